What follows belongs to an exercise in optimizing a design on an open flow for small area; a production flow would make more cautious choices. RTL that was checked went through simulation tests only; none was proved equivalent to the original. Runs are listed by start time; runs that overlapped did not see each other's results, and the first one shown may already differ from the original design. Some runs may be left out. An edit can pass the tests and still lose a function that they never use. The RTL of runs 8 and 9 was laid out without a check of its function.

`flow/design.v`:
```
module LUT (
    input  clk,     
    input  rst_n,   
    input  ce,      
    input  pip,
    output reg [3:0] number
);
reg [207:0] poker_mem;
reg [5:0] pointer;
localparam [207:0] DECK = {
    4'd11, 4'd7 , 4'd9 , 4'd8 , 4'd4 , 4'd1 , 4'd13, 4'd1 , 4'd2 , 4'd12, 4'd10, 4'd2 , 4'd12,  
    4'd5 , 4'd9 , 4'd3 , 4'd12, 4'd1 , 4'd13, 4'd12, 4'd4 , 4'd11, 4'd9 , 4'd7 , 4'd7 , 4'd4 ,  
    4'd3 , 4'd12, 4'd13, 4'd1 , 4'd1 , 4'd1 , 4'd3 , 4'd12, 4'd5 , 4'd1 , 4'd13, 4'd11, 4'd10,  
    4'd13, 4'd4 , 4'd1 , 4'd5 , 4'd6 , 4'd11, 4'd7 , 4'd2 , 4'd2 , 4'd2 , 4'd8 , 4'd10, 4'd10   
};
always @(posedge clk or negedge rst_n) begin 
    if(~rst_n) begin
        number <= 'd0;
    end 
    else if (ce) begin
        if (pip) begin
            number <= (pointer < 6'd52) ? poker_mem[{pointer, 2'b00} +: 4] : 4'd0;
        end
        else begin
            number <= 'd0;
        end
    end
end
always @(posedge clk or negedge rst_n) begin 
    if(~rst_n) begin
        pointer <= 'd0;
    end 
    else if (ce) begin
        if(pip) begin
            pointer <= pointer + 'd1;
        end
    end
end
always @(posedge clk or negedge rst_n) begin
    if(!rst_n) begin
        poker_mem <= 208'd0;
    end 
    else begin
        poker_mem <= DECK;
    end
end
endmodule
module tenthirty(
    input clk,
    input rst_n,  
    input btn_m,  
    input btn_r,  
    output reg [7:0] seg7_sel,
    output reg [7:0] seg7,    
    output reg [7:0] seg7_l,  
    output reg [2:0] led  
);
parameter IDLE     		  = 3'd0;
parameter BEGINING        = 3'd1;
parameter HIT_CARD_PLAYER = 3'd2;
parameter HIT_CARD_DEALER = 3'd3;
parameter COMPARE  		  = 3'd4;
parameter DONE 	  		  = 3'd5;
parameter player = 1'b0;
parameter dealer = 1'b1;
reg [5:0] counter;  
always@(posedge clk or negedge rst_n) begin
    if(!rst_n) begin
        counter <= 0;
    end
    else begin
        counter <= counter + 1;
    end
end
wire dis_clk_rise = (counter[2:0] == 3'b011);      
wire d_clk_rise   = (counter[5:0] == 6'b011111);   
wire d_clk_fall   = (counter[5:0] == 6'b111111);   
reg [7:0] seg7_temp[0:7]; 
reg [7:0] seg7_hold[0:7]; 
reg [2:0] dis_cnt;
reg  pip;
wire [3:0] number;
reg [2:0] state, next_state;
reg [4:0] inhand_cards [0:4];
reg [2:0] round;
reg [5:0] player_total;
reg [5:0] dealer_total;
reg [3:0] int_part;
reg [2:0] pick_times;
reg [3:0] picked_number;
reg player_done;
reg dealer_done;
reg player_done_next;
reg dealer_done_next;
reg winner;
reg press_flag_1, press_flag_2;
wire btn_m_pluse;
wire btn_r_pluse;
always@(posedge clk or negedge rst_n) begin
	if(!rst_n) begin
		press_flag_1 <= 1'b0;
		press_flag_2 <= 1'b0;
	end
	else if(d_clk_rise) begin
		press_flag_1 <= btn_m;
		press_flag_2 <= btn_r;
	end
end	
assign btn_m_pluse = {btn_m, press_flag_1} == 2'b10 ? 1'b1 : 1'b0;
assign btn_r_pluse = {btn_r, press_flag_2} == 2'b10 ? 1'b1 : 1'b0;
always@(posedge clk or negedge rst_n) begin
	if(!rst_n) begin
		state <= IDLE;
	end
	else if(d_clk_rise) begin
		state <= next_state;
	end
end
always@(*) begin
	case(state)
		IDLE 			: next_state = (pip == 1'b1) ? BEGINING : IDLE;
		BEGINING        : next_state = HIT_CARD_PLAYER; 
		HIT_CARD_PLAYER : next_state = (player_done == 1'b1) ? HIT_CARD_DEALER : HIT_CARD_PLAYER;
		HIT_CARD_DEALER : next_state = (dealer_done == 1'b1) ? COMPARE : HIT_CARD_DEALER;
		COMPARE  		: next_state = (round == 3'd4) ? DONE : (btn_r_pluse == 1'b1) ? IDLE : COMPARE; 
		DONE 	  		: next_state = DONE; 
		default  		: next_state = IDLE; 
	endcase
end
always@(posedge clk or negedge rst_n) begin
	if(!rst_n) pip <= 1'b0;
	else if(d_clk_rise) pip <= btn_m_pluse;
end
always@(posedge clk or negedge rst_n) begin
	if(!rst_n) round <= 3'd0;
	else if(d_clk_rise && dealer_done_next && !dealer_done) round <= round + 3'd1;
end
always@(posedge clk or negedge rst_n) begin
	if(!rst_n) begin
		pick_times <= 3'd0;
	end
	else if(d_clk_rise) begin
		case(state)
			IDLE 		    : pick_times <= 3'd0;
			BEGINING        : pick_times <= 3'd1;
			HIT_CARD_PLAYER : pick_times <= (player_done == 1'b1) ? 3'd0 :
										   (pip == 1'b1) ? pick_times + 3'd1 : pick_times;
			HIT_CARD_DEALER : pick_times <= (dealer_done == 1'b1) ? 3'd0 :
										   (pip == 1'b1) ? pick_times + 3'd1 : pick_times;
			default         : pick_times <= pick_times;
		endcase
	end
end
always@(posedge clk or negedge rst_n) begin
	if(!rst_n) begin
		player_total <= 6'd0;
		dealer_total <= 6'd0;
	end
	else if(d_clk_fall) begin
		case(state)
			IDLE : begin
				player_total <= 6'd0;
				dealer_total <= 6'd0;
			end
			BEGINING        : player_total <= (picked_number == 11) ? player_total + 6'b00_0001 : (picked_number == 0) ?  player_total : player_total + (int_part<<1'b1);
			HIT_CARD_PLAYER : player_total <= (picked_number == 11) ? player_total + 6'b00_0001 : (picked_number == 0) ?  player_total : player_total + (int_part<<1'b1);
			HIT_CARD_DEALER : dealer_total <= (picked_number == 11) ? dealer_total + 6'b00_0001 : (picked_number == 0) ?  dealer_total : dealer_total + (int_part<<1'b1);
			default         : ;
		endcase
	end
end
always@(*) begin
	player_done_next = player_done;
	dealer_done_next = dealer_done;
	case(state)
		IDLE : begin
			player_done_next = 1'b0;
			dealer_done_next = 1'b0;
		end
		HIT_CARD_PLAYER : player_done_next = (player_done == 1'b1) ? 1'b0 : 
										 ((pick_times == 5) || (player_total > 6'b010101) || (btn_r_pluse == 1'b1)) ? 1'b1 : 1'b0;
		HIT_CARD_DEALER : dealer_done_next = (dealer_done == 1'b1) ? 1'b0 : 
										 ((pick_times == 5) || (dealer_total > 6'b010101) || (btn_r_pluse == 1'b1)) ? 1'b1 : 1'b0;
		default : ;
	endcase
end
always@(posedge clk or negedge rst_n) begin
	if(!rst_n) begin
		player_done <= 1'b0;
		dealer_done <= 1'b0;
	end
	else if(d_clk_rise) begin
		player_done <= player_done_next;
		dealer_done <= dealer_done_next;
	end
end
always@(*) begin
	int_part      = (number < 11) ? number : 4'd0;
	picked_number = (btn_r_pluse == 1'b1) ? 4'd0 : 
				    (number > 10)   ? 11   : number;
end			
reg player_pass_flag;
reg dealer_pass_flag;
reg player_pass_hold;
reg dealer_pass_hold;
always@(*) begin
	player_pass_flag = player_pass_hold;
	dealer_pass_flag = dealer_pass_hold;
	if(state == IDLE) begin
		player_pass_flag = 1'b0;
		dealer_pass_flag = 1'b0;
	end
	if(state == HIT_CARD_PLAYER) begin
		player_pass_flag = (pick_times == 5) && (player_total <= 6'b010101) ? 1'b1 : player_pass_hold;
	end
	else if(state == HIT_CARD_DEALER) begin
		dealer_pass_flag = (pick_times == 5) && (dealer_total <= 6'b010101) ? 1'b1 : dealer_pass_hold;
	end
end
always@(posedge clk or negedge rst_n) begin
	if(!rst_n) begin
		player_pass_hold <= 1'b0;
		dealer_pass_hold <= 1'b0;
	end
	else begin
		player_pass_hold <= player_pass_flag;
		dealer_pass_hold <= dealer_pass_flag;
	end
end
always@(*) begin
	if(state == COMPARE || state == DONE) begin
		if(dealer_pass_flag == 1'b1) winner = dealer;
		else if(player_pass_flag == 1'b1) winner = player;
		else if(player_total > 6'b010101) winner = dealer;
		else if(dealer_total > 6'b010101) winner = player;
		else if(player_total > dealer_total) winner = player;
		else if(player_total < dealer_total) winner = dealer;
		else winner = dealer;
	end
	else begin 
		winner = 1'b0; 
	end
end				
always@(posedge clk or negedge rst_n)begin
	if(!rst_n) begin
		inhand_cards[0] <= 5'd0;
		inhand_cards[1] <= 5'd0;
		inhand_cards[2] <= 5'd0;
		inhand_cards[3] <= 5'd0;
		inhand_cards[4] <= 5'd0;
	end
	else if(d_clk_fall) begin
		if(player_done == 1'b1 || dealer_done == 1'b1) begin
			inhand_cards[0] <= 5'd0;
			inhand_cards[1] <= 5'd0;
			inhand_cards[2] <= 5'd0;
			inhand_cards[3] <= 5'd0;
			inhand_cards[4] <= 5'd0;
		end
		else begin
			if(picked_number != 4'd0) begin
				case(state)
					IDLE : begin
						inhand_cards[0] <= 5'd0;
						inhand_cards[1] <= 5'd0;
						inhand_cards[2] <= 5'd0;
						inhand_cards[3] <= 5'd0;
						inhand_cards[4] <= 5'd0;
					end
					BEGINING : begin
						inhand_cards[0] <= picked_number;
					end
					HIT_CARD_PLAYER : begin
						case(pick_times)
							3'd2 : inhand_cards[1] <= picked_number;
							3'd3 : inhand_cards[2] <= picked_number;
							3'd4 : inhand_cards[3] <= picked_number;
							3'd5 : inhand_cards[4] <= picked_number;
							default : inhand_cards[0] <= 5'd0;
						endcase
					end
					HIT_CARD_DEALER : begin
						case(pick_times)
							3'd1 : inhand_cards[0] <= picked_number;
							3'd2 : inhand_cards[1] <= picked_number;
							3'd3 : inhand_cards[2] <= picked_number;
							3'd4 : inhand_cards[3] <= picked_number;
							3'd5 : inhand_cards[4] <= picked_number;
							default : inhand_cards[0] <= 5'd0;
						endcase
					end
					default : ;
				endcase
			end
		end
	end
end
parameter num_0_format = 8'b0011_1111;  
parameter num_1_format = 8'b0000_0110;  
parameter num_2_format = 8'b0101_1011;  
parameter num_3_format = 8'b0100_1111;  
parameter num_4_format = 8'b0110_0110;  
parameter num_5_format = 8'b0110_1101;  
parameter num_6_format = 8'b0111_1101;  
parameter num_7_format = 8'b0000_0111;  
parameter num_8_format = 8'b0111_1111;  
parameter num_9_format = 8'b0110_1111;  
parameter point_format = 8'b1000_0000;  
parameter line_format  = 8'b0000_0001;  
wire [7:0] digit_display_0,
		   digit_display_1,
		   digit_display_2,
		   digit_display_3,
		   digit_display_4,
		   player_total_digit_display,
		   dealer_total_digit_display;
wire [3:0] player_total_digit, dealer_total_digit;
assign digit_display_0 = inhand_cards[0] == 10 ? num_0_format : 
						 inhand_cards[0] == 1  ? num_1_format : 
						 inhand_cards[0] == 2  ? num_2_format : 
						 inhand_cards[0] == 3  ? num_3_format : 
						 inhand_cards[0] == 4  ? num_4_format : 
						 inhand_cards[0] == 5  ? num_5_format : 
						 inhand_cards[0] == 6  ? num_6_format : 
						 inhand_cards[0] == 7  ? num_7_format : 
						 inhand_cards[0] == 8  ? num_8_format : 
						 inhand_cards[0] == 9  ? num_9_format : point_format;
assign digit_display_1 = inhand_cards[1] == 10 ? num_0_format : 
						 inhand_cards[1] == 1  ? num_1_format : 
						 inhand_cards[1] == 2  ? num_2_format : 
						 inhand_cards[1] == 3  ? num_3_format : 
						 inhand_cards[1] == 4  ? num_4_format : 
						 inhand_cards[1] == 5  ? num_5_format : 
						 inhand_cards[1] == 6  ? num_6_format : 
						 inhand_cards[1] == 7  ? num_7_format : 
						 inhand_cards[1] == 8  ? num_8_format : 
						 inhand_cards[1] == 9  ? num_9_format : point_format;
assign digit_display_2 = inhand_cards[2] == 10 ? num_0_format : 
						 inhand_cards[2] == 1  ? num_1_format : 
						 inhand_cards[2] == 2  ? num_2_format : 
						 inhand_cards[2] == 3  ? num_3_format : 
						 inhand_cards[2] == 4  ? num_4_format : 
						 inhand_cards[2] == 5  ? num_5_format : 
						 inhand_cards[2] == 6  ? num_6_format : 
						 inhand_cards[2] == 7  ? num_7_format : 
						 inhand_cards[2] == 8  ? num_8_format : 
						 inhand_cards[2] == 9  ? num_9_format : point_format;					 
assign digit_display_3 = inhand_cards[3] == 10 ? num_0_format : 
						 inhand_cards[3] == 1  ? num_1_format : 
						 inhand_cards[3] == 2  ? num_2_format : 
						 inhand_cards[3] == 3  ? num_3_format : 
						 inhand_cards[3] == 4  ? num_4_format : 
						 inhand_cards[3] == 5  ? num_5_format : 
						 inhand_cards[3] == 6  ? num_6_format : 
						 inhand_cards[3] == 7  ? num_7_format : 
						 inhand_cards[3] == 8  ? num_8_format : 
						 inhand_cards[3] == 9  ? num_9_format : point_format;
assign digit_display_4 = inhand_cards[4] == 10 ? num_0_format : 
						 inhand_cards[4] == 1  ? num_1_format : 
						 inhand_cards[4] == 2  ? num_2_format : 
						 inhand_cards[4] == 3  ? num_3_format : 
						 inhand_cards[4] == 4  ? num_4_format : 
						 inhand_cards[4] == 5  ? num_5_format : 
						 inhand_cards[4] == 6  ? num_6_format : 
						 inhand_cards[4] == 7  ? num_7_format : 
						 inhand_cards[4] == 8  ? num_8_format : 
						 inhand_cards[4] == 9  ? num_9_format : point_format;						 
assign player_total_digit = ((player_total>>1'b1) >= 6'b010100) ? (player_total>>1'b1) - 5'b10100 : 
						    ((player_total>>1'b1) >= 6'b001010) ? (player_total>>1'b1) - 5'b01010 : player_total>>1'b1;
assign dealer_total_digit = ((dealer_total>>1'b1) >= 6'b001010) ? (dealer_total>>1'b1) - 5'b01010 : dealer_total>>1'b1;
assign player_total_digit_display = player_total_digit == 0  ? num_0_format : 
									player_total_digit == 1  ? num_1_format : 
									player_total_digit == 2  ? num_2_format : 
									player_total_digit == 3  ? num_3_format : 
									player_total_digit == 4  ? num_4_format : 
									player_total_digit == 5  ? num_5_format : 
									player_total_digit == 6  ? num_6_format : 
									player_total_digit == 7  ? num_7_format : 
									player_total_digit == 8  ? num_8_format : 
									player_total_digit == 9  ? num_9_format : 
									player_total_digit == 10 ? num_0_format : point_format;
assign dealer_total_digit_display = dealer_total_digit == 0  ? num_0_format : 
									dealer_total_digit == 1  ? num_1_format : 
									dealer_total_digit == 2  ? num_2_format : 
									dealer_total_digit == 3  ? num_3_format : 
									dealer_total_digit == 4  ? num_4_format : 
									dealer_total_digit == 5  ? num_5_format : 
									dealer_total_digit == 6  ? num_6_format : 
									dealer_total_digit == 7  ? num_7_format : 
									dealer_total_digit == 8  ? num_8_format : 
									dealer_total_digit == 9  ? num_9_format : 
									dealer_total_digit == 10 ? num_0_format : point_format;									
always@(*) begin
	seg7_temp[0] = seg7_hold[0];
	seg7_temp[1] = seg7_hold[1];
	seg7_temp[2] = seg7_hold[2];
	seg7_temp[3] = seg7_hold[3];
	seg7_temp[4] = seg7_hold[4];
	seg7_temp[5] = seg7_hold[5];
	seg7_temp[6] = seg7_hold[6];
	seg7_temp[7] = seg7_hold[7];
	begin
		case(state)
			IDLE : begin
				seg7_temp[0] = line_format;
				seg7_temp[1] = line_format;
				seg7_temp[2] = line_format;
				seg7_temp[3] = line_format;
				seg7_temp[4] = line_format;
				seg7_temp[5] = line_format;
				seg7_temp[6] = num_0_format;
				seg7_temp[7] = num_0_format;
			end	
			HIT_CARD_PLAYER : begin
			    case(pick_times)
					1 : begin
						seg7_temp[0] = digit_display_0;
						seg7_temp[1] = line_format;
						seg7_temp[2] = line_format;
						seg7_temp[3] = line_format;
						seg7_temp[4] = line_format;
					end
					2 : begin
						seg7_temp[1] = digit_display_1;
						seg7_temp[2] = line_format;
						seg7_temp[3] = line_format;
						seg7_temp[4] = line_format;
					end
					3 : begin
						seg7_temp[2] = digit_display_2;
						seg7_temp[3] = line_format;
						seg7_temp[4] = line_format;
					end
					4 : begin
						seg7_temp[3] = digit_display_3;
						seg7_temp[4] = line_format;
					end
					5 : begin
						seg7_temp[4] = digit_display_4;
					end
			    endcase
				seg7_temp[5] = ((player_total & 6'b00_0001) == 1) ? point_format : line_format;  
				seg7_temp[6] = player_total_digit_display;
				seg7_temp[7] =((player_total>>1'b1) > 19) ? num_2_format : 
							  ((player_total>>1'b1) > 9)  ? num_1_format : num_0_format;
			end
			HIT_CARD_DEALER : begin
				if(pick_times == 3'd0) begin
					seg7_temp[0] = line_format;
					seg7_temp[1] = line_format;
					seg7_temp[2] = line_format;
					seg7_temp[3] = line_format;
					seg7_temp[4] = line_format;
					seg7_temp[5] = line_format;
					seg7_temp[6] = num_0_format;
					seg7_temp[7] = num_0_format;
				end
				else begin
					case(pick_times)
						1 : begin
							seg7_temp[0] = digit_display_0;
							seg7_temp[1] = line_format;
							seg7_temp[2] = line_format;
							seg7_temp[3] = line_format;
							seg7_temp[4] = line_format;
						end
						2 : begin
							seg7_temp[1] = digit_display_1;
							seg7_temp[2] = line_format;
							seg7_temp[3] = line_format;
							seg7_temp[4] = line_format;
						end
						3 : begin
							seg7_temp[2] = digit_display_2;
							seg7_temp[3] = line_format;
							seg7_temp[4] = line_format;
						end
						4 : begin
							seg7_temp[3] = digit_display_3;
							seg7_temp[4] = line_format;
						end
						5 : begin
							seg7_temp[4] = digit_display_4;
						end
					endcase
					seg7_temp[5] = ((dealer_total & 6'b00_0001) == 1) ? point_format : line_format;  
					seg7_temp[6] = dealer_total_digit_display;
					seg7_temp[7] = ((dealer_total>>1'b1) > 19) ? num_2_format : 
								   ((dealer_total>>1'b1) > 19) ? num_1_format : num_0_format;
				end
			end
			COMPARE : begin
				seg7_temp[0] = ((player_total & 6'b00_0001) == 1) ? point_format : line_format;  
				seg7_temp[1] = player_total_digit_display;
				seg7_temp[2] =((player_total>>1'b1) > 19) ? num_2_format : 
							  ((player_total>>1'b1) > 9)  ? num_1_format : num_0_format;
				seg7_temp[3] = line_format;
				seg7_temp[4] = line_format;
				seg7_temp[5] = ((dealer_total & 6'b00_0001) == 1) ? point_format : line_format;  
				seg7_temp[6] = dealer_total_digit_display;
				seg7_temp[7] = ((dealer_total>>1'b1) > 19) ? num_2_format : 
							   ((dealer_total>>1'b1) > 19) ? num_1_format : num_0_format;
			end
		endcase
	end
end
always@(posedge clk or negedge rst_n) begin
	if(!rst_n) begin
		seg7_hold[0] <= line_format;
		seg7_hold[1] <= line_format;
		seg7_hold[2] <= line_format;
		seg7_hold[3] <= line_format;
		seg7_hold[4] <= line_format;
		seg7_hold[5] <= line_format;
		seg7_hold[6] <= num_0_format;
		seg7_hold[7] <= num_0_format;
	end
	else begin
		seg7_hold[0] <= seg7_temp[0];
		seg7_hold[1] <= seg7_temp[1];
		seg7_hold[2] <= seg7_temp[2];
		seg7_hold[3] <= seg7_temp[3];
		seg7_hold[4] <= seg7_temp[4];
		seg7_hold[5] <= seg7_temp[5];
		seg7_hold[6] <= seg7_temp[6];
		seg7_hold[7] <= seg7_temp[7];
	end
end
always@(posedge clk or negedge rst_n) begin
	if(!rst_n) begin
		led <= 3'b000;
	end
	else if(d_clk_rise) begin
		case(state)  
			COMPARE : led <= (winner == player) ? 3'b001 : (winner == dealer) ? 3'b010 : 3'b000;
			DONE 	: led <= 3'b100;
			default : led <= 3'b000;
		endcase
	end
end
always@(posedge clk or negedge rst_n) begin
    if(!rst_n) begin
        dis_cnt <= 0;
    end
    else if(dis_clk_rise) begin
        dis_cnt <= (dis_cnt >= 7) ? 0 : (dis_cnt + 1);
    end
end
always @(posedge clk or negedge rst_n) begin 
    if(!rst_n) begin
        seg7 <= 8'b0000_0001;
    end 
    else if(dis_clk_rise) begin
        if(!dis_cnt[2]) begin
            seg7 <= seg7_temp[dis_cnt];
        end
    end
end
always @(posedge clk or negedge rst_n) begin 
    if(!rst_n) begin
        seg7_l <= 8'b0000_0001;
    end 
    else if(dis_clk_rise) begin
        if(dis_cnt[2]) begin
            seg7_l <= seg7_temp[dis_cnt];
        end
    end
end
always@(posedge clk or negedge rst_n) begin
    if(!rst_n) begin
        seg7_sel <= 8'b11111111;
    end
    else if(dis_clk_rise) begin
        case(dis_cnt)
            0 : seg7_sel <= 8'b00000001;
            1 : seg7_sel <= 8'b00000010;
            2 : seg7_sel <= 8'b00000100;
            3 : seg7_sel <= 8'b00001000;
            4 : seg7_sel <= 8'b00010000;
            5 : seg7_sel <= 8'b00100000;
            6 : seg7_sel <= 8'b01000000;
            7 : seg7_sel <= 8'b10000000;
            default : seg7_sel <= 8'b11111111;
        endcase
    end
end
LUT inst_LUT (.clk(clk), .rst_n(rst_n), .ce(d_clk_rise), .pip(pip), .number(number));
endmodule
```
`flow/run.sh`:
```
#!/bin/bash
# synth_recipe.tcl (not shown) runs the flow's synth.tcl, then flattens the netlist and writes it again
# the make line also repeats each setting of config.mk as NAME=value (left out here)
make -C /OpenROAD-flow-scripts/flow DESIGN_CONFIG=/design/flow/config.mk WORK_HOME=/design/flow/orfs CLKGATE_MAP_FILE= SYNTH_SCRIPT=/design/flow/synth_recipe.tcl finish
```
`flow/config.mk`:
```
export PLATFORM = sky130hd
export DESIGN_NAME = tenthirty
export DESIGN_NICKNAME = tenthirty
export VERILOG_FILES = /design/flow/design.v
export SDC_FILE = /design/flow/constraint.sdc
export NUM_CORES = 4
export LEC_CHECK = 0
export CAP_MARGIN = 20
export CORE_MARGIN = 2
export CORE_UTILIZATION = 40
export SLEW_MARGIN = 20
```
`flow/constraint.sdc`:
```
create_clock -name core_clock -period 10.0 [get_ports {clk}]
set_input_delay 2.0000 -clock core_clock [delete_from_list [all_inputs] [get_ports {clk}]]
set_output_delay 2.0000 -clock core_clock [all_outputs]
set_load 0.01 [all_outputs]
```
==> results of run 1 <==
==> per-layer routing <==
layer | global-route usage | wire length (um)
met5 | 0 | 12
met4 | 0.0622 | 737
met3 | 0.0442 | 2000
met2 | 0.347 | 14100
met1 | 0.330 | 14700
==> logic make-up (layout without fill, tap and decap cells) <==
kind of cell / Yosys count / in the layout
multiplexers: 39 / 39
AO/OA/AOI/OAI: 403 / 403
buffers and inverters: 131 / 116
AND/OR/NAND/NOR: 412 / 412
adder cells (fa/ha/maj): 50 / 50
XOR/XNOR: 22 / 22
flip-flops: 159 / 159
other: 1 / 1
==> critical path, delay by kind of cell (launching register included) <==
family	cells	cell delay, ps
AO/OA/AOI/OAI	4	1720
flip-flops	1	770
AND/OR/NAND/NOR	3	820
buffers and inverters	1	310
adder cells (fa/ha/maj)	1	370
==> worst paths after layout <==
kind	start	endpoint	slack (ps)
setup reg to reg	player_total[3]$_DFFE_PN0P_	seg7[2]$_DFFE_PN0P_	5870
min in group asynchronous	rst_n	inst_LUT.pointer[3]$_DFFE_PN0P_	1640
setup / recovery	player_total[3]$_DFFE_PN0P_	seg7[2]$_DFFE_PN0P_	5870
hold / removal	seg7_hold[7][2]$_DFF_PN1_	seg7_hold[7][2]$_DFF_PN1_	470
max in group asynchronous	rst_n	seg7_hold[3][4]$_DFF_PN0_	7050
hold reg to reg	seg7_hold[7][2]$_DFF_PN1_	seg7_hold[7][2]$_DFF_PN1_	470
==> per-stage QoR <==
stage | setup WS (ps) | utilization | cell area [um^2]
2_1_floorplan | 6200 | - | 10600
3_3_place_gp | 5650 | 0.423 | 11000
3_5_place_dp | 5600 | 0.423 | 11000
4_1_cts | 5990 | 0.446 | 11600
5_1_grt | 5720 | 0.446 | 11600
6_report | 5870 | 0.446 | 11600
==> registers in the layout, indices dropped and copies added, names as in the netlist, 6 cells and up <==
signal / cells
inhand_cards: 20
dealer_total: 6
seg7_l: 8
counter: 6
seg7_hold: 64
seg7: 8
inst_LUT.pointer: 6
player_total: 6
seg7_sel: 8
==> cell type report <==
class | count | area, um^2
well taps | 335 | 419
flip-flops and latches | 159 | 4010
inverters | 46 | 173
multi-input cells | 927 | 6070
clock inverters | 14 | 158
repair buffers | 38 | 364
fillers | 2571 | 14400
clock buffers | 18 | 439
==> cell usage in the layout (no fill, tap or decap), types with 17 or more instances in the layout <==
master	synthesis	routed
dfrtp_1	131	131
nor2_1	92	92
a31oi_1	18	18
nand2_1	122	122
clkdlybuf4s50_1	0	29
nor2b_1	33	33
inv_1	44	44
ha_1	47	47
clkbuf_16	0	17
dfstp_2	28	28
nor3_1	26	26
a21oi_1	77	77
a211oi_1	18	18
and2_1	17	17
nand3_1	32	32
o21ai_0	97	97
mux2_2	30	30
==> load_flow_metrics.sql, run 1 <==
INSERT INTO impl_metrics (metric_group, metric, value, unit) VALUES
('worst_setup_path', 'critical_path.startpoint_type', 'flop', ''),
('logic_synthesis', 'async_reset_ff_frac', '1.00', ''),
('global_route', 'number_of_global_route_vias_before_repair', '8892', ''),
('clock_network', 'cts-buffers-inserted', '17', ''),
('global_route', 'grt_start_max_net_pins', '111', ''),
('global_route', 'grt_pass1_wl', '50600', 'um'),
('detailed_routing', 'via_count', '9321', ''),
('sta', 'slew_at_the_pin_closest_to_its_max_slew_limit', '959', 'ps'),
('min_path', 'timing.hold.worst_path_depth', '2', ''),
('clock_network', 'clock-sinks', '159', ''),
('floorplan', 'floorplan.initialDensity', '0.406', ''),
('sta', 'timing_max_transition_violations_final', '0', ''),
('clock_network', 'cts.root.buffer_cell', 'clkbuf_16', ''),
('worst_setup_path', 'critical_path_s_slowest_cell', 'dfrtp_1', ''),
('placed_design', 'place_congestion', '0.927', ''),
('sta', 'finalWorstPathRequiredPeriod', '4130', 'ps'),
('min_path', 'hold_class', 'reg -> reg', ''),
('sta', 'timing.slew.headroom', '0.361', ''),
('worst_setup_path', 'ff2ff_path_depth', '9', ''),
('logic_synthesis', 'synth_nets', '1270', ''),
('logic_synthesis', 'share_of_the_synthesized_netlist_area_taken_by_xor_and_xnor_gates', '0.0182', ''),
('detailed_routing', 'drt_iter0_drc', '945', ''),
('layout', 'fin_cells', '1537', ''),
('logic_synthesis', 'synth_mux_area_frac', '0.0404', ''),
('logic_synthesis', 'dominantRegCellSynth', 'dfrtp_1', ''),
('sta', 'fin_crit_sh', '0.413', ''),
('clock_network', 'postCtsResizedCells', '0', ''),
('worst_setup_path', 'cp_data_arrival_time', '4440', 'ps'),
('outcome', 'run_status', 'complete, no violations', ''),
('logic_synthesis', 'yosysTopAreaCell', 'dfrtp_1', ''),
('detailed_routing', 'final_antenna_net_count', '0', ''),
('worst_setup_path', 'cp.required', '10310', 'ps'),
('sta', 'fin_skew', '19.4', 'ps'),
('floorplan', 'num_io_pins', '31', ''),
('logic_synthesis', 'synth_compound_gate_area_share', '0.263', ''),
('sta', 'setup-violations-final', '0', ''),
('worst_setup_path', 'critPathMaxFanout', '17', ''),
('clock_network', 'clk_latency', '450', 'ps'),
('logic_synthesis', 'synth_common_cells', 'dfrtp_1 (131), nand2_1 (122), o21ai_0 (97), nor2_1 (92), a21oi_1 (77)', ''),
('logic_synthesis', 'yosysWarnings', '5', ''),
('logic_synthesis', 'synthAdderAreaFrac', '0.0603', ''),
('layout', 'final_net_count', '1242', ''),
('logic_synthesis', 'synth_seq_area_share', '0.379', ''),
('layout', 'final_layout_size_suffix_gt1_frac', '0.107', ''),
('worst_setup_path', 'timing_worst_setup_path_type', 'reg -> reg', ''),
('sta', 'hold_viol', '0', ''),
('clock_network', 'post-cts-setup-buffers', '0', ''),
('logic_synthesis', 'synthesis.instances', '1217', ''),
('worst_setup_path', 'cpMostUsedCell', 'o32ai_1', ''),
('layout', 'antenna-diode-count', '0', ''),
('placed_design', 'dp_cells', '1505', ''),
('logic_synthesis', 'post_synth_and_or_nand_nor_area_fraction', '0.191', ''),
('sta', 'clock.fmax', '0.242', 'GHz'),
('sta', 'final_hold_slack', '465', 'ps'),
('worst_setup_path', 'critical_path.cell_chain', 'inv_1 > ha_1 > nor4b_1 > a221oi_4 > and2_1 > o32ai_1 > nor2_1 > o32ai_1 > o21ai_0', ''),
('logic_synthesis', 'yosysMostFrequentCell', 'dfrtp_1', ''),
('clock_network', 'clkSlewWorstSetupHoldPaths', '80', 'ps'),
('placed_design', 'placement.io_buffers', '30', ''),
('clock_network', 'cts-htree-levels', '4', ''),
('detailed_routing', 'detail_route.drc_violations', '0', ''),
('detailed_routing', 'drt_first_pass_iters', '8', ''),
('logic_synthesis', 'mapped_cell_area', '0.0106', 'mm^2'),
('global_route', 'grt_usage', '0.227', ''),
('floorplan', 'placement_rows', '59', ''),
('floorplan', 'core_outline_area', '0.0261', 'mm^2'),
('clock_network', 'cts_tree', 'yes', ''),
('layout', 'synthToLayoutAreaGrowth', '9.87', '%'),
('run', 'cap_viol_max_count', '0', ''),
('floorplan', 'dieWidth', '167', 'um'),
('logic_synthesis', 'synth.top_cells.by_area', 'dfrtp_1 (31%), dfstp_2 (6.9%), ha_1 (5.6%)', ''),
('worst_setup_path', 'critPathMaxStageDelay', '770', 'ps');
Power of run 1 is not shown: the default activity estimate is doubtful for this run.
==> inputs of run 2 (changes only) <==
==> flow/design.v (replaced) <==
module LUT (
    input      [5:0] addr,
    output reg [3:0] card
);
always @(*) begin
    case (addr)
        6'd1: card = 4'd10;
        6'd2: card = 4'd10;
        6'd3: card = 4'd8;
        6'd4: card = 4'd2;
        6'd5: card = 4'd2;
        6'd6: card = 4'd2;
        6'd7: card = 4'd7;
        6'd8: card = 4'd11;
        6'd9: card = 4'd6;
        6'd10: card = 4'd5;
        6'd11: card = 4'd1;
        6'd12: card = 4'd4;
        6'd13: card = 4'd11;
        6'd14: card = 4'd10;
        6'd15: card = 4'd11;
        6'd16: card = 4'd11;
        6'd17: card = 4'd1;
        6'd18: card = 4'd5;
        6'd19: card = 4'd11;
        6'd20: card = 4'd3;
        6'd21: card = 4'd1;
        6'd22: card = 4'd1;
        6'd23: card = 4'd1;
        6'd24: card = 4'd11;
        6'd25: card = 4'd11;
        6'd26: card = 4'd3;
        6'd27: card = 4'd4;
        6'd28: card = 4'd7;
        6'd29: card = 4'd7;
        6'd30: card = 4'd9;
        6'd31: card = 4'd11;
        6'd32: card = 4'd4;
        6'd33: card = 4'd11;
        6'd34: card = 4'd11;
        6'd35: card = 4'd1;
        6'd36: card = 4'd11;
        6'd37: card = 4'd3;
        6'd38: card = 4'd9;
        6'd39: card = 4'd5;
        6'd40: card = 4'd11;
        6'd41: card = 4'd2;
        6'd42: card = 4'd10;
        6'd43: card = 4'd11;
        6'd44: card = 4'd2;
        6'd45: card = 4'd1;
        6'd46: card = 4'd11;
        6'd47: card = 4'd1;
        6'd48: card = 4'd4;
        6'd49: card = 4'd8;
        6'd50: card = 4'd9;
        6'd51: card = 4'd7;
        6'd52: card = 4'd11;
        default: card = 4'd0;
    endcase
end
endmodule
module tenthirty(
    input clk,
    input rst_n,  
    input btn_m,  
    input btn_r,  
    output reg [7:0] seg7_sel,
    output reg [7:0] seg7,    
    output reg [7:0] seg7_l,  
    output reg [2:0] led  
);
localparam IDLE            = 3'd0;
localparam BEGINING        = 3'd1;
localparam HIT_CARD_PLAYER = 3'd2;
localparam HIT_CARD_DEALER = 3'd3;
localparam COMPARE         = 3'd4;
localparam DONE            = 3'd5;
localparam [3:0] C_POINT = 4'd0;
localparam [3:0] C_NUM0  = 4'd10;
localparam [3:0] C_LINE  = 4'd12;
localparam [3:0] C_RST   = 4'd13;
reg [5:0] cnt;
always @(posedge clk or negedge rst_n) begin
    if (!rst_n) cnt <= 6'd4;
    else        cnt <= cnt + 6'd1;
end
wire       dis_en = (cnt[2:0] == 3'b111);    
wire       rise   = (cnt == 6'd35);          
wire       fall   = (cnt == 6'd3);           
wire [2:0] j      = cnt[5:3];                
reg press_flag_1, press_flag_2;
reg pip;       
reg nflag;     
always @(posedge clk or negedge rst_n) begin
    if (!rst_n) begin
        press_flag_1 <= 1'b0;
        press_flag_2 <= 1'b0;
        pip          <= 1'b0;
        nflag        <= 1'b0;
    end
    else if (rise) begin
        press_flag_1 <= btn_m;
        press_flag_2 <= btn_r;
        pip          <= btn_m & ~press_flag_1;
        nflag        <= pip;
    end
end
wire btn_r_pluse = btn_r & ~press_flag_2;
reg [2:0] state;
reg [2:0] pick_times;
reg       done;           
reg [2:0] round;
reg [5:0] pointer;
reg [5:0] player_total, dealer_total;
reg       player_pass, dealer_pass;
reg [4:0] valid;          
reg [1:0] led_code;
wire st_idle = (state == IDLE);
wire st_beg  = (state == BEGINING);
wire st_hp   = (state == HIT_CARD_PLAYER);
wire st_hd   = (state == HIT_CARD_DEALER);
wire st_cmp  = (state == COMPARE);
wire st_done = (state == DONE);
wire st_hit  = st_hp | st_hd;
wire [5:0] hand_total = st_hp ? player_total : dealer_total;
wire       hand_end   = (pick_times == 3'd5) || (hand_total > 6'd21) || btn_r_pluse;
reg [2:0] next_state;
always @(*) begin
    case (state)
        IDLE            : next_state = pip ? BEGINING : IDLE;
        BEGINING        : next_state = HIT_CARD_PLAYER;
        HIT_CARD_PLAYER : next_state = done ? HIT_CARD_DEALER : HIT_CARD_PLAYER;
        HIT_CARD_DEALER : next_state = done ? COMPARE : HIT_CARD_DEALER;
        COMPARE         : next_state = (round == 3'd4) ? DONE : btn_r_pluse ? IDLE : COMPARE;
        DONE            : next_state = DONE;
        default         : next_state = IDLE;
    endcase
end
wire winner = dealer_pass ? 1'b1 :
              player_pass ? 1'b0 :
              (player_total > 6'd21) ? 1'b1 :
              (dealer_total > 6'd21) ? 1'b0 :
              (player_total > dealer_total) ? 1'b0 : 1'b1;
always @(posedge clk or negedge rst_n) begin
    if (!rst_n) begin
        state      <= IDLE;
        pick_times <= 3'd0;
        done       <= 1'b0;
        round      <= 3'd0;
        pointer    <= 6'd0;
        led_code   <= 2'd0;
    end
    else if (rise) begin
        state <= next_state;
        if (st_hit) begin
            pick_times <= done ? 3'd0 : pick_times + {2'b00, pip};
            done       <= ~done & hand_end;
        end
        else begin
            pick_times <= {2'b00, st_beg};
            done       <= 1'b0;
        end
        if (st_hd & ~done & hand_end) round <= round + 3'd1;
        pointer  <= pointer + {5'd0, pip};
        led_code <= st_cmp ? (winner ? 2'd2 : 2'd1) : st_done ? 2'd3 : 2'd0;
    end
end
always @(*) begin
    led[0] = (led_code == 2'd1);
    led[1] = (led_code == 2'd2);
    led[2] = (led_code == 2'd3);
end
wire [2:0] back = cnt[2] ? (pick_times + ~j) : 3'd0;
wire [5:0] addr = pointer - {3'd0, back};
wire [3:0] card;
LUT inst_LUT (.addr(addr), .card(card));
wire [5:0] add = (~nflag | btn_r_pluse) ? 6'd0 :
                 (card == 4'd11) ? 6'd1 : {1'b0, card, 1'b0};
always @(posedge clk or negedge rst_n) begin
    if (!rst_n) begin
        player_total <= 6'd0;
        dealer_total <= 6'd0;
        valid        <= 5'd0;
    end
    else if (fall) begin
        if (st_idle) begin
            player_total <= 6'd0;
            dealer_total <= 6'd0;
        end
        if (st_beg | st_hp) player_total <= player_total + add;
        if (st_hd)          dealer_total <= dealer_total + add;
        if (nflag & ~done) begin
            if (st_beg) valid[0] <= ~btn_r_pluse;
            if (st_hit) begin
                case (pick_times)
                    3'd1: valid[0] <= ~btn_r_pluse;
                    3'd2: valid[1] <= ~btn_r_pluse;
                    3'd3: valid[2] <= ~btn_r_pluse;
                    3'd4: valid[3] <= ~btn_r_pluse;
                    3'd5: valid[4] <= ~btn_r_pluse;
                    default: ;
                endcase
            end
        end
    end
end
always @(posedge clk or negedge rst_n) begin
    if (!rst_n) begin
        player_pass <= 1'b0;
        dealer_pass <= 1'b0;
    end
    else begin
        if (st_idle) begin
            player_pass <= 1'b0;
            dealer_pass <= 1'b0;
        end
        if (st_hp && pick_times == 3'd5 && player_total <= 6'd21) player_pass <= 1'b1;
        if (st_hd && pick_times == 3'd5 && dealer_total <= 6'd21) dealer_pass <= 1'b1;
    end
end
function [3:0] half_code(input [5:0] t);
    half_code = t[0] ? C_POINT : C_LINE;
endfunction
function [3:0] units_code(input [5:0] t, input is_player);
    reg [4:0] h;
    reg [3:0] u;
    begin
        h = t[5:1];
        if (is_player)
            u = (h >= 5'd20) ? h - 5'd20 : (h >= 5'd10) ? h - 5'd10 : h;
        else
            u = (h >= 5'd10) ? h - 5'd10 : h;
        units_code = (u == 4'd0) ? C_NUM0 : (u > 4'd10) ? C_POINT : u;
    end
endfunction
function [3:0] tens_code(input [5:0] t, input is_player);
    reg [4:0] h;
    begin
        h = t[5:1];
        tens_code = (h > 5'd19) ? 4'd2 : (is_player && h > 5'd9) ? 4'd1 : C_NUM0;
    end
endfunction
wire live      = (j == pick_times - 3'd1);
wire live_void = live & (j[2] ? nflag : done);   
wire [3:0] card_code = (valid[j] & ~live_void) ? card : C_POINT;
reg [3:0] code;
always @(*) begin
    code = C_LINE;
    if (st_hit && !(st_hd && pick_times == 3'd0)) begin
        case (j)
            3'd5: code = half_code(hand_total);
            3'd6: code = units_code(hand_total, st_hp);
            3'd7: code = tens_code(hand_total, st_hp);
            default: code = (j >= pick_times) ? C_LINE : card_code;
        endcase
    end
    else if (st_cmp || st_done) begin
        case (j)
            3'd0: code = half_code(player_total);
            3'd1: code = units_code(player_total, 1'b1);
            3'd2: code = tens_code(player_total, 1'b1);
            3'd3: code = C_LINE;
            3'd4: code = C_LINE;
            3'd5: code = half_code(dealer_total);
            3'd6: code = units_code(dealer_total, 1'b0);
            3'd7: code = tens_code(dealer_total, 1'b0);
        endcase
    end
    else begin
        code = (j >= 3'd6) ? C_NUM0 : C_LINE;
    end
end
reg [3:0] seg_code_r, seg_code_l;
always @(posedge clk or negedge rst_n) begin
    if (!rst_n) begin
        seg_code_r <= C_RST;
        seg_code_l <= C_LINE;
    end
    else if (dis_en) begin
        if (!j[2]) seg_code_r <= code;
        else       seg_code_l <= code;
    end
end
function [7:0] seg_pattern(input [3:0] c);
    case (c)
        4'd1 : seg_pattern = 8'b0000_0110;
        4'd2 : seg_pattern = 8'b0101_1011;
        4'd3 : seg_pattern = 8'b0100_1111;
        4'd4 : seg_pattern = 8'b0110_0110;
        4'd5 : seg_pattern = 8'b0110_1101;
        4'd6 : seg_pattern = 8'b0111_1101;
        4'd7 : seg_pattern = 8'b0000_0111;
        4'd8 : seg_pattern = 8'b0111_1111;
        4'd9 : seg_pattern = 8'b0110_1111;
        4'd10: seg_pattern = 8'b0011_1111;
        4'd12: seg_pattern = 8'b0000_0001;
        4'd13: seg_pattern = 8'b0000_0001;
        default: seg_pattern = 8'b1000_0000;
    endcase
endfunction
always @(*) begin
    seg7   = seg_pattern(seg_code_r);
    seg7_l = seg_pattern(seg_code_l);
    seg7_sel = (seg_code_r == C_RST) ? 8'hff : (8'd1 << (j - 3'd1));
end
endmodule
==> run 2 against run 1 <==
Against the previous run: global-route usage fell by 1.9 points; first-iteration DRC count fell by 51%; critical endpoint is now player_total[3]$_DFFE_PN0P_; cell count fell by 39%; still clean; die area fell by 42%; clock skew fell by 8.2 ps; sequential share of layout area fell by 13 points; largest cell class unchanged; critical path depth rose by 9; worst setup slack got worse by 2100 ps; non-clock buffer count fell by 4; highest routed layer is now met4; core utilization rose by 0.19 points; critical path type unchanged.
==> load_flow_metrics.sql, run 2 <==
INSERT INTO impl_metrics (metric_group, metric, value, unit) VALUES
('detailed_routing', 'drt-wirelength-per-cell', '17.6', 'um'),
('logic_synthesis', 'netlist-cell-type-count', '76', ''),
('detailed_routing', 'post_drt_via_cell_ratio', '6.01', ''),
('worst_setup_path', 'critPathMaxFanout', '17', ''),
('detailed_routing', 'drt_wl_total', '16600', 'um'),
('logic_synthesis', 'synth_nets', '827', ''),
('clock_network', 'cts_tree', 'yes', ''),
('floorplan', 'floorplan.initialDensity', '0.411', ''),
('worst_setup_path', 'cp_data_arrival_time', '6410', 'ps'),
('sta', 'fin_skew', '11.2', 'ps'),
('sta', 'timing.slew.headroom', '0.403', ''),
('layout', 'final_net_count', '827', ''),
('clock_network', 'clk_latency', '310', 'ps'),
('layout', 'layout.filler_cells', '1458', ''),
('logic_synthesis', 'synth_top_area_frac', '0.204', ''),
('logic_synthesis', 'yosysMostFrequentCell', 'nand2_1', ''),
('sta', 'setup-violations-final', '0', ''),
('placed_design', 'hpwl_reported_at_the_end_of_detailed_placement', '12600', 'um'),
('sta', 'slew_at_the_pin_closest_to_its_max_slew_limit', '887', 'ps'),
('logic_synthesis', 'synth_common_cells', 'nand2_1 (89), ha_1 (62), o21ai_0 (61), nor2_1 (54), dfrtp_1 (49)', ''),
('logic_synthesis', 'mapped_cell_area', '0.00600', 'mm^2'),
('logic_synthesis', 'yosysWarnings', '2', ''),
('sta', 'hold_viol', '0', ''),
('clock_network', 'clock-sinks', '55', ''),
('floorplan', 'dieWidth', '126', 'um'),
('logic_synthesis', 'synth_seq_area_share', '0.231', ''),
('floorplan', 'fp.dieArea', '0.0160', 'mm^2'),
('global_route', 'number_of_global_route_vias_before_repair', '5423', ''),
('clock_network', 'clkSlewWorstSetupHoldPaths', '80', 'ps'),
('detailed_routing', 'final_antenna_net_count', '0', ''),
('global_route', 'grt_antenna_before_repair', '0', ''),
('global_route', 'grt_usage', '0.208', ''),
('floorplan', 'placement_rows', '44', ''),
('clock_network', 'post-cts-setup-buffers', '0', ''),
('sta', 'fin_crit_sh', '0.620', ''),
('floorplan', 'num_io_pins', '31', ''),
('outcome', 'run_status', 'complete, no violations', ''),
('global_route', 'grt_remaining_overflow', '0', ''),
('run', 'cap_viol_max_count', '0', ''),
('sta', 'finalWorstPathRequiredPeriod', '6200', 'ps'),
('floorplan', 'core_outline_area', '0.0146', 'mm^2'),
('placed_design', 'placement.setup.worst_slack', '3910', 'ps'),
('clock_network', 'cts-htree-levels', '2', ''),
('worst_setup_path', 'timing_worst_setup_path_type', 'reg -> reg', ''),
('layout', 'antenna-diode-count', '0', ''),
('sta', 'timing_max_transition_violations_final', '0', ''),
('sta', 'fin_setup_tns', '0', 'ps'),
('logic_synthesis', 'synth.top_cells.by_area', 'dfrtp_1 (20%), ha_1 (13%), nand2_1 (5.6%)', ''),
('global_route', 'grt_pass1_wl', '27500', 'um'),
('clock_network', 'cts_hold_repair.buffers', '0', ''),
('placed_design', 'placement.io_buffers', '30', ''),
('clock_network', 'cts-buffers-inserted', '5', ''),
('logic_synthesis', 'mean_post_synth_cell_area', '7.93', 'um^2'),
('worst_setup_path', 'critical_path.startpoint_type', 'flop', ''),
('logic_synthesis', 'dominantRegCellSynth', 'dfrtp_1', ''),
('worst_setup_path', 'worst_setup_path_end_kind', 'flop', ''),
('detailed_routing', 'drt_iter0_drc', '461', ''),
('layout', 'layout.cells.most_common', 'nand2_1', ''),
('clock_network', 'cts-root-to-sink-buffers', '2', ''),
('logic_synthesis', 'yosysTopAreaCell', 'dfrtp_1', ''),
('clock_network', 'postCtsResizedCells', '0', ''),
('layout', 'synthToLayoutAreaGrowth', '9.03', '%'),
('logic_synthesis', 'synth-seq-cells', '55', ''),
('layout', 'final_layout_size_suffix_gt1_frac', '0.0594', ''),
('logic_synthesis', 'async_reset_ff_frac', '1.00', ''),
('floorplan', 'fp.dieH', '126', 'um'),
('global_route', 'grt_start_max_net_pins', '56', ''),
('logic_synthesis', 'synth_enable_flop_cells', '0', ''),
('detailed_routing', 'drt_first_pass_iters', '5', ''),
('placed_design', 'dp_cells', '934', ''),
('layout', 'final_cell_mix', 'nand2_1 (89), ha_1 (62), o21ai_0 (61), nor2_1 (54), dfrtp_1 (49)', ''),
('sta', 'clock.fmax', '0.161', 'GHz'),
('detailed_routing', 'detail_route.drc_violations', '0', ''),
('layout', 'fin_cells', '942', ''),
('clock_network', 'cts.root.buffer_cell', 'clkbuf_16', ''),
('worst_setup_path', 'cp.required', '10210', 'ps'),
('sta', 'finalWorstSetupSlack', '3800', 'ps'),
('sta', 'rsz0062_at_grt', 'false', ''),
('logic_synthesis', 'synthesis.instances', '757', ''),
('placed_design', 'place_congestion', '0.917', ''),
('detailed_routing', 'via_count', '5665', ''),
('min_path', 'hold_class', 'reg -> reg', '');
==> run 2: changes by cell type after synthesis, sizes merged, moves of 11 or more <==
cell,change
nor3,-15
and3,-11
dfrtp,-82
o21ai,-39
dfstp,-22
nor2,-38
ha,+15
mux2,-21
nor2b,-21
a21oi,-30
a221oi,-13
clkbuf,-37
nand2,-33
==> run 2: critical path: stages (launching register included) <==
cell and delay [ps]:
dfrtp_1 700, inv_1 220, fa_1 570, nand2_1 90
fa_1 630, xor2_1 790, nor2_1 110, nor3_1 210
mux2i_1 100, a2bb2oi_1 440, or4_4 320, or2_1 140
nand3_1 90, nor2_1 340, ha_1 310, a21o_1 210
o211a_1 220, or3_1 340, a32o_1 250
==> run 2: layout make-up <==
cell class	count	area (um^2)	share of cell area
flip-flops and latches	55	1380	0.212
repair buffers	34	325	0.0497
inverters	44	165	0.0252
clock inverters	3	27.5	0.00421
well taps	184	230	0.0352
clock buffers	5	125	0.0191
multi-input cells	617	4280	0.655
==> run 2: metrics by stage <==
| stage | util | area, um^2 | hold WS (ps) |
|---|---|---|---|
| floorplan | - | 6000 | 423 |
| global placement | 0.438 | 6390 | 445 |
| detailed placement | 0.438 | 6390 | 452 |
| CTS | 0.448 | 6540 | 468 |
| global route | 0.448 | 6540 | 486 |
| finish | 0.448 | 6540 | 463 |
==> run 2: final timing paths <==
path,startpoint,endpoint,slack [ps],depth (start not counted)
min in group asynchronous,rst_n,round[1]$_DFFE_PN0P_,1830,2
max reg2reg,cnt[4]$_DFF_PN0_,player_total[3]$_DFFE_PN0P_,3800,18
min reg2reg,cnt[0]$_DFF_PN0_,cnt[0]$_DFF_PN0_,460,1
max in group asynchronous,rst_n,seg_code_r[1]$_DFFE_PN0P_,7690,2
min,cnt[0]$_DFF_PN0_,cnt[0]$_DFF_PN0_,460,1
max,cnt[4]$_DFF_PN0_,player_total[3]$_DFFE_PN0P_,3800,18
==> run 2: logic make-up (layout without fill, tap and decap cells) <==
| kind of cell | after synthesis | after routing | synth area share |
|---|---|---|---|
| AOI/OAI and AO/OA | 243 | 243 | 0.276 |
| xor gates and xnor gates | 28 | 28 | 0.0465 |
| adders and majority gates | 68 | 68 | 0.146 |
| buffers and inverters | 85 | 86 | 0.0563 |
| DFF | 55 | 55 | 0.231 |
| muxes | 20 | 20 | 0.0352 |
| and+or+nand+nor | 258 | 258 | 0.209 |
==> run 2: routing by layer <==
metal / track usage / up-vias / part of all wire
met4: 0.0802 / 0 / 0.026
met5: 0 / - / 0
met2: 0.342 / 154 / 0.47
met3: 0.0333 / 32 / 0.047
met1: 0.276 / 2720 / 0.46
li1: - / 2759 / -
Power of run 2 is not shown: the default activity estimate is doubtful for this run.
==> inputs of run 3 (changes only) <==
--- a/flow/design.v
+++ b/flow/design.v
@@ -219,10 +219,7 @@
         if (st_hd && pick_times == 3'd5 && dealer_total <= 6'd21) dealer_pass <= 1'b1;
     end
 end
-function [3:0] half_code(input [5:0] t);
-    half_code = t[0] ? C_POINT : C_LINE;
-endfunction
-function [3:0] units_code(input [5:0] t, input is_player);
+function [3:0] total_code(input [5:0] t, input is_player, input [1:0] pos);
     reg [4:0] h;
     reg [3:0] u;
     begin
@@ -231,45 +228,30 @@
             u = (h >= 5'd20) ? h - 5'd20 : (h >= 5'd10) ? h - 5'd10 : h;
         else
             u = (h >= 5'd10) ? h - 5'd10 : h;
-        units_code = (u == 4'd0) ? C_NUM0 : (u > 4'd10) ? C_POINT : u;
-    end
-endfunction
-function [3:0] tens_code(input [5:0] t, input is_player);
-    reg [4:0] h;
-    begin
-        h = t[5:1];
-        tens_code = (h > 5'd19) ? 4'd2 : (is_player && h > 5'd9) ? 4'd1 : C_NUM0;
+        case (pos)
+            2'd0:    total_code = t[0] ? C_POINT : C_LINE;
+            2'd1:    total_code = (u == 4'd0) ? C_NUM0 : (u > 4'd10) ? C_POINT : u;
+            default: total_code = (h > 5'd19) ? 4'd2 : (is_player && h > 5'd9) ? 4'd1 : C_NUM0;
+        endcase
     end
 endfunction
 wire live      = (j == pick_times - 3'd1);
 wire live_void = live & (j[2] ? nflag : done);   
 wire [3:0] card_code = (valid[j] & ~live_void) ? card : C_POINT;
+wire       show_cmp = st_cmp | st_done;
+wire       show_hit = st_hit & ~(st_hd & (pick_times == 3'd0));
+wire       t_dealer = show_cmp ? j[2] : st_hd;
+wire [5:0] t_sel    = t_dealer ? dealer_total : player_total;
+wire [1:0] t_pos    = (show_cmp & ~j[2]) ? j[1:0] : (j[1:0] - 2'd1);
+wire [3:0] t_code   = total_code(t_sel, ~t_dealer, t_pos);
 reg [3:0] code;
 always @(*) begin
-    code = C_LINE;
-    if (st_hit && !(st_hd && pick_times == 3'd0)) begin
-        case (j)
-            3'd5: code = half_code(hand_total);
-            3'd6: code = units_code(hand_total, st_hp);
-            3'd7: code = tens_code(hand_total, st_hp);
-            default: code = (j >= pick_times) ? C_LINE : card_code;
-        endcase
-    end
-    else if (st_cmp || st_done) begin
-        case (j)
-            3'd0: code = half_code(player_total);
-            3'd1: code = units_code(player_total, 1'b1);
-            3'd2: code = tens_code(player_total, 1'b1);
-            3'd3: code = C_LINE;
-            3'd4: code = C_LINE;
-            3'd5: code = half_code(dealer_total);
-            3'd6: code = units_code(dealer_total, 1'b0);
-            3'd7: code = tens_code(dealer_total, 1'b0);
-        endcase
-    end
-    else begin
+    if (show_hit)
+        code = (j >= 3'd5) ? t_code : (j >= pick_times) ? C_LINE : card_code;
+    else if (show_cmp)
+        code = (j == 3'd3 || j == 3'd4) ? C_LINE : t_code;
+    else
         code = (j >= 3'd6) ? C_NUM0 : C_LINE;
-    end
 end
 reg [3:0] seg_code_r, seg_code_l;
 always @(posedge clk or negedge rst_n) begin
--- a/flow/config.mk
+++ b/flow/config.mk
@@ -5,6 +5,7 @@
 export SDC_FILE = /design/flow/constraint.sdc
 export NUM_CORES = 4
 export LEC_CHECK = 0
+export ABC_AREA = 1
 export CAP_MARGIN = 20
 export CORE_MARGIN = 2
 export CORE_UTILIZATION = 40
==> run 3 against run 2 <==
Against the previous run: still clean; clock skew fell by 6.6 ps; routed wire length shrank 25%; synthesized cell count shrank 4.1%; die area down 16%; sequential share of layout area up 3.1 points; synthesized area decreased by 16%; core utilization is 2.0 points higher; critical endpoint is now dealer_total[3]$_DFFE_PN0P_.
==> load_flow_metrics.sql, run 3 <==
INSERT INTO impl_metrics (metric_group, metric, value, unit) VALUES
('logic_synthesis', 'synth_seq_area_share', '0.275', ''),
('layout', 'final_net_count', '825', ''),
('layout', 'finish.utilization', '0.469', ''),
('global_route', 'grt_antenna_before_repair', '0', ''),
('sta', 'fin_crit_sh', '0.477', ''),
('logic_synthesis', 'synth_common_cells', 'nand2_1 (194), inv_1 (102), o21ai_0 (59), ha_1 (58), nand3_1 (54)', ''),
('clock_network', 'post-cts-setup-buffers', '0', ''),
('clock_network', 'clkSlewWorstSetupHoldPaths', '70', 'ps'),
('outcome', 'run_status', 'complete, no violations', ''),
('sta', 'rsz0062_at_grt', 'false', ''),
('worst_setup_path', 'ff2ff_path_depth', '22', ''),
('floorplan', 'num_io_pins', '31', ''),
('worst_setup_path', 'rrSetupSlack', '5230', 'ps'),
('sta', 'hold_viol', '0', ''),
('worst_setup_path', 'worst_setup_path_end_kind', 'flop', ''),
('floorplan', 'placement_rows', '40', ''),
('detailed_routing', 'drt_wl_total', '12500', 'um'),
('clock_network', 'postCtsResizedCells', '0', ''),
('placed_design', 'placement.io_buffers', '30', ''),
('worst_setup_path', 'worst-path-stages', '22', ''),
('floorplan', 'fp.dieArea', '0.0135', 'mm^2'),
('detailed_routing', 'final_antenna_net_count', '0', ''),
('floorplan', 'dieWidth', '116', 'um'),
('worst_setup_path', 'timing.critical_path.buf_inv', '4', ''),
('logic_synthesis', 'yosysWarnings', '2', ''),
('worst_setup_path', 'cp_data_arrival_time', '4960', 'ps'),
('sta', 'fin_skew', '4.63', 'ps'),
('detailed_routing', 'via_count', '4737', ''),
('worst_setup_path', 'critPathMaxFanout', '9', ''),
('layout', 'final_cell_mix', 'nand2_1 (194), inv_1 (102), o21ai_0 (59), ha_1 (58), nand3_1 (54)', ''),
('logic_synthesis', 'netlist-cell-type-count', '43', ''),
('worst_setup_path', 'r2r_end', 'dealer_total[3]$_DFFE_PN0P_', ''),
('sta', 'clock.fmax', '0.209', 'GHz'),
('clock_network', 'cts_hold_repair.buffers', '0', ''),
('global_route', 'grt_start_max_net_pins', '56', ''),
('sta', 'fin_setup_tns', '0', 'ps'),
('clock_network', 'clock-sinks', '55', ''),
('logic_synthesis', 'yosysTopAreaCell', 'dfrtp_1', ''),
('sta', 'slew_at_the_pin_closest_to_its_max_slew_limit', '718', 'ps'),
('logic_synthesis', 'dominantRegCellSynth', 'dfrtp_1', ''),
('sta', 'timing_max_transition_violations_final', '0', ''),
('logic_synthesis', 'async_reset_ff_frac', '1.00', ''),
('layout', 'finish.instance_area', '0.00570', 'mm^2'),
('clock_network', 'cts.root.buffer_cell', 'clkbuf_16', ''),
('min_path', 'hold_class', 'reg -> reg', ''),
('logic_synthesis', 'synth.top_cells.by_area', 'dfrtp_1 (24%), nand2_1 (14%), ha_1 (14%)', ''),
('placed_design', 'dpl-instance-area', '0.00553', 'mm^2'),
('global_route', 'grt_remaining_overflow', '0', ''),
('worst_setup_path', 'critical_path.startpoint_type', 'flop', ''),
('detailed_routing', 'drt_first_pass_iters', '5', ''),
('clock_network', 'cts-root-to-sink-buffers', '2', ''),
('floorplan', 'floorplan.initialDensity', '0.414', ''),
('logic_synthesis', 'synth-seq-cells', '55', ''),
('logic_synthesis', 'mean_post_synth_cell_area', '6.94', 'um^2'),
('logic_synthesis', 'mapped_cell_area', '0.00504', 'mm^2'),
('detailed_routing', 'drt-wirelength-per-cell', '13.5', 'um'),
('sta', 'timing.slew.headroom', '0.521', ''),
('detailed_routing', 'drt_iter0_drc', '273', ''),
('logic_synthesis', 'synth_nets', '792', ''),
('layout', 'antenna-diode-count', '0', ''),
('worst_setup_path', 'endpoint', 'dealer_total[3]$_DFFE_PN0P_', ''),
('placed_design', 'hpwl_reported_at_the_end_of_detailed_placement', '10000', 'um'),
('clock_network', 'cts_tree', 'yes', ''),
('floorplan', 'fp.dieH', '116', 'um'),
('clock_network', 'cts-htree-levels', '2', ''),
('global_route', 'grt_pass1_wl', '21000', 'um'),
('worst_setup_path', 'cp.required', '10180', 'ps'),
('run', 'cap_viol_max_count', '0', ''),
('layout', 'final_layout_size_suffix_gt1_frac', '0.0500', ''),
('floorplan', 'core_outline_area', '0.0122', 'mm^2'),
('logic_synthesis', 'synth_top_area_frac', '0.243', ''),
('sta', 'finalWorstPathRequiredPeriod', '4770', 'ps'),
('detailed_routing', 'detail_route.drc_violations', '0', ''),
('global_route', 'grt_usage', '0.197', ''),
('global_route', 'number_of_global_route_vias_before_repair', '4508', ''),
('worst_setup_path', 'critical_path_s_slowest_cell', 'fa_1', ''),
('worst_setup_path', 'timing_worst_setup_path_type', 'reg -> reg', ''),
('worst_setup_path', 'crit_path_start', 'cnt[3]$_DFF_PN0_', ''),
('layout', 'layout.filler_cells', '1264', ''),
('clock_network', 'clk_latency', '300', 'ps'),
('sta', 'setup-violations-final', '0', ''),
('logic_synthesis', 'yosysMostFrequentCell', 'nand2_1', ''),
('worst_setup_path', 'critical_path.cell_chain', 'inv_1 > ha_1 > fa_1 > nand2_1 > fa_1 > inv_1 > ha_1 > inv_1 > nand2_1 > o21ai_0 > o21ai_0 > nand3_1 > nand2_1 > inv_1 > nand4_1 > nand2_1 > nor2_1 > ha_1 > a21o_1 > a21oi_1 > xor2_1 > o22ai_1', ''),
('logic_synthesis', 'synthesis.instances', '726', ''),
('worst_setup_path', 'rr_startpoint', 'cnt[3]$_DFF_PN0_', ''),
('worst_setup_path', 'critPathMaxStageDelay', '590', 'ps'),
('layout', 'synthToLayoutAreaGrowth', '13.1', '%'),
('detailed_routing', 'post_drt_via_cell_ratio', '5.10', ''),
('placed_design', 'place_congestion', '0.945', ''),
('layout', 'layout.cells.most_common', 'nand2_1', ''),
('worst_setup_path', 'crit_family', 'adder cells', ''),
('logic_synthesis', 'synth_enable_flop_cells', '0', ''),
('clock_network', 'cts-buffers-inserted', '5', ''),
('sta', 'final_hold_slack', '453', 'ps');
[run 3: worst min-delay path by stage]
stage / from / endpoint / slack [ps] / cells after the start
6_report: cnt[0]$_DFF_PN0_ / cnt[0]$_DFF_PN0_ / 450 / 1
5_1_grt: cnt[0]$_DFF_PN0_ / cnt[0]$_DFF_PN0_ / 500 / 1
4_1_cts: cnt[0]$_DFF_PN0_ / cnt[0]$_DFF_PN0_ / 460 / 1
3_5_place_dp: cnt[0]$_DFF_PN0_ / cnt[0]$_DFF_PN0_ / 450 / 1
3_3_place_gp: cnt[0]$_DFF_PN0_ / cnt[0]$_DFF_PN0_ / 440 / 1
2_1_floorplan: cnt[0]$_DFF_PN0_ / cnt[0]$_DFF_PN0_ / 420 / 1
[run 3: cell families after synthesis]
kind of cell             synth area share
AND/OR/NAND/NOR                     0.284
AO/OA/AOI/OAI                       0.156
buffers and inverters              0.0857
adder cells (fa/ha/maj)             0.160
flip-flops                          0.275
XOR/XNOR                           0.0395
[run 3: cell type report]
cell class,instances,area [um^2],area share
Multi-Input combinational cell,558,3230,0.566
Tap cell,168,210,0.0369
Sequential cell,55,1380,0.243
Clock inverter,2,37.5,0.00659
Clock buffer,6,129,0.0226
Inverter,107,402,0.0705
Timing Repair Buffer,32,310,0.0545
[run 3: through the flow]
| stage | std cells | setup WS [ps] |
|---|---|---|
| 2_1_floorplan | 726 | 5710 |
| 6_report | 928 | 5230 |
| 4_1_cts | 928 | 5260 |
| 3_3_place_gp | 920 | 5370 |
| 5_1_grt | 928 | 4770 |
| 3_5_place_dp | 920 | 5280 |
[run 3: metal layers]
| metal | vias to the layer above | GRT usage | routed length, um |
|---|---|---|---|
| met4 | 0 | 0.0849 | 370 |
| met1 | 2175 | 0.252 | 5860 |
| li1 | 2444 | - | - |
| met3 | 27 | 0.0311 | 416 |
| met5 | - | 0 | 0 |
| met2 | 91 | 0.330 | 5870 |
Power of run 3 is not shown: the default activity estimate is doubtful for this run.
==> inputs of run 4 (changes only) <==
--- a/flow/design.v
+++ b/flow/design.v
@@ -97,14 +97,15 @@
         press_flag_1 <= 1'b0;
         press_flag_2 <= 1'b0;
         pip          <= 1'b0;
-        nflag        <= 1'b0;
     end
     else if (rise) begin
         press_flag_1 <= btn_m;
         press_flag_2 <= btn_r;
         pip          <= btn_m & ~press_flag_1;
-        nflag        <= pip;
-    end
+    end
+end
+always @(posedge clk) begin
+    if (rise) nflag <= pip;
 end
 wire btn_r_pluse = btn_r & ~press_flag_2;
 reg [2:0] state;
@@ -145,14 +146,19 @@
 always @(posedge clk or negedge rst_n) begin
     if (!rst_n) begin
         state      <= IDLE;
-        pick_times <= 3'd0;
-        done       <= 1'b0;
         round      <= 3'd0;
         pointer    <= 6'd0;
         led_code   <= 2'd0;
     end
     else if (rise) begin
         state <= next_state;
+        if (st_hd & ~done & hand_end) round <= round + 3'd1;
+        pointer  <= pointer + {5'd0, pip};
+        led_code <= st_cmp ? (winner ? 2'd2 : 2'd1) : st_done ? 2'd3 : 2'd0;
+    end
+end
+always @(posedge clk) begin
+    if (rise) begin
         if (st_hit) begin
             pick_times <= done ? 3'd0 : pick_times + {2'b00, pip};
             done       <= ~done & hand_end;
@@ -161,9 +167,6 @@
             pick_times <= {2'b00, st_beg};
             done       <= 1'b0;
         end
-        if (st_hd & ~done & hand_end) round <= round + 3'd1;
-        pointer  <= pointer + {5'd0, pip};
-        led_code <= st_cmp ? (winner ? 2'd2 : 2'd1) : st_done ? 2'd3 : 2'd0;
     end
 end
 always @(*) begin
@@ -175,42 +178,32 @@
 wire [5:0] addr = pointer - {3'd0, back};
 wire [3:0] card;
 LUT inst_LUT (.addr(addr), .card(card));
-wire [5:0] add = (~nflag | btn_r_pluse) ? 6'd0 :
+wire land = fall & nflag;                
+wire [5:0] add = (~land | btn_r_pluse) ? 6'd0 :
                  (card == 4'd11) ? 6'd1 : {1'b0, card, 1'b0};
-always @(posedge clk or negedge rst_n) begin
-    if (!rst_n) begin
-        player_total <= 6'd0;
-        dealer_total <= 6'd0;
-        valid        <= 5'd0;
-    end
-    else if (fall) begin
-        if (st_idle) begin
-            player_total <= 6'd0;
-            dealer_total <= 6'd0;
-        end
-        if (st_beg | st_hp) player_total <= player_total + add;
-        if (st_hd)          dealer_total <= dealer_total + add;
-        if (nflag & ~done) begin
-            if (st_beg) valid[0] <= ~btn_r_pluse;
-            if (st_hit) begin
-                case (pick_times)
-                    3'd1: valid[0] <= ~btn_r_pluse;
-                    3'd2: valid[1] <= ~btn_r_pluse;
-                    3'd3: valid[2] <= ~btn_r_pluse;
-                    3'd4: valid[3] <= ~btn_r_pluse;
-                    3'd5: valid[4] <= ~btn_r_pluse;
-                    default: ;
-                endcase
-            end
-        end
-    end
-end
-always @(posedge clk or negedge rst_n) begin
-    if (!rst_n) begin
-        player_pass <= 1'b0;
-        dealer_pass <= 1'b0;
-    end
-    else begin
+always @(posedge clk) begin
+    begin
+        player_total <= st_idle ? 6'd0 : player_total + ((st_beg | st_hp) ? add : 6'd0);
+        dealer_total <= st_idle ? 6'd0 : dealer_total + (st_hd ? add : 6'd0);
+    end
+end
+always @(posedge clk) begin
+    if (land & ~done) begin
+        if (st_beg) valid[0] <= ~btn_r_pluse;
+        if (st_hit) begin
+            case (pick_times)
+                3'd1: valid[0] <= ~btn_r_pluse;
+                3'd2: valid[1] <= ~btn_r_pluse;
+                3'd3: valid[2] <= ~btn_r_pluse;
+                3'd4: valid[3] <= ~btn_r_pluse;
+                3'd5: valid[4] <= ~btn_r_pluse;
+                default: ;
+            endcase
+        end
+    end
+end
+always @(posedge clk) begin
+    begin
         if (st_idle) begin
             player_pass <= 1'b0;
             dealer_pass <= 1'b0;
==> flow/flow/run.sh (new file) <==
#!/bin/bash
# Own layout flow: the standard layout, with
#  - synthesis through flow/synth.tcl (the standard flow's synthesis script with an area
#    oriented ABC script, flow/abc.script, and no adder extraction), and
#  - sky130_fd_sc_hd__buf_1 as the port buffers.
set -euo pipefail
W=$(pwd)
export OWN_ABC_SCRIPT=$W/flow/abc.script
bash standard.sh synth "SYNTH_SCRIPT=$W/flow/synth.tcl" > $W/own_synth.log 2>&1
bash standard.sh finish "BUFFER_PORTS_ARGS=-buffer_cell sky130_fd_sc_hd__buf_1" > $W/own_layout.log 2>&1
==> flow/flow/abc.script (new file) <==
strash
balance -l; resub -K 6 -l; rewrite -l; resub -K 6 -N 2 -l; refactor -l; resub -K 8 -l; balance -l; resub -K 8 -N 2 -l; rewrite -l; resub -K 10 -l; rewrite -z -l; resub -K 10 -N 2 -l; balance -l; resub -K 12 -l; refactor -z -l; resub -K 12 -N 2 -l; rewrite -z -l; balance -l
dch -f
amap
topo
==> flow/flow/synth.tcl (new file) <==
# The standard flow's synthesis script (synth_recipe.tcl), with the combinational logic
# mapped for area by flow/abc.script and without ORFS's adder extraction.
proc synth {args} { yosys synth -nofsm -noshare {*}$args }
proc abc {args} {
  set i [lsearch -exact $args -script]
  if {$i >= 0} { lset args [expr {$i + 1}] $::env(OWN_ABC_SCRIPT) }
  yosys abc {*}$args
}
set ::env(ADDER_MAP_FILE) ""
source $::env(SCRIPTS_DIR)/synth.tcl
# left out here: clear keep_hierarchy, flatten, clean up, hide names made inside functions, write 1_2_yosys.v
==> flow/standard.sh (new file) <==
#!/bin/bash
# synth_recipe.tcl (not shown) runs the flow's synth.tcl, then flattens the netlist and writes it again
# the make line also repeats each setting of config.mk as NAME=value (left out here)
make -C /OpenROAD-flow-scripts/flow DESIGN_CONFIG=/design/flow/config.mk WORK_HOME=/design/flow/orfs CLKGATE_MAP_FILE= SYNTH_SCRIPT=/design/flow/synth_recipe.tcl "${@:-finish}"
--- a/flow/config.mk
+++ b/flow/config.mk
@@ -9,4 +9,6 @@
 export CAP_MARGIN = 20
 export CORE_MARGIN = 2
 export CORE_UTILIZATION = 40
+export CTS_BUF_LIST = sky130_fd_sc_hd__clkbuf_8
+export CTS_CLUSTER_SIZE = 8
 export SLEW_MARGIN = 20
removed: flow/run.sh
==> run 4 against run 3 <==
Against the previous run: worst hold slack gained 19 ps; synthesized cell count decreased by 27%; clock skew increased by 1.2 ps; non-clock buffer count down 1.
==> load_flow_metrics.sql, run 4 <==
INSERT INTO impl_metrics (metric_group, metric, value, unit) VALUES
('outcome', 'run_status', 'complete, no violations', ''),
('clock_network', 'post-cts-setup-buffers', '0', ''),
('floorplan', 'floorplan.initialDensity', '0.415', ''),
('clock_network', 'clk_latency', '310', 'ps'),
('sta', 'finalWorstPathRequiredPeriod', '6230', 'ps'),
('logic_synthesis', 'mapped_cell_area', '0.00364', 'mm^2'),
('logic_synthesis', 'yosysTopAreaCell', 'dfrtp_1', ''),
('logic_synthesis', 'dominantRegCellSynth', 'dfrtp_1', ''),
('global_route', 'grt_start_max_net_pins', '32', ''),
('detailed_routing', 'post_drt_via_cell_ratio', '5.56', ''),
('logic_synthesis', 'netlist-cell-type-count', '41', ''),
('logic_synthesis', 'synth_nets', '533', ''),
('global_route', 'grt_remaining_overflow', '0', ''),
('logic_synthesis', 'synth.top_cells.by_area', 'dfrtp_1 (17%), nor2_1 (16%), edfxtp_1 (8.3%)', ''),
('sta', 'timing_max_transition_violations_final', '0', ''),
('logic_synthesis', 'synth_top_area_frac', '0.172', ''),
('worst_setup_path', 'cpMostUsedCell', 'o21ai_0', ''),
('layout', 'antenna-diode-count', '0', ''),
('worst_setup_path', 'timing_worst_setup_path_type', 'reg -> reg', ''),
('floorplan', 'dieWidth', '99.4', 'um'),
('placed_design', 'hpwl_reported_at_the_end_of_detailed_placement', '7190', 'um'),
('floorplan', 'fp.dieH', '99.4', 'um'),
('clock_network', 'cts_tree', 'yes', ''),
('sta', 'clock.fmax', '0.160', 'GHz'),
('clock_network', 'cts-htree-levels', '2', ''),
('logic_synthesis', 'synth-seq-cells', '55', ''),
('logic_synthesis', 'synth_seq_area_share', '0.375', ''),
('sta', 'rsz0062_at_grt', 'false', ''),
('floorplan', 'placement_rows', '34', ''),
('detailed_routing', 'detail_route.drc_violations', '0', ''),
('worst_setup_path', 'cp_data_arrival_time', '6470', 'ps'),
('logic_synthesis', 'synthesis.instances', '529', ''),
('min_path', 'hold_class', 'reg -> reg', ''),
('floorplan', 'num_io_pins', '31', ''),
('clock_network', 'cts-root-to-sink-buffers', '2', ''),
('clock_network', 'postCtsResizedCells', '0', ''),
('worst_setup_path', 'critPathMaxStageDelay', '620', 'ps'),
('sta', 'fin_setup_tns', '0', 'ps'),
('detailed_routing', 'final_antenna_net_count', '0', ''),
('global_route', 'grt_pass1_wl', '15700', 'um'),
('layout', 'final_cell_mix', 'nor2_1 (152), clkinv_1 (70), o21ai_0 (55), nand2_1 (38), a21oi_1 (32)', ''),
('detailed_routing', 'drt_iter0_drc', '256', ''),
('layout', 'layout.cells.most_common', 'nor2_1', ''),
('layout', 'final_net_count', '571', ''),
('global_route', 'grt_antenna_before_repair', '0', ''),
('logic_synthesis', 'mean_post_synth_cell_area', '6.88', 'um^2'),
('sta', 'final_hold_slack', '472', 'ps'),
('global_route', 'grt_usage', '0.194', ''),
('logic_synthesis', 'synth_enable_flop_cells', '10', ''),
('worst_setup_path', 'critical_path_s_slowest_cell', 'dfrtp_1', ''),
('clock_network', 'cts_hold_repair.buffers', '0', ''),
('layout', 'final_layout_size_suffix_gt1_frac', '0.0299', ''),
('detailed_routing', 'drt-wirelength-per-cell', '13.5', 'um'),
('logic_synthesis', 'async_reset_ff_frac', '0.564', ''),
('logic_synthesis', 'yosysWarnings', '2', ''),
('detailed_routing', 'drt_wl_total', '9110', 'um'),
('detailed_routing', 'drt_first_pass_iters', '5', ''),
('placed_design', 'placement.io_buffers', '30', ''),
('logic_synthesis', 'yosysMostFrequentCell', 'nor2_1', ''),
('logic_synthesis', 'synth_common_cells', 'nor2_1 (152), clkinv_1 (70), o21ai_0 (55), nand2_1 (38), a21oi_1 (32)', ''),
('floorplan', 'fp.dieArea', '0.00988', 'mm^2'),
('clock_network', 'clock-sinks', '55', ''),
('sta', 'timing.slew.headroom', '0.464', ''),
('layout', 'layout.filler_cells', '913', ''),
('worst_setup_path', 'critical_path.startpoint_type', 'flop', ''),
('sta', 'slew_at_the_pin_closest_to_its_max_slew_limit', '804', 'ps'),
('layout', 'synthToLayoutAreaGrowth', '9.80', '%'),
('sta', 'setup-violations-final', '0', ''),
('global_route', 'number_of_global_route_vias_before_repair', '3486', ''),
('worst_setup_path', 'worst_setup_path_end_kind', 'flop', ''),
('clock_network', 'clkSlewWorstSetupHoldPaths', '100', 'ps'),
('worst_setup_path', 'critPathMaxFanout', '14', ''),
('placed_design', 'place_congestion', '0.880', ''),
('clock_network', 'cts.root.buffer_cell', 'clkbuf_8', ''),
('detailed_routing', 'via_count', '3761', ''),
('worst_setup_path', 'cp.required', '10240', 'ps'),
('layout', 'finish.utilization', '0.456', ''),
('sta', 'fin_skew', '5.78', 'ps'),
('clock_network', 'cts-buffers-inserted', '5', ''),
('layout', 'multi_input_comb_area', '0.00202', 'mm^2'),
('sta', 'fin_crit_sh', '0.623', ''),
('run', 'cap_viol_max_count', '0', ''),
('layout', 'area.sequential', '0.00136', 'mm^2'),
('floorplan', 'core_outline_area', '0.00876', 'mm^2'),
('sta', 'hold_viol', '0', '');
## run 4: changes by cell type after synthesis, sizes merged, moves of 23 or more
cell	change
clkinv	+68
dfrtp	-24
ha	-58
inv	-105
nand2	-163
nand3	-49
nor2	+98
o21ai	-23
## run 4: layer usage
layer	up-vias	global-route usage	wire length [um]
li1	1916	-	-
met1	1669	0.250	4200
met2	152	0.323	4130
met3	24	0.0302	521
met4	0	0.0811	259
met5	-	0	0
## run 4: worst max-delay path, delay by kind of cell (launching register included)
family / cells / cell delay (ps)
DFF: 1 / 620
AOI/OAI and AO/OA: 11 / 2390
buffers and inverters: 2 / 680
and+or+nand+nor: 17 / 2470
## run 4: path summary, 6_finish.rpt
path                                       start                         end  slack (ps)  cells after the start
worst max-delay path            cnt[5]$_DFF_PN0_  dealer_total[5]$_SDFF_PN0_        3770                     30
worst max register to register  cnt[5]$_DFF_PN0_  dealer_total[5]$_SDFF_PN0_        3770                     30
worst min register to register  cnt[0]$_DFF_PN0_            cnt[0]$_DFF_PN0_         470                      1
min in group asynchronous                  rst_n    press_flag_1$_DFFE_PN0P_        1750                      1
worst min-delay path            cnt[0]$_DFF_PN0_            cnt[0]$_DFF_PN0_         470                      1
max in group asynchronous                  rst_n   seg_code_l[0]$_DFFE_PN0P_        7740                      1
## run 4: cells by family after synthesis
| logic type | Yosys count | share of synthesized area |
|---|---|---|
| DFF | 55 | 0.375 |
| AOI/OAI and AO/OA | 164 | 0.278 |
| and+or+nand+nor | 240 | 0.275 |
| buffers and inverters | 70 | 0.0722 |
## run 4: per-stage QoR
step / worst slack [ps] / instance area [um^2] / cells
6_report: 3770 / 4000 / 676
5_1_grt: 2930 / 4000 / 676
4_1_cts: 3870 / 3990 / 676
3_5_place_dp: 3920 / 3900 / 668
3_3_place_gp: 3900 / 3900 / 668
2_1_floorplan: 4940 / 3640 / 529
## run 4: final cells by class
cell class / instances / share of cell area
well taps: 108 / 0.0338
clock inverters: 3 / 0.00595
inverters: 70 / 0.0657
multi-input cells: 404 / 0.506
repair buffers: 31 / 0.0304
clock buffers: 5 / 0.0172
flip-flops and latches: 55 / 0.341
Power of run 4 is not shown: the default activity estimate is doubtful for this run.
==> inputs of run 5 (changes only) <==
--- a/flow/config.mk
+++ b/flow/config.mk
@@ -8,7 +8,6 @@
 export ABC_AREA = 1
 export CAP_MARGIN = 20
 export CORE_MARGIN = 2
-export CORE_UTILIZATION = 40
+export CORE_UTILIZATION = 65
 export CTS_BUF_LIST = sky130_fd_sc_hd__clkbuf_8
-export CTS_CLUSTER_SIZE = 8
 export SLEW_MARGIN = 20
==> run 5 against run 4 <==
Against the previous run: still clean on timing, DRC and antenna; worst setup slack worse by 140 ps; sequential share of layout area is 0.32 points higher; design area shrank 0.94%; register-to-register slack lost 140 ps; critical endpoint unchanged.
==> load_flow_metrics.sql, run 5 <==
INSERT INTO impl_metrics (metric_group, metric, value, unit) VALUES
('global_route', 'grt_usage', '0.290', ''),
('sta', 'fin_crit_sh', '0.637', ''),
('sta', 'rsz0062_at_grt', 'false', ''),
('clock_network', 'cts_hold_repair.buffers', '0', ''),
('worst_setup_path', 'worst_setup_path_end_kind', 'flop', ''),
('detailed_routing', 'drt_first_pass_iters', '5', ''),
('floorplan', 'core_outline_area', '0.00547', 'mm^2'),
('worst_setup_path', 'cp.required', '10220', 'ps'),
('logic_synthesis', 'mean_post_synth_cell_area', '6.88', 'um^2'),
('layout', 'synthToLayoutAreaGrowth', '8.77', '%'),
('placed_design', 'hpwl_reported_at_the_end_of_detailed_placement', '6770', 'um'),
('layout', 'layout.cells.most_common', 'nor2_1', ''),
('global_route', 'grt_start_max_net_pins', '32', ''),
('logic_synthesis', 'synth_common_cells', 'nor2_1 (152), clkinv_1 (70), o21ai_0 (55), nand2_1 (38), a21oi_1 (32)', ''),
('global_route', 'grt_remaining_overflow', '0', ''),
('logic_synthesis', 'synthesis.instances', '529', ''),
('layout', 'final_net_count', '571', ''),
('worst_setup_path', 'critical_path_s_slowest_cell', 'dfrtp_1', ''),
('clock_network', 'cts-htree-levels', '2', ''),
('detailed_routing', 'final_antenna_net_count', '0', ''),
('logic_synthesis', 'yosysTopAreaCell', 'dfrtp_1', ''),
('logic_synthesis', 'async_reset_ff_frac', '0.564', ''),
('worst_setup_path', 'critPathMaxFanout', '14', ''),
('clock_network', 'clkSlewWorstSetupHoldPaths', '100', 'ps'),
('floorplan', 'floorplan.initialDensity', '0.665', ''),
('logic_synthesis', 'synth.top_cells.by_area', 'dfrtp_1 (17%), nor2_1 (16%), edfxtp_1 (8.3%)', ''),
('sta', 'fin_skew', '10.4', 'ps'),
('logic_synthesis', 'yosysMostFrequentCell', 'nor2_1', ''),
('clock_network', 'cts.root.buffer_cell', 'clkbuf_8', ''),
('clock_network', 'clk_latency', '300', 'ps'),
('layout', 'final_cell_mix', 'nor2_1 (152), clkinv_1 (71), o21ai_0 (55), nand2_1 (38), a21oi_1 (32)', ''),
('detailed_routing', 'detail_route.drc_violations', '0', ''),
('logic_synthesis', 'netlist-cell-type-count', '41', ''),
('global_route', 'grt_antenna_before_repair', '0', ''),
('logic_synthesis', 'mapped_cell_area', '0.00364', 'mm^2'),
('logic_synthesis', 'synth_seq_area_share', '0.375', ''),
('run', 'cap_viol_max_count', '0', ''),
('layout', 'antenna-diode-count', '0', ''),
('placed_design', 'placement.io_buffers', '30', ''),
('logic_synthesis', 'synth_nets', '533', ''),
('clock_network', 'clock-sinks', '55', ''),
('logic_synthesis', 'synth_enable_flop_cells', '10', ''),
('logic_synthesis', 'synth-seq-cells', '55', ''),
('logic_synthesis', 'yosysWarnings', '2', ''),
('floorplan', 'placement_rows', '27', ''),
('layout', 'layout.filler_cells', '478', ''),
('placed_design', 'place_congestion', '0.943', ''),
('floorplan', 'fp.dieArea', '0.00621', 'mm^2'),
('clock_network', 'cts-root-to-sink-buffers', '2', ''),
('detailed_routing', 'drt_wl_total', '8760', 'um'),
('worst_setup_path', 'cpMostUsedCell', 'o21ai_0', ''),
('detailed_routing', 'drt-wirelength-per-cell', '13.7', 'um'),
('layout', 'final_layout_size_suffix_gt1_frac', '0.0264', ''),
('sta', 'setup-violations-final', '0', ''),
('sta', 'timing_max_transition_violations_final', '0', ''),
('floorplan', 'num_io_pins', '31', ''),
('floorplan', 'dieWidth', '78.8', 'um'),
('sta', 'finalWorstPathRequiredPeriod', '6370', 'ps'),
('clock_network', 'cts_tree', 'yes', ''),
('global_route', 'number_of_global_route_vias_before_repair', '3376', ''),
('outcome', 'run_status', 'complete, no violations', ''),
('clock_network', 'cts-buffers-inserted', '5', ''),
('worst_setup_path', 'cp_data_arrival_time', '6590', 'ps'),
('sta', 'slew_at_the_pin_closest_to_its_max_slew_limit', '1000', 'ps'),
('worst_setup_path', 'timing_worst_setup_path_type', 'reg -> reg', ''),
('detailed_routing', 'via_count', '3847', ''),
('logic_synthesis', 'synth_top_area_frac', '0.172', ''),
('detailed_routing', 'post_drt_via_cell_ratio', '6.01', ''),
('logic_synthesis', 'dominantRegCellSynth', 'dfrtp_1', ''),
('clock_network', 'postCtsResizedCells', '0', ''),
('worst_setup_path', 'critPathMaxStageDelay', '620', 'ps'),
('sta', 'fin_setup_tns', '0', 'ps'),
('min_path', 'hold_class', 'reg -> reg', ''),
('clock_network', 'post-cts-setup-buffers', '0', ''),
('sta', 'hold_viol', '0', ''),
('worst_setup_path', 'critical_path.startpoint_type', 'flop', ''),
('global_route', 'grt_pass1_wl', '14600', 'um'),
('floorplan', 'fp.dieH', '78.8', 'um'),
('sta', 'clock.fmax', '0.157', 'GHz'),
('detailed_routing', 'drt_iter0_drc', '294', ''),
('sta', 'timing.slew.headroom', '0.325', '');
run 5: cell counts after synthesis:
Identical to the previous run, type by type.
run 5: cells by family (layout without fill, tap and decap cells):
logic type	count (synthesis)	after routing	share of synthesized area
compound gates	164	164	0.278
flops	55	55	0.375
buf+inv	70	109	0.0722
simple gates	240	240	0.275
run 5: path summary, 6_finish.rpt:
check	startpoint	to	slack (ps)	depth (start not counted)
setup / recovery	cnt[5]$_DFF_PN0_	dealer_total[5]$_SDFF_PN0_	3630	30
hold / removal	dealer_pass$_SDFFE_PP1N_	dealer_pass$_SDFFE_PP1N_	470	2
setup reg to reg	cnt[5]$_DFF_PN0_	dealer_total[5]$_SDFF_PN0_	3630	30
hold reg to reg	dealer_pass$_SDFFE_PP1N_	dealer_pass$_SDFFE_PP1N_	470	2
max in group asynchronous	rst_n	seg_code_l[0]$_DFFE_PN0P_	7750	1
min in group asynchronous	rst_n	pointer[4]$_DFFE_PN0P_	1750	1
run 5: area by class of cell:
type                            instances  area, um^2  area share
Clock buffer                            5        68.8      0.0174
Clock inverter                          3        38.8     0.00980
Inverter                               70         263      0.0664
Multi-Input combinational cell        404        2010       0.509
Sequential cell                        55        1360       0.345
Tap cell                               72        90.1      0.0228
Timing Repair Buffer                   31         121      0.0307
run 5: metrics by stage:
stage          std cells  setup WS [ps]  hold slack (ps)  area [um^2]  utilization
6_report             640           3630              472         3960        0.723
5_1_grt              640           2940              488         3960        0.723
4_1_cts              640           3850              477         3960        0.723
3_5_place_dp         632           3960              462         3850        0.704
3_3_place_gp         632           4110              451         3850        0.704
2_1_floorplan        529           4940              436         3640            -
run 5: critical path, delay by kind of cell, from the launching register on:
family                 cells  cell delay (ps)
DFF                        1              620
buffers and inverters      2              690
AOI/OAI and AO/OA         11             2390
and+or+nand+nor           17             2550
run 5: per-layer routing:
| metal | wire length, um | up-vias | part of all wire | GRT usage |
|---|---|---|---|---|
| li1 | - | 1917 | - | - |
| met1 | 3950 | 1752 | 0.45 | 0.384 |
| met2 | 4050 | 152 | 0.46 | 0.485 |
| met3 | 563 | 26 | 0.064 | 0.0500 |
| met4 | 202 | 0 | 0.023 | 0.102 |
| met5 | 0 | - | 0 | 0 |
Power of run 5 is not shown: the default activity estimate is doubtful for this run.
==> inputs of run 6 (changes only) <==
--- a/flow/config.mk
+++ b/flow/config.mk
@@ -8,6 +8,8 @@
 export ABC_AREA = 1
 export CAP_MARGIN = 20
 export CORE_MARGIN = 2
-export CORE_UTILIZATION = 65
+export CORE_UTILIZATION = 40
 export CTS_BUF_LIST = sky130_fd_sc_hd__clkbuf_8
+export CTS_CLUSTER_DIAMETER = 20
+export CTS_CLUSTER_SIZE = 8
 export SLEW_MARGIN = 20
==> run 6 against run 5 <==
Against the previous run: routed wire length increased by 3.9%; first-iteration DRC count decreased by 13%; die area increased by 59%; flip-flop and latch count unchanged; critical path depth unchanged; via count decreased by 2.2%; cell count increased by 5.6%; clock skew decreased by 4.6 ps; worst setup slack improved by 140 ps; critical endpoint unchanged.
==> load_flow_metrics.sql, run 6 <==
INSERT INTO impl_metrics (metric_group, metric, value, unit) VALUES
('outcome', 'run_status', 'complete, no violations', ''),
('global_route', 'grt_remaining_overflow', '0', ''),
('clock_network', 'cts.root.buffer_cell', 'clkbuf_8', ''),
('global_route', 'global_route.usage.met2', '0.323', ''),
('clock_network', 'cts_tree', 'yes', ''),
('sta', 'timing_max_transition_violations_final', '0', ''),
('worst_setup_path', 'critical_path_s_slowest_cell', 'dfrtp_1', ''),
('detailed_routing', 'drt_first_pass_iters', '5', ''),
('sta', 'setup-violations-final', '0', ''),
('run', 'cap_viol_max_count', '0', ''),
('floorplan', 'fp.dieArea', '0.00988', 'mm^2'),
('worst_setup_path', 'rrSetupSlack', '3770', 'ps'),
('clock_network', 'cts-htree-levels', '2', ''),
('layout', 'layout.cells.most_common', 'nor2_1', ''),
('sta', 'clock.fmax', '0.160', 'GHz'),
('logic_synthesis', 'synth_seq_area_share', '0.375', ''),
('global_route', 'grt_use_met3', '0.0302', ''),
('worst_setup_path', 'cp_data_arrival_time', '6470', 'ps'),
('logic_synthesis', 'synth_nets', '533', ''),
('worst_setup_path', 'cp.required', '10240', 'ps'),
('worst_setup_path', 'rr_startpoint', 'cnt[5]$_DFF_PN0_', ''),
('placed_design', 'hpwl_reported_at_the_end_of_detailed_placement', '7190', 'um'),
('logic_synthesis', 'synth_top_area_frac', '0.172', ''),
('global_route', 'busiest_layer', 'met2', ''),
('clock_network', 'cts-root-to-sink-buffers', '2', ''),
('worst_setup_path', 'cpMostUsedCell', 'o21ai_0', ''),
('layout', 'final_net_count', '571', ''),
('sta', 'fin_crit_sh', '0.623', ''),
('worst_setup_path', 'timing_worst_setup_path_type', 'reg -> reg', ''),
('floorplan', 'placement_rows', '34', ''),
('global_route', 'grt_start_max_net_pins', '32', ''),
('floorplan', 'core_outline_area', '0.00876', 'mm^2'),
('detailed_routing', 'via_count', '3761', ''),
('global_route', 'grt_pass1_wl', '15700', 'um'),
('logic_synthesis', 'mapped_cell_area', '0.00364', 'mm^2'),
('sta', 'rsz0062_at_grt', 'false', ''),
('clock_network', 'clkSlewWorstSetupHoldPaths', '100', 'ps'),
('global_route', 'number_of_global_route_vias_before_repair', '3486', ''),
('min_path', 'min_to', 'cnt[0]$_DFF_PN0_', ''),
('sta', 'fin_setup_tns', '0', 'ps'),
('clock_network', 'post-cts-setup-buffers', '0', ''),
('logic_synthesis', 'yosysWarnings', '2', ''),
('placed_design', 'place_congestion', '0.880', ''),
('layout', 'final_cell_mix', 'nor2_1 (152), clkinv_1 (70), o21ai_0 (55), nand2_1 (38), a21oi_1 (32)', ''),
('layout', 'antenna-diode-count', '0', ''),
('floorplan', 'floorplan.initialDensity', '0.415', ''),
('logic_synthesis', 'synth_enable_flop_cells', '10', ''),
('sta', 'fin_skew', '5.78', 'ps'),
('sta', 'timing.slew.headroom', '0.464', ''),
('sta', 'finalWorstPathRequiredPeriod', '6230', 'ps'),
('layout', 'synthToLayoutAreaGrowth', '9.80', '%'),
('worst_setup_path', 'worst_setup_path_end_kind', 'flop', ''),
('logic_synthesis', 'synthesis.instances', '529', ''),
('detailed_routing', 'drt_wl_total', '9110', 'um'),
('global_route', 'grt_antenna_before_repair', '0', ''),
('detailed_routing', 'post_drt_via_cell_ratio', '5.56', ''),
('floorplan', 'fp.dieH', '99.4', 'um'),
('detailed_routing', 'final_antenna_net_count', '0', ''),
('min_path', 'hold_path.startpoint', 'cnt[0]$_DFF_PN0_', ''),
('detailed_routing', 'detail_route.drc_violations', '0', ''),
('logic_synthesis', 'synth.top_cells.by_area', 'dfrtp_1 (17%), nor2_1 (16%), edfxtp_1 (8.3%)', ''),
('logic_synthesis', 'mean_post_synth_cell_area', '6.88', 'um^2'),
('detailed_routing', 'drt_iter0_drc', '256', ''),
('clock_network', 'clock-sinks', '55', ''),
('worst_setup_path', 'critPathMaxFanout', '14', ''),
('logic_synthesis', 'dominantRegCellSynth', 'dfrtp_1', ''),
('clock_network', 'cts_hold_repair.buffers', '0', ''),
('floorplan', 'num_io_pins', '31', ''),
('clock_network', 'postCtsResizedCells', '0', ''),
('logic_synthesis', 'yosysTopAreaCell', 'dfrtp_1', ''),
('clock_network', 'clk_latency', '310', 'ps'),
('min_path', 'timing.hold.worst_path_depth', '1', ''),
('layout', 'final_layout_size_suffix_gt1_frac', '0.0299', ''),
('floorplan', 'dieWidth', '99.4', 'um'),
('placed_design', 'placement.io_buffers', '30', ''),
('logic_synthesis', 'synth_common_cells', 'nor2_1 (152), clkinv_1 (70), o21ai_0 (55), nand2_1 (38), a21oi_1 (32)', ''),
('logic_synthesis', 'async_reset_ff_frac', '0.564', ''),
('detailed_routing', 'drt-wirelength-per-cell', '13.5', 'um'),
('worst_setup_path', 'critical_path.startpoint_type', 'flop', ''),
('logic_synthesis', 'yosysMostFrequentCell', 'nor2_1', ''),
('sta', 'hold_viol', '0', ''),
('sta', 'slew_at_the_pin_closest_to_its_max_slew_limit', '804', 'ps'),
('clock_network', 'cts-buffers-inserted', '5', ''),
('logic_synthesis', 'netlist-cell-type-count', '41', ''),
('worst_setup_path', 'ff2ff_path_depth', '30', ''),
('worst_setup_path', 'r2r_end', 'dealer_total[5]$_SDFF_PN0_', ''),
('min_path', 'hold_class', 'reg -> reg', ''),
('logic_synthesis', 'synth-seq-cells', '55', ''),
('global_route', 'grt_usage', '0.194', ''),
('worst_setup_path', 'critPathMaxStageDelay', '620', 'ps'),
('global_route', 'groute.layer.met1.usage', '0.250', '');
==> run 6: cell type report <==
cell class,count,area [um^2]
timing repair buffer,31,121
inverter,70,263
fill,913,4770
multi-input combinational,404,2020
clock buffer,5,68.8
tap,108,135
sequential,55,1360
clock inverter,3,23.8
==> run 6: stage by stage <==
step                cell area [um^2]  hold WS [ps]  utilization  setup WS (ps)  instances
floorplan                       3640           436            -           4940        529
global placement                3900           450        0.445           3900        668
detailed placement              3900           457        0.445           3920        668
CTS                             3990           476        0.455           3870        676
global route                    4000           495        0.456           2930        676
finish                          4000           472        0.456           3770        676
==> run 6: logic make-up (layout without fill, tap and decap cells) <==
kind of cell / after synthesis / after routing / synth area share
and+or+nand+nor: 240 / 240 / 0.275
AOI/OAI and AO/OA: 164 / 164 / 0.278
buffers and inverters: 70 / 109 / 0.0722
DFF: 55 / 55 / 0.375
==> run 6: worst max-delay path by stage <==
stage / slack, ps / cells past startpoint / startpoint / endpoint
detailed placement: 3920 / 30 / cnt[5]$_DFF_PN0_ / dealer_total[5]$_SDFF_PN0_
floorplan: 4940 / 32 / cnt[4]$_DFF_PN0_ / player_total[5]$_SDFF_PN0_
global route: 2930 / 31 / cnt[4]$_DFF_PN0_ / dealer_total[5]$_SDFF_PN0_
finish: 3770 / 30 / cnt[5]$_DFF_PN0_ / dealer_total[5]$_SDFF_PN0_
global placement: 3900 / 29 / cnt[5]$_DFF_PN0_ / player_total[5]$_SDFF_PN0_
CTS: 3870 / 30 / cnt[5]$_DFF_PN0_ / dealer_total[5]$_SDFF_PN0_
==> run 6: worst max-delay path, delay by kind of cell (launching register included) <==
family / cells / cell delay (ps)
DFF: 1 / 620
AOI/OAI and AO/OA: 11 / 2390
buffers and inverters: 2 / 680
and+or+nand+nor: 17 / 2470
==> run 6: metal layers <==
metal | share of wire | wire [um]
met1 | 0.46 | 4200
met2 | 0.45 | 4130
met3 | 0.057 | 521
met4 | 0.028 | 259
met5 | 0 | 0
Power of run 6 is not shown: the default activity estimate is doubtful for this run.
==> inputs of run 7 (changes only) <==
==> flow/flow/abc.script (replaced) <==
strash
&get -n
&deepsyn -T 60
&put
dch -f
amap
topo
--- a/flow/config.mk
+++ b/flow/config.mk
@@ -8,8 +8,6 @@
 export ABC_AREA = 1
 export CAP_MARGIN = 20
 export CORE_MARGIN = 2
-export CORE_UTILIZATION = 40
+export CORE_UTILIZATION = 65
 export CTS_BUF_LIST = sky130_fd_sc_hd__clkbuf_8
-export CTS_CLUSTER_DIAMETER = 20
-export CTS_CLUSTER_SIZE = 8
 export SLEW_MARGIN = 20
==> run 7 against run 6 <==
Against the previous run: synthesized cell count is 7.4% lower; die area is 40% lower; first-iteration DRC count rose by 77%.
==> load_flow_metrics.sql, run 7 <==
INSERT INTO impl_metrics (metric_group, metric, value, unit) VALUES
('layout', 'area.sequential', '0.00136', 'mm^2'),
('detailed_routing', 'detail_route.drc_violations', '0', ''),
('worst_setup_path', 'critPathMaxStageDelay', '690', 'ps'),
('worst_setup_path', 'critical_path_s_slowest_cell', 'o21ai_0', ''),
('clock_network', 'cts-buffers-inserted', '5', ''),
('global_route', 'grt_antenna_before_repair', '0', ''),
('clock_network', 'cts-htree-levels', '2', ''),
('logic_synthesis', 'dominantRegCellSynth', 'dfrtp_1', ''),
('worst_setup_path', 'rrSetupSlack', '3760', 'ps'),
('min_path', 'timing.hold.worst_path_depth', '1', ''),
('worst_setup_path', 'ff2ff_path_depth', '27', ''),
('sta', 'fin_skew', '12.9', 'ps'),
('clock_network', 'clk_latency', '320', 'ps'),
('worst_setup_path', 'timing.critical_path.buf_inv', '2', ''),
('clock_network', 'cts_tree', 'yes', ''),
('detailed_routing', 'drt_iter0_drc', '452', ''),
('worst_setup_path', 'cpMostUsedCell', 'o21ai_0', ''),
('layout', 'multi_input_comb_area', '0.00184', 'mm^2'),
('logic_synthesis', 'mean_post_synth_cell_area', '7.03', 'um^2'),
('logic_synthesis', 'synth_common_cells', 'nor2_1 (115), clkinv_1 (64), o21ai_0 (51), nand2_1 (46), a21oi_1 (30)', ''),
('floorplan', 'num_io_pins', '31', ''),
('outcome', 'run_status', 'complete, no violations', ''),
('layout', 'final_cell_mix', 'nor2_1 (115), clkinv_1 (64), o21ai_0 (51), nand2_1 (46), a21oi_1 (30)', ''),
('sta', 'finalWorstSetupSlack', '3760', 'ps'),
('clock_network', 'post-cts-setup-buffers', '0', ''),
('sta', 'fin_crit_sh', '0.624', ''),
('detailed_routing', 'via_count', '3653', ''),
('worst_setup_path', 'worst_setup_path_end_kind', 'flop', ''),
('layout', 'synthToLayoutAreaGrowth', '8.98', '%'),
('logic_synthesis', 'yosysWarnings', '2', ''),
('layout', 'final_layout_size_suffix_gt1_frac', '0.0321', ''),
('logic_synthesis', 'synth_top_area_frac', '0.182', ''),
('worst_setup_path', 'cp_data_arrival_time', '6480', 'ps'),
('placed_design', 'placement.io_buffers', '30', ''),
('placed_design', 'hpwl_reported_at_the_end_of_detailed_placement', '6690', 'um'),
('logic_synthesis', 'yosysTopAreaCell', 'dfrtp_1', ''),
('layout', 'final_net_count', '533', ''),
('global_route', 'grt_pass1_wl', '14600', 'um'),
('worst_setup_path', 'crit_family', 'compound AO/OA/AOI/OAI gates', ''),
('sta', 'setup-violations-final', '0', ''),
('clock_network', 'cts.root.buffer_cell', 'clkbuf_8', ''),
('global_route', 'grt_usage', '0.304', ''),
('sta', 'clock.fmax', '0.160', 'GHz'),
('placed_design', 'placement.setup.worst_slack', '3980', 'ps'),
('floorplan', 'core_outline_area', '0.00511', 'mm^2'),
('run', 'cap_viol_max_count', '0', ''),
('clock_network', 'clkSlewWorstSetupHoldPaths', '100', 'ps'),
('layout', 'antenna-diode-count', '0', ''),
('sta', 'timing.slew.headroom', '0.423', ''),
('clock_network', 'cts-root-to-sink-buffers', '2', ''),
('layout', 'layout.filler_cells', '431', ''),
('worst_setup_path', 'critical_path.startpoint_type', 'flop', ''),
('detailed_routing', 'drt_first_pass_iters', '6', ''),
('min_path', 'hold_class', 'reg -> reg', ''),
('clock_network', 'cts_hold_repair.buffers', '0', ''),
('detailed_routing', 'drt-wirelength-per-cell', '14.6', 'um'),
('logic_synthesis', 'netlist-cell-type-count', '38', ''),
('worst_setup_path', 'r2r_end', 'player_total[5]$_SDFF_PN0_', ''),
('sta', 'hold_viol', '0', ''),
('layout', 'layout.cells.most_common', 'nor2_1', ''),
('global_route', 'grt_remaining_overflow', '0', ''),
('worst_setup_path', 'critPathMaxFanout', '8', ''),
('floorplan', 'fp.dieH', '76.8', 'um'),
('worst_setup_path', 'timing_worst_setup_path_type', 'reg -> reg', ''),
('logic_synthesis', 'async_reset_ff_frac', '0.564', ''),
('global_route', 'number_of_global_route_vias_before_repair', '3223', ''),
('logic_synthesis', 'mapped_cell_area', '0.00344', 'mm^2'),
('sta', 'fin_setup_tns', '0', 'ps'),
('global_route', 'grt_start_max_net_pins', '32', ''),
('detailed_routing', 'post_drt_via_cell_ratio', '6.09', ''),
('floorplan', 'floorplan.initialDensity', '0.674', ''),
('floorplan', 'dieWidth', '76.8', 'um'),
('min_path', 'hold_path.startpoint', 'press_flag_1$_DFFE_PN0P_', ''),
('min_path', 'min_to', 'pip$_DFFE_PN0P_', ''),
('logic_synthesis', 'synth_seq_area_share', '0.396', ''),
('placed_design', 'place_congestion', '0.917', ''),
('logic_synthesis', 'synth-seq-cells', '55', ''),
('clock_network', 'postCtsResizedCells', '0', ''),
('worst_setup_path', 'crit_path_start', 'cnt[4]$_DFF_PN0_', ''),
('worst_setup_path', 'cp.required', '10240', 'ps'),
('logic_synthesis', 'yosysMostFrequentCell', 'nor2_1', ''),
('sta', 'slew_at_the_pin_closest_to_its_max_slew_limit', '856', 'ps'),
('floorplan', 'fp.dieArea', '0.00590', 'mm^2'),
('floorplan', 'placement_rows', '26', ''),
('logic_synthesis', 'synth_enable_flop_cells', '10', ''),
('logic_synthesis', 'synthesis.instances', '490', ''),
('detailed_routing', 'final_antenna_net_count', '0', ''),
('sta', 'timing_max_transition_violations_final', '0', ''),
('sta', 'finalWorstPathRequiredPeriod', '6240', 'ps'),
('logic_synthesis', 'synth_nets', '494', ''),
('worst_setup_path', 'rr_startpoint', 'cnt[4]$_DFF_PN0_', ''),
('detailed_routing', 'drt_wl_total', '8730', 'um'),
('sta', 'rsz0062_at_grt', 'false', ''),
('clock_network', 'clock-sinks', '55', ''),
('logic_synthesis', 'synth.top_cells.by_area', 'dfrtp_1 (18%), nor2_1 (13%), edfxtp_1 (8.7%)', '');
run 7: cell types whose count changed in the layout (fill, tap and decap cells not counted), moves of 4 or more:
cell / delta
clkinv_1: -6
nand2_1: +8
nor2_1: -37
nor3_1: +12
o21a_1: -12
o21ai_0: -4
o22ai_1: +6
run 7: cell type report:
class	count	share of cell area
clock inverters	3	0.00634
clock buffers	5	0.0183
multi-input cells	371	0.490
inverters	64	0.0640
flip-flops and latches	55	0.363
well taps	70	0.0233
repair buffers	32	0.0343
run 7: layer usage:
metal  GRT usage  vias up  share of wire
met3      0.0553       29          0.086
met4       0.104        0          0.027
met5           0        -              0
li1            -     1805              -
met2       0.475      172           0.45
met1       0.426     1647           0.44
run 7: stage by stage:
| stage | util | hold WS, ps | std cells | area (um^2) |
|---|---|---|---|---|
| 2_1_floorplan | - | 420 | 490 | 3440 |
| 3_3_place_gp | 0.717 | 448 | 592 | 3660 |
| 3_5_place_dp | 0.717 | 446 | 592 | 3660 |
| 4_1_cts | 0.735 | 478 | 600 | 3750 |
| 5_1_grt | 0.735 | 508 | 600 | 3750 |
| 6_report | 0.735 | 477 | 600 | 3750 |
run 7: logic make-up (layout without fill, tap and decap cells):
logic type | Yosys count | in the layout | share of synthesized area
AO/OA/AOI/OAI | 147 | 147 | 0.256
buffers and inverters | 64 | 104 | 0.0698
flip-flops | 55 | 55 | 0.396
AND/OR/NAND/NOR | 224 | 224 | 0.278
run 7: how the worst max path moves through the flow:
stage / to / depth (start not counted)
floorplan: dealer_total[5]$_SDFF_PN0_ / 28
global placement: dealer_total[5]$_SDFF_PN0_ / 27
detailed placement: dealer_total[5]$_SDFF_PN0_ / 27
CTS: dealer_total[5]$_SDFF_PN0_ / 27
global route: player_total[5]$_SDFF_PN0_ / 27
finish: player_total[5]$_SDFF_PN0_ / 27
run 7: worst register-to-register path, cell delays in order, from the launching register on:
cell      delay, ps
dfrtp_1         460
clkinv_1        190
nor2_1          170
a21oi_1          90
o211ai_1        270
nor2_1           70
o21ai_0         260
a21oi_1         130
o21ai_0         690
clkinv_1        220
nor2_1          170
nor2b_1         100
nor3_1          310
nor3_1           80
a311oi_1        260
o21bai_1        250
o221ai_1        160
o21ai_0         210
nor3b_1         120
or3_1           340
or2_0           220
o21ai_0         200
nor2b_1         290
o22ai_1         170
o21ai_0         240
and2_0          190
nor2_1           60
a211oi_1        230
Power of run 7 is not shown: the default activity estimate is doubtful for this run.
==> inputs of run 8 (changes only) <==
--- a/flow/design.v
+++ b/flow/design.v
@@ -71,15 +71,33 @@
     output reg [2:0] led  
 );
 localparam IDLE            = 3'd0;
-localparam BEGINING        = 3'd1;
+localparam BEGINING        = 3'd4;
 localparam HIT_CARD_PLAYER = 3'd2;
 localparam HIT_CARD_DEALER = 3'd3;
-localparam COMPARE         = 3'd4;
-localparam DONE            = 3'd5;
-localparam [3:0] C_POINT = 4'd0;
+localparam COMPARE         = 3'd6;
+localparam DONE            = 3'd7;
+localparam [3:0] C_POINT = 4'd0;   
 localparam [3:0] C_NUM0  = 4'd10;
 localparam [3:0] C_LINE  = 4'd12;
 localparam [3:0] C_RST   = 4'd13;
+localparam [3:0] C_D1    = 4'd1;
+localparam [3:0] C_D2    = 4'd2;
+function [3:0] digit_code(input [3:0] u);
+    case (u)
+        4'd0: digit_code = 4'd10;
+        4'd1: digit_code = 4'd1;
+        4'd2: digit_code = 4'd2;
+        4'd3: digit_code = 4'd3;
+        4'd4: digit_code = 4'd4;
+        4'd5: digit_code = 4'd5;
+        4'd6: digit_code = 4'd6;
+        4'd7: digit_code = 4'd7;
+        4'd8: digit_code = 4'd8;
+        4'd9: digit_code = 4'd9;
+        4'd10: digit_code = 4'd10;
+        default: digit_code = 4'd0;
+    endcase
+endfunction
 reg [5:0] cnt;
 always @(posedge clk or negedge rst_n) begin
     if (!rst_n) cnt <= 6'd4;
@@ -95,17 +113,18 @@
 always @(posedge clk or negedge rst_n) begin
     if (!rst_n) begin
         press_flag_1 <= 1'b0;
-        press_flag_2 <= 1'b0;
         pip          <= 1'b0;
     end
     else if (rise) begin
         press_flag_1 <= btn_m;
-        press_flag_2 <= btn_r;
         pip          <= btn_m & ~press_flag_1;
     end
 end
 always @(posedge clk) begin
-    if (rise) nflag <= pip;
+    if (rise) begin
+        nflag        <= pip;
+        press_flag_2 <= btn_r;
+    end
 end
 wire btn_r_pluse = btn_r & ~press_flag_2;
 reg [2:0] state;
@@ -124,8 +143,10 @@
 wire st_cmp  = (state == COMPARE);
 wire st_done = (state == DONE);
 wire st_hit  = st_hp | st_hd;
-wire [5:0] hand_total = st_hp ? player_total : dealer_total;
-wire       hand_end   = (pick_times == 3'd5) || (hand_total > 6'd21) || btn_r_pluse;
+wire [5:0] hand_total = st_hd ? dealer_total : player_total;
+wire       hand_over  = (hand_total > 6'd21);
+wire       five_cards = pick_times[2] & pick_times[0];
+wire       hand_end   = five_cards | hand_over | btn_r_pluse;
 reg [2:0] next_state;
 always @(*) begin
     case (state)
@@ -133,7 +154,7 @@
         BEGINING        : next_state = HIT_CARD_PLAYER;
         HIT_CARD_PLAYER : next_state = done ? HIT_CARD_DEALER : HIT_CARD_PLAYER;
         HIT_CARD_DEALER : next_state = done ? COMPARE : HIT_CARD_DEALER;
-        COMPARE         : next_state = (round == 3'd4) ? DONE : btn_r_pluse ? IDLE : COMPARE;
+        COMPARE         : next_state = round[2] ? DONE : btn_r_pluse ? IDLE : COMPARE;
         DONE            : next_state = DONE;
         default         : next_state = IDLE;
     endcase
@@ -179,12 +200,29 @@
 wire [3:0] card;
 LUT inst_LUT (.addr(addr), .card(card));
 wire land = fall & nflag;                
-wire [5:0] add = (~land | btn_r_pluse) ? 6'd0 :
-                 (card == 4'd11) ? 6'd1 : {1'b0, card, 1'b0};
+reg [5:0] card_value;    
+always @(*) begin
+    case (card)
+        4'd1: card_value = 6'd2;
+        4'd2: card_value = 6'd4;
+        4'd3: card_value = 6'd6;
+        4'd4: card_value = 6'd8;
+        4'd5: card_value = 6'd10;
+        4'd6: card_value = 6'd12;
+        4'd7: card_value = 6'd14;
+        4'd8: card_value = 6'd16;
+        4'd9: card_value = 6'd18;
+        4'd10: card_value = 6'd20;
+        4'd11: card_value = 6'd1;
+        default: card_value = 6'd0;
+    endcase
+end
+wire [5:0] add = (~land | btn_r_pluse) ? 6'd0 : card_value;
+wire [5:0] hand_sum = hand_total + add;
 always @(posedge clk) begin
     begin
-        player_total <= st_idle ? 6'd0 : player_total + ((st_beg | st_hp) ? add : 6'd0);
-        dealer_total <= st_idle ? 6'd0 : dealer_total + (st_hd ? add : 6'd0);
+        player_total <= st_idle ? 6'd0 : (st_beg | st_hp) ? hand_sum : player_total;
+        dealer_total <= st_idle ? 6'd0 : st_hd ? hand_sum : dealer_total;
     end
 end
 always @(posedge clk) begin
@@ -208,8 +246,8 @@
             player_pass <= 1'b0;
             dealer_pass <= 1'b0;
         end
-        if (st_hp && pick_times == 3'd5 && player_total <= 6'd21) player_pass <= 1'b1;
-        if (st_hd && pick_times == 3'd5 && dealer_total <= 6'd21) dealer_pass <= 1'b1;
+        if (st_hp && five_cards && !hand_over) player_pass <= 1'b1;
+        if (st_hd && five_cards && !hand_over) dealer_pass <= 1'b1;
     end
 end
 function [3:0] total_code(input [5:0] t, input is_player, input [1:0] pos);
@@ -223,8 +261,8 @@
             u = (h >= 5'd10) ? h - 5'd10 : h;
         case (pos)
             2'd0:    total_code = t[0] ? C_POINT : C_LINE;
-            2'd1:    total_code = (u == 4'd0) ? C_NUM0 : (u > 4'd10) ? C_POINT : u;
-            default: total_code = (h > 5'd19) ? 4'd2 : (is_player && h > 5'd9) ? 4'd1 : C_NUM0;
+            2'd1:    total_code = digit_code(u);
+            default: total_code = (h > 5'd19) ? C_D2 : (is_player && h > 5'd9) ? C_D1 : C_NUM0;
         endcase
     end
 endfunction
@@ -259,19 +297,21 @@
 end
 function [7:0] seg_pattern(input [3:0] c);
     case (c)
-        4'd1 : seg_pattern = 8'b0000_0110;
-        4'd2 : seg_pattern = 8'b0101_1011;
-        4'd3 : seg_pattern = 8'b0100_1111;
-        4'd4 : seg_pattern = 8'b0110_0110;
-        4'd5 : seg_pattern = 8'b0110_1101;
-        4'd6 : seg_pattern = 8'b0111_1101;
-        4'd7 : seg_pattern = 8'b0000_0111;
-        4'd8 : seg_pattern = 8'b0111_1111;
-        4'd9 : seg_pattern = 8'b0110_1111;
-        4'd10: seg_pattern = 8'b0011_1111;
-        4'd12: seg_pattern = 8'b0000_0001;
-        4'd13: seg_pattern = 8'b0000_0001;
-        default: seg_pattern = 8'b1000_0000;
+        4'd0: seg_pattern = 8'h80;
+        4'd1: seg_pattern = 8'h06;
+        4'd2: seg_pattern = 8'h5b;
+        4'd3: seg_pattern = 8'h4f;
+        4'd4: seg_pattern = 8'h66;
+        4'd5: seg_pattern = 8'h6d;
+        4'd6: seg_pattern = 8'h7d;
+        4'd7: seg_pattern = 8'h07;
+        4'd8: seg_pattern = 8'h7f;
+        4'd9: seg_pattern = 8'h6f;
+        4'd10: seg_pattern = 8'h3f;
+        4'd11: seg_pattern = 8'h80;
+        4'd12: seg_pattern = 8'h01;
+        4'd13: seg_pattern = 8'h01;
+        default: seg_pattern = 8'h80;
     endcase
 endfunction
 always @(*) begin
--- a/flow/flow/run.sh
+++ b/flow/flow/run.sh
@@ -7,4 +7,4 @@
 W=$(pwd)
 export OWN_ABC_SCRIPT=$W/flow/abc.script
 bash standard.sh synth "SYNTH_SCRIPT=$W/flow/synth.tcl" > $W/own_synth.log 2>&1
-bash standard.sh finish "BUFFER_PORTS_ARGS=-buffer_cell sky130_fd_sc_hd__buf_1" > $W/own_layout.log 2>&1
+bash standard.sh finish "BUFFER_PORTS_ARGS=-buffer_cell sky130_fd_sc_hd__buf_1" "CTS_ARGS=-buf_list sky130_fd_sc_hd__clkbuf_8 -sink_clustering_enable -sink_clustering_size 30 -sink_clustering_max_diameter 300 -repair_clock_nets" > $W/own_layout.log 2>&1
==> run 8 against run 7 <==
Against the previous run: still clean on timing, DRC and antenna; critical path depth up 8; synthesized area up 0.29%; clock-buffer cell count unchanged; die area grew 0.27%; core utilization is 0.20 points higher; sequential share of layout area about the same; worst hold slack got worse by 7.9 ps; highest routed layer unchanged.
==> load_flow_metrics.sql, run 8 <==
INSERT INTO impl_metrics (metric_group, metric, value, unit) VALUES
('global_route', 'grt_antenna_before_repair', '0', ''),
('detailed_routing', 'via_count', '3651', ''),
('logic_synthesis', 'synth_seq_area_share', '0.396', ''),
('global_route', 'number_of_global_route_vias_before_repair', '3207', ''),
('sta', 'timing_max_transition_violations_final', '0', ''),
('worst_setup_path', 'critical_path.startpoint_type', 'flop', ''),
('layout', 'antenna-diode-count', '0', ''),
('logic_synthesis', 'mapped_cell_area', '0.00345', 'mm^2'),
('clock_network', 'cts-htree-levels', '2', ''),
('global_route', 'busiest_layer', 'met2', ''),
('detailed_routing', 'drt_first_pass_iters', '5', ''),
('sta', 'slew_at_the_pin_closest_to_its_max_slew_limit', '763', 'ps'),
('logic_synthesis', 'synth.top_cells.by_area', 'dfrtp_1 (17%), nor2_1 (12%), edfxtp_1 (9.6%)', ''),
('worst_setup_path', 'cp.required', '10220', 'ps'),
('sta', 'fin_skew', '12.7', 'ps'),
('layout', 'layout.filler_cells', '420', ''),
('clock_network', 'post-cts-setup-buffers', '0', ''),
('detailed_routing', 'drt_iter0_drc', '326', ''),
('sta', 'fin_setup_tns', '0', 'ps'),
('sta', 'fin_crit_sh', '0.713', ''),
('min_path', 'hold_class', 'reg -> reg', ''),
('sta', 'rsz0062_at_grt', 'false', ''),
('global_route', 'grt_use_met3', '0.0447', ''),
('floorplan', 'fp.dieH', '76.9', 'um'),
('logic_synthesis', 'yosysTopAreaCell', 'dfrtp_1', ''),
('logic_synthesis', 'mean_post_synth_cell_area', '7.12', 'um^2'),
('detailed_routing', 'post_drt_via_cell_ratio', '6.14', ''),
('worst_setup_path', 'cpMostUsedCell', 'o21ai_0', ''),
('placed_design', 'dpl-instance-area', '0.00366', 'mm^2'),
('sta', 'finalWorstPathRequiredPeriod', '7130', 'ps'),
('detailed_routing', 'final_antenna_net_count', '0', ''),
('clock_network', 'postCtsResizedCells', '0', ''),
('layout', 'area.sequential', '0.00137', 'mm^2'),
('global_route', 'global_route.usage.met2', '0.502', ''),
('layout', 'final_layout_size_suffix_gt1_frac', '0.0324', ''),
('layout', 'layout.cells.most_common', 'nor2_1', ''),
('clock_network', 'cts.root.buffer_cell', 'clkbuf_8', ''),
('clock_network', 'cts_tree', 'yes', ''),
('detailed_routing', 'drt-wirelength-per-cell', '14.4', 'um'),
('floorplan', 'fp.dieArea', '0.00591', 'mm^2'),
('clock_network', 'cts-buffers-inserted', '5', ''),
('logic_synthesis', 'netlist-cell-type-count', '36', ''),
('clock_network', 'cts-root-to-sink-buffers', '2', ''),
('logic_synthesis', 'synth_common_cells', 'nor2_1 (114), clkinv_1 (75), o21ai_0 (50), nand2_1 (36), a21oi_1 (35)', ''),
('global_route', 'grt_pass1_wl', '14200', 'um'),
('logic_synthesis', 'synth_enable_flop_cells', '11', ''),
('logic_synthesis', 'yosysMostFrequentCell', 'nor2_1', ''),
('logic_synthesis', 'dominantRegCellSynth', 'dfrtp_1', ''),
('logic_synthesis', 'async_reset_ff_frac', '0.545', ''),
('detailed_routing', 'drt_wl_total', '8590', 'um'),
('logic_synthesis', 'synth_nets', '489', ''),
('clock_network', 'clk_latency', '320', 'ps'),
('sta', 'setup-violations-final', '0', ''),
('sta', 'timing.slew.headroom', '0.492', ''),
('worst_setup_path', 'worst_setup_path_end_kind', 'flop', ''),
('global_route', 'grt_remaining_overflow', '0', ''),
('clock_network', 'cts_hold_repair.buffers', '0', ''),
('floorplan', 'placement_rows', '26', ''),
('run', 'cap_viol_max_count', '0', ''),
('logic_synthesis', 'synthesis.instances', '485', ''),
('placed_design', 'placement.io_buffers', '30', ''),
('global_route', 'grt_usage', '0.294', ''),
('logic_synthesis', 'synth-seq-cells', '55', ''),
('sta', 'hold_viol', '0', ''),
('floorplan', 'floorplan.initialDensity', '0.676', ''),
('sta', 'clock.fmax', '0.140', 'GHz'),
('placed_design', 'place_congestion', '1.01', ''),
('worst_setup_path', 'timing_worst_setup_path_type', 'reg -> reg', ''),
('layout', 'synthToLayoutAreaGrowth', '8.95', '%'),
('layout', 'multi_input_comb_area', '0.00180', 'mm^2'),
('global_route', 'grt_start_max_net_pins', '31', ''),
('clock_network', 'clkSlewWorstSetupHoldPaths', '110', 'ps'),
('floorplan', 'dieWidth', '76.9', 'um'),
('logic_synthesis', 'synth_top_area_frac', '0.174', ''),
('outcome', 'run_status', 'complete, no violations', ''),
('floorplan', 'core_outline_area', '0.00511', 'mm^2'),
('layout', 'final_net_count', '528', ''),
('placed_design', 'hpwl_reported_at_the_end_of_detailed_placement', '6650', 'um'),
('floorplan', 'num_io_pins', '31', ''),
('global_route', 'groute.layer.met1.usage', '0.377', ''),
('worst_setup_path', 'critPathMaxFanout', '12', ''),
('layout', 'finish.instance_area', '0.00376', 'mm^2'),
('layout', 'final_cell_mix', 'nor2_1 (114), clkinv_1 (75), o21ai_0 (50), nand2_1 (36), a21oi_1 (35)', ''),
('sta', 'final_hold_slack', '469', 'ps'),
('clock_network', 'clock-sinks', '55', ''),
('worst_setup_path', 'critPathMaxStageDelay', '560', 'ps'),
('worst_setup_path', 'critical_path_s_slowest_cell', 'a21oi_1', ''),
('detailed_routing', 'detail_route.drc_violations', '0', ''),
('worst_setup_path', 'cp_data_arrival_time', '7350', 'ps'),
('logic_synthesis', 'yosysWarnings', '2', '');
[run 8: cell types whose count changed in the layout (fill, tap and decap cells not counted), moves of 4 or more]
cell / change
a21oi_1: +5
a31oi_1: +6
clkinv_1: +11
nand2_1: -10
nor3_1: -13
o21a_1: +4
o22ai_1: -9
o32ai_1: +4
[run 8: layer usage]
metal | up-vias | part of all wire
met4 | 0 | 0.025
li1 | 1791 | -
met5 | - | 0
met2 | 172 | 0.48
met3 | 30 | 0.070
met1 | 1658 | 0.43
[run 8: path summary, 6_finish.rpt]
kind                                      start                            to  slack, ps  cells after the start
min in group asynchronous                 rst_n        pointer[5]$_DFFE_PN0P_       1730                      1
max reg2reg                    cnt[4]$_DFF_PN0_  player_total[5]$_SDFFE_PN0P_       2870                     35
min reg2reg                round[2]$_DFFE_PN0P_          round[2]$_DFFE_PN0P_        470                      1
min                        round[2]$_DFFE_PN0P_          round[2]$_DFFE_PN0P_        470                      1
max in group asynchronous                 rst_n              cnt[4]$_DFF_PN0_       7780                      1
max                            cnt[4]$_DFF_PN0_  player_total[5]$_SDFFE_PN0P_       2870                     35
[run 8: layout make-up]
| cell class | instances | area share |
|---|---|---|
| tap | 70 | 0.0233 |
| clock inverter | 3 | 0.00698 |
| clock buffer | 5 | 0.0183 |
| multi-input combinational | 355 | 0.479 |
| timing repair buffer | 32 | 0.0336 |
| sequential | 55 | 0.364 |
| inverter | 75 | 0.0748 |
[run 8: per-stage QoR]
stage | instances | utilization | setup WS (ps)
2_1_floorplan | 485 | - | 4170
3_3_place_gp | 586 | 0.717 | 3560
3_5_place_dp | 586 | 0.717 | 3090
4_1_cts | 594 | 0.736 | 3070
5_1_grt | 595 | 0.737 | 1950
6_report | 595 | 0.737 | 2870
[run 8: cells by family after synthesis]
group                  after synthesis  share of synthesized area
AND/OR/NAND/NOR                    193                      0.234
flip-flops                          55                      0.396
buffers and inverters               75                     0.0815
AO/OA/AOI/OAI                      162                      0.288
[run 8: critical path, delay by kind of cell (launching register included)]
| family | cells | cell delay, ps |
|---|---|---|
| compound gates | 18 | 4400 |
| flops | 1 | 510 |
| simple gates | 14 | 1530 |
| buf+inv | 3 | 600 |
Power of run 8 is not shown: the default activity estimate is doubtful for this run.
==> inputs of run 9 (changes only) <==
==> flow/flow/run.sh (replaced) <==
#!/bin/bash
# Own layout flow: the standard layout, with
#  - synthesis through flow/synth.tcl (the standard flow's synthesis script with an area
#    oriented ABC script, flow/abc.script, and no adder extraction), and
#  - sky130_fd_sc_hd__buf_1 as the port buffers.
set -euo pipefail
W=$(pwd)
export OWN_ABC_SCRIPT=$W/flow/abc.script
bash standard.sh synth "SYNTH_SCRIPT=$W/flow/synth.tcl" > $W/own_synth.log 2>&1
bash standard.sh finish "BUFFER_PORTS_ARGS=-buffer_cell sky130_fd_sc_hd__buf_1" "CTS_ARGS=-buf_list sky130_fd_sc_hd__clkbuf_16 -root_buf sky130_fd_sc_hd__clkbuf_16 -repair_clock_nets" > $W/own_layout.log 2>&1
==> run 9 against run 8 <==
Against the previous run: still clean; register-to-register slack better by 20 ps; cell count down 0.17%; sequential share of layout area down 0.49 points; via count up 1.5%; critical path type unchanged; worst hold slack worse by 5.7 ps.
==> load_flow_metrics.sql, run 9 <==
INSERT INTO impl_metrics (metric_group, metric, value, unit) VALUES
('worst_setup_path', 'critPathMaxStageDelay', '550', 'ps'),
('layout', 'final_cell_mix', 'nor2_1 (114), clkinv_1 (75), o21ai_0 (50), nand2_1 (36), a21oi_1 (35)', ''),
('worst_setup_path', 'critPathMaxFanout', '12', ''),
('detailed_routing', 'final_antenna_net_count', '0', ''),
('layout', 'layout.cells.most_common', 'nor2_1', ''),
('worst_setup_path', 'rr_startpoint', 'cnt[4]$_DFF_PN0_', ''),
('clock_network', 'cts_hold_repair.buffers', '0', ''),
('outcome', 'run_status', 'complete, no violations', ''),
('worst_setup_path', 'cpMostUsedCell', 'o21ai_0', ''),
('sta', 'finalWorstPathRequiredPeriod', '7120', 'ps'),
('detailed_routing', 'drt-wirelength-per-cell', '14.6', 'um'),
('sta', 'timing.slew.headroom', '0.214', ''),
('logic_synthesis', 'synth_nets', '489', ''),
('clock_network', 'cts.root.buffer_cell', 'clkbuf_16', ''),
('sta', 'setup-violations-final', '0', ''),
('sta', 'hold_viol', '0', ''),
('detailed_routing', 'drt_first_pass_iters', '5', ''),
('sta', 'timing_max_transition_violations_final', '0', ''),
('floorplan', 'num_io_pins', '31', ''),
('worst_setup_path', 'critical_path.startpoint_type', 'flop', ''),
('global_route', 'number_of_global_route_vias_before_repair', '3279', ''),
('logic_synthesis', 'synth_seq_area_share', '0.396', ''),
('global_route', 'grt_start_max_net_pins', '31', ''),
('detailed_routing', 'detail_route.drc_violations', '0', ''),
('logic_synthesis', 'mapped_cell_area', '0.00345', 'mm^2'),
('layout', 'antenna-diode-count', '0', ''),
('global_route', 'grt_pass1_wl', '14300', 'um'),
('sta', 'clock.fmax', '0.141', 'GHz'),
('clock_network', 'cts-htree-levels', '2', ''),
('floorplan', 'dieWidth', '76.9', 'um'),
('logic_synthesis', 'mean_post_synth_cell_area', '7.12', 'um^2'),
('floorplan', 'core_outline_area', '0.00511', 'mm^2'),
('detailed_routing', 'via_count', '3707', ''),
('worst_setup_path', 'cp.required', '10190', 'ps'),
('floorplan', 'placement_rows', '26', ''),
('floorplan', 'floorplan.initialDensity', '0.676', ''),
('logic_synthesis', 'synth_top_area_frac', '0.174', ''),
('layout', 'final_layout_size_suffix_gt1_frac', '0.0305', ''),
('layout', 'final_net_count', '527', ''),
('logic_synthesis', 'async_reset_ff_frac', '0.545', ''),
('detailed_routing', 'post_drt_via_cell_ratio', '6.24', ''),
('floorplan', 'fp.dieArea', '0.00591', 'mm^2'),
('logic_synthesis', 'yosysTopAreaCell', 'dfrtp_1', ''),
('sta', 'fin_crit_sh', '0.712', ''),
('layout', 'synthToLayoutAreaGrowth', '10.4', '%'),
('clock_network', 'clkSlewWorstSetupHoldPaths', '80', 'ps'),
('worst_setup_path', 'timing_worst_setup_path_type', 'reg -> reg', ''),
('clock_network', 'clock-sinks', '55', ''),
('sta', 'final_hold_slack', '463', 'ps'),
('logic_synthesis', 'synth_enable_flop_cells', '11', ''),
('logic_synthesis', 'synthesis.instances', '485', ''),
('logic_synthesis', 'yosysWarnings', '2', ''),
('global_route', 'grt_remaining_overflow', '0', ''),
('placed_design', 'placement.io_buffers', '30', ''),
('clock_network', 'post-cts-setup-buffers', '0', ''),
('min_path', 'hold_path.startpoint', 'round[2]$_DFFE_PN0P_', ''),
('detailed_routing', 'drt_iter0_drc', '319', ''),
('worst_setup_path', 'crit_path_start', 'cnt[4]$_DFF_PN0_', ''),
('min_path', 'hold_class', 'reg -> reg', ''),
('floorplan', 'fp.dieH', '76.9', 'um'),
('sta', 'fin_skew', '7.96', 'ps'),
('sta', 'slew_at_the_pin_closest_to_its_max_slew_limit', '1170', 'ps'),
('sta', 'fin_setup_tns', '0', 'ps'),
('clock_network', 'cts-buffers-inserted', '5', ''),
('worst_setup_path', 'cp_data_arrival_time', '7310', 'ps'),
('logic_synthesis', 'yosysMostFrequentCell', 'nor2_1', ''),
('logic_synthesis', 'synth.top_cells.by_area', 'dfrtp_1 (17%), nor2_1 (12%), edfxtp_1 (9.6%)', ''),
('logic_synthesis', 'synth_common_cells', 'nor2_1 (114), clkinv_1 (75), o21ai_0 (50), nand2_1 (36), a21oi_1 (35)', ''),
('worst_setup_path', 'critical_path_s_slowest_cell', 'a21oi_1', ''),
('global_route', 'grt_usage', '0.294', ''),
('detailed_routing', 'drt_wl_total', '8690', 'um'),
('logic_synthesis', 'dominantRegCellSynth', 'dfrtp_1', ''),
('worst_setup_path', 'worst_setup_path_end_kind', 'flop', ''),
('clock_network', 'cts_tree', 'yes', ''),
('run', 'cap_viol_max_count', '0', ''),
('logic_synthesis', 'netlist-cell-type-count', '36', ''),
('sta', 'rsz0062_at_grt', 'false', ''),
('global_route', 'grt_antenna_before_repair', '0', ''),
('clock_network', 'cts-root-to-sink-buffers', '2', ''),
('placed_design', 'place_congestion', '1.01', ''),
('placed_design', 'hpwl_reported_at_the_end_of_detailed_placement', '6650', 'um'),
('clock_network', 'postCtsResizedCells', '0', ''),
('clock_network', 'clk_latency', '290', 'ps'),
('logic_synthesis', 'synth-seq-cells', '55', '');
run 9: kinds of logic (layout without fill, tap and decap cells):
logic type / after synthesis / count (layout) / share of synthesized area
AO/OA/AOI/OAI: 162 / 162 / 0.288
buffers and inverters: 75 / 114 / 0.0815
flip-flops: 55 / 55 / 0.396
AND/OR/NAND/NOR: 193 / 193 / 0.234
run 9: layer usage:
| layer | global-route usage | wire length, um | vias up |
|---|---|---|---|
| li1 | - | - | 1785 |
| met1 | 0.377 | 3650 | 1686 |
| met2 | 0.508 | 4110 | 190 |
| met3 | 0.0353 | 627 | 46 |
| met4 | 0.116 | 297 | 0 |
| met5 | 0 | 0 | - |
run 9: final timing paths:
path / to / slack, ps / cells after the start
setup / recovery: player_total[5]$_SDFFE_PN0P_ / 2880 / 35
max in group asynchronous: cnt[4]$_DFF_PN0_ / 7730 / 1
setup reg to reg: player_total[5]$_SDFFE_PN0P_ / 2880 / 35
hold reg to reg: round[2]$_DFFE_PN0P_ / 460 / 1
min in group asynchronous: pointer[5]$_DFFE_PN0P_ / 1770 / 1
hold / removal: round[2]$_DFFE_PN0P_ / 460 / 1
run 9: metrics by stage:
stage	util	worst slack (ps)	instance area, um^2	instances
after floorplan	-	4170	3450	485
after global placement	0.717	3560	3660	586
final	0.747	2880	3810	594
after CTS	0.747	3070	3810	594
after global routing	0.747	1960	3810	594
after detailed placement	0.717	3090	3660	586
run 9: cell type report:
| cell class | instances | area (um^2) |
|---|---|---|
| Fill cell | 407 | 1290 |
| Multi-Input combinational cell | 355 | 1800 |
| Clock buffer | 5 | 125 |
| Sequential cell | 55 | 1370 |
| Timing Repair Buffer | 31 | 121 |
| Clock inverter | 3 | 26.3 |
| Tap cell | 70 | 87.6 |
| Inverter | 75 | 282 |
run 9: worst max-delay path: cells and delay by family, from the launching register on:
| family | cells | cell delay [ps] |
|---|---|---|
| simple gates | 14 | 1510 |
| buf+inv | 3 | 600 |
| flops | 1 | 500 |
| compound gates | 18 | 4420 |
Power of run 9 is not shown: the default activity estimate is doubtful for this run.
==> inputs of run 10 (changes only) <==
--- a/flow/design.v
+++ b/flow/design.v
@@ -76,6 +76,8 @@
 localparam HIT_CARD_DEALER = 3'd3;
 localparam COMPARE         = 3'd6;
 localparam DONE            = 3'd7;
+localparam PLAYER_DONE     = 3'd1;
+localparam DEALER_DONE     = 3'd5;
 localparam [3:0] C_POINT = 4'd0;   
 localparam [3:0] C_NUM0  = 4'd10;
 localparam [3:0] C_LINE  = 4'd12;
@@ -129,17 +131,17 @@
 wire btn_r_pluse = btn_r & ~press_flag_2;
 reg [2:0] state;
 reg [2:0] pick_times;
-reg       done;           
-reg [2:0] round;
+reg [1:0] round;          
 reg [5:0] pointer;
 reg [5:0] player_total, dealer_total;
 reg       player_pass, dealer_pass;
 reg [4:0] valid;          
-reg [1:0] led_code;
+reg       was_cmp;        
 wire st_idle = (state == IDLE);
 wire st_beg  = (state == BEGINING);
-wire st_hp   = (state == HIT_CARD_PLAYER);
-wire st_hd   = (state == HIT_CARD_DEALER);
+wire done    = (state == PLAYER_DONE) | (state == DEALER_DONE);
+wire st_hp   = (state == HIT_CARD_PLAYER) | (state == PLAYER_DONE);
+wire st_hd   = (state == HIT_CARD_DEALER) | (state == DEALER_DONE);
 wire st_cmp  = (state == COMPARE);
 wire st_done = (state == DONE);
 wire st_hit  = st_hp | st_hd;
@@ -152,11 +154,12 @@
     case (state)
         IDLE            : next_state = pip ? BEGINING : IDLE;
         BEGINING        : next_state = HIT_CARD_PLAYER;
-        HIT_CARD_PLAYER : next_state = done ? HIT_CARD_DEALER : HIT_CARD_PLAYER;
-        HIT_CARD_DEALER : next_state = done ? COMPARE : HIT_CARD_DEALER;
-        COMPARE         : next_state = round[2] ? DONE : btn_r_pluse ? IDLE : COMPARE;
+        HIT_CARD_PLAYER : next_state = hand_end ? PLAYER_DONE : HIT_CARD_PLAYER;
+        PLAYER_DONE     : next_state = HIT_CARD_DEALER;
+        HIT_CARD_DEALER : next_state = hand_end ? DEALER_DONE : HIT_CARD_DEALER;
+        DEALER_DONE     : next_state = COMPARE;
+        COMPARE         : next_state = (round == 2'd0) ? DONE : btn_r_pluse ? IDLE : COMPARE;
         DONE            : next_state = DONE;
-        default         : next_state = IDLE;
     endcase
 end
 wire winner = dealer_pass ? 1'b1 :
@@ -167,33 +170,29 @@
 always @(posedge clk or negedge rst_n) begin
     if (!rst_n) begin
         state      <= IDLE;
-        round      <= 3'd0;
+        round      <= 2'd0;
         pointer    <= 6'd0;
-        led_code   <= 2'd0;
+        was_cmp    <= 1'b0;
     end
     else if (rise) begin
         state <= next_state;
-        if (st_hd & ~done & hand_end) round <= round + 3'd1;
+        if ((state == HIT_CARD_DEALER) & hand_end) round <= round + 2'd1;
         pointer  <= pointer + {5'd0, pip};
-        led_code <= st_cmp ? (winner ? 2'd2 : 2'd1) : st_done ? 2'd3 : 2'd0;
+        was_cmp  <= st_cmp;
     end
 end
 always @(posedge clk) begin
     if (rise) begin
-        if (st_hit) begin
+        if (st_hit)
             pick_times <= done ? 3'd0 : pick_times + {2'b00, pip};
-            done       <= ~done & hand_end;
-        end
-        else begin
+        else
             pick_times <= {2'b00, st_beg};
-            done       <= 1'b0;
-        end
     end
 end
 always @(*) begin
-    led[0] = (led_code == 2'd1);
-    led[1] = (led_code == 2'd2);
-    led[2] = (led_code == 2'd3);
+    led[0] = was_cmp & ~winner;
+    led[1] = was_cmp & winner;
+    led[2] = ~was_cmp & st_done;
 end
 wire [2:0] back = cnt[2] ? (pick_times + ~j) : 3'd0;
 wire [5:0] addr = pointer - {3'd0, back};
@@ -221,8 +220,8 @@
 wire [5:0] hand_sum = hand_total + add;
 always @(posedge clk) begin
     begin
-        player_total <= st_idle ? 6'd0 : (st_beg | st_hp) ? hand_sum : player_total;
-        dealer_total <= st_idle ? 6'd0 : st_hd ? hand_sum : dealer_total;
+        player_total <= (st_idle & rise) ? 6'd0 : (st_beg | st_hp) ? hand_sum : player_total;
+        dealer_total <= (st_idle & rise) ? 6'd0 : st_hd ? hand_sum : dealer_total;
     end
 end
 always @(posedge clk) begin
@@ -242,7 +241,7 @@
 end
 always @(posedge clk) begin
     begin
-        if (st_idle) begin
+        if (st_idle & rise) begin
             player_pass <= 1'b0;
             dealer_pass <= 1'b0;
         end
--- a/flow/flow/run.sh
+++ b/flow/flow/run.sh
@@ -7,4 +7,4 @@
 W=$(pwd)
 export OWN_ABC_SCRIPT=$W/flow/abc.script
 bash standard.sh synth "SYNTH_SCRIPT=$W/flow/synth.tcl" > $W/own_synth.log 2>&1
-bash standard.sh finish "BUFFER_PORTS_ARGS=-buffer_cell sky130_fd_sc_hd__buf_1" "CTS_ARGS=-buf_list sky130_fd_sc_hd__clkbuf_16 -root_buf sky130_fd_sc_hd__clkbuf_16 -repair_clock_nets" > $W/own_layout.log 2>&1
+bash standard.sh finish "BUFFER_PORTS_ARGS=-buffer_cell sky130_fd_sc_hd__buf_1" > $W/own_layout.log 2>&1
--- a/flow/config.mk
+++ b/flow/config.mk
@@ -6,8 +6,8 @@
 export NUM_CORES = 4
 export LEC_CHECK = 0
 export ABC_AREA = 1
-export CAP_MARGIN = 20
+export CAP_MARGIN = 0
 export CORE_MARGIN = 2
 export CORE_UTILIZATION = 65
 export CTS_BUF_LIST = sky130_fd_sc_hd__clkbuf_8
-export SLEW_MARGIN = 20
+export SLEW_MARGIN = 0
==> run 10 against run 9 <==
Against the previous run: still clean; flip-flop and latch count is 3 lower; clock skew is 1.8 ps lower; worst hold slack better by 11 ps; critical path depth down 1; register-to-register slack better by 960 ps; largest cell class unchanged.
==> load_flow_metrics.sql, run 10 <==
INSERT INTO impl_metrics (metric_group, metric, value, unit) VALUES
('outcome', 'run_status', 'complete, no violations', ''),
('sta', 'finalWorstSetupSlack', '3840', 'ps'),
('layout', 'final_net_count', '512', ''),
('floorplan', 'num_io_pins', '31', ''),
('detailed_routing', 'drt_first_pass_iters', '5', ''),
('sta', 'final_hold_slack', '474', 'ps'),
('floorplan', 'core_outline_area', '0.00504', 'mm^2'),
('detailed_routing', 'post_drt_via_cell_ratio', '6.26', ''),
('clock_network', 'cts-root-to-sink-buffers', '2', ''),
('worst_setup_path', 'crit_family', 'compound AO/OA/AOI/OAI gates', ''),
('worst_setup_path', 'critPathMaxStageDelay', '520', 'ps'),
('layout', 'finish.utilization', '0.729', ''),
('layout', 'synthToLayoutAreaGrowth', '9.83', '%'),
('global_route', 'grt_start_max_net_pins', '29', ''),
('logic_synthesis', 'synth-seq-cells', '52', ''),
('sta', 'timing.slew.headroom', '0.489', ''),
('run', 'cap_viol_max_count', '0', ''),
('logic_synthesis', 'mean_post_synth_cell_area', '7.15', 'um^2'),
('placed_design', 'hpwl_reported_at_the_end_of_detailed_placement', '6420', 'um'),
('clock_network', 'clk_latency', '310', 'ps'),
('layout', 'final_cell_mix', 'nor2_1 (95), clkinv_1 (66), nand2_1 (48), o21ai_0 (42), a21oi_1 (35)', ''),
('worst_setup_path', 'timing.critical_path.buf_inv', '5', ''),
('sta', 'hold_viol', '0', ''),
('logic_synthesis', 'synth_seq_area_share', '0.385', ''),
('placed_design', 'placement.setup.worst_slack', '4050', 'ps'),
('detailed_routing', 'detail_route.drc_violations', '0', ''),
('floorplan', 'fp.dieArea', '0.00574', 'mm^2'),
('detailed_routing', 'drt-wirelength-per-cell', '14.5', 'um'),
('clock_network', 'clock-sinks', '52', ''),
('clock_network', 'cts_tree', 'yes', ''),
('detailed_routing', 'drt_wl_total', '8390', 'um'),
('worst_setup_path', 'critical_path.startpoint_type', 'flop', ''),
('floorplan', 'dieWidth', '75.8', 'um'),
('logic_synthesis', 'yosysWarnings', '2', ''),
('layout', 'area.sequential', '0.00129', 'mm^2'),
('clock_network', 'post-cts-setup-buffers', '0', ''),
('worst_setup_path', 'cpMostUsedCell', 'nor2_1', ''),
('layout', 'final_layout_size_suffix_gt1_frac', '0.0295', ''),
('layout', 'layout.filler_cells', '396', ''),
('clock_network', 'cts_hold_repair.buffers', '0', ''),
('worst_setup_path', 'cp_data_arrival_time', '6390', 'ps'),
('floorplan', 'fp.dieH', '75.8', 'um'),
('detailed_routing', 'final_antenna_net_count', '0', ''),
('layout', 'antenna-diode-count', '0', ''),
('clock_network', 'cts.root.buffer_cell', 'clkbuf_8', ''),
('placed_design', 'placement.io_buffers', '30', ''),
('global_route', 'grt_antenna_before_repair', '0', ''),
('worst_setup_path', 'worst_setup_path_end_kind', 'flop', ''),
('clock_network', 'clkSlewWorstSetupHoldPaths', '90', 'ps'),
('logic_synthesis', 'dominantRegCellSynth', 'dfrtp_1', ''),
('logic_synthesis', 'netlist-cell-type-count', '35', ''),
('sta', 'setup-violations-final', '0', ''),
('logic_synthesis', 'async_reset_ff_frac', '0.538', ''),
('global_route', 'grt_usage', '0.304', ''),
('logic_synthesis', 'mapped_cell_area', '0.00335', 'mm^2'),
('min_path', 'hold_class', 'reg -> reg', ''),
('global_route', 'grt_pass1_wl', '13200', 'um'),
('sta', 'finalWorstPathRequiredPeriod', '6160', 'ps'),
('logic_synthesis', 'yosysMostFrequentCell', 'nor2_1', ''),
('detailed_routing', 'via_count', '3622', ''),
('detailed_routing', 'drt_iter0_drc', '409', ''),
('clock_network', 'cts-htree-levels', '2', ''),
('sta', 'fin_skew', '6.13', 'ps'),
('sta', 'fin_crit_sh', '0.616', ''),
('sta', 'fin_setup_tns', '0', 'ps'),
('clock_network', 'cts-buffers-inserted', '5', ''),
('logic_synthesis', 'synth_common_cells', 'nor2_1 (95), clkinv_1 (66), nand2_1 (48), o21ai_0 (42), a21oi_1 (35)', ''),
('worst_setup_path', 'critPathMaxFanout', '8', ''),
('global_route', 'grt_remaining_overflow', '0', ''),
('sta', 'clock.fmax', '0.162', 'GHz'),
('logic_synthesis', 'synth_top_area_frac', '0.164', ''),
('placed_design', 'place_congestion', '1.02', ''),
('worst_setup_path', 'critical_path_s_slowest_cell', 'dfrtp_1', ''),
('sta', 'rsz0062_at_grt', 'false', ''),
('logic_synthesis', 'yosysTopAreaCell', 'dfrtp_1', ''),
('sta', 'slew_at_the_pin_closest_to_its_max_slew_limit', '758', 'ps'),
('floorplan', 'placement_rows', '26', ''),
('logic_synthesis', 'synthesis.instances', '468', ''),
('layout', 'layout.cells.most_common', 'nor2_1', ''),
('logic_synthesis', 'synth.top_cells.by_area', 'dfrtp_1 (16%), nor2_1 (11%), edfxtp_1 (9.0%)', ''),
('layout', 'multi_input_comb_area', '0.00181', 'mm^2'),
('worst_setup_path', 'timing_worst_setup_path_type', 'reg -> reg', ''),
('global_route', 'number_of_global_route_vias_before_repair', '2926', ''),
('logic_synthesis', 'synth_enable_flop_cells', '10', ''),
('sta', 'timing_max_transition_violations_final', '0', ''),
('clock_network', 'postCtsResizedCells', '0', ''),
('floorplan', 'floorplan.initialDensity', '0.664', ''),
('worst_setup_path', 'cp.required', '10230', 'ps'),
('logic_synthesis', 'synth_nets', '472', '');
==> run 10: cell types whose count changed in the layout (fill, tap and decap cells not counted), moves of 5 or more <==
cell / change
a22oi_1: +5
clkbuf_16: -5
clkbuf_8: +5
clkinv_1: -9
nand2_1: +12
nor2_1: -19
o21ai_0: -8
o22ai_1: +6
==> run 10: logic make-up (layout without fill, tap and decap cells) <==
family,count (synthesis),count (layout),share of synthesized area
AOI/OAI and AO/OA,165,165,0.310
buffers and inverters,66,107,0.0740
and+or+nand+nor,185,185,0.231
DFF,52,52,0.385
==> run 10: worst reg2reg max path, delay by kind of cell, from the launching register on <==
family                 cells  cell delay (ps)
AO/OA/AOI/OAI             12             2420
AND/OR/NAND/NOR           17             2220
flip-flops                 1              520
buffers and inverters      5              880
==> run 10: per-stage QoR <==
stage          area, um^2  instances
2_1_floorplan        3350        468
3_3_place_gp         3570        571
3_5_place_dp         3570        571
4_1_cts              3680        579
5_1_grt              3680        579
6_report             3680        579
==> run 10: routing by layer <==
metal | vias to the layer above | routed length [um] | track usage
met5 | - | 0 | 0
met2 | 193 | 3790 | 0.476
met3 | 38 | 690 | 0.0688
met4 | 0 | 232 | 0.107
li1 | 1767 | - | -
met1 | 1624 | 3680 | 0.414
==> run 10: final timing paths <==
| check | endpoint | startpoint | slack (ps) | depth (start not counted) |
|---|---|---|---|---|
| setup / recovery | player_total[5]$_SDFFE_PP0P_ | cnt[4]$_DFF_PN0_ | 3840 | 34 |
| hold / removal | dealer_pass$_SDFFE_PP1P_ | dealer_pass$_SDFFE_PP1P_ | 470 | 2 |
| setup reg to reg | player_total[5]$_SDFFE_PP0P_ | cnt[4]$_DFF_PN0_ | 3840 | 34 |
| hold reg to reg | dealer_pass$_SDFFE_PP1P_ | dealer_pass$_SDFFE_PP1P_ | 470 | 2 |
| max in group asynchronous | cnt[2]$_DFF_PN1_ | rst_n | 8010 | 2 |
| min in group asynchronous | cnt[1]$_DFF_PN0_ | rst_n | 1690 | 2 |
==> run 10: layout make-up <==
class                      count  share of cell area
inverter                      66              0.0674
clock buffer                   5              0.0187
clock inverter                 3              0.0102
timing repair buffer          33              0.0367
sequential                    52               0.350
multi-input combinational    350               0.493
tap                           70              0.0238
Power of run 10 is not shown: the default activity estimate is doubtful for this run.
==> inputs of run 11 (changes only) <==
--- a/flow/config.mk
+++ b/flow/config.mk
@@ -6,8 +6,8 @@
 export NUM_CORES = 4
 export LEC_CHECK = 0
 export ABC_AREA = 1
-export CAP_MARGIN = 0
+export CAP_MARGIN = 20
 export CORE_MARGIN = 2
 export CORE_UTILIZATION = 65
 export CTS_BUF_LIST = sky130_fd_sc_hd__clkbuf_8
-export SLEW_MARGIN = 0
+export SLEW_MARGIN = 20
==> run 11 against run 10 <==
Against the previous run: clock-buffer cell count did not move; non-clock buffer count did not move; routed wire length did not move; register-to-register slack barely moved; worst hold slack did not move; first-iteration DRC count did not move; maximum frequency did not move; core utilization did not move; design area did not move; via count did not move; synthesized cell count did not move; global-route usage did not move.
==> load_flow_metrics.sql, run 11 <==
INSERT INTO impl_metrics (metric_group, metric, value, unit) VALUES
('logic_synthesis', 'synth_top_area_frac', '0.164', ''),
('worst_setup_path', 'rr_startpoint', 'cnt[4]$_DFF_PN0_', ''),
('min_path', 'hold_class', 'reg -> reg', ''),
('sta', 'setup-violations-final', '0', ''),
('outcome', 'run_status', 'complete, no violations', ''),
('detailed_routing', 'highest-signal-layer', 'met4', ''),
('worst_setup_path', 'cpMostUsedCell', 'nor2_1', ''),
('detailed_routing', 'detail_route.wirelength.met1', '3680', 'um'),
('logic_synthesis', 'yosysTopAreaCell', 'dfrtp_1', ''),
('detailed_routing', 'detail_route.drc_violations', '0', ''),
('run', 'cap_viol_max_count', '0', ''),
('clock_network', 'clock-sinks', '52', ''),
('sta', 'timing.slew.headroom', '0.489', ''),
('min_path', 'min_to', 'dealer_pass$_SDFFE_PP1P_', ''),
('detailed_routing', 'post_drt_via_cell_ratio', '6.26', ''),
('sta', 'hold_viol', '0', ''),
('floorplan', 'num_io_pins', '31', ''),
('global_route', 'grt_start_max_net_pins', '29', ''),
('sta', 'finalWorstPathRequiredPeriod', '6160', 'ps'),
('clock_network', 'clkSlewWorstSetupHoldPaths', '90', 'ps'),
('worst_setup_path', 'cp_data_arrival_time', '6390', 'ps'),
('placed_design', 'placement.io_buffers', '30', ''),
('logic_synthesis', 'synth.top_cells.by_area', 'dfrtp_1 (16%), nor2_1 (11%), edfxtp_1 (9.0%)', ''),
('logic_synthesis', 'netlist-cell-type-count', '35', ''),
('floorplan', 'dieWidth', '75.8', 'um'),
('floorplan', 'fp.dieH', '75.8', 'um'),
('logic_synthesis', 'mapped_cell_area', '0.00335', 'mm^2'),
('global_route', 'number_of_global_route_vias_before_repair', '2926', ''),
('clock_network', 'post-cts-setup-buffers', '0', ''),
('sta', 'fin_crit_sh', '0.616', ''),
('global_route', 'grt_usage', '0.304', ''),
('worst_setup_path', 'ff2ff_path_depth', '34', ''),
('sta', 'rsz0062_at_grt', 'false', ''),
('worst_setup_path', 'cp.required', '10230', 'ps'),
('logic_synthesis', 'yosysMostFrequentCell', 'nor2_1', ''),
('worst_setup_path', 'r2r_end', 'player_total[5]$_SDFFE_PP0P_', ''),
('detailed_routing', 'final_antenna_net_count', '0', ''),
('logic_synthesis', 'synthesis.instances', '468', ''),
('worst_setup_path', 'critical_path_s_slowest_cell', 'dfrtp_1', ''),
('layout', 'synthToLayoutAreaGrowth', '9.83', '%'),
('sta', 'fin_skew', '6.13', 'ps'),
('floorplan', 'placement_rows', '26', ''),
('logic_synthesis', 'dominantRegCellSynth', 'dfrtp_1', ''),
('logic_synthesis', 'yosysWarnings', '2', ''),
('layout', 'final_layout_size_suffix_gt1_frac', '0.0295', ''),
('min_path', 'hold_path.startpoint', 'dealer_pass$_SDFFE_PP1P_', ''),
('logic_synthesis', 'synth_seq_area_share', '0.385', ''),
('clock_network', 'cts-htree-levels', '2', ''),
('floorplan', 'floorplan.initialDensity', '0.664', ''),
('detailed_routing', 'via_count', '3622', ''),
('global_route', 'grt_pass1_wl', '13200', 'um'),
('detailed_routing', 'drt_iter0_drc', '409', ''),
('worst_setup_path', 'worst_setup_path_end_kind', 'flop', ''),
('floorplan', 'core_outline_area', '0.00504', 'mm^2'),
('worst_setup_path', 'timing_worst_setup_path_type', 'reg -> reg', ''),
('logic_synthesis', 'synth_enable_flop_cells', '10', ''),
('layout', 'antenna-diode-count', '0', ''),
('worst_setup_path', 'rrSetupSlack', '3840', 'ps'),
('detailed_routing', 'drt_first_pass_iters', '5', ''),
('placed_design', 'place_congestion', '1.02', ''),
('clock_network', 'cts.root.buffer_cell', 'clkbuf_8', ''),
('floorplan', 'fp.dieArea', '0.00574', 'mm^2'),
('sta', 'clock.fmax', '0.162', 'GHz'),
('logic_synthesis', 'synth-seq-cells', '52', ''),
('layout', 'final_net_count', '512', ''),
('detailed_routing', 'drt-wirelength-per-cell', '14.5', 'um'),
('detailed_routing', 'drt_wl_total', '8390', 'um'),
('clock_network', 'cts_hold_repair.buffers', '0', ''),
('clock_network', 'postCtsResizedCells', '0', ''),
('logic_synthesis', 'synth_common_cells', 'nor2_1 (95), clkinv_1 (66), nand2_1 (48), o21ai_0 (42), a21oi_1 (35)', ''),
('sta', 'timing_max_transition_violations_final', '0', ''),
('sta', 'slew_at_the_pin_closest_to_its_max_slew_limit', '758', 'ps'),
('worst_setup_path', 'crit_path_start', 'cnt[4]$_DFF_PN0_', ''),
('clock_network', 'clk_latency', '310', 'ps'),
('logic_synthesis', 'mean_post_synth_cell_area', '7.15', 'um^2'),
('detailed_routing', 'met2RoutedLength', '3790', 'um'),
('clock_network', 'cts_tree', 'yes', ''),
('worst_setup_path', 'critical_path.startpoint_type', 'flop', ''),
('logic_synthesis', 'synth_nets', '472', ''),
('clock_network', 'cts-buffers-inserted', '5', ''),
('placed_design', 'hpwl_reported_at_the_end_of_detailed_placement', '6420', 'um'),
('worst_setup_path', 'critPathMaxStageDelay', '520', 'ps'),
('sta', 'fin_setup_tns', '0', 'ps'),
('min_path', 'timing.hold.worst_path_depth', '2', ''),
('detailed_routing', 'dr_wl_met3', '690', 'um'),
('logic_synthesis', 'async_reset_ff_frac', '0.538', ''),
('clock_network', 'cts-root-to-sink-buffers', '2', ''),
('layout', 'layout.cells.most_common', 'nor2_1', ''),
('worst_setup_path', 'critPathMaxFanout', '8', ''),
('global_route', 'grt_antenna_before_repair', '0', ''),
('global_route', 'grt_remaining_overflow', '0', ''),
('layout', 'final_cell_mix', 'nor2_1 (95), clkinv_1 (66), nand2_1 (48), o21ai_0 (42), a21oi_1 (35)', '');
[run 11: cells by family (layout without fill, tap and decap cells)]
kind of cell | Yosys count | in the layout | share of synthesized area
AND/OR/NAND/NOR | 185 | 185 | 0.231
flip-flops | 52 | 52 | 0.385
AO/OA/AOI/OAI | 165 | 165 | 0.310
buffers and inverters | 66 | 107 | 0.0740
[run 11: stage by stage]
step	cells	area, um^2	utilization	setup slack, ps	hold slack (ps)
floorplan	468	3350	-	4910	431
global placement	571	3570	0.708	4050	444
detailed placement	571	3570	0.708	4050	459
CTS	579	3680	0.729	3990	476
global route	579	3680	0.729	3180	488
finish	579	3680	0.729	3840	474
[run 11: critical path: cells and delay by family, from the launching register on]
kind | cells | cell delay [ps]
buffers and inverters | 5 | 880
AO/OA/AOI/OAI | 12 | 2420
AND/OR/NAND/NOR | 17 | 2220
flip-flops | 1 | 520
[run 11: area by class of cell]
type,instances,area [um^2]
tap,70,87.6
clock buffer,5,68.8
fill,396,1370
inverter,66,248
multi-input combinational,350,1810
clock inverter,3,37.5
timing repair buffer,33,135
sequential,52,1290
[run 11: how the worst max path moves through the flow]
| stage | cells after the start | end |
|---|---|---|
| final | 34 | player_total[5]$_SDFFE_PP0P_ |
| after floorplan | 32 | dealer_total[5]$_SDFFE_PP0N_ |
| after global placement | 34 | dealer_total[5]$_SDFFE_PP0N_ |
| after CTS | 32 | player_total[5]$_SDFFE_PP0P_ |
| after global routing | 32 | player_total[5]$_SDFFE_PP0P_ |
| after detailed placement | 34 | player_total[5]$_SDFFE_PP0P_ |
[run 11: layer usage]
metal  vias to the layer above  global-route usage
li1                       1767                   -
met1                      1624               0.414
met2                       193               0.476
met3                        38              0.0688
met4                         0               0.107
met5                         -                   0
Power of run 11 is not shown: the default activity estimate is doubtful for this run.
==> inputs of run 12 (changes only) <==
--- a/flow/flow/run.sh
+++ b/flow/flow/run.sh
@@ -7,4 +7,4 @@
 W=$(pwd)
 export OWN_ABC_SCRIPT=$W/flow/abc.script
 bash standard.sh synth "SYNTH_SCRIPT=$W/flow/synth.tcl" > $W/own_synth.log 2>&1
-bash standard.sh finish "BUFFER_PORTS_ARGS=-buffer_cell sky130_fd_sc_hd__buf_1" > $W/own_layout.log 2>&1
+bash standard.sh finish "BUFFER_PORTS_ARGS=-buffer_cell sky130_fd_sc_hd__buf_1" "CTS_ARGS=-sink_clustering_enable -repair_clock_nets -buf_list sky130_fd_sc_hd__clkbuf_8 -dont_use_dummy_load" > $W/own_layout.log 2>&1
--- a/flow/config.mk
+++ b/flow/config.mk
@@ -6,8 +6,8 @@
 export NUM_CORES = 4
 export LEC_CHECK = 0
 export ABC_AREA = 1
-export CAP_MARGIN = 20
+export CAP_MARGIN = 0
 export CORE_MARGIN = 2
 export CORE_UTILIZATION = 65
 export CTS_BUF_LIST = sky130_fd_sc_hd__clkbuf_8
-export SLEW_MARGIN = 20
+export SLEW_MARGIN = 0
==> run 12 against run 11 <==
Against the previous run: clock-buffer cell count is the same; clock skew grew 3.6 ps; non-clock buffer count is the same; register-to-register slack gained 70 ps; worst setup slack gained 71 ps; flip-flop and latch count is the same; worst hold slack lost 3.3 ps; first-iteration DRC count shrank 7.3%; critical path depth shrank 2; routed wire length shrank 0.48%; critical endpoint unchanged; largest cell class unchanged.
==> load_flow_metrics.sql, run 12 <==
INSERT INTO impl_metrics (metric_group, metric, value, unit) VALUES
('clock_network', 'cts.root.buffer_cell', 'clkbuf_8', ''),
('sta', 'finalWorstSetupSlack', '3910', 'ps'),
('global_route', 'number_of_global_route_vias_before_repair', '2925', ''),
('sta', 'timing.slew.headroom', '0.482', ''),
('floorplan', 'fp.dieH', '75.8', 'um'),
('logic_synthesis', 'mapped_cell_area', '0.00335', 'mm^2'),
('logic_synthesis', 'synth_seq_area_share', '0.385', ''),
('logic_synthesis', 'yosysWarnings', '2', ''),
('logic_synthesis', 'mean_post_synth_cell_area', '7.15', 'um^2'),
('detailed_routing', 'drt-wirelength-per-cell', '14.5', 'um'),
('detailed_routing', 'via_count', '3613', ''),
('sta', 'fin_crit_sh', '0.609', ''),
('logic_synthesis', 'netlist-cell-type-count', '35', ''),
('floorplan', 'floorplan.initialDensity', '0.664', ''),
('layout', 'layout.filler_cells', '403', ''),
('logic_synthesis', 'synth_nets', '472', ''),
('sta', 'clock.fmax', '0.164', 'GHz'),
('clock_network', 'clkSlewWorstSetupHoldPaths', '90', 'ps'),
('sta', 'rsz0062_at_grt', 'false', ''),
('clock_network', 'clock-sinks', '52', ''),
('worst_setup_path', 'critical_path_s_slowest_cell', 'o21ai_0', ''),
('detailed_routing', 'drt_first_pass_iters', '6', ''),
('floorplan', 'dieWidth', '75.8', 'um'),
('placed_design', 'dp_cells', '571', ''),
('clock_network', 'postCtsResizedCells', '0', ''),
('run', 'cap_viol_max_count', '0', ''),
('floorplan', 'placement_rows', '26', ''),
('worst_setup_path', 'worst_setup_path_end_kind', 'flop', ''),
('global_route', 'grt_usage', '0.302', ''),
('floorplan', 'num_io_pins', '31', ''),
('detailed_routing', 'drt_wl_total', '8350', 'um'),
('placed_design', 'placement.setup.worst_slack', '4050', 'ps'),
('layout', 'fin_cells', '576', ''),
('logic_synthesis', 'synthesis.instances', '468', ''),
('min_path', 'hold_class', 'reg -> reg', ''),
('clock_network', 'cts_tree', 'yes', ''),
('worst_setup_path', 'critPathMaxStageDelay', '570', 'ps'),
('global_route', 'grt_pass1_wl', '13200', 'um'),
('global_route', 'grt_start_max_net_pins', '29', ''),
('floorplan', 'fp.dieArea', '0.00574', 'mm^2'),
('clock_network', 'cts-htree-levels', '2', ''),
('sta', 'fin_setup_tns', '0', 'ps'),
('layout', 'final_cell_mix', 'nor2_1 (95), clkinv_1 (66), nand2_1 (48), o21ai_0 (42), a21oi_1 (35)', ''),
('clock_network', 'cts_hold_repair.buffers', '0', ''),
('detailed_routing', 'detail_route.drc_violations', '0', ''),
('sta', 'finalWorstPathRequiredPeriod', '6090', 'ps'),
('worst_setup_path', 'crit_family', 'compound AO/OA/AOI/OAI gates', ''),
('clock_network', 'cts-root-to-sink-buffers', '2', ''),
('global_route', 'grt_antenna_before_repair', '0', ''),
('layout', 'final_layout_size_suffix_gt1_frac', '0.0277', ''),
('global_route', 'grt_remaining_overflow', '0', ''),
('logic_synthesis', 'synth.top_cells.by_area', 'dfrtp_1 (16%), nor2_1 (11%), edfxtp_1 (9.0%)', ''),
('layout', 'antenna-diode-count', '0', ''),
('clock_network', 'post-cts-setup-buffers', '0', ''),
('sta', 'setup-violations-final', '0', ''),
('sta', 'hold_viol', '0', ''),
('placed_design', 'place_congestion', '1.02', ''),
('floorplan', 'core_outline_area', '0.00504', 'mm^2'),
('layout', 'layout.cells.most_common', 'nor2_1', ''),
('logic_synthesis', 'dominantRegCellSynth', 'dfrtp_1', ''),
('worst_setup_path', 'timing_worst_setup_path_type', 'reg -> reg', ''),
('detailed_routing', 'final_antenna_net_count', '0', ''),
('clock_network', 'clk_latency', '300', 'ps'),
('worst_setup_path', 'timing.critical_path.buf_inv', '5', ''),
('logic_synthesis', 'synth_enable_flop_cells', '10', ''),
('worst_setup_path', 'cp.required', '10220', 'ps'),
('logic_synthesis', 'synth-seq-cells', '52', ''),
('logic_synthesis', 'yosysMostFrequentCell', 'nor2_1', ''),
('sta', 'slew_at_the_pin_closest_to_its_max_slew_limit', '769', 'ps'),
('detailed_routing', 'post_drt_via_cell_ratio', '6.27', ''),
('logic_synthesis', 'async_reset_ff_frac', '0.538', ''),
('logic_synthesis', 'synth_top_area_frac', '0.164', ''),
('placed_design', 'placement.io_buffers', '30', ''),
('clock_network', 'cts-buffers-inserted', '5', ''),
('layout', 'final_net_count', '512', ''),
('detailed_routing', 'drt_iter0_drc', '379', ''),
('outcome', 'run_status', 'complete, no violations', ''),
('layout', 'finish.utilization', '0.722', ''),
('logic_synthesis', 'synth_common_cells', 'nor2_1 (95), clkinv_1 (66), nand2_1 (48), o21ai_0 (42), a21oi_1 (35)', ''),
('worst_setup_path', 'critical_path.startpoint_type', 'flop', ''),
('layout', 'synthToLayoutAreaGrowth', '8.71', '%'),
('worst_setup_path', 'critPathMaxFanout', '8', ''),
('sta', 'fin_skew', '9.70', 'ps'),
('placed_design', 'hpwl_reported_at_the_end_of_detailed_placement', '6420', 'um'),
('logic_synthesis', 'yosysTopAreaCell', 'dfrtp_1', ''),
('sta', 'timing_max_transition_violations_final', '0', ''),
('worst_setup_path', 'cp_data_arrival_time', '6310', 'ps');
==> run 12: worst register-to-register path: cells and delay by family, from the launching register on <==
kind                   cells  cell delay, ps
AOI/OAI and AO/OA         13            2550
buffers and inverters      5             940
DFF                        1             500
and+or+nand+nor           14            2020
==> run 12: cell families after synthesis <==
kind of cell,after synthesis,synth area share
simple gates,185,0.231
compound gates,165,0.310
flops,52,0.385
buf+inv,66,0.0740
==> run 12: cell type report <==
class	instances	area [um^2]	share of cell area
Tap cell	70	87.6	0.0241
Multi-Input combinational cell	350	1810	0.498
Sequential cell	52	1290	0.354
Inverter	66	248	0.0681
Timing Repair Buffer	33	135	0.0371
Clock buffer	5	68.8	0.0189
==> run 12: layer usage <==
| metal | part of all wire | GRT usage | wire [um] | vias to the layer above |
|---|---|---|---|---|
| met5 | 0 | 0 | 0 | - |
| met2 | 0.46 | 0.483 | 3820 | 200 |
| met3 | 0.085 | 0.0648 | 710 | 26 |
| met1 | 0.44 | 0.413 | 3630 | 1628 |
| li1 | - | - | - | 1759 |
| met4 | 0.022 | 0.0897 | 187 | 0 |
==> run 12: metrics by stage <==
| stage | hold slack (ps) | cell area, um^2 |
|---|---|---|
| floorplan | 431 | 3350 |
| global placement | 444 | 3570 |
| detailed placement | 459 | 3570 |
| CTS | 476 | 3640 |
| global route | 488 | 3640 |
| finish | 470 | 3640 |
==> run 12: worst paths after layout <==
kind / startpoint / cells after the start / end / slack [ps]
max in group asynchronous: rst_n / 2 / cnt[2]$_DFF_PN1_ / 7990
min in group asynchronous: rst_n / 2 / cnt[1]$_DFF_PN0_ / 1700
worst min register to register: dealer_pass$_SDFFE_PP1P_ / 2 / dealer_pass$_SDFFE_PP1P_ / 470
worst max register to register: cnt[4]$_DFF_PN0_ / 32 / player_total[5]$_SDFFE_PP0P_ / 3910
worst max-delay path: cnt[4]$_DFF_PN0_ / 32 / player_total[5]$_SDFFE_PP0P_ / 3910
worst min-delay path: dealer_pass$_SDFFE_PP1P_ / 2 / dealer_pass$_SDFFE_PP1P_ / 470
Power of run 12 is not shown: the default activity estimate is doubtful for this run.
==> inputs of run 13 (changes only) <==
--- a/flow/config.mk
+++ b/flow/config.mk
@@ -10,4 +10,5 @@
 export CORE_MARGIN = 2
 export CORE_UTILIZATION = 65
 export CTS_BUF_LIST = sky130_fd_sc_hd__clkbuf_8
+export GPL_TIMING_DRIVEN = 0
 export SLEW_MARGIN = 0
==> run 13 against run 12 <==
Against the previous run: still clean; maximum frequency fell by 4.9%; cell count shrank 0.52%; first-iteration DRC count down 29%; critical path type unchanged; highest routed layer unchanged.
==> load_flow_metrics.sql, run 13 <==
INSERT INTO impl_metrics (metric_group, metric, value, unit) VALUES
('outcome', 'run_status', 'complete, no violations', ''),
('layout', 'synthToLayoutAreaGrowth', '8.07', '%'),
('clock_network', 'cts_tree', 'yes', ''),
('placed_design', 'place_congestion', '0.969', ''),
('clock_network', 'postCtsResizedCells', '0', ''),
('detailed_routing', 'post_drt_via_cell_ratio', '6.05', ''),
('min_path', 'hold_class', 'reg -> reg', ''),
('sta', 'timing.slew.headroom', '0.290', ''),
('sta', 'fin_setup_tns', '0', 'ps'),
('sta', 'fin_crit_sh', '0.640', ''),
('layout', 'final_cell_mix', 'nor2_1 (95), clkinv_1 (66), nand2_1 (48), o21ai_0 (41), a21oi_1 (35)', ''),
('sta', 'hold_viol', '0', ''),
('floorplan', 'num_io_pins', '31', ''),
('clock_network', 'post-cts-setup-buffers', '0', ''),
('logic_synthesis', 'synth_common_cells', 'nor2_1 (95), clkinv_1 (66), nand2_1 (48), o21ai_0 (42), a21oi_1 (35)', ''),
('logic_synthesis', 'synth_nets', '472', ''),
('global_route', 'grt_pass1_wl', '13000', 'um'),
('detailed_routing', 'via_count', '3467', ''),
('detailed_routing', 'detail_route.drc_violations', '0', ''),
('worst_setup_path', 'cp_data_arrival_time', '6620', 'ps'),
('clock_network', 'cts_hold_repair.buffers', '0', ''),
('detailed_routing', 'drt-wirelength-per-cell', '14.1', 'um'),
('logic_synthesis', 'dominantRegCellSynth', 'dfrtp_1', ''),
('sta', 'setup-violations-final', '0', ''),
('logic_synthesis', 'synth_enable_flop_cells', '10', ''),
('logic_synthesis', 'yosysMostFrequentCell', 'nor2_1', ''),
('min_path', 'hold_path.startpoint', 'press_flag_1$_DFFE_PN0N_', ''),
('layout', 'final_layout_size_suffix_gt1_frac', '0.0239', ''),
('clock_network', 'clk_latency', '300', 'ps'),
('sta', 'timing_max_transition_violations_final', '0', ''),
('logic_synthesis', 'synth_top_area_frac', '0.164', ''),
('detailed_routing', 'final_antenna_net_count', '0', ''),
('floorplan', 'dieWidth', '75.8', 'um'),
('worst_setup_path', 'critPathMaxFanout', '8', ''),
('clock_network', 'cts-root-to-sink-buffers', '2', ''),
('worst_setup_path', 'worst_setup_path_end_kind', 'flop', ''),
('floorplan', 'core_outline_area', '0.00504', 'mm^2'),
('sta', 'rsz0062_at_grt', 'false', ''),
('logic_synthesis', 'yosysWarnings', '2', ''),
('worst_setup_path', 'critical_path_s_slowest_cell', 'o21ai_0', ''),
('worst_setup_path', 'critPathMaxStageDelay', '630', 'ps'),
('worst_setup_path', 'crit_path_start', 'cnt[4]$_DFF_PN0_', ''),
('global_route', 'grt_antenna_before_repair', '0', ''),
('clock_network', 'clock-sinks', '52', ''),
('global_route', 'number_of_global_route_vias_before_repair', '2877', ''),
('logic_synthesis', 'synth_seq_area_share', '0.385', ''),
('floorplan', 'floorplan.initialDensity', '0.664', ''),
('logic_synthesis', 'mean_post_synth_cell_area', '7.15', 'um^2'),
('sta', 'fin_skew', '14.7', 'ps'),
('global_route', 'grt_start_max_net_pins', '29', ''),
('floorplan', 'placement_rows', '26', ''),
('clock_network', 'cts-buffers-inserted', '5', ''),
('logic_synthesis', 'mapped_cell_area', '0.00335', 'mm^2'),
('detailed_routing', 'drt_first_pass_iters', '5', ''),
('logic_synthesis', 'yosysTopAreaCell', 'dfrtp_1', ''),
('worst_setup_path', 'rr_startpoint', 'cnt[4]$_DFF_PN0_', ''),
('floorplan', 'fp.dieArea', '0.00574', 'mm^2'),
('global_route', 'grt_usage', '0.294', ''),
('worst_setup_path', 'critical_path.startpoint_type', 'flop', ''),
('clock_network', 'cts.root.buffer_cell', 'clkbuf_8', ''),
('run', 'cap_viol_max_count', '0', ''),
('global_route', 'grt_remaining_overflow', '0', ''),
('clock_network', 'clkSlewWorstSetupHoldPaths', '90', 'ps'),
('layout', 'layout.cells.most_common', 'nor2_1', ''),
('logic_synthesis', 'async_reset_ff_frac', '0.538', ''),
('layout', 'antenna-diode-count', '0', ''),
('placed_design', 'placement.io_buffers', '30', ''),
('sta', 'clock.fmax', '0.156', 'GHz'),
('worst_setup_path', 'cp.required', '10220', 'ps'),
('logic_synthesis', 'synthesis.instances', '468', ''),
('logic_synthesis', 'netlist-cell-type-count', '35', ''),
('floorplan', 'fp.dieH', '75.8', 'um'),
('detailed_routing', 'drt_iter0_drc', '268', ''),
('worst_setup_path', 'timing_worst_setup_path_type', 'reg -> reg', ''),
('clock_network', 'cts-htree-levels', '2', ''),
('logic_synthesis', 'synth-seq-cells', '52', ''),
('sta', 'slew_at_the_pin_closest_to_its_max_slew_limit', '1050', 'ps'),
('detailed_routing', 'drt_wl_total', '8100', 'um'),
('sta', 'finalWorstPathRequiredPeriod', '6400', 'ps'),
('logic_synthesis', 'synth.top_cells.by_area', 'dfrtp_1 (16%), nor2_1 (11%), edfxtp_1 (9.0%)', ''),
('layout', 'final_net_count', '509', ''),
('placed_design', 'hpwl_reported_at_the_end_of_detailed_placement', '6330', 'um');
## run 13: cell types whose count changed in the layout (fill, tap and decap cells not counted)
cell	change
o21ai_0	-1
buf_2	+1
buf_1	-1
buf_4	-3
o21ai_1	+1
## run 13: routing by layer
| layer | share of wire | vias up | track usage |
|---|---|---|---|
| li1 | - | 1754 | - |
| met1 | 0.45 | 1558 | 0.406 |
| met2 | 0.47 | 143 | 0.489 |
| met3 | 0.066 | 12 | 0.0463 |
| met4 | 0.012 | 0 | 0.0663 |
| met5 | 0 | - | 0 |
## run 13: worst paths after layout
check / cells past startpoint / slack [ps] / end
max in group asynchronous: 1 / 7880 / seg_code_l[0]$_DFFE_PN0P_
min in group asynchronous: 1 / 1700 / pointer[5]$_DFFE_PN0N_
setup reg to reg: 32 / 3600 / dealer_total[5]$_SDFFE_PP0N_
hold reg to reg: 1 / 470 / pip$_DFFE_PN0N_
setup / recovery: 32 / 3600 / dealer_total[5]$_SDFFE_PP0N_
hold / removal: 1 / 470 / pip$_DFFE_PN0N_
## run 13: metrics by stage
stage	setup WS, ps	cells	cell area, um^2	utilization	hold WS (ps)
2_1_floorplan	4910	468	3350	-	431
6_report	3600	573	3620	0.718	467
5_1_grt	2850	573	3620	0.718	485
3_5_place_dp	3830	568	3550	0.704	453
3_3_place_gp	4010	568	3550	0.704	439
4_1_cts	3770	573	3620	0.718	464
## run 13: layout make-up
class	count	area, um^2
clock buffer	5	68.8
fill	440	1420
inverter	66	248
multi-input combinational	350	1810
sequential	52	1290
tap	70	87.6
timing repair buffer	30	114
## run 13: cells by family after synthesis
kind of cell | share of synthesized area
buffers and inverters | 0.0740
DFF | 0.385
and+or+nand+nor | 0.231
AOI/OAI and AO/OA | 0.310
## run 13: worst max-delay path, delay by kind of cell (launching register included)
kind            cells  cell delay, ps
buf+inv             5            1000
flops               1             510
compound gates     13            2730
simple gates       14            2090
Power of run 13 is not shown: the default activity estimate is doubtful for this run.
==> inputs of run 14 (changes only) <==
--- a/flow/design.v
+++ b/flow/design.v
@@ -267,7 +267,8 @@
 endfunction
 wire live      = (j == pick_times - 3'd1);
 wire live_void = live & (j[2] ? nflag : done);   
-wire [3:0] card_code = (valid[j] & ~live_void) ? card : C_POINT;
+wire [7:0] valid_j   = {3'b000, valid};    
+wire [3:0] card_code = (valid_j[j] & ~live_void) ? card : C_POINT;
 wire       show_cmp = st_cmp | st_done;
 wire       show_hit = st_hit & ~(st_hd & (pick_times == 3'd0));
 wire       t_dealer = show_cmp ? j[2] : st_hd;
==> run 14 against run 13 <==
Against the previous run: global-route usage grew 1.6 points; register-to-register slack lost 210 ps; cell count shrank 2.3%; synthesized cell count shrank 2.1%; flip-flop and latch count is the same; maximum frequency shrank 3.2%; critical endpoint is now player_total[5]$_SDFFE_PP0P_; largest cell class unchanged.
==> load_flow_metrics.sql, run 14 <==
INSERT INTO impl_metrics (metric_group, metric, value, unit) VALUES
('outcome', 'run_status', 'complete, no violations', ''),
('floorplan', 'num_io_pins', '31', ''),
('sta', 'setup-violations-final', '0', ''),
('logic_synthesis', 'yosysWarnings', '2', ''),
('min_path', 'min_to', 'cnt[0]$_DFF_PN0_', ''),
('worst_setup_path', 'ff2ff_path_depth', '30', ''),
('clock_network', 'clock-sinks', '52', ''),
('global_route', 'global_route.usage.met2', '0.525', ''),
('run', 'cap_viol_max_count', '0', ''),
('clock_network', 'cts-buffers-inserted', '5', ''),
('detailed_routing', 'post_drt_via_cell_ratio', '6.29', ''),
('layout', 'final_cell_mix', 'nor2_1 (102), clkinv_1 (77), o21ai_0 (42), a21oi_1 (35), nand2_1 (31)', ''),
('global_route', 'busiest_layer', 'met2', ''),
('clock_network', 'cts_hold_repair.buffers', '0', ''),
('placed_design', 'placement.io_buffers', '30', ''),
('worst_setup_path', 'rrSetupSlack', '3390', 'ps'),
('layout', 'multi_input_comb_area', '0.00173', 'mm^2'),
('global_route', 'grt_antenna_before_repair', '0', ''),
('worst_setup_path', 'cp.required', '10200', 'ps'),
('worst_setup_path', 'critical_path_s_slowest_cell', 'o32ai_1', ''),
('global_route', 'grt_usage', '0.310', ''),
('global_route', 'grt_pass1_wl', '13800', 'um'),
('global_route', 'groute.layer.met1.usage', '0.412', ''),
('clock_network', 'cts-htree-levels', '2', ''),
('floorplan', 'dieWidth', '75.3', 'um'),
('global_route', 'number_of_global_route_vias_before_repair', '3139', ''),
('global_route', 'grt_start_max_net_pins', '29', ''),
('sta', 'timing_max_transition_violations_final', '0', ''),
('sta', 'finalWorstPathRequiredPeriod', '6610', 'ps'),
('sta', 'rsz0062_at_grt', 'false', ''),
('detailed_routing', 'final_antenna_net_count', '0', ''),
('detailed_routing', 'drt-wirelength-per-cell', '15.0', 'um'),
('detailed_routing', 'drt_wl_total', '8410', 'um'),
('clock_network', 'cts_tree', 'yes', ''),
('worst_setup_path', 'worst_setup_path_end_kind', 'flop', ''),
('floorplan', 'floorplan.initialDensity', '0.686', ''),
('logic_synthesis', 'synth_common_cells', 'nor2_1 (102), clkinv_1 (77), o21ai_0 (42), a21oi_1 (35), nand2_1 (31)', ''),
('worst_setup_path', 'timing_worst_setup_path_type', 'reg -> reg', ''),
('min_path', 'hold_path.startpoint', 'cnt[0]$_DFF_PN0_', ''),
('logic_synthesis', 'yosysTopAreaCell', 'dfrtp_1', ''),
('layout', 'layout.filler_cells', '380', ''),
('sta', 'slew_at_the_pin_closest_to_its_max_slew_limit', '906', 'ps'),
('worst_setup_path', 'rr_startpoint', 'pick_times[0]$_DFFE_PN_', ''),
('layout', 'area.sequential', '0.00129', 'mm^2'),
('logic_synthesis', 'netlist-cell-type-count', '41', ''),
('worst_setup_path', 'timing.critical_path.buf_inv', '3', ''),
('logic_synthesis', 'mean_post_synth_cell_area', '7.22', 'um^2'),
('detailed_routing', 'drt_first_pass_iters', '5', ''),
('sta', 'hold_viol', '0', ''),
('layout', 'final_layout_size_suffix_gt1_frac', '0.0264', ''),
('logic_synthesis', 'synth-seq-cells', '52', ''),
('sta', 'fin_skew', '22.9', 'ps'),
('global_route', 'grt_remaining_overflow', '0', ''),
('layout', 'synthToLayoutAreaGrowth', '8.21', '%'),
('sta', 'clock.fmax', '0.151', 'GHz'),
('worst_setup_path', 'critPathMaxStageDelay', '590', 'ps'),
('min_path', 'timing.hold.worst_path_depth', '1', ''),
('placed_design', 'hpwl_reported_at_the_end_of_detailed_placement', '6440', 'um'),
('global_route', 'grt_use_met3', '0.0516', ''),
('logic_synthesis', 'synth_enable_flop_cells', '10', ''),
('placed_design', 'place_congestion', '0.982', ''),
('layout', 'layout.cells.most_common', 'nor2_1', ''),
('worst_setup_path', 'r2r_end', 'player_total[5]$_SDFFE_PP0P_', ''),
('sta', 'timing.slew.headroom', '0.390', ''),
('logic_synthesis', 'synth_seq_area_share', '0.390', ''),
('clock_network', 'cts.root.buffer_cell', 'clkbuf_8', ''),
('logic_synthesis', 'synth_nets', '462', ''),
('layout', 'final_net_count', '499', ''),
('sta', 'fin_crit_sh', '0.661', ''),
('worst_setup_path', 'crit_family', 'compound AO/OA/AOI/OAI gates', ''),
('worst_setup_path', 'critical_path.startpoint_type', 'flop', ''),
('floorplan', 'fp.dieArea', '0.00567', 'mm^2'),
('floorplan', 'core_outline_area', '0.00482', 'mm^2'),
('logic_synthesis', 'mapped_cell_area', '0.00331', 'mm^2'),
('clock_network', 'post-cts-setup-buffers', '0', ''),
('logic_synthesis', 'async_reset_ff_frac', '0.538', ''),
('clock_network', 'cts-root-to-sink-buffers', '2', ''),
('logic_synthesis', 'synth.top_cells.by_area', 'dfrtp_1 (17%), nor2_1 (12%), edfxtp_1 (9.1%)', ''),
('detailed_routing', 'via_count', '3522', ''),
('sta', 'fin_setup_tns', '0', 'ps'),
('logic_synthesis', 'synthesis.instances', '458', ''),
('detailed_routing', 'drt_iter0_drc', '375', ''),
('logic_synthesis', 'synth_top_area_frac', '0.167', ''),
('layout', 'antenna-diode-count', '0', ''),
('worst_setup_path', 'cp_data_arrival_time', '6810', 'ps'),
('logic_synthesis', 'yosysMostFrequentCell', 'nor2_1', ''),
('floorplan', 'fp.dieH', '75.3', 'um'),
('clock_network', 'postCtsResizedCells', '0', ''),
('floorplan', 'placement_rows', '25', ''),
('clock_network', 'clk_latency', '310', 'ps'),
('min_path', 'hold_class', 'reg -> reg', ''),
('clock_network', 'clkSlewWorstSetupHoldPaths', '100', 'ps'),
('logic_synthesis', 'dominantRegCellSynth', 'dfrtp_1', ''),
('detailed_routing', 'detail_route.drc_violations', '0', ''),
('worst_setup_path', 'critPathMaxFanout', '7', '');
==> run 14: per-layer routing <==
metal,share of wire,wire length (um),vias to the layer above
met5,0,0,-
met4,0.022,185,0
met3,0.076,637,28
met2,0.48,4010,186
met1,0.43,3580,1605
li1,-,-,1703
==> run 14: area by class of cell <==
cell class                      instances  share of cell area
Clock buffer                            5              0.0192
Multi-Input combinational cell        329               0.484
Sequential cell                        52               0.360
Timing Repair Buffer                   30              0.0318
Tap cell                               67              0.0234
Inverter                               77              0.0808
==> run 14: stage by stage <==
| stage | utilization | hold slack [ps] | worst slack (ps) | instance area (um^2) | cells |
|---|---|---|---|---|---|
| finish | 0.743 | 477 | 3390 | 3580 | 560 |
| global route | 0.743 | 495 | 2550 | 3580 | 560 |
| CTS | 0.742 | 471 | 3510 | 3570 | 560 |
| detailed placement | 0.727 | 453 | 3620 | 3500 | 555 |
| global placement | 0.727 | 439 | 3650 | 3500 | 555 |
| floorplan | - | 420 | 4830 | 3310 | 458 |
==> run 14: cell families after synthesis <==
group / synth area share
AOI/OAI and AO/OA: 0.307
and+or+nand+nor: 0.215
DFF: 0.390
buffers and inverters: 0.0874
==> run 14: worst register-to-register path: cells and delay by family, from the launching register on <==
kind	cells	cell delay [ps]
flops	1	510
simple gates	13	1950
buf+inv	3	620
compound gates	14	3390
==> run 14: worst max path at each step <==
stage | startpoint | to | slack, ps | cells past startpoint
2_1_floorplan | cnt[4]$_DFF_PN0_ | player_total[4]$_SDFFE_PP0P_ | 4830 | 33
3_3_place_gp | pick_times[0]$_DFFE_PN_ | player_total[5]$_SDFFE_PP0P_ | 3650 | 30
3_5_place_dp | pick_times[0]$_DFFE_PN_ | player_total[5]$_SDFFE_PP0P_ | 3620 | 30
4_1_cts | pick_times[0]$_DFFE_PN_ | player_total[5]$_SDFFE_PP0P_ | 3510 | 30
5_1_grt | cnt[4]$_DFF_PN0_ | player_total[5]$_SDFFE_PP0P_ | 2550 | 32
6_report | pick_times[0]$_DFFE_PN_ | player_total[5]$_SDFFE_PP0P_ | 3390 | 30
Power of run 14 is not shown: the default activity estimate is doubtful for this run.
==> inputs of run 15 (changes only) <==
--- a/flow/design.v
+++ b/flow/design.v
@@ -145,7 +145,9 @@
 wire st_cmp  = (state == COMPARE);
 wire st_done = (state == DONE);
 wire st_hit  = st_hp | st_hd;
-wire [5:0] hand_total = st_hd ? dealer_total : player_total;
+wire       show_cmp   = st_cmp | st_done;
+wire       t_dealer   = show_cmp ? j[2] : st_hd;
+wire [5:0] hand_total = t_dealer ? dealer_total : player_total;
 wire       hand_over  = (hand_total > 6'd21);
 wire       five_cards = pick_times[2] & pick_times[0];
 wire       hand_end   = five_cards | hand_over | btn_r_pluse;
@@ -269,12 +271,9 @@
 wire live_void = live & (j[2] ? nflag : done);   
 wire [7:0] valid_j   = {3'b000, valid};    
 wire [3:0] card_code = (valid_j[j] & ~live_void) ? card : C_POINT;
-wire       show_cmp = st_cmp | st_done;
 wire       show_hit = st_hit & ~(st_hd & (pick_times == 3'd0));
-wire       t_dealer = show_cmp ? j[2] : st_hd;
-wire [5:0] t_sel    = t_dealer ? dealer_total : player_total;
 wire [1:0] t_pos    = (show_cmp & ~j[2]) ? j[1:0] : (j[1:0] - 2'd1);
-wire [3:0] t_code   = total_code(t_sel, ~t_dealer, t_pos);
+wire [3:0] t_code   = total_code(hand_total, ~t_dealer, t_pos);
 reg [3:0] code;
 always @(*) begin
     if (show_hit)
==> flow/flow/run.sh (replaced) <==
#!/bin/bash
# Own layout flow: the standard layout, with
#  - synthesis through flow/synth.tcl: the standard flow's synthesis script, with ABC
#    run as flow/abc.script (area oriented) on four seeds, keeping the
#    smallest netlist, and no adder extraction;
#  - sky130_fd_sc_hd__buf_1 as the port buffers;
#  - clock tree of sky130_fd_sc_hd__clkbuf_8 without dummy loads.
# Each tool's output goes to own_synth.log / own_layout.log here and to
# ORFS's own logs under orfs/logs.
set -euo pipefail
W=$(pwd)
export OWN_ABC_SCRIPT=$W/flow/abc.script
export OWN_ABC_SEEDS="0 1 2 3"
export OWN_ABC_DIR=$W/own_abc
mkdir -p $OWN_ABC_DIR
bash standard.sh synth "SYNTH_SCRIPT=$W/flow/synth.tcl" > $W/own_synth.log 2>&1
bash standard.sh finish "BUFFER_PORTS_ARGS=-buffer_cell sky130_fd_sc_hd__buf_1" "CTS_ARGS=-sink_clustering_enable -repair_clock_nets -buf_list sky130_fd_sc_hd__clkbuf_8 -dont_use_dummy_load" > $W/own_layout.log 2>&1
==> flow/flow/abc.script (replaced) <==
strash
&get -n
&deepsyn -T 45 -S @SEED@
&put
dch -f
amap
topo
==> flow/flow/synth.tcl (replaced) <==
# The standard flow's synthesis script (synth_recipe.tcl), with the combinational logic
# mapped for area: each ABC call runs flow/abc.script (an area oriented
# script) with several random seeds and keeps the smallest result, and
# ORFS's adder extraction is left out.
proc synth {args} { yosys synth -nofsm -noshare {*}$args }
proc abc {args} {
  set dir $::env(OWN_ABC_DIR)
  set lib [lindex $args [expr {[lsearch -exact $args -liberty] + 1}]]
  set template [read [open $::env(OWN_ABC_SCRIPT)]]
  set i [lsearch -exact $args -script]
  yosys design -save own_pre_abc
  set best_area -1
  foreach seed $::env(OWN_ABC_SEEDS) {
    yosys design -load own_pre_abc
    set script $dir/abc_seed$seed.script
    set f [open $script w]
    puts -nonewline $f [string map [list @SEED@ $seed] $template]
    close $f
    lset args [expr {$i + 1}] $script
    yosys abc {*}$args
    yosys tee -q -o $dir/abc_seed$seed.stat stat -liberty $lib
    set text [read [open $dir/abc_seed$seed.stat]]
    regexp {Chip area for module[^:]*:\s*([0-9.]+)} $text -> area
    puts "own abc: seed $seed area $area"
    if {$best_area < 0 || $area < $best_area} {
      set best_area $area
      yosys design -save own_best_abc
    }
  }
  yosys design -load own_best_abc
  puts "own abc: kept area $best_area"
}
set ::env(ADDER_MAP_FILE) ""
source $::env(SCRIPTS_DIR)/synth.tcl
# left out here: clear keep_hierarchy, flatten, clean up, hide names made inside functions, write 1_2_yosys.v
==> run 15 against run 14 <==
Against the previous run: clock skew decreased by 1.7 ps; first-iteration DRC count down 18%; register-to-register slack got worse by 420 ps.
==> load_flow_metrics.sql, run 15 <==
INSERT INTO impl_metrics (metric_group, metric, value, unit) VALUES
('floorplan', 'core_outline_area', '0.00479', 'mm^2'),
('floorplan', 'floorplan.initialDensity', '0.682', ''),
('logic_synthesis', 'synthesis.instances', '451', ''),
('clock_network', 'cts-htree-levels', '2', ''),
('sta', 'rsz0062_at_grt', 'false', ''),
('min_path', 'hold_class', 'reg -> reg', ''),
('worst_setup_path', 'cp_data_arrival_time', '7250', 'ps'),
('detailed_routing', 'post_drt_via_cell_ratio', '6.11', ''),
('worst_setup_path', 'critPathMaxStageDelay', '760', 'ps'),
('worst_setup_path', 'worst_setup_path_end_kind', 'flop', ''),
('outcome', 'run_status', 'complete, no violations', ''),
('logic_synthesis', 'mapped_cell_area', '0.00326', 'mm^2'),
('layout', 'synthToLayoutAreaGrowth', '8.32', '%'),
('detailed_routing', 'final_antenna_net_count', '0', ''),
('detailed_routing', 'detail_route.drc_violations', '0', ''),
('logic_synthesis', 'synth_seq_area_share', '0.395', ''),
('logic_synthesis', 'synth_enable_flop_cells', '10', ''),
('sta', 'fin_skew', '21.2', 'ps'),
('clock_network', 'cts.root.buffer_cell', 'clkbuf_8', ''),
('sta', 'setup-violations-final', '0', ''),
('logic_synthesis', 'yosysTopAreaCell', 'dfrtp_1', ''),
('worst_setup_path', 'critical_path_s_slowest_cell', 'a222oi_1', ''),
('worst_setup_path', 'timing_worst_setup_path_type', 'reg -> reg', ''),
('global_route', 'grt_start_max_net_pins', '29', ''),
('worst_setup_path', 'cpMostUsedCell', 'nor2_1', ''),
('logic_synthesis', 'async_reset_ff_frac', '0.538', ''),
('detailed_routing', 'highest-signal-layer', 'met4', ''),
('clock_network', 'post-cts-setup-buffers', '0', ''),
('detailed_routing', 'drt_first_pass_iters', '5', ''),
('layout', 'finish.utilization', '0.739', ''),
('floorplan', 'fp.dieArea', '0.00560', 'mm^2'),
('placed_design', 'place_congestion', '0.942', ''),
('detailed_routing', 'detail_route.wirelength.met1', '3570', 'um'),
('logic_synthesis', 'synth-seq-cells', '52', ''),
('logic_synthesis', 'synth_common_cells', 'nor2_1 (92), clkinv_1 (76), o21ai_0 (40), nand2_1 (34), o22ai_1 (33)', ''),
('placed_design', 'placement.setup.worst_slack', '3260', 'ps'),
('layout', 'final_cell_mix', 'nor2_1 (92), clkinv_1 (76), o21ai_0 (40), nand2_1 (34), o22ai_1 (33)', ''),
('global_route', 'grt_usage', '0.300', ''),
('clock_network', 'clkSlewWorstSetupHoldPaths', '100', 'ps'),
('floorplan', 'num_io_pins', '31', ''),
('floorplan', 'placement_rows', '25', ''),
('worst_setup_path', 'ff2ff_path_depth', '29', ''),
('layout', 'antenna-diode-count', '0', ''),
('min_path', 'timing.hold.worst_path_depth', '2', ''),
('logic_synthesis', 'synth.top_cells.by_area', 'dfrtp_1 (17%), nor2_1 (11%), edfxtp_1 (9.2%)', ''),
('clock_network', 'clk_latency', '310', 'ps'),
('detailed_routing', 'dr_wl_met3', '468', 'um'),
('clock_network', 'clock-sinks', '52', ''),
('worst_setup_path', 'rrSetupSlack', '2970', 'ps'),
('global_route', 'grt_antenna_before_repair', '0', ''),
('sta', 'fin_crit_sh', '0.703', ''),
('clock_network', 'cts-root-to-sink-buffers', '2', ''),
('detailed_routing', 'via_count', '3380', ''),
('logic_synthesis', 'mean_post_synth_cell_area', '7.24', 'um^2'),
('worst_setup_path', 'cp.required', '10220', 'ps'),
('sta', 'slew_at_the_pin_closest_to_its_max_slew_limit', '1170', 'ps'),
('logic_synthesis', 'yosysWarnings', '2', ''),
('logic_synthesis', 'netlist-cell-type-count', '43', ''),
('clock_network', 'postCtsResizedCells', '0', ''),
('floorplan', 'fp.dieH', '74.9', 'um'),
('worst_setup_path', 'rr_startpoint', 'cnt[4]$_DFF_PN0_', ''),
('floorplan', 'dieWidth', '74.9', 'um'),
('sta', 'finalWorstPathRequiredPeriod', '7030', 'ps'),
('placed_design', 'hpwl_reported_at_the_end_of_detailed_placement', '6270', 'um'),
('clock_network', 'cts-buffers-inserted', '5', ''),
('placed_design', 'placement.io_buffers', '30', ''),
('layout', 'final_net_count', '492', ''),
('detailed_routing', 'drt_wl_total', '8040', 'um'),
('run', 'cap_viol_max_count', '0', ''),
('detailed_routing', 'drt_iter0_drc', '308', ''),
('clock_network', 'cts_hold_repair.buffers', '0', ''),
('global_route', 'grt_remaining_overflow', '0', ''),
('worst_setup_path', 'critPathMaxFanout', '12', ''),
('logic_synthesis', 'dominantRegCellSynth', 'dfrtp_1', ''),
('global_route', 'number_of_global_route_vias_before_repair', '3007', ''),
('sta', 'finalWorstSetupSlack', '2970', 'ps'),
('detailed_routing', 'met2RoutedLength', '3860', 'um'),
('min_path', 'min_to', 'dealer_pass$_SDFFE_PP1P_', ''),
('logic_synthesis', 'synth_nets', '455', ''),
('worst_setup_path', 'r2r_end', 'player_total[5]$_SDFFE_PP0P_', ''),
('sta', 'hold_viol', '0', ''),
('worst_setup_path', 'critical_path.startpoint_type', 'flop', ''),
('sta', 'fin_setup_tns', '0', 'ps'),
('global_route', 'grt_pass1_wl', '13100', 'um'),
('clock_network', 'cts_tree', 'yes', ''),
('sta', 'timing_max_transition_violations_final', '0', ''),
('logic_synthesis', 'yosysMostFrequentCell', 'nor2_1', ''),
('layout', 'final_layout_size_suffix_gt1_frac', '0.0267', ''),
('detailed_routing', 'drt-wirelength-per-cell', '14.5', 'um'),
('min_path', 'hold_path.startpoint', 'dealer_pass$_SDFFE_PP1P_', ''),
('sta', 'clock.fmax', '0.142', 'GHz'),
('logic_synthesis', 'synth_top_area_frac', '0.169', ''),
('sta', 'timing.slew.headroom', '0.209', ''),
('layout', 'layout.cells.most_common', 'nor2_1', '');
[run 15: changes by cell type in the layout (fill, tap and decap cells not counted), sizes merged, moves of 3 or more]
| cell | previous run | this run |
|---|---|---|
| nand2 | 31 | 34 |
| a31oi | 4 | 10 |
| nor3 | 15 | 18 |
| o32ai | 15 | 4 |
| a21oi | 35 | 30 |
| nor2 | 102 | 92 |
| a221oi | 7 | 1 |
| o22ai | 19 | 33 |
[run 15: metrics by stage]
| stage | hold WS [ps] | instance area (um^2) | instances |
|---|---|---|---|
| floorplan | 430 | 3260 | 451 |
| global placement | 437 | 3460 | 548 |
| detailed placement | 448 | 3460 | 548 |
| CTS | 465 | 3530 | 553 |
| global route | 498 | 3540 | 553 |
| finish | 462 | 3540 | 553 |
[run 15: layer usage]
metal	up-vias	global-route usage
li1	1687	-
met1	1525	0.384
met2	145	0.516
met3	23	0.0482
met4	0	0.105
met5	-	0
[run 15: area by class of cell]
type / count / area [um^2]
multi-input cells: 323 / 1700
well taps: 67 / 83.8
flip-flops and latches: 52 / 1290
fillers: 405 / 1250
repair buffers: 30 / 114
inverters: 76 / 285
clock buffers: 5 / 68.8
[run 15: worst max-delay path: cells and delay by family, from the launching register on]
| family | cells | cell delay (ps) |
|---|---|---|
| AOI/OAI and AO/OA | 13 | 3580 |
| and+or+nand+nor | 14 | 2210 |
| buffers and inverters | 2 | 630 |
| DFF | 1 | 510 |
[run 15: cells by family (layout without fill, tap and decap cells)]
kind of cell,after synthesis,after routing,synth area share
flops,52,52,0.395
simple gates,166,166,0.213
compound gates,157,157,0.304
buf+inv,76,111,0.0874
[run 15: worst max path at each step]
stage,cells after the start,endpoint,startpoint
2_1_floorplan,29,player_total[5]$_SDFFE_PP0P_,cnt[4]$_DFF_PN0_
3_3_place_gp,29,dealer_total[5]$_SDFFE_PP0N_,cnt[4]$_DFF_PN0_
3_5_place_dp,29,player_total[5]$_SDFFE_PP0P_,cnt[4]$_DFF_PN0_
4_1_cts,29,player_total[5]$_SDFFE_PP0P_,cnt[4]$_DFF_PN0_
5_1_grt,31,dealer_total[5]$_SDFFE_PP0N_,pick_times[0]$_DFFE_PN_
6_report,29,player_total[5]$_SDFFE_PP0P_,cnt[4]$_DFF_PN0_
Power of run 15 is not shown: the default activity estimate is doubtful for this run.
==> inputs of run 16 (changes only) <==
--- a/flow/design.v
+++ b/flow/design.v
@@ -188,7 +188,7 @@
         if (st_hit)
             pick_times <= done ? 3'd0 : pick_times + {2'b00, pip};
         else
-            pick_times <= {2'b00, st_beg};
+            pick_times <= 3'd1;
     end
 end
 always @(*) begin
@@ -196,7 +196,8 @@
     led[1] = was_cmp & winner;
     led[2] = ~was_cmp & st_done;
 end
-wire [2:0] back = cnt[2] ? (pick_times + ~j) : 3'd0;
+wire [3:0] pj   = {1'b0, pick_times} + {1'b1, ~j};
+wire [2:0] back = cnt[2] ? pj[2:0] : 3'd0;
 wire [5:0] addr = pointer - {3'd0, back};
 wire [3:0] card;
 LUT inst_LUT (.addr(addr), .card(card));
@@ -228,17 +229,14 @@
 end
 always @(posedge clk) begin
     if (land & ~done) begin
-        if (st_beg) valid[0] <= ~btn_r_pluse;
-        if (st_hit) begin
-            case (pick_times)
-                3'd1: valid[0] <= ~btn_r_pluse;
-                3'd2: valid[1] <= ~btn_r_pluse;
-                3'd3: valid[2] <= ~btn_r_pluse;
-                3'd4: valid[3] <= ~btn_r_pluse;
-                3'd5: valid[4] <= ~btn_r_pluse;
-                default: ;
-            endcase
-        end
+        case (pick_times)
+            3'd1: valid[0] <= ~btn_r_pluse;
+            3'd2: valid[1] <= ~btn_r_pluse;
+            3'd3: valid[2] <= ~btn_r_pluse;
+            3'd4: valid[3] <= ~btn_r_pluse;
+            3'd5: valid[4] <= ~btn_r_pluse;
+            default: ;
+        endcase
     end
 end
 always @(posedge clk) begin
@@ -267,7 +265,7 @@
         endcase
     end
 endfunction
-wire live      = (j == pick_times - 3'd1);
+wire live      = (pj == 4'd0);
 wire live_void = live & (j[2] ? nflag : done);   
 wire [7:0] valid_j   = {3'b000, valid};    
 wire [3:0] card_code = (valid_j[j] & ~live_void) ? card : C_POINT;
@@ -277,7 +275,7 @@
 reg [3:0] code;
 always @(*) begin
     if (show_hit)
-        code = (j >= 3'd5) ? t_code : (j >= pick_times) ? C_LINE : card_code;
+        code = (j >= 3'd5) ? t_code : pj[3] ? C_LINE : card_code;
     else if (show_cmp)
         code = (j == 3'd3 || j == 3'd4) ? C_LINE : t_code;
     else
==> run 16 against run 15 <==
Against the previous run: worst hold slack better by 4.8 ps; flip-flop and latch count is the same; cell count increased by 0.54%; routed wire length up 4.9%; first-iteration DRC count is 18% higher; critical endpoint unchanged; non-clock buffer count unchanged; still clean on timing, DRC and antenna; worst setup slack improved by 42 ps; core utilization is 0.31 points higher; via count rose by 3.0%; sequential share of layout area down 0.15 points; highest routed layer unchanged; critical path type unchanged; clock skew is 11 ps higher; synthesized area grew 0.61%.
==> load_flow_metrics.sql, run 16 <==
INSERT INTO impl_metrics (metric_group, metric, value, unit) VALUES
('outcome', 'run_status', 'complete, no violations', ''),
('sta', 'fin_crit_sh', '0.699', ''),
('logic_synthesis', 'synth_common_cells', 'nor2_1 (91), clkinv_1 (69), a21oi_1 (37), nand2_1 (37), o21ai_0 (36)', ''),
('worst_setup_path', 'worst_setup_path_end_kind', 'flop', ''),
('logic_synthesis', 'synth_enable_flop_cells', '10', ''),
('layout', 'finish.utilization', '0.742', ''),
('global_route', 'grt_start_max_net_pins', '29', ''),
('logic_synthesis', 'dominantRegCellSynth', 'dfrtp_1', ''),
('logic_synthesis', 'netlist-cell-type-count', '37', ''),
('layout', 'fin_cells', '556', ''),
('worst_setup_path', 'critPathMaxFanout', '11', ''),
('worst_setup_path', 'cp.required', '10150', 'ps'),
('layout', 'layout.cells.most_common', 'nor2_1', ''),
('global_route', 'grt_remaining_overflow', '0', ''),
('global_route', 'grt_antenna_before_repair', '0', ''),
('worst_setup_path', 'critical_path_s_slowest_cell', 'a222oi_1', ''),
('logic_synthesis', 'synth_mux_area_frac', '0', ''),
('logic_synthesis', 'synth-seq-cells', '52', ''),
('logic_synthesis', 'synth_top_area_frac', '0.168', ''),
('detailed_routing', 'drt_first_pass_iters', '5', ''),
('sta', 'fin_setup_tns', '0', 'ps'),
('sta', 'timing.slew.headroom', '0.207', ''),
('logic_synthesis', 'yosysTopAreaCell', 'dfrtp_1', ''),
('layout', 'synthToLayoutAreaGrowth', '8.11', '%'),
('sta', 'clock.fmax', '0.143', 'GHz'),
('detailed_routing', 'post_drt_via_cell_ratio', '6.26', ''),
('detailed_routing', 'final_antenna_net_count', '0', ''),
('logic_synthesis', 'synth_compound_gate_area_share', '0.293', ''),
('sta', 'timing_max_transition_violations_final', '0', ''),
('logic_synthesis', 'mean_post_synth_cell_area', '7.23', 'um^2'),
('layout', 'final_net_count', '495', ''),
('sta', 'hold_viol', '0', ''),
('logic_synthesis', 'yosysWarnings', '2', ''),
('clock_network', 'cts-root-to-sink-buffers', '2', ''),
('global_route', 'grt_usage', '0.317', ''),
('logic_synthesis', 'synth.top_cells.by_area', 'dfrtp_1 (17%), nor2_1 (10%), edfxtp_1 (9.1%)', ''),
('clock_network', 'cts-htree-levels', '2', ''),
('worst_setup_path', 'rr_startpoint', 'cnt[4]$_DFF_PN0_', ''),
('clock_network', 'clk_latency', '320', 'ps'),
('worst_setup_path', 'critical_path.startpoint_type', 'flop', ''),
('global_route', 'number_of_global_route_vias_before_repair', '3133', ''),
('detailed_routing', 'via_count', '3481', ''),
('placed_design', 'dp_cells', '551', ''),
('logic_synthesis', 'synthesis.instances', '454', ''),
('clock_network', 'cts-buffers-inserted', '5', ''),
('logic_synthesis', 'post_synth_and_or_nand_nor_area_fraction', '0.236', ''),
('floorplan', 'fp.dieArea', '0.00564', 'mm^2'),
('layout', 'final_layout_size_suffix_gt1_frac', '0.0245', ''),
('clock_network', 'cts.root.buffer_cell', 'clkbuf_8', ''),
('min_path', 'timing.hold.worst_path_depth', '2', ''),
('worst_setup_path', 'cp_data_arrival_time', '7140', 'ps'),
('floorplan', 'placement_rows', '25', ''),
('floorplan', 'num_io_pins', '31', ''),
('run', 'cap_viol_max_count', '0', ''),
('min_path', 'hold_path.startpoint', 'dealer_pass$_SDFFE_PP1P_', ''),
('worst_setup_path', 'ff2ff_path_depth', '34', ''),
('worst_setup_path', 'critPathMaxStageDelay', '650', 'ps'),
('logic_synthesis', 'synth_nets', '458', ''),
('sta', 'finalWorstPathRequiredPeriod', '6990', 'ps'),
('detailed_routing', 'drt-wirelength-per-cell', '15.2', 'um'),
('layout', 'antenna-diode-count', '0', ''),
('sta', 'setup-violations-final', '0', ''),
('logic_synthesis', 'async_reset_ff_frac', '0.538', ''),
('sta', 'rsz0062_at_grt', 'false', ''),
('clock_network', 'clock-sinks', '52', ''),
('placed_design', 'placement.io_buffers', '30', ''),
('min_path', 'hold_class', 'reg -> reg', ''),
('logic_synthesis', 'synth_seq_area_share', '0.392', ''),
('floorplan', 'fp.dieH', '75.1', 'um'),
('min_path', 'min_to', 'dealer_pass$_SDFFE_PP1P_', ''),
('detailed_routing', 'detail_route.drc_violations', '0', ''),
('clock_network', 'clkSlewWorstSetupHoldPaths', '80', 'ps'),
('logic_synthesis', 'synth_top_family_by_area', 'compound AO/OA/AOI/OAI gates', ''),
('logic_synthesis', 'share_of_the_synthesized_netlist_area_taken_by_xor_and_xnor_gates', '0', ''),
('clock_network', 'cts_tree', 'yes', ''),
('floorplan', 'dieWidth', '75.1', 'um'),
('layout', 'final_cell_mix', 'nor2_1 (91), clkinv_1 (69), nand2_1 (37), a21oi_1 (37), o21ai_0 (36)', ''),
('global_route', 'grt_pass1_wl', '13900', 'um'),
('worst_setup_path', 'rrSetupSlack', '3010', 'ps'),
('sta', 'slew_at_the_pin_closest_to_its_max_slew_limit', '1180', 'ps'),
('worst_setup_path', 'timing_worst_setup_path_type', 'reg -> reg', ''),
('clock_network', 'post-cts-setup-buffers', '0', ''),
('clock_network', 'postCtsResizedCells', '0', ''),
('logic_synthesis', 'mapped_cell_area', '0.00328', 'mm^2'),
('sta', 'fin_skew', '32.2', 'ps'),
('logic_synthesis', 'synthAdderAreaFrac', '0', ''),
('detailed_routing', 'drt_iter0_drc', '362', ''),
('clock_network', 'cts_hold_repair.buffers', '0', ''),
('detailed_routing', 'drt_wl_total', '8430', 'um'),
('worst_setup_path', 'r2r_end', 'player_total[5]$_SDFFE_PP0P_', ''),
('logic_synthesis', 'yosysMostFrequentCell', 'nor2_1', ''),
('floorplan', 'floorplan.initialDensity', '0.686', ''),
('placed_design', 'hpwl_reported_at_the_end_of_detailed_placement', '6410', 'um'),
('floorplan', 'core_outline_area', '0.00479', 'mm^2'),
('worst_setup_path', 'cpMostUsedCell', 'nor2_1', ''),
('placed_design', 'place_congestion', '0.966', '');
run 16: worst max path at each step:
stage                          start                           end  slack (ps)  cells after the start
floorplan           cnt[4]$_DFF_PN0_  player_total[5]$_SDFFE_PP0P_        4500                     33
global route        cnt[4]$_DFF_PN0_  player_total[5]$_SDFFE_PP0P_        2250                     35
finish              cnt[4]$_DFF_PN0_  player_total[5]$_SDFFE_PP0P_        3010                     34
detailed placement  cnt[4]$_DFF_PN0_  player_total[5]$_SDFFE_PP0P_        3260                     28
global placement    cnt[4]$_DFF_PN0_  player_total[5]$_SDFFE_PP0P_        3380                     34
CTS                 cnt[4]$_DFF_PN0_  player_total[5]$_SDFFE_PP0P_        3160                     34
run 16: logic make-up (layout without fill, tap and decap cells):
group,count (synthesis),after routing
buffers and inverters,69,104
AND/OR/NAND/NOR,179,179
AO/OA/AOI/OAI,154,154
flip-flops,52,52
run 16: critical path, delay by kind of cell, from the launching register on:
kind / cells / cell delay (ps)
buffers and inverters: 3 / 630
AOI/OAI and AO/OA: 17 / 3830
and+or+nand+nor: 14 / 1820
DFF: 1 / 560
run 16: cell type report:
cell class	count	area [um^2]
clock buffers	5	68.8
inverters	69	259
flip-flops and latches	52	1290
fillers	378	1230
well taps	67	83.8
multi-input cells	333	1740
repair buffers	30	114
run 16: stage by stage:
stage	hold WS (ps)	cell area, um^2	setup WS [ps]
4_1_cts	465	3550	3160
6_report	467	3550	3010
3_5_place_dp	452	3480	3260
5_1_grt	484	3550	2250
3_3_place_gp	445	3480	3380
2_1_floorplan	430	3280	4500
run 16: layer usage:
metal / vias to the layer above / GRT usage / wire [um]
met4: 0 / 0.107 / 158
met1: 1570 / 0.419 / 3610
met3: 27 / 0.0549 / 755
met5: - / 0 / 0
met2: 197 / 0.526 / 3910
li1: 1687 / - / -
Power of run 16 is not shown: the default activity estimate is doubtful for this run.
==> inputs of run 17 (changes only) <==
--- a/flow/flow/run.sh
+++ b/flow/flow/run.sh
@@ -1,7 +1,7 @@
 #!/bin/bash
 # Own layout flow: the standard layout, with
 #  - synthesis through flow/synth.tcl: the standard flow's synthesis script, with ABC
-#    run as flow/abc.script (area oriented) on four seeds, keeping the
+#    run as flow/abc.script (area oriented) on eight seeds, keeping the
 #    smallest netlist, and no adder extraction;
 #  - sky130_fd_sc_hd__buf_1 as the port buffers;
 #  - clock tree of sky130_fd_sc_hd__clkbuf_8 without dummy loads.
@@ -10,7 +10,7 @@
 set -euo pipefail
 W=$(pwd)
 export OWN_ABC_SCRIPT=$W/flow/abc.script
-export OWN_ABC_SEEDS="0 1 2 3"
+export OWN_ABC_SEEDS="0 1 2 3 4 5 6 7"
 export OWN_ABC_DIR=$W/own_abc
 mkdir -p $OWN_ABC_DIR
 bash standard.sh synth "SYNTH_SCRIPT=$W/flow/synth.tcl" > $W/own_synth.log 2>&1
==> flow/flow/abc.script (replaced) <==
strash
&get -n
&deepsyn -T 25 -S @SEED@
&put
dch -f
amap
topo
==> run 17 against run 16 <==
Against the previous run: die area fell by 0.69%; worst setup slack improved by 510 ps; core utilization fell by 0.50 points; global-route usage fell by 0.23 points; maximum frequency rose by 7.9%; routed wire length fell by 3.4%; clock skew fell by 12 ps; critical path depth fell by 2; via count fell by 1.1%; sequential share of layout area rose by 0.24 points; largest cell class unchanged.
==> load_flow_metrics.sql, run 17 <==
INSERT INTO impl_metrics (metric_group, metric, value, unit) VALUES
('worst_setup_path', 'rrSetupSlack', '3530', 'ps'),
('detailed_routing', 'detail_route.drc_violations', '0', ''),
('clock_network', 'cts_tree', 'yes', ''),
('detailed_routing', 'via_count', '3441', ''),
('logic_synthesis', 'synth.top_cells.by_area', 'dfrtp_1 (17%), nor2_1 (11%), edfxtp_1 (9.2%)', ''),
('logic_synthesis', 'synthesis.instances', '455', ''),
('min_path', 'min_to', 'dealer_pass$_SDFFE_PP1P_', ''),
('placed_design', 'hpwl_reported_at_the_end_of_detailed_placement', '6370', 'um'),
('detailed_routing', 'final_antenna_net_count', '0', ''),
('global_route', 'grt_antenna_before_repair', '0', ''),
('logic_synthesis', 'yosysMostFrequentCell', 'nor2_1', ''),
('clock_network', 'cts.root.buffer_cell', 'clkbuf_8', ''),
('layout', 'final_layout_size_suffix_gt1_frac', '0.0245', ''),
('sta', 'hold_viol', '0', ''),
('worst_setup_path', 'critical_path.startpoint_type', 'flop', ''),
('logic_synthesis', 'synth_enable_flop_cells', '10', ''),
('floorplan', 'placement_rows', '25', ''),
('worst_setup_path', 'critPathMaxFanout', '9', ''),
('logic_synthesis', 'async_reset_ff_frac', '0.538', ''),
('worst_setup_path', 'worst_setup_path_end_kind', 'flop', ''),
('sta', 'timing.slew.headroom', '0.145', ''),
('run', 'cap_viol_max_count', '0', ''),
('sta', 'fin_skew', '19.8', 'ps'),
('layout', 'final_cell_mix', 'nor2_1 (97), clkinv_1 (69), o21ai_0 (50), nand2_1 (40), a21oi_1 (31)', ''),
('sta', 'setup-violations-final', '0', ''),
('clock_network', 'cts-buffers-inserted', '5', ''),
('sta', 'fin_crit_sh', '0.647', ''),
('worst_setup_path', 'ff2ff_path_depth', '32', ''),
('detailed_routing', 'drt_iter0_drc', '317', ''),
('clock_network', 'cts-root-to-sink-buffers', '2', ''),
('floorplan', 'fp.dieArea', '0.00560', 'mm^2'),
('layout', 'layout.filler_cells', '418', ''),
('sta', 'rsz0062_at_grt', 'false', ''),
('global_route', 'grt_remaining_overflow', '0', ''),
('logic_synthesis', 'dominantRegCellSynth', 'dfrtp_1', ''),
('logic_synthesis', 'synth-seq-cells', '52', ''),
('worst_setup_path', 'cp.required', '10230', 'ps'),
('logic_synthesis', 'synth_top_area_frac', '0.169', ''),
('floorplan', 'fp.dieH', '74.8', 'um'),
('logic_synthesis', 'yosysWarnings', '2', ''),
('layout', 'antenna-diode-count', '0', ''),
('logic_synthesis', 'netlist-cell-type-count', '37', ''),
('logic_synthesis', 'synth_seq_area_share', '0.395', ''),
('worst_setup_path', 'r2r_end', 'player_total[5]$_SDFFE_PP0P_', ''),
('placed_design', 'placement.io_buffers', '30', ''),
('logic_synthesis', 'synth_nets', '459', ''),
('global_route', 'number_of_global_route_vias_before_repair', '3045', ''),
('worst_setup_path', 'cpMostUsedCell', 'nor2_1', ''),
('detailed_routing', 'drt_wl_total', '8150', 'um'),
('global_route', 'grt_start_max_net_pins', '29', ''),
('clock_network', 'cts_hold_repair.buffers', '0', ''),
('outcome', 'run_status', 'complete, no violations', ''),
('placed_design', 'dpl-instance-area', '0.00346', 'mm^2'),
('clock_network', 'clock-sinks', '52', ''),
('layout', 'layout.cells.most_common', 'nor2_1', ''),
('sta', 'timing_max_transition_violations_final', '0', ''),
('global_route', 'grt_pass1_wl', '13700', 'um'),
('logic_synthesis', 'yosysTopAreaCell', 'dfrtp_1', ''),
('sta', 'fin_setup_tns', '0', 'ps'),
('floorplan', 'floorplan.initialDensity', '0.681', ''),
('floorplan', 'dieWidth', '74.8', 'um'),
('worst_setup_path', 'critPathMaxStageDelay', '900', 'ps'),
('min_path', 'hold_class', 'reg -> reg', ''),
('logic_synthesis', 'mapped_cell_area', '0.00326', 'mm^2'),
('detailed_routing', 'drt-wirelength-per-cell', '14.6', 'um'),
('floorplan', 'core_outline_area', '0.00479', 'mm^2'),
('clock_network', 'cts-htree-levels', '2', ''),
('worst_setup_path', 'timing_worst_setup_path_type', 'reg -> reg', ''),
('logic_synthesis', 'mean_post_synth_cell_area', '7.17', 'um^2'),
('min_path', 'timing.hold.worst_path_depth', '2', ''),
('min_path', 'hold_path.startpoint', 'dealer_pass$_SDFFE_PP1P_', ''),
('sta', 'slew_at_the_pin_closest_to_its_max_slew_limit', '1270', 'ps'),
('floorplan', 'num_io_pins', '31', ''),
('sta', 'final_hold_slack', '471', 'ps'),
('layout', 'finish.utilization', '0.737', ''),
('detailed_routing', 'post_drt_via_cell_ratio', '6.18', ''),
('sta', 'finalWorstPathRequiredPeriod', '6470', 'ps'),
('worst_setup_path', 'cp_data_arrival_time', '6700', 'ps'),
('sta', 'clock.fmax', '0.154', 'GHz'),
('worst_setup_path', 'rr_startpoint', 'cnt[4]$_DFF_PN0_', ''),
('layout', 'synthToLayoutAreaGrowth', '8.17', '%'),
('layout', 'finish.instance_area', '0.00353', 'mm^2'),
('detailed_routing', 'drt_first_pass_iters', '5', ''),
('clock_network', 'post-cts-setup-buffers', '0', ''),
('layout', 'final_net_count', '496', ''),
('clock_network', 'clkSlewWorstSetupHoldPaths', '90', 'ps'),
('logic_synthesis', 'synth_common_cells', 'nor2_1 (97), clkinv_1 (69), o21ai_0 (50), nand2_1 (40), a21oi_1 (31)', ''),
('clock_network', 'clk_latency', '310', 'ps'),
('worst_setup_path', 'critical_path_s_slowest_cell', 'a2111oi_0', ''),
('clock_network', 'postCtsResizedCells', '0', ''),
('placed_design', 'place_congestion', '0.976', ''),
('global_route', 'grt_usage', '0.314', '');
[run 17: changes by cell type in the layout (fill, tap and decap cells not counted), moves of 6 or more]
cell / previous run / this run
o22ai_1: 27 / 21
a21oi_1: 37 / 31
o21ai_0: 36 / 50
nor3_1: 19 / 11
nor2_1: 91 / 97
a31oi_1: 6 / 12
[run 17: final cells by class]
cell class	count	area (um^2)	area share
well taps	67	83.8	0.0238
flip-flops and latches	52	1290	0.365
inverters	69	259	0.0734
repair buffers	30	114	0.0323
multi-input cells	334	1710	0.486
clock buffers	5	68.8	0.0195
[run 17: metrics by stage]
stage | instances | worst slack, ps
after floorplan | 455 | 4970
after global placement | 552 | 3900
after detailed placement | 552 | 3750
after CTS | 557 | 3690
after global routing | 557 | 2690
final | 557 | 3530
[run 17: routing by layer]
metal	up-vias	part of all wire	track usage
met5	-	0	0
met4	0	0.015	0.0873
met2	133	0.48	0.536
met3	18	0.059	0.0442
met1	1586	0.44	0.421
li1	1704	-	-
[run 17: cells by family after synthesis]
kind of cell / synth area share
and+or+nand+nor: 0.219
AOI/OAI and AO/OA: 0.307
buffers and inverters: 0.0794
DFF: 0.395
[run 17: worst max-delay path, delay by kind of cell (launching register included)]
kind / cells / cell delay (ps)
compound gates: 13 / 3540
buf+inv: 4 / 720
flops: 1 / 460
simple gates: 15 / 1690
[run 17: how the worst max path moves through the flow]
| stage | startpoint | cells after the start | slack, ps | end |
|---|---|---|---|---|
| CTS | cnt[4]$_DFF_PN0_ | 32 | 3690 | player_total[5]$_SDFFE_PP0P_ |
| global route | cnt[4]$_DFF_PN0_ | 32 | 2690 | player_total[5]$_SDFFE_PP0P_ |
| finish | cnt[4]$_DFF_PN0_ | 32 | 3530 | player_total[5]$_SDFFE_PP0P_ |
| global placement | cnt[4]$_DFF_PN0_ | 32 | 3900 | player_total[5]$_SDFFE_PP0P_ |
| detailed placement | cnt[4]$_DFF_PN0_ | 32 | 3750 | player_total[5]$_SDFFE_PP0P_ |
| floorplan | cnt[4]$_DFF_PN0_ | 35 | 4970 | dealer_total[4]$_SDFFE_PP0N_ |
Power of run 17 is not shown: the default activity estimate is doubtful for this run.
==> inputs of run 18 (changes only) <==
--- a/flow/flow/run.sh
+++ b/flow/flow/run.sh
@@ -14,4 +14,4 @@
 export OWN_ABC_DIR=$W/own_abc
 mkdir -p $OWN_ABC_DIR
 bash standard.sh synth "SYNTH_SCRIPT=$W/flow/synth.tcl" > $W/own_synth.log 2>&1
-bash standard.sh finish "BUFFER_PORTS_ARGS=-buffer_cell sky130_fd_sc_hd__buf_1" "CTS_ARGS=-sink_clustering_enable -repair_clock_nets -buf_list sky130_fd_sc_hd__clkbuf_8 -dont_use_dummy_load" > $W/own_layout.log 2>&1
+bash standard.sh finish "BUFFER_PORTS_ARGS=-buffer_cell sky130_fd_sc_hd__buf_1" "CTS_ARGS=-sink_clustering_enable -sink_clustering_size 6 -sink_clustering_max_diameter 40 -repair_clock_nets -buf_list sky130_fd_sc_hd__clkbuf_4 -root_buf sky130_fd_sc_hd__clkbuf_8 -dont_use_dummy_load" > $W/own_layout.log 2>&1
==> run 18 against run 17 <==
Against the previous run: die area did not move; critical path depth did not move; design area did not move; via count did not move; routed wire length did not move; worst hold slack did not move; cell count did not move; critical path type unchanged; largest cell class unchanged.
==> load_flow_metrics.sql, run 18 <==
INSERT INTO impl_metrics (metric_group, metric, value, unit) VALUES
('floorplan', 'fp.dieH', '74.8', 'um'),
('outcome', 'run_status', 'complete, no violations', ''),
('logic_synthesis', 'yosysWarnings', '2', ''),
('worst_setup_path', 'critical_path.startpoint_type', 'flop', ''),
('sta', 'slew_at_the_pin_closest_to_its_max_slew_limit', '1270', 'ps'),
('sta', 'rsz0062_at_grt', 'false', ''),
('layout', 'final_cell_mix', 'nor2_1 (97), clkinv_1 (69), o21ai_0 (50), nand2_1 (40), a21oi_1 (31)', ''),
('logic_synthesis', 'async_reset_ff_frac', '0.538', ''),
('clock_network', 'clk_latency', '310', 'ps'),
('worst_setup_path', 'cp.required', '10230', 'ps'),
('clock_network', 'postCtsResizedCells', '0', ''),
('clock_network', 'post-cts-setup-buffers', '0', ''),
('logic_synthesis', 'mean_post_synth_cell_area', '7.17', 'um^2'),
('sta', 'hold_viol', '0', ''),
('global_route', 'grt_antenna_before_repair', '0', ''),
('floorplan', 'dieWidth', '74.8', 'um'),
('layout', 'layout.filler_cells', '418', ''),
('logic_synthesis', 'synth_nets', '459', ''),
('global_route', 'grt_pass1_wl', '13700', 'um'),
('layout', 'synthToLayoutAreaGrowth', '8.17', '%'),
('clock_network', 'clock-sinks', '52', ''),
('detailed_routing', 'drt-wirelength-per-cell', '14.6', 'um'),
('worst_setup_path', 'critPathMaxFanout', '9', ''),
('sta', 'timing_max_transition_violations_final', '0', ''),
('floorplan', 'core_outline_area', '0.00479', 'mm^2'),
('run', 'cap_viol_max_count', '0', ''),
('logic_synthesis', 'netlist-cell-type-count', '37', ''),
('clock_network', 'cts_hold_repair.buffers', '0', ''),
('worst_setup_path', 'critPathMaxStageDelay', '900', 'ps'),
('logic_synthesis', 'synth-seq-cells', '52', ''),
('clock_network', 'cts-root-to-sink-buffers', '2', ''),
('detailed_routing', 'drt_wl_total', '8150', 'um'),
('min_path', 'hold_class', 'reg -> reg', ''),
('logic_synthesis', 'synth_seq_area_share', '0.395', ''),
('sta', 'fin_skew', '19.8', 'ps'),
('worst_setup_path', 'critical_path_s_slowest_cell', 'a2111oi_0', ''),
('placed_design', 'place_congestion', '0.976', ''),
('global_route', 'grt_usage', '0.314', ''),
('worst_setup_path', 'ff2ff_path_depth', '32', ''),
('worst_setup_path', 'crit_family', 'compound AO/OA/AOI/OAI gates', ''),
('logic_synthesis', 'mapped_cell_area', '0.00326', 'mm^2'),
('clock_network', 'cts-buffers-inserted', '5', ''),
('floorplan', 'num_io_pins', '31', ''),
('layout', 'antenna-diode-count', '0', ''),
('logic_synthesis', 'synth.top_cells.by_area', 'dfrtp_1 (17%), nor2_1 (11%), edfxtp_1 (9.2%)', ''),
('worst_setup_path', 'timing_worst_setup_path_type', 'reg -> reg', ''),
('worst_setup_path', 'timing.critical_path.buf_inv', '4', ''),
('worst_setup_path', 'worst_setup_path_end_kind', 'flop', ''),
('sta', 'fin_setup_tns', '0', 'ps'),
('logic_synthesis', 'yosysTopAreaCell', 'dfrtp_1', ''),
('layout', 'final_layout_size_suffix_gt1_frac', '0.0245', ''),
('layout', 'layout.cells.most_common', 'nor2_1', ''),
('clock_network', 'cts_tree', 'yes', ''),
('logic_synthesis', 'synth_enable_flop_cells', '10', ''),
('detailed_routing', 'drt_first_pass_iters', '5', ''),
('global_route', 'grt_remaining_overflow', '0', ''),
('global_route', 'grt_start_max_net_pins', '29', ''),
('detailed_routing', 'drt_iter0_drc', '317', ''),
('global_route', 'number_of_global_route_vias_before_repair', '3045', ''),
('logic_synthesis', 'yosysMostFrequentCell', 'nor2_1', ''),
('worst_setup_path', 'worst-path-stages', '32', ''),
('layout', 'final_net_count', '496', ''),
('logic_synthesis', 'synth_top_area_frac', '0.169', ''),
('clock_network', 'clkSlewWorstSetupHoldPaths', '90', 'ps'),
('detailed_routing', 'via_count', '3441', ''),
('clock_network', 'cts-htree-levels', '2', ''),
('detailed_routing', 'post_drt_via_cell_ratio', '6.18', ''),
('logic_synthesis', 'dominantRegCellSynth', 'dfrtp_1', ''),
('sta', 'fin_crit_sh', '0.647', ''),
('sta', 'finalWorstPathRequiredPeriod', '6470', 'ps'),
('logic_synthesis', 'synthesis.instances', '455', ''),
('detailed_routing', 'final_antenna_net_count', '0', ''),
('placed_design', 'hpwl_reported_at_the_end_of_detailed_placement', '6370', 'um'),
('floorplan', 'fp.dieArea', '0.00560', 'mm^2'),
('sta', 'setup-violations-final', '0', ''),
('clock_network', 'cts.root.buffer_cell', 'clkbuf_8', ''),
('min_path', 'timing.hold.worst_path_depth', '2', ''),
('worst_setup_path', 'cpMostUsedCell', 'nor2_1', ''),
('placed_design', 'placement.io_buffers', '30', ''),
('sta', 'timing.slew.headroom', '0.145', ''),
('logic_synthesis', 'synth_common_cells', 'nor2_1 (97), clkinv_1 (69), o21ai_0 (50), nand2_1 (40), a21oi_1 (31)', ''),
('worst_setup_path', 'cp_data_arrival_time', '6700', 'ps'),
('sta', 'clock.fmax', '0.154', 'GHz'),
('detailed_routing', 'detail_route.drc_violations', '0', ''),
('floorplan', 'placement_rows', '25', ''),
('floorplan', 'floorplan.initialDensity', '0.681', '');
==> run 18: worst min-delay path: stages (launching register included) <==
cell     delay (ps)
dfxtp_1         330
a21oi_1          40
nor2_1           70
==> run 18: routing by layer <==
| metal | vias up | part of all wire | GRT usage | wire, um |
|---|---|---|---|---|
| met4 | 0 | 0.015 | 0.0873 | 125 |
| met1 | 1586 | 0.44 | 0.421 | 3620 |
| met5 | - | 0 | 0 | 0 |
| li1 | 1704 | - | - | - |
| met3 | 18 | 0.059 | 0.0442 | 484 |
| met2 | 133 | 0.48 | 0.536 | 3920 |
==> run 18: final cells by class <==
type	count	area [um^2]	share of cell area
timing repair buffer	30	114	0.0323
tap	67	83.8	0.0238
multi-input combinational	334	1710	0.486
clock buffer	5	68.8	0.0195
sequential	52	1290	0.365
inverter	69	259	0.0734
==> run 18: worst paths after layout <==
check / start / endpoint / slack [ps]
min: dealer_pass$_SDFFE_PP1P_ / dealer_pass$_SDFFE_PP1P_ / 470
min reg2reg: dealer_pass$_SDFFE_PP1P_ / dealer_pass$_SDFFE_PP1P_ / 470
max reg2reg: cnt[4]$_DFF_PN0_ / player_total[5]$_SDFFE_PP0P_ / 3530
max in group asynchronous: rst_n / cnt[0]$_DFF_PN0_ / 7890
min in group asynchronous: rst_n / cnt[3]$_DFF_PN0_ / 1710
max: cnt[4]$_DFF_PN0_ / player_total[5]$_SDFFE_PP0P_ / 3530
==> run 18: logic make-up (layout without fill, tap and decap cells) <==
group / after synthesis / count (layout) / share of synthesized area
AOI/OAI and AO/OA: 162 / 162 / 0.307
buffers and inverters: 69 / 104 / 0.0794
DFF: 52 / 52 / 0.395
and+or+nand+nor: 172 / 172 / 0.219
==> run 18: metrics by stage <==
step | worst slack (ps) | utilization | cells | instance area (um^2) | hold slack (ps)
after global placement | 3900 | 0.722 | 552 | 3460 | 442
after floorplan | 4970 | - | 455 | 3260 | 431
after global routing | 2690 | 0.737 | 557 | 3530 | 501
final | 3530 | 0.737 | 557 | 3530 | 471
after CTS | 3690 | 0.737 | 557 | 3530 | 473
after detailed placement | 3750 | 0.723 | 552 | 3460 | 454
Power of run 18 is not shown: the default activity estimate is doubtful for this run.
==> inputs of run 19 (changes only) <==
==> flow/flow/run.sh (replaced) <==
#!/bin/bash
# Own layout flow: the standard layout, with
#  - synthesis through flow/synth.tcl: the standard flow's synthesis script, with ABC
#    run as flow/abc.script (area oriented) on twelve seeds, keeping the
#    smallest netlist, and no adder extraction;
#  - sky130_fd_sc_hd__buf_1 as the port buffers;
#  - clock tree of sky130_fd_sc_hd__clkbuf_8 without dummy loads.
# Each tool's output goes to own_synth.log / own_layout.log here and to
# ORFS's own logs under orfs/logs.
set -euo pipefail
W=$(pwd)
export OWN_ABC_SCRIPT=$W/flow/abc.script
export OWN_ABC_SEEDS="0 1 2 3 4 5 6 7 8 9 10 11"
export OWN_ABC_DIR=$W/own_abc
mkdir -p $OWN_ABC_DIR
bash standard.sh synth "SYNTH_SCRIPT=$W/flow/synth.tcl" > $W/own_synth.log 2>&1
bash standard.sh finish "BUFFER_PORTS_ARGS=-buffer_cell sky130_fd_sc_hd__buf_1" "CTS_ARGS=-sink_clustering_enable -repair_clock_nets -buf_list sky130_fd_sc_hd__clkbuf_8 -dont_use_dummy_load" > $W/own_layout.log 2>&1
==> run 19 against run 18 <==
Against the previous run: critical path depth rose by 4; critical path type unchanged; global-route usage shrank 0.57 points; core utilization rose by 0.26 points; maximum frequency is 1.6% higher; critical endpoint unchanged; routed wire length shrank 1.9%; flip-flop and latch count unchanged; worst hold slack worse by 10 ps; clock-buffer cell count is the same; synthesized cell count grew 0.22%.
==> load_flow_metrics.sql, run 19 <==
INSERT INTO impl_metrics (metric_group, metric, value, unit) VALUES
('logic_synthesis', 'yosysWarnings', '2', ''),
('layout', 'antenna-diode-count', '0', ''),
('clock_network', 'cts_tree', 'yes', ''),
('placed_design', 'dpl-instance-area', '0.00347', 'mm^2'),
('clock_network', 'cts-root-to-sink-buffers', '2', ''),
('clock_network', 'postCtsResizedCells', '0', ''),
('floorplan', 'fp.dieH', '75.0', 'um'),
('worst_setup_path', 'critPathMaxFanout', '8', ''),
('worst_setup_path', 'endpoint', 'player_total[5]$_SDFFE_PP0P_', ''),
('sta', 'fin_skew', '14.9', 'ps'),
('worst_setup_path', 'cp.required', '10220', 'ps'),
('global_route', 'grt_pass1_wl', '13500', 'um'),
('worst_setup_path', 'critPathMaxStageDelay', '490', 'ps'),
('logic_synthesis', 'yosysTopAreaCell', 'dfrtp_1', ''),
('sta', 'clock.fmax', '0.157', 'GHz'),
('layout', 'final_layout_size_suffix_gt1_frac', '0.0244', ''),
('logic_synthesis', 'synth_enable_flop_cells', '10', ''),
('clock_network', 'cts-buffers-inserted', '5', ''),
('floorplan', 'core_outline_area', '0.00479', 'mm^2'),
('worst_setup_path', 'crit_path_start', 'cnt[4]$_DFF_PN0_', ''),
('logic_synthesis', 'synth_top_area_frac', '0.168', ''),
('worst_setup_path', 'rr_startpoint', 'cnt[4]$_DFF_PN0_', ''),
('floorplan', 'num_io_pins', '31', ''),
('layout', 'final_net_count', '497', ''),
('clock_network', 'cts_hold_repair.buffers', '0', ''),
('run', 'cap_viol_max_count', '0', ''),
('global_route', 'grt_antenna_before_repair', '0', ''),
('sta', 'finalWorstPathRequiredPeriod', '6370', 'ps'),
('detailed_routing', 'post_drt_via_cell_ratio', '6.18', ''),
('sta', 'fin_setup_tns', '0', 'ps'),
('detailed_routing', 'drt_iter0_drc', '229', ''),
('worst_setup_path', 'cpMostUsedCell', 'nor2_1', ''),
('logic_synthesis', 'synth_nets', '460', ''),
('logic_synthesis', 'synth_seq_area_share', '0.394', ''),
('sta', 'setup-violations-final', '0', ''),
('sta', 'rsz0062_at_grt', 'false', ''),
('worst_setup_path', 'rrSetupSlack', '3630', 'ps'),
('worst_setup_path', 'ff2ff_path_depth', '36', ''),
('worst_setup_path', 'crit_family', 'simple AND/OR/NAND/NOR gates', ''),
('layout', 'layout.filler_cells', '372', ''),
('min_path', 'hold_class', 'reg -> reg', ''),
('clock_network', 'clk_latency', '310', 'ps'),
('placed_design', 'placement.setup.worst_slack', '3840', 'ps'),
('layout', 'final_cell_mix', 'nor2_1 (93), clkinv_1 (63), nand2_1 (49), o21ai_0 (41), o22ai_1 (35)', ''),
('detailed_routing', 'detail_route.drc_violations', '0', ''),
('global_route', 'grt_remaining_overflow', '0', ''),
('sta', 'fin_crit_sh', '0.637', ''),
('clock_network', 'post-cts-setup-buffers', '0', ''),
('detailed_routing', 'via_count', '3447', ''),
('detailed_routing', 'drt_first_pass_iters', '5', ''),
('outcome', 'run_status', 'complete, no violations', ''),
('detailed_routing', 'drt-wirelength-per-cell', '14.3', 'um'),
('global_route', 'grt_start_max_net_pins', '29', ''),
('global_route', 'number_of_global_route_vias_before_repair', '3082', ''),
('detailed_routing', 'drt_wl_total', '8000', 'um'),
('logic_synthesis', 'synth-seq-cells', '52', ''),
('logic_synthesis', 'mapped_cell_area', '0.00327', 'mm^2'),
('layout', 'synthToLayoutAreaGrowth', '8.14', '%'),
('worst_setup_path', 'critical_path.startpoint_type', 'flop', ''),
('clock_network', 'clock-sinks', '52', ''),
('worst_setup_path', 'cp_data_arrival_time', '6590', 'ps'),
('layout', 'fin_cells', '558', ''),
('floorplan', 'dieWidth', '75.0', 'um'),
('placed_design', 'place_congestion', '0.980', ''),
('global_route', 'grt_usage', '0.309', ''),
('clock_network', 'cts-htree-levels', '2', ''),
('worst_setup_path', 'critical_path_s_slowest_cell', 'dfrtp_1', ''),
('sta', 'timing_max_transition_violations_final', '0', ''),
('detailed_routing', 'final_antenna_net_count', '0', ''),
('logic_synthesis', 'dominantRegCellSynth', 'dfrtp_1', ''),
('sta', 'timing.slew.headroom', '0.338', ''),
('logic_synthesis', 'yosysMostFrequentCell', 'nor2_1', ''),
('placed_design', 'hpwl_reported_at_the_end_of_detailed_placement', '6100', 'um'),
('floorplan', 'fp.dieArea', '0.00562', 'mm^2'),
('logic_synthesis', 'synthesis.instances', '456', ''),
('placed_design', 'dp_cells', '553', ''),
('worst_setup_path', 'timing.critical_path.buf_inv', '4', ''),
('logic_synthesis', 'synth.top_cells.by_area', 'dfrtp_1 (17%), nor2_1 (11%), edfxtp_1 (9.2%)', ''),
('clock_network', 'cts.root.buffer_cell', 'clkbuf_8', ''),
('floorplan', 'placement_rows', '25', ''),
('sta', 'finalWorstSetupSlack', '3630', 'ps'),
('layout', 'finish.instance_area', '0.00354', 'mm^2'),
('worst_setup_path', 'worst-path-stages', '36', ''),
('logic_synthesis', 'netlist-cell-type-count', '37', ''),
('floorplan', 'floorplan.initialDensity', '0.684', ''),
('min_path', 'timing.hold.worst_path_depth', '1', ''),
('logic_synthesis', 'async_reset_ff_frac', '0.538', ''),
('layout', 'layout.cells.most_common', 'nor2_1', ''),
('logic_synthesis', 'synth_common_cells', 'nor2_1 (93), clkinv_1 (63), nand2_1 (49), o21ai_0 (41), o22ai_1 (35)', ''),
('worst_setup_path', 'timing_worst_setup_path_type', 'reg -> reg', ''),
('worst_setup_path', 'r2r_end', 'player_total[5]$_SDFFE_PP0P_', ''),
('logic_synthesis', 'mean_post_synth_cell_area', '7.18', 'um^2'),
('worst_setup_path', 'worst_setup_path_end_kind', 'flop', ''),
('placed_design', 'placement.io_buffers', '30', ''),
('clock_network', 'clkSlewWorstSetupHoldPaths', '90', 'ps'),
('sta', 'slew_at_the_pin_closest_to_its_max_slew_limit', '982', 'ps'),
('sta', 'hold_viol', '0', '');
==> run 19: cell types whose count changed after synthesis, moves of 4 or more <==
cell / before / now
clkinv_1: 69 / 63
o221ai_1: 4 / 0
or2_0: 5 / 9
o22ai_1: 21 / 35
or3_1: 1 / 6
o21ai_0: 50 / 41
a31oi_1: 12 / 6
nor3_1: 11 / 7
nor2_1: 97 / 93
nand2_1: 40 / 49
==> run 19: cells by family (layout without fill, tap and decap cells) <==
kind of cell | count (synthesis) | in the layout | share of synthesized area
compound gates | 156 | 156 | 0.293
simple gates | 185 | 185 | 0.241
flops | 52 | 52 | 0.394
buf+inv | 63 | 98 | 0.0722
==> run 19: worst min path at each step <==
stage | slack, ps | from | end
2_1_floorplan | 430 | dealer_pass$_SDFFE_PP1P_ | dealer_pass$_SDFFE_PP1P_
3_3_place_gp | 440 | press_flag_1$_DFFE_PN0N_ | pip$_DFFE_PN0N_
3_5_place_dp | 450 | press_flag_1$_DFFE_PN0N_ | pip$_DFFE_PN0N_
4_1_cts | 460 | press_flag_1$_DFFE_PN0N_ | pip$_DFFE_PN0N_
5_1_grt | 490 | dealer_pass$_SDFFE_PP1P_ | dealer_pass$_SDFFE_PP1P_
6_report | 460 | press_flag_1$_DFFE_PN0N_ | pip$_DFFE_PN0N_
==> run 19: layer usage <==
metal	share of wire	up-vias	track usage
met5	0	-	0
met4	0.017	0	0.0972
met3	0.058	17	0.0375
met2	0.48	153	0.518
met1	0.45	1589	0.419
li1	-	1688	-
==> run 19: layout make-up <==
type	count	area, um^2	share of cell area
Clock buffer	5	68.8	0.0194
Inverter	63	236	0.0668
Multi-Input combinational cell	341	1750	0.494
Sequential cell	52	1290	0.364
Tap cell	67	83.8	0.0237
Timing Repair Buffer	30	114	0.0322
==> run 19: worst reg2reg max path: cells and delay by family, from the launching register on <==
family / cells / cell delay, ps
flip-flops: 1 / 490
buffers and inverters: 4 / 860
AO/OA/AOI/OAI: 12 / 2410
AND/OR/NAND/NOR: 20 / 2560
==> run 19: per-stage QoR <==
step	util	hold slack, ps
after global placement	0.725	438
after CTS	0.740	463
after floorplan	-	431
after global routing	0.740	486
after detailed placement	0.725	447
final	0.740	461
Power of run 19 is not shown: the default activity estimate is doubtful for this run.

-- static timing again, ports no longer ideal --
No port has a modelled driver above. Below, the same layouts with a new extraction and two added sets of constraints.
Step 1 assumes that a clkbuf_16 drives the clock port and a buf_2 every other input.
Step 2 times the ports against the registers' clock, not the clock port: input delays grow and output delays shrink by t, the midpoint of the rising clock arrivals with the driver on.
Slacks: ideal / step 1 / step 2; pairs: ideal / step 1.
run	t (ns)	setup WS [ns]	slew at the worst register clock pin (ns)
run 1	0.489	5.870 / 5.870 / 5.532	0.08 / 0.08
run 2	0.351	3.798 / 3.798 / 3.798	0.08 / 0.08
run 3	0.339	5.226 / 5.226 / 5.226	0.07 / 0.07
run 4	0.340	3.769 / 3.769 / 3.769	0.10 / 0.10
run 5	0.329	3.626 / 3.626 / 3.626	0.10 / 0.10
run 6	0.340	3.769 / 3.769 / 3.769	0.10 / 0.10
run 7	0.347	3.764 / 3.764 / 3.764	0.11 / 0.11
run 8	0.344	2.866 / 2.866 / 2.866	0.11 / 0.11
run 9	0.323	2.883 / 2.883 / 2.883	0.08 / 0.08
run 10	0.338	3.841 / 3.841 / 3.841	0.09 / 0.09
run 11	0.338	3.841 / 3.841 / 3.841	0.09 / 0.09
run 12	0.324	3.912 / 3.912 / 3.912	0.09 / 0.09
run 13	0.323	3.602 / 3.602 / 3.602	0.09 / 0.09
run 14	0.327	3.392 / 3.392 / 3.392	0.10 / 0.10
run 15	0.327	2.969 / 2.969 / 2.969	0.10 / 0.10
run 16	0.330	3.011 / 3.011 / 3.011	0.11 / 0.11
run 17	0.327	3.526 / 3.526 / 3.526	0.09 / 0.09
run 18	0.327	3.526 / 3.526 / 3.526	0.09 / 0.09
run 19	0.333	3.630 / 3.630 / 3.630	0.09 / 0.09
After both steps setup and hold are still met in every run listed. The setup slack of run 1, which loses most, moves by 0.000 ns with the drivers and by -0.338 ns with both steps.
